This is an optimization exercise on Yosys and OpenROAD, whose aim is small area, a short achievable clock period and few clock cycles per item, not a production implementation.
In this exercise RTL edits were held to simulation tests only and were not proved equivalent to the original.
Runs are listed by start time; runs that overlapped did not see each other's results, and the first one shown may already differ from the original design.
Not every run is shown, and edits may drop behaviour that the tests do not exercise.

<file path="flow/config.mk">
export PLATFORM = sky130hd
export DESIGN_NAME = fft1024
export DESIGN_NICKNAME = fft1024
export VERILOG_FILES = /design/flow/design.v
export SDC_FILE = /design/flow/constraint.sdc
export NUM_CORES = 4
export LEC_CHECK = 0
export CAP_MARGIN = 20
export CORE_MARGIN = 2
export CORE_UTILIZATION = 40
export SLEW_MARGIN = 20
</file>
<file path="flow/constraint.sdc">
create_clock -name core_clock -period 16.0 [get_ports {clk}]
set_input_delay 3.2000 -clock core_clock [delete_from_list [all_inputs] [get_ports {clk}]]
set_output_delay 3.2000 -clock core_clock [all_outputs]
set_load 0.01 [all_outputs]
</file>
<file path="flow/design.v">
module butterfly
(
    input [15:0] x0_re,
    input [15:0] x0_im,
    input [15:0] _x1_re,
    input [15:0] _x1_im,
    input [15:0] w_re,
    input w_re_sign,
    input [15:0] w_im,
    input w_im_sign,
    output [15:0] res_x0_re,
    output [15:0] res_x0_im,
    output [15:0] res_x1_re,
    output [15:0] res_x1_im
);
wire A, A0, A1, B, B0, B1, C, C0, C1, D, D0, D1;
wire [15:0] x1_re;
wire [15:0] x1_im;
wire [15:0] x1re_wre;
wire [15:0] x1im_wim;
wire [15:0] x1im_wre;
wire [15:0] x1re_wim;
wire [31:0] _x1re_wre;
wire [31:0] _x1im_wim;
wire [31:0] _x1im_wre;
wire [31:0] _x1re_wim;
assign A = _x1_re[15] ^ w_re_sign;
assign B = _x1_im[15] ^ w_im_sign;
assign C = _x1_im[15] ^ w_re_sign;
assign D = _x1_re[15] ^ w_im_sign;
assign A0 = A;
assign B0 = ~B;
assign C0 = C;
assign D0 = D;
assign A1 = ~A0;
assign B1 = ~B0;
assign C1 = ~C0;
assign D1 = ~D0;
assign x1_re = _x1_re[15] ? ~_x1_re + 16'd1 : _x1_re;
assign x1_im = _x1_im[15] ? ~_x1_im + 16'd1 : _x1_im;
assign _x1re_wre = x1_re * w_re;
assign _x1im_wim = x1_im * w_im;
assign _x1im_wre = x1_im * w_re;
assign _x1re_wim = x1_re * w_im;
assign x1re_wre = _x1re_wre[14] ? _x1re_wre[30:15] + 16'd1 : _x1re_wre[30:15];
assign x1im_wim = _x1im_wim[14] ? _x1im_wim[30:15] + 16'd1 : _x1im_wim[30:15];
assign x1im_wre = _x1im_wre[14] ? _x1im_wre[30:15] + 16'd1 : _x1im_wre[30:15];
assign x1re_wim = _x1re_wim[14] ? _x1re_wim[30:15] + 16'd1 : _x1re_wim[30:15];
function [15:0] calc;
input [15:0] x0;
input [15:0] x1w_0;
input [15:0] x1w_1;
input s0;
input s1;
case ({s0, s1})
    2'd0: calc = x0 + x1w_0 + x1w_1;
    2'd1: calc = x0 + x1w_0 + ~x1w_1 + 16'd1;
    2'd2: calc = x0 + ~x1w_0 + 16'd1 + x1w_1;
    2'd3: calc = x0 + ~x1w_0 + ~x1w_1 + 16'd2;
endcase
endfunction
assign res_x0_re = calc(x0_re, x1re_wre, x1im_wim, A0, B0);
assign res_x0_im = calc(x0_im, x1im_wre, x1re_wim, C0, D0);
assign res_x1_re = calc(x0_re, x1re_wre, x1im_wim, A1, B1);
assign res_x1_im = calc(x0_im, x1im_wre, x1re_wim, C1, D1);
endmodule
module fft1024_twindle_factor_index
(
    input [9:0] i,
    output [23:0] res
);
localparam N = 11'd1024;
localparam N4 = 11'd256;
localparam N4_2 = 11'd512;
localparam N4_3 = 11'd768;
function [23:0] calc;
    input [9:0] i;
    reg [10:0] _ad_re;
    reg [10:0] _ad_im;
    reg [10:0] ad_re;
    reg [10:0] ad_im;
    reg sign_re;
    reg sign_im;
    if (0 <= i && i <= N4) begin
        _ad_re = N4 - i;
        _ad_im = i;
        ad_re = _ad_re << 2;
        ad_im = _ad_im << 2;
        sign_re = 1'd0;
        sign_im = 1'd1;
        calc = {sign_re, ad_re, sign_im, ad_im};
    end
    else if(N4 < i && i <= N4_2) begin
        _ad_re = i - N4;
        _ad_im = N4_2 - i;
        ad_re = _ad_re << 2;
        ad_im = _ad_im << 2;
        sign_re = 1'd1;
        sign_im = 1'd1;
        calc = {sign_re, ad_re, sign_im, ad_im};
    end
    else if(N4_2 < i && i <= N4_3) begin
        _ad_re = N4_3 - i;
        _ad_im = i - N4_2;
        ad_re = _ad_re << 2;
        ad_im = _ad_im << 2;
        sign_re = 1'd1;
        sign_im = 1'd0;
        calc = {sign_re, ad_re, sign_im, ad_im};
    end
    else begin
        _ad_re = i - N4_3;
        _ad_im = i & (N4 - i);
        ad_re = _ad_re << 2;
        ad_im = _ad_im << 2;
        sign_re = 1'd0;
        sign_im = 1'd0;
        calc = {sign_re, ad_re, sign_im, ad_im};
    end
endfunction
assign res = calc(i);
endmodule
module fft1024
(
    input clk,
    input rst_n,
    input start,
    output reg finish,
    input clear,
    input [31:0] dout0,
    output reg oce0,
    output reg ce0,
    output reg wre0,
    output reg [10:0] ad0,
    output reg [31:0] din0,
    input [31:0] dout1,
    output reg oce1,
    output reg ce1,
    output reg wre1,
    output reg [10:0] ad1,
    output reg [31:0] din1,
    input [15:0] dout_w,
    output reg oce_w,
    output reg ce_w,
    output reg [10:0] ad_w
);
localparam N = 1024;
localparam N2 = N / 2;
localparam N4 = N / 4;
localparam N4_2 = N4 * 2;
localparam N4_3 = N4 * 3;
reg [15:0] w_re;
reg [15:0] x0_re;
reg [15:0] x0_im;
reg [15:0] x1_re;
reg [15:0] x1_im;
reg [9:0] step;
reg [9:0] half_step;
reg [9:0] index;
reg [9:0] i;
reg [9:0] j;
reg [9:0] k;
reg [10:0] prom_i_im;
reg w_re_sign;
reg w_im_sign;
reg [9:0] x_index;
reg [9:0] x_half_step_index;
localparam S_IDLE = 2'd0;
localparam S_BUTTERFLY2 = 2'd1;
localparam S_BUTTERFLY1 = 2'd2;
localparam S_FINISH = 2'd3;
reg [1:0] state;
reg [1:0] next_state;
reg [2:0] clk_cnt;
wire [63:0] butterfly0_res;
wire [63:0] butterfly1_res;
wire [31:0] butterfly_dout0;
wire [23:0] fft_twindle_factor_index_res;
assign butterfly_dout0 = (state == S_BUTTERFLY1) ? dout1 : dout0;
fft1024_twindle_factor_index fft_twindle_factor_index_instance
(
    i,
    fft_twindle_factor_index_res
);
butterfly butterfly0
(
    x0_re,
    x0_im,
    butterfly_dout0[31:16],
    butterfly_dout0[15:0],
    w_re,
    w_re_sign,
    dout_w,
    w_im_sign,
    butterfly0_res[63:48],
    butterfly0_res[47:32],
    butterfly0_res[31:16],
    butterfly0_res[15:0]
);
butterfly butterfly1
(
    x1_re,
    x1_im,
    dout1[31:16],
    dout1[15:0],
    w_re,
    w_re_sign,
    dout_w,
    w_im_sign,
    butterfly1_res[63:48],
    butterfly1_res[47:32],
    butterfly1_res[31:16],
    butterfly1_res[15:0]
);
always @(posedge clk or negedge rst_n) begin
    if (!rst_n) begin
        finish <= 1'd0;
        oce0 <= 1'd0;
        ce0 <= 1'd0;
        wre0 <= 1'd0;
        ad0 <= 11'd0;
        din0 <= 32'd0;
        oce1 <= 1'd0;
        ce1 <= 1'd0;
        wre1 <= 1'd0;
        ad1 <= 11'd0;
        din1 <= 32'd0;
        oce_w <= 1'd0;
        ce_w <= 1'd0;
        ad_w <= 11'd0;
        w_re <= 16'd0;
        x0_re <= 16'd0;
        x0_im <= 16'd0;
        x1_re <= 16'd0;
        x1_im <= 16'd0;
        step <= 10'd0;
        half_step <= 10'd0;
        index <= 10'd0;
        i <= 10'd0;
        j <= 10'd0;
        k <= 10'd0;
        prom_i_im <= 11'd0;
        w_re_sign <= 1'd0;
        w_im_sign <= 1'd0;
        x_index <= 10'd0;
        x_half_step_index <= 10'd0;
        state <= S_IDLE;
        next_state <= S_IDLE;
        clk_cnt <= 3'd0;
    end
    else begin
        if (clear == 1'd1 && state != S_FINISH) begin
            finish <= 1'd0;
        end
        case (state)
            S_IDLE: begin
                if (start == 1'd1) begin
                    ce_w <= 1'd1;
                    oce_w <= 1'd1;
                    ce0 <= 1'd1;
                    oce0 <= 1'd1;
                    wre0 <= 1'd0;
                    ad0 <= 11'd0;
                    ce1 <= 1'd1;
                    oce1 <= 1'd1;
                    wre1 <= 1'd0;
                    ad1 <= 11'd0;
                    half_step <= 10'd1;
                    step <= 10'd2;
                    index <= N2;
                    i <= 10'd0;
                    j <= 10'd0;
                    k <= 10'd0;
                    state <= S_BUTTERFLY2;
                    next_state <= S_BUTTERFLY2;
                    clk_cnt <= 3'd0;
                    w_re_sign <= fft_twindle_factor_index_res[23];
                    ad_w <= fft_twindle_factor_index_res[22:12];
                    w_im_sign <= fft_twindle_factor_index_res[11];
                    prom_i_im <= fft_twindle_factor_index_res[10:0];
                end
            end
            S_BUTTERFLY2: begin
                case (clk_cnt)
                    3'd0: begin
                        x_index <= k + j;
                        x_half_step_index <= k + j + half_step;
                        if (j == half_step - 1'd1) begin
                            j <= 10'd0;
                            i <= 10'd0;
                            if (k == N2 - step) begin
                                k <= 10'd0;
                                half_step <= step;
                                step <= step << 1;
                                index <= index >> 1;
                                next_state <= (step == N2) ? S_BUTTERFLY1 : S_BUTTERFLY2;
                            end
                            else begin
                                k <= k + step;
                            end
                        end
                        else begin
                            j <= j + 1'd1;
                            i <= i + index;
                        end
                        wre0 <= 1'd0;
                        wre1 <= 1'd0;
                        ad0 <= {1'd0, k + j};
                        ad1 <= {1'd0, k + j};
                        w_re_sign <= fft_twindle_factor_index_res[23];
                        ad_w <= fft_twindle_factor_index_res[22:12];
                        w_im_sign <= fft_twindle_factor_index_res[11];
                        prom_i_im <= fft_twindle_factor_index_res[10:0];
                        clk_cnt <= 3'd1;
                    end
                    3'd1: begin
                        ad0 <= {1'd0, x_half_step_index};
                        ad1 <= {1'd0, x_half_step_index};
                        ad_w <= prom_i_im;
                        clk_cnt <= 3'd2;
                    end
                    3'd2: begin
                        x0_re <= dout0[31:16];
                        x0_im <= dout0[15:0];
                        x1_re <= dout1[31:16];
                        x1_im <= dout1[15:0];
                        w_re <= dout_w;
                        clk_cnt <= 3'd3;
                    end
                    3'd3: begin
                        din0 <= butterfly0_res[63:32];
                        x0_re <= butterfly0_res[31:16];
                        x0_im <= butterfly0_res[15:0];
                        din1 <= butterfly1_res[63:32];
                        x1_re <= butterfly1_res[31:16];
                        x1_im <= butterfly1_res[15:0];
                        wre0 <= 1'd1;
                        wre1 <= 1'd1;
                        ad0 <= {1'd0, x_index};
                        ad1 <= {1'd0, x_index};
                        clk_cnt <= 3'd4;
                    end
                    3'd4: begin
                        ad0 <= {1'd0, x_half_step_index};
                        din0 <= {x0_re, x0_im};
                        ad1 <= {1'd0, x_half_step_index};
                        din1 <= {x1_re, x1_im};
                        state <= next_state;
                        if (next_state == S_BUTTERFLY1) begin
                            half_step <= N2;
                        end
                        clk_cnt <= 3'd0;
                    end
                endcase
            end
            S_BUTTERFLY1: begin
                case (clk_cnt)
                    3'd0: begin
                        x_index <= j;
                        x_half_step_index <= j + half_step;
                        if (j == half_step - 1'd1) begin
                            next_state <= S_FINISH;
                        end
                        else begin
                            j <= j + 1'd1;
                            i <= i + 1'd1;
                        end
                        wre0 <= 1'd0;
                        wre1 <= 1'd0;
                        ad0 <= {1'd0, j};
                        w_re_sign <= fft_twindle_factor_index_res[23];
                        ad_w <= fft_twindle_factor_index_res[22:12];
                        w_im_sign <= fft_twindle_factor_index_res[11];
                        prom_i_im <= fft_twindle_factor_index_res[10:0];
                        clk_cnt <= 3'd1;
                    end
                    3'd1: begin
                        ad1 <= {1'd0, x_index};
                        ad_w <= prom_i_im;
                        clk_cnt <= 3'd2;
                    end
                    3'd2: begin
                        x0_re <= dout0[31:16];
                        x0_im <= dout0[15:0];
                        w_re <= dout_w;
                        clk_cnt <= 3'd3;
                    end
                    3'd3: begin
                        din0 <= butterfly0_res[63:32];
                        x0_re <= butterfly0_res[31:16];
                        x0_im <= butterfly0_res[15:0];
                        wre0 <= 1'd1;
                        wre1 <= 1'd0;
                        ad0 <= {1'd0, x_index};
                        clk_cnt <= 3'd4;
                    end
                    3'd4: begin
                        wre0 <= 1'd0;
                        wre1 <= 1'd1;
                        ad1 <= {1'd0, x_index};
                        din1 <= {x0_re, x0_im};
                        state <= next_state;
                        clk_cnt <= 3'd0;
                    end
                endcase
            end
            S_FINISH: begin
                case (clk_cnt)
                    3'd0: begin
                        ce_w <= 1'd0;
                        oce_w <= 1'd0;
                        ad_w <= 11'd0;
                        ce0 <= 1'd0;
                        oce0 <= 1'd0;
                        wre0 <= 1'd0;
                        ad0 <= 11'd0;
                        ce1 <= 1'd0;
                        oce1 <= 1'd0;
                        wre1 <= 1'd0;
                        ad1 <= 11'd0;
                        clk_cnt <= 3'd1;
                        i <= 10'd0;
                    end
                    3'd1: begin
                        finish <= 1'd1;
                        state <= S_IDLE;
                        next_state <= S_IDLE;
                    end
                endcase
            end
        endcase
    end
end
endmodule
</file>
<file path="flow/run.sh">
#!/bin/bash
# synth_recipe.tcl (not shown) runs the flow's synth.tcl, then flattens the netlist and writes it again
# the make line also repeats each setting of config.mk as NAME=value (left out here)
make -C /OpenROAD-flow-scripts/flow DESIGN_CONFIG=/design/flow/config.mk WORK_HOME=/design/flow/orfs CLKGATE_MAP_FILE= SYNTH_SCRIPT=/design/flow/synth_recipe.tcl finish
</file>
==> results_dict.tcl, run 1 <==
set metrics [dict create \
    worstPathRequired_ns 16.48 \
    final_common_cell "inv_1" \
    tns_ns 0 \
    fillers 25617 \
    startpoint_type "input pin" \
    io_pins 190 \
    post_cts_buffers 0 \
    grt_util_all_layers 0.2568 \
    dr.pass1.iters 6 \
    synth_top_area_frac 0.3031 \
    avgSynthCellArea_um2 8.269 \
    post_drt_wl_per_cell_um 20.70 \
    grt_pass1_wl_um 523600 \
    clk_latency_ns 0.63 \
    fmax_mhz 65.28 \
    min_period_over_period 0.9575 \
    core_area_um2 256700 \
    drv_slew 0 \
    skew_ns 0.03631 \
    htree_levels 2 \
    die_w_um 512.0 \
    cts.sinks 264 \
    async_flop_share 1.000 \
    cp.arrival_ns 15.80 \
    synth-edff-count 0 \
    die-area_um2 262100 \
    utilization 0.4465 \
    slowest_delay_ns 0.63 \
    setup.worst_path.end_class "flip-flop" \
    layout_common_cells "inv_1 (2206), nand2_1 (1815), fa_1 (1563)" \
    port-buffer-count 185 \
    grt_overflow 0 \
    antenna_found_initial 22 \
    hp-class "flip-flop to flip-flop" \
    avgViaCountPerCell 5.316 \
    drt_iter0_markers 6235 \
    cts_tree "yes" \
    vias 86051 \
    gp_congestion 0.9496 \
    cp_top_family "adder cells" \
    rows 186 \
    yosys-top-cells-area "fa_1 (30%), ha_1 (15%), inv_1 (8.0%)" \
    dieHeight_um 512.0 \
    min_period_ns 15.32 \
    start_util 0.4021 \
    run_status "finished clean" \
    drive_above_1_share 0.08817 \
    relSlewSlack 0.2518 \
    rsz0062_at_grt "false" \
    drcViolationCount 0 \
    wirelength_um 335000 \
    cts-root-buf "clkbuf_16" \
    yosysTopAreaCell "fa_1" \
    finalHoldViolations 0 \
    path_buf_inv 7 \
    yosys_register_bits 264 \
    synth_warnings 3 \
    setup_violations 0 \
    syn_inst 12483 \
    critical_path_class "input pin to flip-flop" \
    clkTransAtPathRegs_ns 0.06 \
    netlist_area_um2 103200 \
    critPathSlowestCell "clkdlybuf4s50_1" \
    clk_path_buf_depth 3 \
    grt_pass1_vias 86580 \
    ys_seq_area_frac 0.06400 \
    synthDistinctLibCells 112 \
    drv_cap 0 \
    area_growth_syn_to_layout_pct 11.05 \
    path_max_fanout 5 \
    drtAntennaViolNets 0 \
    dp_hpwl_um 273600 \
    synth_ff_type "dfrtp_1" \
    tightest_slew_ns 1.115 \
    nets 15674 \
    cts_buffers 37 \
    cpMostUsedCell "fa_1" \
    grt_max_degree 91 \
]
==> state kept, by name (all words and copies together), names as in the netlist, 16 cells and up <==
name   flops
din0      32
w_re      16
x1_im     16
x0_im     16
x1_re     16
din1      32
x0_re     16
==> stage by stage <==
stage                     setup WS [ns]  hold slack (ns)  cells  instance area [um^2]
after floorplan                  0.9992           0.4386  12486                103200
after global placement          0.03098           0.4492  16112                113200
after detailed placement        0.05467           0.4572  16113                113200
after CTS                        0.6597           0.4690  16178                114600
after global routing            0.01142           0.4967  16181                114600
final                            0.6806           0.4655  16187                114600
==> cell type report <==
class                           count  area, um^2  share of cell area
Antenna cell                        9       22.52           0.0001965
Tap cell                         3384        4234             0.03694
Timing Repair Buffer              913        7427             0.06479
Inverter                         2207        8284             0.07227
Multi-Input combinational cell   9345       86650              0.7559
Clock inverter                     17       337.8            0.002947
Sequential cell                   264        6626             0.05781
Clock buffer                       48        1047            0.009136
==> repair_timing <==
| action | 4_1_cts | 5_1_grt |
|---|---|---|
| resized for setup | 0 | 6 |
| hold buffers | 0 | 0 |
| endpoints found under the setup margin | 0 | 6 |
==> routing by layer <==
layer | GRT usage | vias up | share of wire
met4 | 0.07118 | 8 | 0.032
li1 | - | 39895 | -
met5 | 0 | - | 0.00017
met3 | 0.04319 | 335 | 0.079
met2 | 0.4081 | 2658 | 0.45
met1 | 0.3589 | 43155 | 0.44
==> cells in the mapped netlist, types with 17 or more instances <==
library cell	n
o21a_1	50
a21o_1	174
a22oi_1	37
nand4_1	36
a311oi_1	19
and2_1	740
nand3_1	107
o41ai_1	21
o211ai_1	45
dfrtp_1	264
xnor2_1	494
nand2_1	1819
a211oi_1	71
o22ai_1	20
nor3b_1	32
fa_1	1563
nor2b_1	128
a21oi_1	535
nor2_1	451
o31ai_1	47
xor2_1	222
ha_1	1259
and3_1	54
nor4_1	17
clkbuf_1	624
or3_1	44
mux2_2	59
inv_1	2206
nand2b_1	70
or2_2	28
buf_1	24
mux4_2	63
nor3_1	145
mux2i_1	64
o21bai_1	92
o21ai_0	498
a22o_1	25
a31oi_1	36
==> worst register-to-register path: cells and delay by family, from the launching register on <==
kind | cells | cell delay [ns]
AOI/OAI and AO/OA | 19 | 3.62
xor gates and xnor gates | 5 | 0.86
adders and majority gates | 11 | 4.50
buffers and inverters | 10 | 1.44
DFF | 1 | 0.46
and+or+nand+nor | 11 | 2.49
==> kinds of logic after synthesis <==
group | synth area share
mux | 0.02639
other cells | 0.00003633
simple gates | 0.1712
flops | 0.06400
xor+xnor | 0.06287
buf+inv | 0.1051
compound gates | 0.1146
fa+ha+maj | 0.4559
==> final timing paths <==
kind | from | to | slack, ns | cells after the start
setup / recovery | dout1[6] | din1[15] | 0.68 | 51
min in group asynchronous | rst_n | x_index[6] | 2.58 | 1
hold / removal | prom_i_im[7] | prom_i_im[7] | 0.47 | 2
hold reg to reg | prom_i_im[7] | prom_i_im[7] | 0.47 | 2
max in group asynchronous | rst_n | x0_im[0] | 11.24 | 3
setup reg to reg | state[0] | x0_re[15] | 2.51 | 56
Testbench counts, summed over its fixed seeds: cycles 168,996, ffts 12.
Power of run 1 is left out: the tool's default activity adds up to more than one toggle a clock period on the data nets, which glitch-free logic cannot reach.
==> inputs of run 2 (changes only) <==
==> flow/design.v (replaced) <==
module bfly_mul
(
    input clk,
    input [15:0] x,
    input [14:0] t,
    output reg [15:0] s,
    output reg [15:0] c,
    output reg ci
);
wire signed [15:0] xs = x;
wire signed [16:0] ts = {2'b00, t};
wire signed [31:0] rc = 32'd16383 + {31'd0, ~x[15]};
wire signed [31:0] p = xs * ts + rc;
always @(posedge clk) begin
    s <= p[30:15];
    c <= 16'd0;
    ci <= 1'b0;
end
endmodule
module fft1024
(
    input clk,
    input rst_n,
    input start,
    output reg finish,
    input clear,
    input [31:0] dout0,
    output reg oce0,
    output reg ce0,
    output reg wre0,
    output reg [10:0] ad0,
    output reg [31:0] din0,
    input [31:0] dout1,
    output reg oce1,
    output reg ce1,
    output reg wre1,
    output reg [10:0] ad1,
    output reg [31:0] din1,
    input [15:0] dout_w,
    output reg oce_w,
    output reg ce_w,
    output reg [10:0] ad_w
);
reg run;             
reg ph;              
reg [3:0] s;         
reg [8:0] u;         
reg gap;             
wire        n_valid = (s <= 4'd9) && !gap;
wire        n_cross = (s == 4'd9) && !gap;
wire        n_bank  = u[0];
wire [7:0]  n_b     = u[8:1];
reg  [8:0]  n_mask;    
always @(*) begin
    case (s)
        4'd0: n_mask = 9'h000;
        4'd1: n_mask = 9'h001;
        4'd2: n_mask = 9'h003;
        4'd3: n_mask = 9'h007;
        4'd4: n_mask = 9'h00f;
        4'd5: n_mask = 9'h01f;
        4'd6: n_mask = 9'h03f;
        4'd7: n_mask = 9'h07f;
        default: n_mask = 9'h0ff;
    endcase
end
wire [8:0] n_bw  = {1'b0, n_b};
wire [8:0] n_ins = ((n_bw << 1) & ~{n_mask[7:0], 1'b1}) | (n_bw & n_mask);
wire [8:0] n_a0  = n_cross ? u : n_ins;
wire [8:0] n_a1  = n_cross ? u : (n_ins | (n_mask + 9'd1));
reg  [8:0] n_i;
always @(*) begin
    case (s)
        4'd0: n_i = 9'd0;
        4'd1: n_i = {n_b[0], 8'd0};
        4'd2: n_i = {n_b[1:0], 7'd0};
        4'd3: n_i = {n_b[2:0], 6'd0};
        4'd4: n_i = {n_b[3:0], 5'd0};
        4'd5: n_i = {n_b[4:0], 4'd0};
        4'd6: n_i = {n_b[5:0], 3'd0};
        4'd7: n_i = {n_b[6:0], 2'd0};
        4'd8: n_i = {n_b[7:0], 1'd0};
        default: n_i = u;
    endcase
end
reg       e0_v, e1_v, e2_v, e3_v;
reg       e0_x, e1_x, e2_x, e3_x;      
reg       e0_b, e1_b, e2_b, e3_b;      
reg [8:0] e0_a0, e1_a0, e2_a0;
reg [8:0] e0_a1, e1_a1, e2_a1, e3_a1;
reg [8:0] e0_i;
reg       e1_sr, e2_sr;
wire e0_sr = e0_i > 9'd256;
wire [10:0] e0_adre = e0_sr ? {e0_i - 9'd256, 2'b00} : {9'd256 - e0_i, 2'b00};
wire [10:0] e0_adim = e0_sr ? {9'd0 - e0_i, 2'b00} : {e0_i, 2'b00};
wire advance = run ? ph : start;
wire done = run && !ph && (s == 4'd10) && !e0_v && !e1_v && !e2_v && !(e3_v && !e3_x);
always @(posedge clk or negedge rst_n) begin
    if (!rst_n) begin
        run <= 1'b0;
        ph <= 1'b0;
        s <= 4'd0;
        u <= 9'd0;
        gap <= 1'b0;
        e0_v <= 1'b0;
        e1_v <= 1'b0;
        e2_v <= 1'b0;
        e3_v <= 1'b0;
        finish <= 1'b0;
    end
    else begin
        if (clear)
            finish <= 1'b0;
        if (!run) begin
            ph <= 1'b0;
            if (start)
                run <= 1'b1;
        end
        else begin
            ph <= ~ph;
            if (done) begin
                run <= 1'b0;
                finish <= 1'b1;
                s <= 4'd0;
                u <= 9'd0;
            end
        end
        if (advance) begin
            e0_v <= n_valid;
            e1_v <= e0_v;
            e2_v <= e1_v;
            e3_v <= e2_v;
            if (gap) begin
                gap <= 1'b0;
            end
            else if (s <= 4'd9) begin
                u <= u + 9'd1;
                if (u == 9'd511) begin
                    s <= s + 4'd1;
                    if (s == 4'd8)
                        gap <= 1'b1;
                end
            end
        end
    end
end
always @(posedge clk) begin
    if (advance) begin
        e0_x <= n_cross;  e1_x <= e0_x;  e2_x <= e1_x;  e3_x <= e2_x;
        e0_b <= n_bank;   e1_b <= e0_b;  e2_b <= e1_b;  e3_b <= e2_b;
        e0_a0 <= n_a0;    e1_a0 <= e0_a0; e2_a0 <= e1_a0;
        e0_a1 <= n_a1;    e1_a1 <= e0_a1; e2_a1 <= e1_a1; e3_a1 <= e2_a1;
        e0_i <= n_i;
        e1_sr <= e0_sr;   e2_sr <= e1_sr;
    end
end
wire r1_0 = e0_v && !e0_x && !e0_b;             
wire r1_1 = e0_v && (e0_x || e0_b);             
wire r0_0 = e1_v && (e1_x || !e1_b);            
wire r0_1 = e1_v && !e1_x && e1_b;              
wire w0_0 = e2_v && (e2_x || !e2_b);            
wire w0_1 = e2_v && !e2_x && e2_b;              
wire w1_0 = e3_v && !e3_x && !e3_b;             
wire w1_1 = (e3_v && !e3_x && e3_b) || (e2_v && e2_x);   
always @(posedge clk or negedge rst_n) begin
    if (!rst_n) begin
        ce0 <= 1'b0; oce0 <= 1'b0; wre0 <= 1'b0;
        ce1 <= 1'b0; oce1 <= 1'b0; wre1 <= 1'b0;
        ce_w <= 1'b0; oce_w <= 1'b0;
    end
    else if (run && !done) begin
        if (!ph) begin
            ce0 <= r1_0 || r0_0;  oce0 <= r1_0 || r0_0;  wre0 <= 1'b0;
            ce1 <= r1_1 || r0_1;  oce1 <= r1_1 || r0_1;  wre1 <= 1'b0;
        end
        else begin
            ce0 <= w0_0 || w1_0;  oce0 <= w0_0 || w1_0;  wre0 <= 1'b1;
            ce1 <= w0_1 || w1_1;  oce1 <= w0_1 || w1_1;  wre1 <= 1'b1;
        end
        ce_w <= 1'b1; oce_w <= 1'b1;
    end
    else begin
        ce0 <= 1'b0; oce0 <= 1'b0; wre0 <= 1'b0;
        ce1 <= 1'b0; oce1 <= 1'b0; wre1 <= 1'b0;
        ce_w <= 1'b0; oce_w <= 1'b0;
    end
end
always @(posedge clk) begin
    if (!ph) begin
        ad0 <= {2'b00, r1_0 ? e0_a1 : e1_a0};
        ad1 <= {2'b00, r1_1 ? e0_a1 : e1_a0};
        ad_w <= e0_adre;
    end
    else begin
        ad0 <= {2'b00, w0_0 ? e2_a0 : e3_a1};
        ad1 <= {2'b00, w0_1 ? e2_a0 : (e2_x ? e2_a1 : e3_a1)};
        ad_w <= e0_adim;
    end
end
reg [14:0] tw;                  
reg [31:0] x1;                  
reg [31:0] x0;                  
reg [15:0] rrr, rir;            
reg [31:0] hold;                
wire [15:0] ma_s, ma_c, mb_s, mb_c;
wire ma_ci, mb_ci;
bfly_mul mul_a (.clk(clk), .x(x1[31:16]), .t(tw), .s(ma_s), .c(ma_c), .ci(ma_ci));
bfly_mul mul_b (.clk(clk), .x(x1[15:0]),  .t(tw), .s(mb_s), .c(mb_c), .ci(mb_ci));
wire [15:0] ra = ma_s + ma_c + {15'd0, ma_ci};
wire [15:0] rb = mb_s + mb_c + {15'd0, mb_ci};
wire [15:0] pre = rrr + rb;     
wire [15:0] pim = rir - ra;     
wire [31:0] y0 = {x0[31:16] + pre, x0[15:0] + pim};
wire [31:0] y1 = {x0[31:16] - pre, x0[15:0] - pim};
always @(posedge clk) begin
    tw <= dout_w[14:0];
    x0 <= (e2_x || !e2_b) ? dout0 : dout1;           
    rrr <= e2_sr ? 16'd0 - ra : ra;                   
    rir <= e2_sr ? 16'd0 - rb : rb;                   
    din0 <= (e2_x || !e2_b) ? y0 : hold;              
    din1 <= e2_x ? y1 : (e2_b ? y0 : hold);           
    if (!ph)
        x1 <= (e1_x || e1_b) ? dout1 : dout0;
    else
        hold <= y1;
end
endmodule
==> run 2 against run 1 <==
Compared with the run above:
- clock-buffer cell count rose by 21
- die area fell by 64%
- design area fell by 64%
- critical endpoint is now mul_a.s[15]
==> results_dict.tcl, run 2 <==
set metrics [dict create \
    run_status "finished clean" \
    nets 4756 \
    startpoint_type "flip-flop" \
    drv_cap 0 \
    post_cts_buffers 0 \
    min_period_ns 6.839 \
    grt_max_degree 78 \
    htree_levels 2 \
    setup_slack_ns 9.161 \
    grt_pass1_wl_um 144300 \
    finalInstanceArea_um2 40810 \
    post_drt_wl_per_cell_um 17.73 \
    dp_hpwl_um 68650 \
    area_growth_syn_to_layout_pct 12.47 \
    tightest_slew_ns 1.019 \
    yosys-top-cells-area "fa_1 (28%), edfxtp_1 (12%), dfxtp_1 (11%)" \
    drt_iter0_markers 1663 \
    cts-root-buf "clkbuf_16" \
    rows 110 \
    cts_tree "yes" \
    synthDistinctLibCells 80 \
    drv_slew 0 \
    skew_ns 0.03023 \
    async_flop_share 0.06702 \
    hp-class "flip-flop to flip-flop" \
    yosysMostFrequentCell "inv_1" \
    postCtsHoldBufs 0 \
    clk_latency_ns 0.64 \
    post-place-ws_ns 9.117 \
    wirelength_um 90490 \
    final_common_cell "inv_1" \
    start_util 0.4032 \
    cts.sinks 373 \
    yosysTopAreaCell "fa_1" \
    cts_resized 0 \
    synth_ff_type "dfxtp_1" \
    port-buffer-count 182 \
    synth-edff-count 146 \
    clkTransAtPathRegs_ns 0.07 \
    relSlewSlack 0.3206 \
    worstPathRequired_ns 16.49 \
    synth_common_cells "inv_1 (733), fa_1 (512), nand2_1 (500)" \
    synth_warnings 2 \
    drive_above_1_share 0.04180 \
    antenna_found_initial 3 \
    drcViolationCount 0 \
    grt_util_all_layers 0.1974 \
    core_area_um2 90010 \
    gp_congestion 0.8761 \
    avgViaCountPerCell 4.949 \
    grt_overflow 0 \
    path_max_fanout 19 \
    die_w_um 305.2 \
    rsz0062_at_grt "false" \
    dr.pass1.iters 5 \
    yosys_register_bits 373 \
    ys_seq_area_frac 0.2495 \
    grt_pass1_vias 25998 \
    vias 25253 \
    tns_ns 0 \
    layout_common_cells "inv_1 (732), fa_1 (512), nand2_1 (499)" \
    netlist_area_um2 36290 \
    die-area_um2 93150 \
    synth_top_area_frac 0.2825 \
    worst_hold_slack_ns 0.3977 \
    min_period_over_period 0.4274 \
    cp.arrival_ns 7.33 \
    cts_buffers 45 \
    finalHoldViolations 0 \
    critical_path_class "flip-flop to flip-flop" \
    io_pins 190 \
    fmax_mhz 146.2 \
    setup_violations 0 \
    drtAntennaViolNets 0 \
    dieHeight_um 305.2 \
    avgSynthCellArea_um2 9.595 \
    syn_inst 3782 \
    placed_area_um2 39220 \
    setup.worst_path.end_class "flip-flop" \
    clk_path_buf_depth 3 \
]
[run 2: cell count changes after synthesis, moves of 486 or more]
cell,delta
inv_1,-1473
fa_1,-1051
and2_1,-501
ha_1,-985
nand2_1,-1319
clkbuf_1,-486
[run 2: cell families (layout without fill, tap and decap cells)]
| group | count (synthesis) | in the layout | synth area share |
|---|---|---|---|
| AOI/OAI and AO/OA | 455 | 455 | 0.08279 |
| xor gates and xnor gates | 175 | 175 | 0.04224 |
| buffers and inverters | 899 | 1035 | 0.09416 |
| adders and majority gates | 786 | 786 | 0.3769 |
| and+or+nand+nor | 1016 | 1016 | 0.1318 |
| other | 1 | 10 | 0.0001033 |
| DFF | 373 | 373 | 0.2495 |
| muxes | 77 | 77 | 0.02248 |
[run 2: final cells by class]
type                       instances  area [um^2]
antenna                            4        10.01
clock buffer                      69         1421
clock inverter                    15        167.7
fill                            8673        49200
inverter                         738         2770
multi-input combinational       2515        23860
sequential                       373         9055
tap                             1176         1471
timing repair buffer             213         2054
[run 2: per-stage QoR]
stage | util | std cells
detailed placement | 0.4357 | 5015
global route | 0.4533 | 5099
CTS | 0.4533 | 5099
finish | 0.4534 | 5103
global placement | 0.4357 | 5015
floorplan | - | 3787
[run 2: per-layer routing]
layer	wire (um)	GRT usage	vias to the layer above
met5	0	0	-
met4	1990	0.04789	0
met3	5001	0.02940	120
met2	41830	0.3263	556
met1	41660	0.2728	12585
li1	-	-	11992
[run 2: path summary, 6_finish.rpt]
| check | slack (ns) | start | endpoint | depth (start not counted) |
|---|---|---|---|---|
| hold reg to reg | 0.40 | e0_i[0] | ad_w[2] | 0 |
| min in group asynchronous | 2.98 | rst_n | e0_v | 2 |
| max in group asynchronous | 12.72 | rst_n | ph | 2 |
| setup / recovery | 9.16 | x1[31] | mul_a.s[15] | 18 |
| hold / removal | 0.40 | e0_i[0] | ad_w[2] | 0 |
| setup reg to reg | 9.16 | x1[31] | mul_a.s[15] | 18 |
[run 2: worst max-delay path, cell delays in order, from the launching register on]
cell and delay (ns):
edfxtp_1 0.85, nand2_1 0.28, fa_1 0.56, fa_1 0.53, fa_1 0.52, inv_1 0.07, fa_1 0.50, fa_1 0.49
inv_1 0.05, fa_1 0.47, inv_1 0.04, ha_1 0.41, nand4_1 0.12, o32ai_1 0.72, o211a_1 0.33, a31oi_1 0.18
o2111ai_1 0.30, a21oi_1 0.12, xnor2_1 0.14
Testbench counts for the RTL of run 2, summed over its fixed seeds: cycles 122,976, ffts 12.
Power of run 2 is left out for the same reason.
==> inputs of run 3 (changes only) <==
--- a/flow/design.v
+++ b/flow/design.v
@@ -5,14 +5,1333 @@
     input [14:0] t,
-    output reg [15:0] s,
-    output reg [15:0] c,
+    output reg [22:0] s,
+    output reg [22:0] c,
     output reg ci
 );
-wire signed [15:0] xs = x;
-wire signed [16:0] ts = {2'b00, t};
-wire signed [31:0] rc = 32'd16383 + {31'd0, ~x[15]};
-wire signed [31:0] p = xs * ts + rc;
+wire pp1;
+wire pp2;
+wire pp3;
+wire pp4;
+wire pp5;
+wire pp6;
+wire pp7;
+wire pp8;
+wire pp9;
+wire pp10;
+wire pp11;
+wire pp12;
+wire pp13;
+wire pp14;
+wire pp15;
+wire pp16;
+wire pp17;
+wire pp18;
+wire pp19;
+wire pp20;
+wire pp21;
+wire pp22;
+wire pp23;
+wire pp24;
+wire pp25;
+wire pp26;
+wire pp27;
+wire pp28;
+wire pp29;
+wire pp30;
+wire pp31;
+wire pp32;
+wire pp33;
+wire pp34;
+wire pp35;
+wire pp36;
+wire pp37;
+wire pp38;
+wire pp39;
+wire pp40;
+wire pp41;
+wire pp42;
+wire pp43;
+wire pp44;
+wire pp45;
+wire pp46;
+wire pp47;
+wire pp48;
+wire pp49;
+wire pp50;
+wire pp51;
+wire pp52;
+wire pp53;
+wire pp54;
+wire pp55;
+wire pp56;
+wire pp57;
+wire pp58;
+wire pp59;
+wire pp60;
+wire pp61;
+wire pp62;
+wire pp63;
+wire pp64;
+wire pp65;
+wire pp66;
+wire pp67;
+wire pp68;
+wire pp69;
+wire pp70;
+wire pp71;
+wire pp72;
+wire pp73;
+wire pp74;
+wire pp75;
+wire pp76;
+wire pp77;
+wire pp78;
+wire pp79;
+wire pp80;
+wire pp81;
+wire pp82;
+wire pp83;
+wire pp84;
+wire pp85;
+wire pp86;
+wire pp87;
+wire pp88;
+wire pp89;
+wire pp90;
+wire pp91;
+wire pp92;
+wire pp93;
+wire pp94;
+wire pp95;
+wire pp96;
+wire pp97;
+wire pp98;
+wire pp99;
+wire pp100;
+wire pp101;
+wire pp102;
+wire pp103;
+wire pp104;
+wire pp105;
+wire pp106;
+wire pp107;
+wire pp108;
+wire pp109;
+wire pp110;
+wire pp111;
+wire pp112;
+wire pp113;
+wire pp114;
+wire pp115;
+wire pp116;
+wire pp117;
+wire pp118;
+wire pp119;
+wire pp120;
+wire pp121;
+wire pp122;
+wire pp123;
+wire pp124;
+wire pp125;
+wire pp126;
+wire pp127;
+wire pp128;
+wire pp129;
+wire pp130;
+wire pp131;
+wire pp132;
+wire pp133;
+wire pp134;
+wire pp135;
+wire pp136;
+wire pp137;
+wire pp138;
+wire pp139;
+wire pp140;
+wire pp141;
+wire pp142;
+wire pp143;
+wire pp144;
+wire pp145;
+wire pp146;
+wire pp147;
+wire pp148;
+wire pp149;
+wire pp150;
+wire pp151;
+wire pp152;
+wire pp153;
+wire pp154;
+wire pp155;
+wire pp156;
+wire pp157;
+wire pp158;
+wire pp159;
+wire pp160;
+wire pp161;
+wire pp162;
+wire pp163;
+wire pp164;
+wire pp165;
+wire pp166;
+wire pp167;
+wire pp168;
+wire pp169;
+wire pp170;
+wire pp171;
+wire pp172;
+wire pp173;
+wire pp174;
+wire pp175;
+wire pp176;
+wire pp177;
+wire pp178;
+wire pp179;
+wire pp180;
+wire pp181;
+wire pp182;
+wire pp183;
+wire pp184;
+wire pp185;
+wire pp186;
+wire pp187;
+wire pp188;
+wire pp189;
+wire pp190;
+wire pp191;
+wire pp192;
+wire pp193;
+wire pp194;
+wire pp195;
+wire pp196;
+wire pp197;
+wire pp198;
+wire pp199;
+wire pp200;
+wire pp201;
+wire pp202;
+wire pp203;
+wire pp204;
+wire pp205;
+wire pp206;
+wire pp207;
+wire pp208;
+wire pp209;
+wire pp210;
+wire pp211;
+wire pp212;
+wire pp213;
+wire pp214;
+wire pp215;
+wire pp216;
+wire pp217;
+wire pp218;
+wire pp219;
+wire pp220;
+wire pp221;
+wire pp222;
+wire pp223;
+wire pp224;
+wire pp225;
+wire pp226;
+wire pp227;
+wire pp228;
+wire pp229;
+wire pp230;
+wire pp231;
+wire pp232;
+wire pp233;
+wire pp234;
+wire pp235;
+wire pp236;
+wire pp237;
+wire pp238;
+wire pp239;
+wire pp240;
+wire pp241;
+wire s242;
+wire c243;
+wire s244;
+wire c245;
+wire s246;
+wire c247;
+wire s248;
+wire c249;
+wire s250;
+wire c251;
+wire s252;
+wire c253;
+wire s254;
+wire c255;
+wire s256;
+wire c257;
+wire s258;
+wire c259;
+wire s260;
+wire c261;
+wire s262;
+wire c263;
+wire s264;
+wire c265;
+wire s266;
+wire c267;
+wire s268;
+wire c269;
+wire s270;
+wire c271;
+wire s272;
+wire c273;
+wire s274;
+wire c275;
+wire s276;
+wire c277;
+wire s278;
+wire c279;
+wire s280;
+wire c281;
+wire s282;
+wire c283;
+wire s284;
+wire c285;
+wire s286;
+wire c287;
+wire s288;
+wire c289;
+wire s290;
+wire c291;
+wire s292;
+wire c293;
+wire s294;
+wire c295;
+wire s296;
+wire c297;
+wire s298;
+wire c299;
+wire s300;
+wire c301;
+wire s302;
+wire c303;
+wire s304;
+wire c305;
+wire s306;
+wire c307;
+wire s308;
+wire c309;
+wire s310;
+wire c311;
+wire s312;
+wire c313;
+wire s314;
+wire c315;
+wire s316;
+wire c317;
+wire s318;
+wire c319;
+wire s320;
+wire c321;
+wire s322;
+wire c323;
+wire s324;
+wire c325;
+wire s326;
+wire c327;
+wire s328;
+wire c329;
+wire s330;
+wire c331;
+wire s332;
+wire c333;
+wire s334;
+wire c335;
+wire s336;
+wire c337;
+wire s338;
+wire c339;
+wire s340;
+wire c341;
+wire s342;
+wire c343;
+wire s344;
+wire c345;
+wire s346;
+wire c347;
+wire s348;
+wire c349;
+wire s350;
+wire c351;
+wire s352;
+wire c353;
+wire s354;
+wire c355;
+wire s356;
+wire c357;
+wire s358;
+wire c359;
+wire s360;
+wire c361;
+wire s362;
+wire c363;
+wire s364;
+wire c365;
+wire s366;
+wire c367;
+wire s368;
+wire c369;
+wire s370;
+wire c371;
+wire s372;
+wire c373;
+wire s374;
+wire c375;
+wire s376;
+wire c377;
+wire s378;
+wire c379;
+wire s380;
+wire c381;
+wire s382;
+wire c383;
+wire s384;
+wire c385;
+wire s386;
+wire c387;
+wire s388;
+wire c389;
+wire s390;
+wire c391;
+wire s392;
+wire c393;
+wire s394;
+wire c395;
+wire s396;
+wire c397;
+wire s398;
+wire c399;
+wire s400;
+wire c401;
+wire s402;
+wire c403;
+wire s404;
+wire c405;
+wire s406;
+wire c407;
+wire s408;
+wire c409;
+wire s410;
+wire c411;
+wire s412;
+wire c413;
+wire s414;
+wire c415;
+wire s416;
+wire c417;
+wire s418;
+wire c419;
+wire s420;
+wire c421;
+wire s422;
+wire c423;
+wire s424;
+wire c425;
+wire s426;
+wire c427;
+wire s428;
+wire c429;
+wire s430;
+wire c431;
+wire s432;
+wire c433;
+wire s434;
+wire c435;
+wire s436;
+wire c437;
+wire s438;
+wire c439;
+wire s440;
+wire c441;
+wire s442;
+wire c443;
+wire s444;
+wire c445;
+wire s446;
+wire c447;
+wire s448;
+wire c449;
+wire s450;
+wire c451;
+wire s452;
+wire c453;
+wire s454;
+wire c455;
+wire s456;
+wire c457;
+wire s458;
+wire c459;
+wire s460;
+wire c461;
+wire s462;
+wire c463;
+wire s464;
+wire c465;
+wire s466;
+wire c467;
+wire s468;
+wire c469;
+wire s470;
+wire c471;
+wire s472;
+wire c473;
+wire s474;
+wire c475;
+wire s476;
+wire c477;
+wire s478;
+wire c479;
+wire s480;
+wire c481;
+wire s482;
+wire c483;
+wire s484;
+wire c485;
+wire s486;
+wire c487;
+wire s488;
+wire c489;
+wire s490;
+wire c491;
+wire s492;
+wire c493;
+wire s494;
+wire c495;
+wire s496;
+wire c497;
+wire s498;
+wire c499;
+wire s500;
+wire c501;
+wire s502;
+wire c503;
+wire s504;
+wire c505;
+wire s506;
+wire c507;
+wire s508;
+wire c509;
+wire s510;
+wire c511;
+wire s512;
+wire c513;
+wire s514;
+wire c515;
+wire s516;
+wire c517;
+wire s518;
+wire c519;
+wire s520;
+wire c521;
+wire s522;
+wire c523;
+wire s524;
+wire c525;
+wire s526;
+wire c527;
+wire s528;
+wire c529;
+wire s530;
+wire c531;
+wire s532;
+wire c533;
+wire s534;
+wire c535;
+wire s536;
+wire c537;
+wire s538;
+wire c539;
+wire s540;
+wire c541;
+wire s542;
+wire c543;
+wire s544;
+wire c545;
+wire s546;
+wire c547;
+wire s548;
+wire c549;
+wire s550;
+wire c551;
+wire s552;
+wire c553;
+wire s554;
+wire c555;
+wire s556;
+wire c557;
+wire s558;
+wire c559;
+wire s560;
+wire c561;
+wire s562;
+wire c563;
+wire s564;
+wire c565;
+wire s566;
+wire c567;
+wire s568;
+wire c569;
+wire s570;
+wire c571;
+wire s572;
+wire c573;
+wire s574;
+wire c575;
+wire s576;
+wire c577;
+wire s578;
+wire c579;
+wire s580;
+wire c581;
+wire s582;
+wire c583;
+wire s584;
+wire c585;
+wire s586;
+wire c587;
+wire s588;
+wire c589;
+wire s590;
+wire c591;
+wire s592;
+wire c593;
+wire s594;
+wire c595;
+wire s596;
+wire c597;
+wire s598;
+wire c599;
+wire s600;
+wire c601;
+wire s602;
+wire c603;
+wire s604;
+wire c605;
+wire s606;
+wire c607;
+wire s608;
+wire c609;
+wire s610;
+wire c611;
+wire s612;
+wire c613;
+wire s614;
+wire c615;
+wire s616;
+wire c617;
+wire s618;
+wire c619;
+wire s620;
+wire c621;
+wire s622;
+wire c623;
+wire s624;
+wire c625;
+wire s626;
+wire c627;
+wire s628;
+wire c629;
+wire s630;
+wire c631;
+wire s632;
+wire c633;
+wire s634;
+wire c635;
+wire s636;
+wire c637;
+wire s638;
+wire c639;
+wire s640;
+wire c641;
+wire s642;
+wire c643;
+wire s644;
+wire c645;
+wire s646;
+wire c647;
+wire s648;
+wire c649;
+wire s650;
+wire c651;
+wire s652;
+wire c653;
+wire s654;
+wire c655;
+wire s656;
+wire c657;
+wire s658;
+wire c659;
+wire s660;
+wire c661;
+assign pp1 = x[0] & t[0];
+assign pp2 = x[0] & t[1];
+assign pp3 = x[0] & t[2];
+assign pp4 = x[0] & t[3];
+assign pp5 = x[0] & t[4];
+assign pp6 = x[0] & t[5];
+assign pp7 = x[0] & t[6];
+assign pp8 = x[0] & t[7];
+assign pp9 = x[0] & t[8];
+assign pp10 = x[0] & t[9];
+assign pp11 = x[0] & t[10];
+assign pp12 = x[0] & t[11];
+assign pp13 = x[0] & t[12];
+assign pp14 = x[0] & t[13];
+assign pp15 = x[0] & t[14];
+assign pp16 = x[1] & t[0];
+assign pp17 = x[1] & t[1];
+assign pp18 = x[1] & t[2];
+assign pp19 = x[1] & t[3];
+assign pp20 = x[1] & t[4];
+assign pp21 = x[1] & t[5];
+assign pp22 = x[1] & t[6];
+assign pp23 = x[1] & t[7];
+assign pp24 = x[1] & t[8];
+assign pp25 = x[1] & t[9];
+assign pp26 = x[1] & t[10];
+assign pp27 = x[1] & t[11];
+assign pp28 = x[1] & t[12];
+assign pp29 = x[1] & t[13];
+assign pp30 = x[1] & t[14];
+assign pp31 = x[2] & t[0];
+assign pp32 = x[2] & t[1];
+assign pp33 = x[2] & t[2];
+assign pp34 = x[2] & t[3];
+assign pp35 = x[2] & t[4];
+assign pp36 = x[2] & t[5];
+assign pp37 = x[2] & t[6];
+assign pp38 = x[2] & t[7];
+assign pp39 = x[2] & t[8];
+assign pp40 = x[2] & t[9];
+assign pp41 = x[2] & t[10];
+assign pp42 = x[2] & t[11];
+assign pp43 = x[2] & t[12];
+assign pp44 = x[2] & t[13];
+assign pp45 = x[2] & t[14];
+assign pp46 = x[3] & t[0];
+assign pp47 = x[3] & t[1];
+assign pp48 = x[3] & t[2];
+assign pp49 = x[3] & t[3];
+assign pp50 = x[3] & t[4];
+assign pp51 = x[3] & t[5];
+assign pp52 = x[3] & t[6];
+assign pp53 = x[3] & t[7];
+assign pp54 = x[3] & t[8];
+assign pp55 = x[3] & t[9];
+assign pp56 = x[3] & t[10];
+assign pp57 = x[3] & t[11];
+assign pp58 = x[3] & t[12];
+assign pp59 = x[3] & t[13];
+assign pp60 = x[3] & t[14];
+assign pp61 = x[4] & t[0];
+assign pp62 = x[4] & t[1];
+assign pp63 = x[4] & t[2];
+assign pp64 = x[4] & t[3];
+assign pp65 = x[4] & t[4];
+assign pp66 = x[4] & t[5];
+assign pp67 = x[4] & t[6];
+assign pp68 = x[4] & t[7];
+assign pp69 = x[4] & t[8];
+assign pp70 = x[4] & t[9];
+assign pp71 = x[4] & t[10];
+assign pp72 = x[4] & t[11];
+assign pp73 = x[4] & t[12];
+assign pp74 = x[4] & t[13];
+assign pp75 = x[4] & t[14];
+assign pp76 = x[5] & t[0];
+assign pp77 = x[5] & t[1];
+assign pp78 = x[5] & t[2];
+assign pp79 = x[5] & t[3];
+assign pp80 = x[5] & t[4];
+assign pp81 = x[5] & t[5];
+assign pp82 = x[5] & t[6];
+assign pp83 = x[5] & t[7];
+assign pp84 = x[5] & t[8];
+assign pp85 = x[5] & t[9];
+assign pp86 = x[5] & t[10];
+assign pp87 = x[5] & t[11];
+assign pp88 = x[5] & t[12];
+assign pp89 = x[5] & t[13];
+assign pp90 = x[5] & t[14];
+assign pp91 = x[6] & t[0];
+assign pp92 = x[6] & t[1];
+assign pp93 = x[6] & t[2];
+assign pp94 = x[6] & t[3];
+assign pp95 = x[6] & t[4];
+assign pp96 = x[6] & t[5];
+assign pp97 = x[6] & t[6];
+assign pp98 = x[6] & t[7];
+assign pp99 = x[6] & t[8];
+assign pp100 = x[6] & t[9];
+assign pp101 = x[6] & t[10];
+assign pp102 = x[6] & t[11];
+assign pp103 = x[6] & t[12];
+assign pp104 = x[6] & t[13];
+assign pp105 = x[6] & t[14];
+assign pp106 = x[7] & t[0];
+assign pp107 = x[7] & t[1];
+assign pp108 = x[7] & t[2];
+assign pp109 = x[7] & t[3];
+assign pp110 = x[7] & t[4];
+assign pp111 = x[7] & t[5];
+assign pp112 = x[7] & t[6];
+assign pp113 = x[7] & t[7];
+assign pp114 = x[7] & t[8];
+assign pp115 = x[7] & t[9];
+assign pp116 = x[7] & t[10];
+assign pp117 = x[7] & t[11];
+assign pp118 = x[7] & t[12];
+assign pp119 = x[7] & t[13];
+assign pp120 = x[7] & t[14];
+assign pp121 = x[8] & t[0];
+assign pp122 = x[8] & t[1];
+assign pp123 = x[8] & t[2];
+assign pp124 = x[8] & t[3];
+assign pp125 = x[8] & t[4];
+assign pp126 = x[8] & t[5];
+assign pp127 = x[8] & t[6];
+assign pp128 = x[8] & t[7];
+assign pp129 = x[8] & t[8];
+assign pp130 = x[8] & t[9];
+assign pp131 = x[8] & t[10];
+assign pp132 = x[8] & t[11];
+assign pp133 = x[8] & t[12];
+assign pp134 = x[8] & t[13];
+assign pp135 = x[8] & t[14];
+assign pp136 = x[9] & t[0];
+assign pp137 = x[9] & t[1];
+assign pp138 = x[9] & t[2];
+assign pp139 = x[9] & t[3];
+assign pp140 = x[9] & t[4];
+assign pp141 = x[9] & t[5];
+assign pp142 = x[9] & t[6];
+assign pp143 = x[9] & t[7];
+assign pp144 = x[9] & t[8];
+assign pp145 = x[9] & t[9];
+assign pp146 = x[9] & t[10];
+assign pp147 = x[9] & t[11];
+assign pp148 = x[9] & t[12];
+assign pp149 = x[9] & t[13];
+assign pp150 = x[9] & t[14];
+assign pp151 = x[10] & t[0];
+assign pp152 = x[10] & t[1];
+assign pp153 = x[10] & t[2];
+assign pp154 = x[10] & t[3];
+assign pp155 = x[10] & t[4];
+assign pp156 = x[10] & t[5];
+assign pp157 = x[10] & t[6];
+assign pp158 = x[10] & t[7];
+assign pp159 = x[10] & t[8];
+assign pp160 = x[10] & t[9];
+assign pp161 = x[10] & t[10];
+assign pp162 = x[10] & t[11];
+assign pp163 = x[10] & t[12];
+assign pp164 = x[10] & t[13];
+assign pp165 = x[10] & t[14];
+assign pp166 = x[11] & t[0];
+assign pp167 = x[11] & t[1];
+assign pp168 = x[11] & t[2];
+assign pp169 = x[11] & t[3];
+assign pp170 = x[11] & t[4];
+assign pp171 = x[11] & t[5];
+assign pp172 = x[11] & t[6];
+assign pp173 = x[11] & t[7];
+assign pp174 = x[11] & t[8];
+assign pp175 = x[11] & t[9];
+assign pp176 = x[11] & t[10];
+assign pp177 = x[11] & t[11];
+assign pp178 = x[11] & t[12];
+assign pp179 = x[11] & t[13];
+assign pp180 = x[11] & t[14];
+assign pp181 = x[12] & t[0];
+assign pp182 = x[12] & t[1];
+assign pp183 = x[12] & t[2];
+assign pp184 = x[12] & t[3];
+assign pp185 = x[12] & t[4];
+assign pp186 = x[12] & t[5];
+assign pp187 = x[12] & t[6];
+assign pp188 = x[12] & t[7];
+assign pp189 = x[12] & t[8];
+assign pp190 = x[12] & t[9];
+assign pp191 = x[12] & t[10];
+assign pp192 = x[12] & t[11];
+assign pp193 = x[12] & t[12];
+assign pp194 = x[12] & t[13];
+assign pp195 = x[12] & t[14];
+assign pp196 = x[13] & t[0];
+assign pp197 = x[13] & t[1];
+assign pp198 = x[13] & t[2];
+assign pp199 = x[13] & t[3];
+assign pp200 = x[13] & t[4];
+assign pp201 = x[13] & t[5];
+assign pp202 = x[13] & t[6];
+assign pp203 = x[13] & t[7];
+assign pp204 = x[13] & t[8];
+assign pp205 = x[13] & t[9];
+assign pp206 = x[13] & t[10];
+assign pp207 = x[13] & t[11];
+assign pp208 = x[13] & t[12];
+assign pp209 = x[13] & t[13];
+assign pp210 = x[13] & t[14];
+assign pp211 = x[14] & t[0];
+assign pp212 = x[14] & t[1];
+assign pp213 = x[14] & t[2];
+assign pp214 = x[14] & t[3];
+assign pp215 = x[14] & t[4];
+assign pp216 = x[14] & t[5];
+assign pp217 = x[14] & t[6];
+assign pp218 = x[14] & t[7];
+assign pp219 = x[14] & t[8];
+assign pp220 = x[14] & t[9];
+assign pp221 = x[14] & t[10];
+assign pp222 = x[14] & t[11];
+assign pp223 = x[14] & t[12];
+assign pp224 = x[14] & t[13];
+assign pp225 = x[14] & t[14];
+assign pp226 = ~(x[15] & t[0]);
+assign pp227 = ~(x[15] & t[1]);
+assign pp228 = ~(x[15] & t[2]);
+assign pp229 = ~(x[15] & t[3]);
+assign pp230 = ~(x[15] & t[4]);
+assign pp231 = ~(x[15] & t[5]);
+assign pp232 = ~(x[15] & t[6]);
+assign pp233 = ~(x[15] & t[7]);
+assign pp234 = ~(x[15] & t[8]);
+assign pp235 = ~(x[15] & t[9]);
+assign pp236 = ~(x[15] & t[10]);
+assign pp237 = ~(x[15] & t[11]);
+assign pp238 = ~(x[15] & t[12]);
+assign pp239 = ~(x[15] & t[13]);
+assign pp240 = ~(x[15] & t[14]);
+assign pp241 = ~x[15];
+assign s242 = 1'b1 ^ pp13;
+assign c243 = 1'b1 & pp13;
+assign s244 = 1'b1 ^ pp14 ^ pp28;
+assign c245 = (1'b1 & pp14) | (pp28 & (1'b1 ^ pp14));
+assign s246 = pp42 ^ pp56;
+assign c247 = pp42 & pp56;
+assign s248 = pp15 ^ pp29 ^ pp43;
+assign c249 = (pp15 & pp29) | (pp43 & (pp15 ^ pp29));
+assign s250 = pp57 ^ pp71 ^ pp85;
+assign c251 = (pp57 & pp71) | (pp85 & (pp57 ^ pp71));
+assign s252 = 1'b1 ^ pp30 ^ pp44;
+assign c253 = (1'b1 & pp30) | (pp44 & (1'b1 ^ pp30));
+assign s254 = pp58 ^ pp72 ^ pp86;
+assign c255 = (pp58 & pp72) | (pp86 & (pp58 ^ pp72));
+assign s256 = pp100 ^ pp114;
+assign c257 = pp100 & pp114;
+assign s258 = pp45 ^ pp59 ^ pp73;
+assign c259 = (pp45 & pp59) | (pp73 & (pp45 ^ pp59));
+assign s260 = pp87 ^ pp101 ^ pp115;
+assign c261 = (pp87 & pp101) | (pp115 & (pp87 ^ pp101));
+assign s262 = pp60 ^ pp74 ^ pp88;
+assign c263 = (pp60 & pp74) | (pp88 & (pp60 ^ pp74));
+assign s264 = 1'b1 ^ pp9;
+assign c265 = 1'b1 & pp9;
+assign s266 = 1'b1 ^ pp10 ^ pp24;
+assign c267 = (1'b1 & pp10) | (pp24 & (1'b1 ^ pp10));
+assign s268 = pp38 ^ pp52;
+assign c269 = pp38 & pp52;
+assign s270 = 1'b1 ^ pp11 ^ pp25;
+assign c271 = (1'b1 & pp11) | (pp25 & (1'b1 ^ pp11));
+assign s272 = pp39 ^ pp53 ^ pp67;
+assign c273 = (pp39 & pp53) | (pp67 & (pp39 ^ pp53));
+assign s274 = pp81 ^ pp95;
+assign c275 = pp81 & pp95;
+assign s276 = 1'b1 ^ pp12 ^ pp26;
+assign c277 = (1'b1 & pp12) | (pp26 & (1'b1 ^ pp12));
+assign s278 = pp40 ^ pp54 ^ pp68;
+assign c279 = (pp40 & pp54) | (pp68 & (pp40 ^ pp54));
+assign s280 = pp82 ^ pp96 ^ pp110;
+assign c281 = (pp82 & pp96) | (pp110 & (pp82 ^ pp96));
+assign s282 = pp124 ^ pp138;
+assign c283 = pp124 & pp138;
+assign s284 = pp27 ^ pp41 ^ pp55;
+assign c285 = (pp27 & pp41) | (pp55 & (pp27 ^ pp41));
+assign s286 = pp69 ^ pp83 ^ pp97;
+assign c287 = (pp69 & pp83) | (pp97 & (pp69 ^ pp83));
+assign s288 = pp111 ^ pp125 ^ pp139;
+assign c289 = (pp111 & pp125) | (pp139 & (pp111 ^ pp125));
+assign s290 = pp153 ^ pp167 ^ pp181;
+assign c291 = (pp153 & pp167) | (pp181 & (pp153 ^ pp167));
+assign s292 = pp70 ^ pp84 ^ pp98;
+assign c293 = (pp70 & pp84) | (pp98 & (pp70 ^ pp84));
+assign s294 = pp112 ^ pp126 ^ pp140;
+assign c295 = (pp112 & pp126) | (pp140 & (pp112 ^ pp126));
+assign s296 = pp154 ^ pp168 ^ pp182;
+assign c297 = (pp154 & pp168) | (pp182 & (pp154 ^ pp168));
+assign s298 = pp196 ^ c243 ^ s246;
+assign c299 = (pp196 & c243) | (s246 & (pp196 ^ c243));
+assign s300 = pp99 ^ pp113 ^ pp127;
+assign c301 = (pp99 & pp113) | (pp127 & (pp99 ^ pp113));
+assign s302 = pp141 ^ pp155 ^ pp169;
+assign c303 = (pp141 & pp155) | (pp169 & (pp141 ^ pp155));
+assign s304 = pp183 ^ pp197 ^ pp211;
+assign c305 = (pp183 & pp197) | (pp211 & (pp183 ^ pp197));
+assign s306 = c247 ^ c245 ^ s248;
+assign c307 = (c247 & c245) | (s248 & (c247 ^ c245));
+assign s308 = pp128 ^ pp142 ^ pp156;
+assign c309 = (pp128 & pp142) | (pp156 & (pp128 ^ pp142));
+assign s310 = pp170 ^ pp184 ^ pp198;
+assign c311 = (pp170 & pp184) | (pp198 & (pp170 ^ pp184));
+assign s312 = pp212 ^ pp226 ^ s256;
+assign c313 = (pp212 & pp226) | (s256 & (pp212 ^ pp226));
+assign s314 = c249 ^ c251 ^ s252;
+assign c315 = (c249 & c251) | (s252 & (c249 ^ c251));
+assign s316 = pp129 ^ pp143 ^ pp157;
+assign c317 = (pp129 & pp143) | (pp157 & (pp129 ^ pp143));
+assign s318 = pp171 ^ pp185 ^ pp199;
+assign c319 = (pp171 & pp185) | (pp199 & (pp171 ^ pp185));
+assign s320 = pp213 ^ pp227 ^ c257;
+assign c321 = (pp213 & pp227) | (c257 & (pp213 ^ pp227));
+assign s322 = c253 ^ c255 ^ s258;
+assign c323 = (c253 & c255) | (s258 & (c253 ^ c255));
+assign s324 = pp102 ^ pp116 ^ pp130;
+assign c325 = (pp102 & pp116) | (pp130 & (pp102 ^ pp116));
+assign s326 = pp144 ^ pp158 ^ pp172;
+assign c327 = (pp144 & pp158) | (pp172 & (pp144 ^ pp158));
+assign s328 = pp186 ^ pp200 ^ pp214;
+assign c329 = (pp186 & pp200) | (pp214 & (pp186 ^ pp200));
+assign s330 = pp228 ^ c259 ^ c261;
+assign c331 = (pp228 & c259) | (c261 & (pp228 ^ c259));
+assign s332 = pp75 ^ pp89 ^ pp103;
+assign c333 = (pp75 & pp89) | (pp103 & (pp75 ^ pp89));
+assign s334 = pp117 ^ pp131 ^ pp145;
+assign c335 = (pp117 & pp131) | (pp145 & (pp117 ^ pp131));
+assign s336 = pp159 ^ pp173 ^ pp187;
+assign c337 = (pp159 & pp173) | (pp187 & (pp159 ^ pp173));
+assign s338 = pp201 ^ pp215 ^ pp229;
+assign c339 = (pp201 & pp215) | (pp229 & (pp201 ^ pp215));
+assign s340 = pp90 ^ pp104 ^ pp118;
+assign c341 = (pp90 & pp104) | (pp118 & (pp90 ^ pp104));
+assign s342 = pp132 ^ pp146 ^ pp160;
+assign c343 = (pp132 & pp146) | (pp160 & (pp132 ^ pp146));
+assign s344 = pp174 ^ pp188 ^ pp202;
+assign c345 = (pp174 & pp188) | (pp202 & (pp174 ^ pp188));
+assign s346 = pp105 ^ pp119 ^ pp133;
+assign c347 = (pp105 & pp119) | (pp133 & (pp105 ^ pp119));
+assign s348 = pp147 ^ pp161 ^ pp175;
+assign c349 = (pp147 & pp161) | (pp175 & (pp147 ^ pp161));
+assign s350 = pp120 ^ pp134 ^ pp148;
+assign c351 = (pp120 & pp134) | (pp148 & (pp120 ^ pp134));
+assign s352 = 1'b1 ^ pp6;
+assign c353 = 1'b1 & pp6;
+assign s354 = 1'b1 ^ pp7 ^ pp21;
+assign c355 = (1'b1 & pp7) | (pp21 & (1'b1 ^ pp7));
+assign s356 = pp35 ^ pp49;
+assign c357 = pp35 & pp49;
+assign s358 = 1'b1 ^ pp8 ^ pp22;
+assign c359 = (1'b1 & pp8) | (pp22 & (1'b1 ^ pp8));
+assign s360 = pp36 ^ pp50 ^ pp64;
+assign c361 = (pp36 & pp50) | (pp64 & (pp36 ^ pp50));
+assign s362 = pp78 ^ pp92;
+assign c363 = pp78 & pp92;
+assign s364 = pp23 ^ pp37 ^ pp51;
+assign c365 = (pp23 & pp37) | (pp51 & (pp23 ^ pp37));
+assign s366 = pp65 ^ pp79 ^ pp93;
+assign c367 = (pp65 & pp79) | (pp93 & (pp65 ^ pp79));
+assign s368 = pp107 ^ pp121 ^ s264;
+assign c369 = (pp107 & pp121) | (s264 & (pp107 ^ pp121));
+assign s370 = pp66 ^ pp80 ^ pp94;
+assign c371 = (pp66 & pp80) | (pp94 & (pp66 ^ pp80));
+assign s372 = pp108 ^ pp122 ^ pp136;
+assign c373 = (pp108 & pp122) | (pp136 & (pp108 ^ pp122));
+assign s374 = c265 ^ s268 ^ s266;
+assign c375 = (c265 & s268) | (s266 & (c265 ^ s268));
+assign s376 = pp109 ^ pp123 ^ pp137;
+assign c377 = (pp109 & pp123) | (pp137 & (pp109 ^ pp123));
+assign s378 = pp151 ^ c269 ^ s274;
+assign c379 = (pp151 & c269) | (s274 & (pp151 ^ c269));
+assign s380 = c267 ^ s270 ^ s272;
+assign c381 = (c267 & s270) | (s272 & (c267 ^ s270));
+assign s382 = pp152 ^ pp166 ^ c275;
+assign c383 = (pp152 & pp166) | (c275 & (pp152 ^ pp166));
+assign s384 = s282 ^ c271 ^ c273;
+assign c385 = (s282 & c271) | (c273 & (s282 ^ c271));
+assign s386 = s276 ^ s278 ^ s280;
+assign c387 = (s276 & s278) | (s280 & (s276 ^ s278));
+assign s388 = c283 ^ s242 ^ c277;
+assign c389 = (c283 & s242) | (c277 & (c283 ^ s242));
+assign s390 = c279 ^ c281 ^ s284;
+assign c391 = (c279 & c281) | (s284 & (c279 ^ c281));
+assign s392 = s286 ^ s288 ^ s290;
+assign c393 = (s286 & s288) | (s290 & (s286 ^ s288));
+assign s394 = c285 ^ c287 ^ c289;
+assign c395 = (c285 & c287) | (c289 & (c285 ^ c287));
+assign s396 = c291 ^ s244 ^ s292;
+assign c397 = (c291 & s244) | (s292 & (c291 ^ s244));
+assign s398 = s294 ^ s296 ^ s298;
+assign c399 = (s294 & s296) | (s298 & (s294 ^ s296));
+assign s400 = c293 ^ c295 ^ c297;
+assign c401 = (c293 & c295) | (c297 & (c293 ^ c295));
+assign s402 = s250 ^ s300 ^ s302;
+assign c403 = (s250 & s300) | (s302 & (s250 ^ s300));
+assign s404 = s304 ^ c299 ^ s306;
+assign c405 = (s304 & c299) | (s306 & (s304 ^ c299));
+assign s406 = c301 ^ c303 ^ c305;
+assign c407 = (c301 & c303) | (c305 & (c301 ^ c303));
+assign s408 = s254 ^ s308 ^ s310;
+assign c409 = (s254 & s308) | (s310 & (s254 ^ s308));
+assign s410 = s312 ^ c307 ^ s314;
+assign c411 = (s312 & c307) | (s314 & (s312 ^ c307));
+assign s412 = c309 ^ c311 ^ s260;
+assign c413 = (c309 & c311) | (s260 & (c309 ^ c311));
+assign s414 = s316 ^ s318 ^ s320;
+assign c415 = (s316 & s318) | (s320 & (s316 ^ s318));
+assign s416 = c313 ^ c315 ^ s322;
+assign c417 = (c313 & c315) | (s322 & (c313 ^ c315));
+assign s418 = c317 ^ c319 ^ s262;
+assign c419 = (c317 & c319) | (s262 & (c317 ^ c319));
+assign s420 = s324 ^ s326 ^ s328;
+assign c421 = (s324 & s326) | (s328 & (s324 ^ s326));
+assign s422 = c321 ^ s330 ^ c323;
+assign c423 = (c321 & s330) | (c323 & (c321 ^ s330));
+assign s424 = c263 ^ c325 ^ c327;
+assign c425 = (c263 & c325) | (c327 & (c263 ^ c325));
+assign s426 = c329 ^ s332 ^ s334;
+assign c427 = (c329 & s332) | (s334 & (c329 ^ s332));
+assign s428 = s336 ^ s338 ^ c331;
+assign c429 = (s336 & s338) | (c331 & (s336 ^ s338));
+assign s430 = pp216 ^ pp230 ^ c333;
+assign c431 = (pp216 & pp230) | (c333 & (pp216 ^ pp230));
+assign s432 = c335 ^ c337 ^ c339;
+assign c433 = (c335 & c337) | (c339 & (c335 ^ c337));
+assign s434 = s340 ^ s342 ^ s344;
+assign c435 = (s340 & s342) | (s344 & (s340 ^ s342));
+assign s436 = pp189 ^ pp203 ^ pp217;
+assign c437 = (pp189 & pp203) | (pp217 & (pp189 ^ pp203));
+assign s438 = pp231 ^ c341 ^ c343;
+assign c439 = (pp231 & c341) | (c343 & (pp231 ^ c341));
+assign s440 = c345 ^ s346 ^ s348;
+assign c441 = (c345 & s346) | (s348 & (c345 ^ s346));
+assign s442 = pp162 ^ pp176 ^ pp190;
+assign c443 = (pp162 & pp176) | (pp190 & (pp162 ^ pp176));
+assign s444 = pp204 ^ pp218 ^ pp232;
+assign c445 = (pp204 & pp218) | (pp232 & (pp204 ^ pp218));
+assign s446 = c347 ^ c349 ^ s350;
+assign c447 = (c347 & c349) | (s350 & (c347 ^ c349));
+assign s448 = pp135 ^ pp149 ^ pp163;
+assign c449 = (pp135 & pp149) | (pp163 & (pp135 ^ pp149));
+assign s450 = pp177 ^ pp191 ^ pp205;
+assign c451 = (pp177 & pp191) | (pp205 & (pp177 ^ pp191));
+assign s452 = pp219 ^ pp233 ^ c351;
+assign c453 = (pp219 & pp233) | (c351 & (pp219 ^ pp233));
+assign s454 = pp150 ^ pp164 ^ pp178;
+assign c455 = (pp150 & pp164) | (pp178 & (pp150 ^ pp164));
+assign s456 = pp192 ^ pp206 ^ pp220;
+assign c457 = (pp192 & pp206) | (pp220 & (pp192 ^ pp206));
+assign s458 = pp165 ^ pp179 ^ pp193;
+assign c459 = (pp165 & pp179) | (pp193 & (pp165 ^ pp179));
+assign s460 = 1'b1 ^ pp4;
+assign c461 = 1'b1 & pp4;
+assign s462 = 1'b1 ^ pp5 ^ pp19;
+assign c463 = (1'b1 & pp5) | (pp19 & (1'b1 ^ pp5));
+assign s464 = pp33 ^ pp47;
+assign c465 = pp33 & pp47;
+assign s466 = pp20 ^ pp34 ^ pp48;
+assign c467 = (pp20 & pp34) | (pp48 & (pp20 ^ pp34));
+assign s468 = pp62 ^ pp76 ^ s352;
+assign c469 = (pp62 & pp76) | (s352 & (pp62 ^ pp76));
+assign s470 = pp63 ^ pp77 ^ pp91;
+assign c471 = (pp63 & pp77) | (pp91 & (pp63 ^ pp77));
+assign s472 = c353 ^ s356 ^ s354;
+assign c473 = (c353 & s356) | (s354 & (c353 ^ s356));
+assign s474 = pp106 ^ c357 ^ s362;
+assign c475 = (pp106 & c357) | (s362 & (pp106 ^ c357));
+assign s476 = c355 ^ s358 ^ s360;
+assign c477 = (c355 & s358) | (s360 & (c355 ^ s358));
+assign s478 = c363 ^ c359 ^ c361;
+assign c479 = (c363 & c359) | (c361 & (c363 ^ c359));
+assign s480 = s364 ^ s366 ^ s368;
+assign c481 = (s364 & s366) | (s368 & (s364 ^ s366));
+assign s482 = c365 ^ c367 ^ s370;
+assign c483 = (c365 & c367) | (s370 & (c365 ^ c367));
+assign s484 = s372 ^ c369 ^ s374;
+assign c485 = (s372 & c369) | (s374 & (s372 ^ c369));
+assign s486 = c371 ^ c373 ^ s376;
+assign c487 = (c371 & c373) | (s376 & (c371 ^ c373));
+assign s488 = s378 ^ c375 ^ s380;
+assign c489 = (s378 & c375) | (s380 & (s378 ^ c375));
+assign s490 = c377 ^ s382 ^ c379;
+assign c491 = (c377 & s382) | (c379 & (c377 ^ s382));
+assign s492 = s384 ^ c381 ^ s386;
+assign c493 = (s384 & c381) | (s386 & (s384 ^ c381));
+assign s494 = c383 ^ c385 ^ s388;
+assign c495 = (c383 & c385) | (s388 & (c383 ^ c385));
+assign s496 = c387 ^ s390 ^ s392;
+assign c497 = (c387 & s390) | (s392 & (c387 ^ s390));
+assign s498 = c389 ^ s394 ^ c391;
+assign c499 = (c389 & s394) | (c391 & (c389 ^ s394));
+assign s500 = c393 ^ s396 ^ s398;
+assign c501 = (c393 & s396) | (s398 & (c393 ^ s396));
+assign s502 = c395 ^ s400 ^ c397;
+assign c503 = (c395 & s400) | (c397 & (c395 ^ s400));
+assign s504 = s402 ^ c399 ^ s404;
+assign c505 = (s402 & c399) | (s404 & (s402 ^ c399));
+assign s506 = c401 ^ s406 ^ c403;
+assign c507 = (c401 & s406) | (c403 & (c401 ^ s406));
+assign s508 = s408 ^ c405 ^ s410;
+assign c509 = (s408 & c405) | (s410 & (s408 ^ c405));
+assign s510 = c407 ^ c409 ^ s412;
+assign c511 = (c407 & c409) | (s412 & (c407 ^ c409));
+assign s512 = s414 ^ c411 ^ s416;
+assign c513 = (s414 & c411) | (s416 & (s414 ^ c411));
+assign s514 = c413 ^ s418 ^ s420;
+assign c515 = (c413 & s418) | (s420 & (c413 ^ s418));
+assign s516 = c415 ^ s422 ^ c417;
+assign c517 = (c415 & s422) | (c417 & (c415 ^ s422));
+assign s518 = s424 ^ c419 ^ c421;
+assign c519 = (s424 & c419) | (c421 & (s424 ^ c419));
+assign s520 = s426 ^ c423 ^ s428;
+assign c521 = (s426 & c423) | (s428 & (s426 ^ c423));
+assign s522 = c425 ^ s430 ^ s432;
+assign c523 = (c425 & s430) | (s432 & (c425 ^ s430));
+assign s524 = c427 ^ s434 ^ c429;
+assign c525 = (c427 & s434) | (c429 & (c427 ^ s434));
+assign s526 = s436 ^ c431 ^ c433;
+assign c527 = (s436 & c431) | (c433 & (s436 ^ c431));
+assign s528 = s438 ^ c435 ^ s440;
+assign c529 = (s438 & c435) | (s440 & (s438 ^ c435));
+assign s530 = c437 ^ s442 ^ s444;
+assign c531 = (c437 & s442) | (s444 & (c437 ^ s442));
+assign s532 = c439 ^ c441 ^ s446;
+assign c533 = (c439 & c441) | (s446 & (c439 ^ c441));
+assign s534 = c443 ^ c445 ^ s448;
+assign c535 = (c443 & c445) | (s448 & (c443 ^ c445));
+assign s536 = s450 ^ s452 ^ c447;
+assign c537 = (s450 & s452) | (c447 & (s450 ^ s452));
+assign s538 = pp234 ^ c449 ^ c451;
+assign c539 = (pp234 & c449) | (c451 & (pp234 ^ c449));
+assign s540 = s454 ^ s456 ^ c453;
+assign c541 = (s454 & s456) | (c453 & (s454 ^ s456));
+assign s542 = pp207 ^ pp221 ^ pp235;
+assign c543 = (pp207 & pp221) | (pp235 & (pp207 ^ pp221));
+assign s544 = c455 ^ c457 ^ s458;
+assign c545 = (c455 & c457) | (s458 & (c455 ^ c457));
+assign s546 = pp180 ^ pp194 ^ pp208;
+assign c547 = (pp180 & pp194) | (pp208 & (pp180 ^ pp194));
+assign s548 = pp222 ^ pp236 ^ c459;
+assign c549 = (pp222 & pp236) | (c459 & (pp222 ^ pp236));
+assign s550 = pp195 ^ pp209 ^ pp223;
+assign c551 = (pp195 & pp209) | (pp223 & (pp195 ^ pp209));
+assign s552 = 1'b1 ^ pp3;
+assign c553 = 1'b1 & pp3;
+assign s554 = pp18 ^ pp32 ^ pp46;
+assign c555 = (pp18 & pp32) | (pp46 & (pp18 ^ pp32));
+assign s556 = pp61 ^ c461 ^ s464;
+assign c557 = (pp61 & c461) | (s464 & (pp61 ^ c461));
+assign s558 = c465 ^ c463 ^ s466;
+assign c559 = (c465 & c463) | (s466 & (c465 ^ c463));
+assign s560 = c467 ^ s470 ^ c469;
+assign c561 = (c467 & s470) | (c469 & (c467 ^ s470));
+assign s562 = c471 ^ s474 ^ c473;
+assign c563 = (c471 & s474) | (c473 & (c471 ^ s474));
+assign s564 = c475 ^ s478 ^ c477;
+assign c565 = (c475 & s478) | (c477 & (c475 ^ s478));
+assign s566 = c479 ^ s482 ^ c481;
+assign c567 = (c479 & s482) | (c481 & (c479 ^ s482));
+assign s568 = c483 ^ s486 ^ c485;
+assign c569 = (c483 & s486) | (c485 & (c483 ^ s486));
+assign s570 = c487 ^ s490 ^ c489;
+assign c571 = (c487 & s490) | (c489 & (c487 ^ s490));
+assign s572 = c491 ^ s494 ^ c493;
+assign c573 = (c491 & s494) | (c493 & (c491 ^ s494));
+assign s574 = c495 ^ s498 ^ c497;
+assign c575 = (c495 & s498) | (c497 & (c495 ^ s498));
+assign s576 = c499 ^ s502 ^ c501;
+assign c577 = (c499 & s502) | (c501 & (c499 ^ s502));
+assign s578 = c503 ^ s506 ^ c505;
+assign c579 = (c503 & s506) | (c505 & (c503 ^ s506));
+assign s580 = c507 ^ s510 ^ c509;
+assign c581 = (c507 & s510) | (c509 & (c507 ^ s510));
+assign s582 = c511 ^ s514 ^ s516;
+assign c583 = (c511 & s514) | (s516 & (c511 ^ s514));
+assign s584 = s518 ^ c515 ^ s520;
+assign c585 = (s518 & c515) | (s520 & (s518 ^ c515));
+assign s586 = c519 ^ s522 ^ s524;
+assign c587 = (c519 & s522) | (s524 & (c519 ^ s522));
+assign s588 = c523 ^ s526 ^ s528;
+assign c589 = (c523 & s526) | (s528 & (c523 ^ s526));
+assign s590 = s530 ^ c527 ^ c529;
+assign c591 = (s530 & c527) | (c529 & (s530 ^ c527));
+assign s592 = c531 ^ s534 ^ s536;
+assign c593 = (c531 & s534) | (s536 & (c531 ^ s534));
+assign s594 = s538 ^ c535 ^ c537;
+assign c595 = (s538 & c535) | (c537 & (s538 ^ c535));
+assign s596 = s542 ^ c539 ^ s544;
+assign c597 = (s542 & c539) | (s544 & (s542 ^ c539));
+assign s598 = c543 ^ s546 ^ s548;
+assign c599 = (c543 & s546) | (s548 & (c543 ^ s546));
+assign s600 = pp237 ^ c547 ^ s550;
+assign c601 = (pp237 & c547) | (s550 & (pp237 ^ c547));
+assign s602 = pp210 ^ pp224 ^ pp238;
+assign c603 = (pp210 & pp224) | (pp238 & (pp210 ^ pp224));
+assign s604 = 1'b1 ^ pp241;
+assign c605 = 1'b1 & pp241;
+assign s606 = 1'b1 ^ pp2 ^ pp16;
+assign c607 = (1'b1 & pp2) | (pp16 & (1'b1 ^ pp2));
+assign s608 = pp17 ^ pp31 ^ s552;
+assign c609 = (pp17 & pp31) | (s552 & (pp17 ^ pp31));
+assign s610 = c553 ^ s460 ^ s554;
+assign c611 = (c553 & s460) | (s554 & (c553 ^ s460));
+assign s612 = c555 ^ s462 ^ s556;
+assign c613 = (c555 & s462) | (s556 & (c555 ^ s462));
+assign s614 = c557 ^ s468 ^ s558;
+assign c615 = (c557 & s468) | (s558 & (c557 ^ s468));
+assign s616 = c559 ^ s472 ^ s560;
+assign c617 = (c559 & s472) | (s560 & (c559 ^ s472));
+assign s618 = s476 ^ c561 ^ s562;
+assign c619 = (s476 & c561) | (s562 & (s476 ^ c561));
+assign s620 = c563 ^ s480 ^ s564;
+assign c621 = (c563 & s480) | (s564 & (c563 ^ s480));
+assign s622 = c565 ^ s484 ^ s566;
+assign c623 = (c565 & s484) | (s566 & (c565 ^ s484));
+assign s624 = s488 ^ c567 ^ s568;
+assign c625 = (s488 & c567) | (s568 & (s488 ^ c567));
+assign s626 = s492 ^ c569 ^ s570;
+assign c627 = (s492 & c569) | (s570 & (s492 ^ c569));
+assign s628 = s496 ^ c571 ^ s572;
+assign c629 = (s496 & c571) | (s572 & (s496 ^ c571));
+assign s630 = s500 ^ c573 ^ s574;
+assign c631 = (s500 & c573) | (s574 & (s500 ^ c573));
+assign s632 = c575 ^ s504 ^ s576;
+assign c633 = (c575 & s504) | (s576 & (c575 ^ s504));
+assign s634 = s508 ^ c577 ^ s578;
+assign c635 = (s508 & c577) | (s578 & (s508 ^ c577));
+assign s636 = s512 ^ c579 ^ s580;
+assign c637 = (s512 & c579) | (s580 & (s512 ^ c579));
+assign s638 = c513 ^ c581 ^ s582;
+assign c639 = (c513 & c581) | (s582 & (c513 ^ c581));
+assign s640 = c517 ^ s584 ^ c583;
+assign c641 = (c517 & s584) | (c583 & (c517 ^ s584));
+assign s642 = c521 ^ c585 ^ s586;
+assign c643 = (c521 & c585) | (s586 & (c521 ^ c585));
+assign s644 = c525 ^ s588 ^ c587;
+assign c645 = (c525 & s588) | (c587 & (c525 ^ s588));
+assign s646 = s532 ^ s590 ^ c589;
+assign c647 = (s532 & s590) | (c589 & (s532 ^ s590));
+assign s648 = c533 ^ c591 ^ s592;
+assign c649 = (c533 & c591) | (s592 & (c533 ^ c591));
+assign s650 = s540 ^ s594 ^ c593;
+assign c651 = (s540 & s594) | (c593 & (s540 ^ s594));
+assign s652 = c541 ^ s596 ^ c595;
+assign c653 = (c541 & s596) | (c595 & (c541 ^ s596));
+assign s654 = c545 ^ s598 ^ c597;
+assign c655 = (c545 & s598) | (c597 & (c545 ^ s598));
+assign s656 = c549 ^ s600 ^ c599;
+assign c657 = (c549 & s600) | (c599 & (c549 ^ s600));
+assign s658 = c551 ^ s602 ^ c601;
+assign c659 = (c551 & s602) | (c601 & (c551 ^ s602));
+assign s660 = pp225 ^ pp239 ^ c603;
+assign c661 = (pp225 & pp239) | (c603 & (pp225 ^ pp239));
+wire [8:0] lo = {1'b0, {s618, s616, s614, s612, s610, s608, s606, pp1}} + {1'b0, {c617, c615, c613, c611, c609, c607, c605, s604}};
 always @(posedge clk) begin
-    s <= p[30:15];
-    c <= 16'd0;
-    ci <= 1'b0;
+    s <= {1'b1, pp240, s660, s658, s656, s654, s652, s650, s648, s646, s644, s642, s640, s638, s636, s634, s632, s630, s628, s626, s624, s622, s620};
+    c <= {1'b0, c661, c659, c657, c655, c653, c651, c649, c647, c645, c643, c641, c639, c637, c635, c633, c631, c629, c627, c625, c623, c621, c619};
+    ci <= lo[8];
 end
@@ -95,3 +1414,3 @@
 wire [10:0] e0_adim = e0_sr ? {9'd0 - e0_i, 2'b00} : {e0_i, 2'b00};
-wire advance = run ? ph : start;
+wire advance = !run || ph;
 wire done = run && !ph && (s == 4'd10) && !e0_v && !e1_v && !e2_v && !(e3_v && !e3_x);
@@ -127,3 +1446,11 @@
         end
-        if (advance) begin
+        if (!run) begin
+            e0_v <= start;
+            e1_v <= 1'b0;
+            e2_v <= 1'b0;
+            e3_v <= 1'b0;
+            if (start)
+                u <= 9'd1;
+        end
+        else if (advance) begin
             e0_v <= n_valid;
@@ -204,3 +1531,4 @@
 reg [31:0] hold;                
-wire [15:0] ma_s, ma_c, mb_s, mb_c;
+localparam MK = 8;                  
+wire [30-MK:0] ma_s, ma_c, mb_s, mb_c;
 wire ma_ci, mb_ci;
@@ -208,8 +1536,15 @@
 bfly_mul mul_b (.clk(clk), .x(x1[15:0]),  .t(tw), .s(mb_s), .c(mb_c), .ci(mb_ci));
-wire [15:0] ra = ma_s + ma_c + {15'd0, ma_ci};
-wire [15:0] rb = mb_s + mb_c + {15'd0, mb_ci};
-wire [15:0] pre = rrr + rb;     
-wire [15:0] pim = rir - ra;     
-wire [31:0] y0 = {x0[31:16] + pre, x0[15:0] + pim};
-wire [31:0] y1 = {x0[31:16] - pre, x0[15:0] - pim};
+wire [15-MK:0] la = {1'b0, ma_s[14-MK:0]} + {1'b0, ma_c[14-MK:0]} + {{(15-MK){1'b0}}, ma_ci};
+wire [15-MK:0] lb = {1'b0, mb_s[14-MK:0]} + {1'b0, mb_c[14-MK:0]} + {{(15-MK){1'b0}}, mb_ci};
+wire lca = la[15-MK];
+wire lcb = lb[15-MK];
+wire [15:0] sah = ma_s[30-MK:15-MK], cah = ma_c[30-MK:15-MK];
+wire [15:0] sbh = mb_s[30-MK:15-MK], cbh = mb_c[30-MK:15-MK];
+wire [15:0] e2_m = {16{e2_sr}};
+wire [15:0] rrr_n = (sah ^ e2_m) + (cah ^ e2_m) + {14'd0, e2_sr & ~lca, lca};
+wire [15:0] rir_n = (sbh ^ e2_m) + (cbh ^ e2_m) + {14'd0, e2_sr & ~lcb, lcb};
+wire [31:0] y0 = {x0[31:16] + rrr + sbh + cbh + {15'd0, lcb},
+                  x0[15:0] + rir - sah - cah - {15'd0, lca}};
+wire [31:0] y1 = {x0[31:16] - rrr - sbh - cbh - {15'd0, lcb},
+                  x0[15:0] - rir + sah + cah + {15'd0, lca}};
 always @(posedge clk) begin
@@ -217,4 +1552,4 @@
     x0 <= (e2_x || !e2_b) ? dout0 : dout1;           
-    rrr <= e2_sr ? 16'd0 - ra : ra;                   
-    rir <= e2_sr ? 16'd0 - rb : rb;                   
+    rrr <= rrr_n;                                     
+    rir <= rir_n;                                     
     din0 <= (e2_x || !e2_b) ? y0 : hold;              
==> run 3 against run 2 <==
Compared with the run above:
- register-to-register slack improved by 1.3 ns
- still clean
- flip-flop and latch count increased by 58
- wire length decreased by 0.62%
- design area decreased by 1.6%
- critical endpoint is now din1[14]
- sequential share of layout area increased by 3.3 points
- critical path depth increased by 2
- setup slack improved by 1.3 ns
- final cell count decreased by 4.8%
- utilization increased by 0.32 points
- clock skew increased by 0.00084 ns
- synthesized area decreased by 2.6%
==> results_dict.tcl, run 3 <==
set metrics [dict create \
    post-place-ws_ns 10.51 \
    finalHoldViolations 0 \
    setup.worst_path.end_class "flip-flop" \
    avgViaCountPerCell 4.971 \
    drv_slew 0 \
    io_pins 190 \
    nets 4428 \
    postCtsHoldBufs 0 \
    path_buf_inv 2 \
    path_cells "ha_1 > a21o_1 > a21o_1 > a21o_1 > a21o_1 > a21oi_1 > o21ai_0 > fa_1 > fa_1 > inv_1 > ha_1 > inv_1 > fa_1 > nor2b_1 > o31a_1 > a41oi_1 > a21oi_1 > a31oi_1 > and3_1 > o32a_1" \
    synth-edff-count 146 \
    drtAntennaViolNets 0 \
    min_period_ns 5.536 \
    grt_pass1_wl_um 143100 \
    grt_overflow 0 \
    yosysMostFrequentCell "inv_1" \
    port-buffer-count 182 \
    met3_length_um 5358 \
    start_util 0.4018 \
    synthDistinctLibCells 83 \
    post_cts_buffers 0 \
    synth_ff_type "dfxtp_1" \
    synth_warnings 2 \
    cp.arrival_ns 6.05 \
    cts_resized 0 \
    core_area_um2 87970 \
    relSlewSlack 0.3265 \
    cpMostUsedCell "a21o_1" \
    fillers 8339 \
    drt_iter0_markers 1182 \
    die_w_um 301.3 \
    num_antenna_cells 0 \
    vias 24146 \
    netlist_area_um2 35340 \
    dieHeight_um 301.3 \
    yosys-top-cells-area "fa_1 (28%), dfxtp_1 (15%), edfxtp_1 (12%)" \
    fmax_mhz 180.6 \
    drive_above_1_share 0.04848 \
    route.met2.wl_um 43570 \
    die-area_um2 90750 \
    startpoint_type "flip-flop" \
    drt-met1-wl_um 38330 \
    drv_cap 0 \
    area_growth_syn_to_layout_pct 13.64 \
    clk_latency_ns 0.63 \
    cts.sinks 431 \
    post_drt_wl_per_cell_um 18.51 \
    wirelength_um 89930 \
    path_max_fanout 4 \
    clk_path_buf_depth 3 \
    critPathSlowestCell "fa_1" \
    antenna_found_initial 15 \
    clkTransAtPathRegs_ns 0.06 \
    grt_util_all_layers 0.2046 \
    layout_common_cells "inv_1 (621), fa_1 (498), and2_1 (392)" \
    critical_path_class "flip-flop to flip-flop" \
    tns_ns 0 \
    drcViolationCount 0 \
    synth_top_area_frac 0.2821 \
    rows 109 \
    htree_levels 2 \
    rsz0062_at_grt "false" \
    dr.pass1.iters 7 \
    skew_ns 0.03106 \
    yosysTopAreaCell "fa_1" \
    yosys_register_bits 431 \
    cts_buffers 50 \
    run_status "finished clean" \
    cts-root-buf "clkbuf_16" \
    async_flop_share 0.05800 \
    cts_tree "yes" \
    slowest_delay_ns 0.63 \
    synth_common_cells "inv_1 (622), fa_1 (498), and2_1 (392)" \
    worstPathRequired_ns 16.51 \
    grt_pass1_vias 25646 \
    avgSynthCellArea_um2 10.01 \
    final_common_cell "inv_1" \
    dp_hpwl_um 66570 \
    setup_violations 0 \
    hp-class "flip-flop to flip-flop" \
    highest_layer "met5" \
    setup_slack_ns 10.46 \
    min_period_over_period 0.3460 \
    syn_inst 3530 \
    grt_max_degree 84 \
    gp_congestion 0.8665 \
    cp_top_family "compound AO/OA/AOI/OAI gates" \
    tightest_slew_ns 1.010 \
    ys_seq_area_frac 0.2890 \
    reg2reg_slack_ns 10.46 \
]
run 3: changes by cell type in the layout (fill, tap and decap cells not counted), moves of 30 or more:
cell	before	now
o21ai_0	74	114
xnor2_1	134	64
inv_1	732	621
and2_1	239	392
ha_1	274	196
nand2_1	499	387
nor2_1	109	79
dfxtp_1	202	253
run 3: layout make-up:
class                      count  area, um^2  area share
clock buffer                  73        1545     0.03847
clock inverter                21       294.0    0.007321
inverter                     625        2346     0.05841
multi-input combinational   2333       22250      0.5540
sequential                   431       10220      0.2546
tap                         1165        1458     0.03629
timing repair buffer         209        2044     0.05090
run 3: final timing paths:
| check | to | cells after the start | from |
|---|---|---|---|
| max | din1[14] | 20 | mul_a.s[0] |
| max reg2reg | din1[14] | 20 | mul_a.s[0] |
| min | e2_a1[5] | 0 | e1_a1[5] |
| max in group asynchronous | ph | 2 | rst_n |
| min in group asynchronous | ce1 | 2 | rst_n |
| min reg2reg | e2_a1[5] | 0 | e1_a1[5] |
run 3: cell families after synthesis:
group	share of synthesized area
AOI/OAI and AO/OA	0.07640
adders and majority gates	0.3515
xor gates and xnor gates	0.02676
DFF	0.2890
and+or+nand+nor	0.1477
muxes	0.02556
buffers and inverters	0.08301
other	0.0001061
run 3: worst register-to-register path, cell delays in order, from the launching register on:
cell	delay (ns)
dfxtp_1	0.30
ha_1	0.27
a21o_1	0.19
a21o_1	0.18
a21o_1	0.17
a21o_1	0.17
a21oi_1	0.18
o21ai_0	0.35
fa_1	0.63
fa_1	0.41
inv_1	0.07
ha_1	0.17
inv_1	0.06
fa_1	0.40
nor2b_1	0.20
o31a_1	0.25
a41oi_1	0.24
a21oi_1	0.39
a31oi_1	0.25
and3_1	0.25
o32a_1	0.33
run 3: layer usage:
metal  track usage  vias to the layer above
met2        0.3547                      532
met3       0.04070                      146
met1        0.2583                    12128
met4       0.05828                       26
li1              -                    11314
met5             0                        -
run 3: through the flow:
stage	hold slack [ns]	instances	utilization	cell area, um^2
after global routing	0.4246	4857	0.4566	40160
after global placement	0.4005	4762	0.4353	38290
after CTS	0.4193	4856	0.4562	40130
after detailed placement	0.4045	4762	0.4353	38290
after floorplan	0.3724	3535	-	35360
final	0.4183	4857	0.4566	40160
Testbench counts for the RTL of run 3, summed over its fixed seeds: cycles 122,976, ffts 12.
Power of run 3 is left out for the same reason.
==> inputs of run 4 (changes only) <==
--- a/flow/design.v
+++ b/flow/design.v
@@ -5,4 +5,4 @@
     input [14:0] t,
-    output reg [22:0] s,
-    output reg [22:0] c,
+    output reg [18:0] s,
+    output reg [18:0] c,
     output reg ci
@@ -1331,7 +1331,7 @@
 assign c661 = (pp225 & pp239) | (c603 & (pp225 ^ pp239));
-wire [8:0] lo = {1'b0, {s618, s616, s614, s612, s610, s608, s606, pp1}} + {1'b0, {c617, c615, c613, c611, c609, c607, c605, s604}};
+wire [12:0] lo = {1'b0, {s626, s624, s622, s620, s618, s616, s614, s612, s610, s608, s606, pp1}} + {1'b0, {c625, c623, c621, c619, c617, c615, c613, c611, c609, c607, c605, s604}};
 always @(posedge clk) begin
-    s <= {1'b1, pp240, s660, s658, s656, s654, s652, s650, s648, s646, s644, s642, s640, s638, s636, s634, s632, s630, s628, s626, s624, s622, s620};
-    c <= {1'b0, c661, c659, c657, c655, c653, c651, c649, c647, c645, c643, c641, c639, c637, c635, c633, c631, c629, c627, c625, c623, c621, c619};
-    ci <= lo[8];
+    s <= {1'b1, pp240, s660, s658, s656, s654, s652, s650, s648, s646, s644, s642, s640, s638, s636, s634, s632, s630, s628};
+    c <= {1'b0, c661, c659, c657, c655, c653, c651, c649, c647, c645, c643, c641, c639, c637, c635, c633, c631, c629, c627};
+    ci <= lo[12];
 end
@@ -1531,3 +1531,3 @@
 reg [31:0] hold;                
-localparam MK = 8;                  
+localparam MK = 12;                  
 wire [30-MK:0] ma_s, ma_c, mb_s, mb_c;
@@ -1536,15 +1536,20 @@
 bfly_mul mul_b (.clk(clk), .x(x1[15:0]),  .t(tw), .s(mb_s), .c(mb_c), .ci(mb_ci));
-wire [15-MK:0] la = {1'b0, ma_s[14-MK:0]} + {1'b0, ma_c[14-MK:0]} + {{(15-MK){1'b0}}, ma_ci};
-wire [15-MK:0] lb = {1'b0, mb_s[14-MK:0]} + {1'b0, mb_c[14-MK:0]} + {{(15-MK){1'b0}}, mb_ci};
-wire lca = la[15-MK];
-wire lcb = lb[15-MK];
-wire [15:0] sah = ma_s[30-MK:15-MK], cah = ma_c[30-MK:15-MK];
-wire [15:0] sbh = mb_s[30-MK:15-MK], cbh = mb_c[30-MK:15-MK];
-wire [15:0] e2_m = {16{e2_sr}};
-wire [15:0] rrr_n = (sah ^ e2_m) + (cah ^ e2_m) + {14'd0, e2_sr & ~lca, lca};
-wire [15:0] rir_n = (sbh ^ e2_m) + (cbh ^ e2_m) + {14'd0, e2_sr & ~lcb, lcb};
-wire [31:0] y0 = {x0[31:16] + rrr + sbh + cbh + {15'd0, lcb},
-                  x0[15:0] + rir - sah - cah - {15'd0, lca}};
-wire [31:0] y1 = {x0[31:16] - rrr - sbh - cbh - {15'd0, lcb},
-                  x0[15:0] - rir + sah + cah + {15'd0, lca}};
+localparam SH = 15 - MK;
+localparam WW = 31 - MK;
+wire [WW-1:0] ci_a = {{(WW-1){1'b0}}, ma_ci};
+wire [WW-1:0] ci_b = {{(WW-1){1'b0}}, mb_ci};
+wire [WW-1:0] e2_m = {WW{e2_sr}};
+wire [WW-1:0] e2_ka = {{(WW-SH-1){1'b0}}, e2_sr, {(SH-1){1'b0}}, e2_sr ^ ma_ci};
+wire [WW-1:0] e2_kb = {{(WW-SH-1){1'b0}}, e2_sr, {(SH-1){1'b0}}, e2_sr ^ mb_ci};
+wire [WW-1:0] rrr_w = (ma_s ^ e2_m) + (ma_c ^ e2_m) + e2_ka;
+wire [WW-1:0] rir_w = (mb_s ^ e2_m) + (mb_c ^ e2_m) + e2_kb;
+wire [15:0] rrr_n = rrr_w[WW-1:SH];
+wire [15:0] rir_n = rir_w[WW-1:SH];
+wire [WW-1:0] rnd = {{(WW-SH){1'b0}}, {SH{1'b1}}};
+wire [WW-1:0] t0re = {x0[31:16], {SH{1'b0}}} + {rrr, {SH{1'b0}}} + mb_s + mb_c + ci_b;
+wire [WW-1:0] t1re = {x0[31:16], {SH{1'b0}}} - {rrr, {SH{1'b0}}} - mb_s - mb_c - ci_b + rnd;
+wire [WW-1:0] t0im = {x0[15:0], {SH{1'b0}}} + {rir, {SH{1'b0}}} - ma_s - ma_c - ci_a + rnd;
+wire [WW-1:0] t1im = {x0[15:0], {SH{1'b0}}} - {rir, {SH{1'b0}}} + ma_s + ma_c + ci_a;
+wire [31:0] y0 = {t0re[WW-1:SH], t0im[WW-1:SH]};
+wire [31:0] y1 = {t1re[WW-1:SH], t1im[WW-1:SH]};
 always @(posedge clk) begin
==> run 4 against run 3 <==
Compared with the run above:
- flip-flop and latch count fell by 16
- wire length grew 5.0%
- worst hold slack lost 0.0048 ns
- die area rose by 2.2%
==> results_dict.tcl, run 4 <==
set metrics [dict create \
    path_max_fanout 2 \
    cp.arrival_ns 1.61 \
    tns_ns 0 \
    synth-edff-count 146 \
    cts_resized 0 \
    met3_length_um 7706 \
    antenna_found_initial 5 \
    min_period_over_period 0.3005 \
    drv_cap 0 \
    hp-class "flip-flop to flip-flop" \
    drtAntennaViolNets 0 \
    die_w_um 304.5 \
    dieHeight_um 304.5 \
    reg2reg_slack_ns 11.53 \
    crit_cells 1 \
    drive_above_1_share 0.04840 \
    run_status "finished clean" \
    postCtsHoldBufs 0 \
    gp_congestion 0.8815 \
    dr.pass1.iters 5 \
    htree_levels 2 \
    ys_seq_area_frac 0.2739 \
    core_area_um2 89740 \
    critPathSlowestCell "clkdlybuf4s50_1" \
    start_util 0.4025 \
    drcViolationCount 0 \
    yosys_register_bits 415 \
    nets 4672 \
    cts.sinks 415 \
    path_buf_inv 1 \
    die-area_um2 92720 \
    grt_util_all_layers 0.2079 \
    path_cells "clkdlybuf4s50_1" \
    drv_slew 0 \
    fmax_mhz 208.0 \
    startpoint_type "flip-flop" \
    clkTransAtPathRegs_ns 0.06 \
    area_growth_syn_to_layout_pct 13.09 \
    wirelength_um 94450 \
    vias 24681 \
    synth_warnings 2 \
    port-buffer-count 182 \
    clk_path_buf_depth 3 \
    rows 110 \
    drt_iter0_markers 1320 \
    avgSynthCellArea_um2 9.715 \
    clk_latency_ns 0.65 \
    avgViaCountPerCell 4.877 \
    tightest_slew_ns 0.9862 \
    reg2reg_depth 15 \
    synth_ff_type "dfxtp_1" \
    cts_tree "yes" \
    dp_hpwl_um 71350 \
    cts_buffers 50 \
    cp_top_family "buffers and inverters" \
    skew_ns 0.04576 \
    grt_max_degree 84 \
    netlist_area_um2 36120 \
    io_pins 190 \
    yosysMostFrequentCell "inv_1" \
    synth_common_cells "inv_1 (780), fa_1 (510), nand2_1 (506)" \
    yosysTopAreaCell "fa_1" \
    slowest_delay_ns 0.56 \
    grt_pass1_wl_um 148300 \
    setup_violations 0 \
    finalHoldViolations 0 \
    synthDistinctLibCells 85 \
    route.met2.wl_um 43680 \
    worstPathRequired_ns 12.80 \
    async_flop_share 0.06024 \
    post_cts_buffers 0 \
    cts-root-buf "clkbuf_16" \
    min_period_ns 4.808 \
    hold_depth 0 \
    drt-met1-wl_um 40530 \
    highest_layer "met5" \
    yosys-top-cells-area "fa_1 (28%), dfxtp_1 (14%), edfxtp_1 (12%)" \
    syn_inst 3718 \
    rsz0062_at_grt "false" \
    layout_common_cells "inv_1 (779), fa_1 (510), nand2_1 (504)" \
    relSlewSlack 0.3425 \
    post_drt_wl_per_cell_um 18.66 \
    fillers 8540 \
    final_common_cell "inv_1" \
    grt_overflow 0 \
    grt_pass1_vias 26060 \
    synth_top_area_frac 0.2827 \
    setup.worst_path.end_class "output pin" \
    critical_path_class "flip-flop to output pin" \
]
-- run 4: path summary, 6_finish.rpt --
path	from	to
worst max-delay path	wre1	wre0
worst min-delay path	e0_a0[2]	e1_a0[2]
max in group asynchronous	rst_n	ph
min in group asynchronous	rst_n	ce0
worst max register to register	mul_b.c[4]	din1[27]
worst min register to register	e0_a0[2]	e1_a0[2]
-- run 4: layout make-up --
type / instances / area (um^2) / area share
Multi-Input combinational cell: 2379 / 22750 / 0.5571
Timing Repair Buffer: 213 / 2054 / 0.05030
Tap cell: 1176 / 1471 / 0.03602
Clock inverter: 25 / 265.3 / 0.006494
Antenna cell: 1 / 2.502 / 0.00006126
Inverter: 783 / 2939 / 0.07195
Clock buffer: 69 / 1454 / 0.03559
Sequential cell: 415 / 9906 / 0.2425
-- run 4: per-layer routing --
layer  global-route usage  vias up
li1                     -    11646
met1               0.2670    12185
met2               0.3444      704
met3              0.05577      140
met4              0.05918        6
met5                    0        -
-- run 4: through the flow --
stage | setup slack [ns] | utilization | instances | hold slack, ns | cell area, um^2
detailed placement | 11.48 | 0.4359 | 4966 | 0.4045 | 39120
global placement | 11.47 | 0.4359 | 4966 | 0.4011 | 39120
CTS | 11.13 | 0.4551 | 5060 | 0.4169 | 40840
global route | 11.14 | 0.4552 | 5060 | 0.4221 | 40840
floorplan | 11.11 | - | 3723 | 0.3724 | 36140
finish | 11.19 | 0.4552 | 5061 | 0.4134 | 40850
-- run 4: kinds of logic (layout without fill, tap and decap cells) --
logic type                 after synthesis  count (layout)  share of synthesized area
DFF                                    415             415                     0.2739
buffers and inverters                  929            1090                    0.09769
AOI/OAI and AO/OA                      372             372                    0.06849
muxes                                   83              83                    0.02411
other                                    1               7                  0.0001038
xor gates and xnor gates               144             144                    0.03492
and+or+nand+nor                       1028            1028                     0.1363
adders and majority gates              746             746                     0.3644
Testbench counts for the RTL of run 4, summed over its fixed seeds: cycles 122,976, ffts 12.
Power of run 4 is left out for the same reason.
==> inputs of run 5 (changes only) <==
--- a/flow/design.v
+++ b/flow/design.v
@@ -1367,46 +1367,39 @@
 reg gap;             
-wire        n_valid = (s <= 4'd9) && !gap;
-wire        n_cross = (s == 4'd9) && !gap;
-wire        n_bank  = u[0];
-wire [7:0]  n_b     = u[8:1];
-reg  [8:0]  n_mask;    
+wire        e0_v = run && (s <= 4'd9) && !gap;
+wire        e0_x = (s == 4'd9) && !gap;
+wire        e0_b = u[0];
+wire [7:0]  e0_bi = u[8:1];
+reg  [8:0]  e0_mask;    
 always @(*) begin
     case (s)
-        4'd0: n_mask = 9'h000;
-        4'd1: n_mask = 9'h001;
-        4'd2: n_mask = 9'h003;
-        4'd3: n_mask = 9'h007;
-        4'd4: n_mask = 9'h00f;
-        4'd5: n_mask = 9'h01f;
-        4'd6: n_mask = 9'h03f;
-        4'd7: n_mask = 9'h07f;
-        default: n_mask = 9'h0ff;
+        4'd0: e0_mask = 9'h000;
+        4'd1: e0_mask = 9'h001;
+        4'd2: e0_mask = 9'h003;
+        4'd3: e0_mask = 9'h007;
+        4'd4: e0_mask = 9'h00f;
+        4'd5: e0_mask = 9'h01f;
+        4'd6: e0_mask = 9'h03f;
+        4'd7: e0_mask = 9'h07f;
+        default: e0_mask = 9'h0ff;
     endcase
 end
-wire [8:0] n_bw  = {1'b0, n_b};
-wire [8:0] n_ins = ((n_bw << 1) & ~{n_mask[7:0], 1'b1}) | (n_bw & n_mask);
-wire [8:0] n_a0  = n_cross ? u : n_ins;
-wire [8:0] n_a1  = n_cross ? u : (n_ins | (n_mask + 9'd1));
-reg  [8:0] n_i;
+wire [8:0] e0_bw  = {1'b0, e0_bi};
+wire [8:0] e0_ins = ((e0_bw << 1) & ~{e0_mask[7:0], 1'b1}) | (e0_bw & e0_mask);
+wire [8:0] e0_a0  = e0_x ? u : e0_ins;
+wire [8:0] e0_a1  = e0_x ? u : (e0_ins | (e0_mask + 9'd1));
+reg  [8:0] e0_i;
 always @(*) begin
     case (s)
-        4'd0: n_i = 9'd0;
-        4'd1: n_i = {n_b[0], 8'd0};
-        4'd2: n_i = {n_b[1:0], 7'd0};
-        4'd3: n_i = {n_b[2:0], 6'd0};
-        4'd4: n_i = {n_b[3:0], 5'd0};
-        4'd5: n_i = {n_b[4:0], 4'd0};
-        4'd6: n_i = {n_b[5:0], 3'd0};
-        4'd7: n_i = {n_b[6:0], 2'd0};
-        4'd8: n_i = {n_b[7:0], 1'd0};
-        default: n_i = u;
+        4'd0: e0_i = 9'd0;
+        4'd1: e0_i = {e0_bi[0], 8'd0};
+        4'd2: e0_i = {e0_bi[1:0], 7'd0};
+        4'd3: e0_i = {e0_bi[2:0], 6'd0};
+        4'd4: e0_i = {e0_bi[3:0], 5'd0};
+        4'd5: e0_i = {e0_bi[4:0], 4'd0};
+        4'd6: e0_i = {e0_bi[5:0], 3'd0};
+        4'd7: e0_i = {e0_bi[6:0], 2'd0};
+        4'd8: e0_i = {e0_bi[7:0], 1'd0};
+        default: e0_i = u;
     endcase
 end
-reg       e0_v, e1_v, e2_v, e3_v;
-reg       e0_x, e1_x, e2_x, e3_x;      
-reg       e0_b, e1_b, e2_b, e3_b;      
-reg [8:0] e0_a0, e1_a0, e2_a0;
-reg [8:0] e0_a1, e1_a1, e2_a1, e3_a1;
-reg [8:0] e0_i;
-reg       e1_sr, e2_sr;
 wire e0_sr = e0_i > 9'd256;
@@ -1414,4 +1407,9 @@
 wire [10:0] e0_adim = e0_sr ? {9'd0 - e0_i, 2'b00} : {e0_i, 2'b00};
-wire advance = !run || ph;
-wire done = run && !ph && (s == 4'd10) && !e0_v && !e1_v && !e2_v && !(e3_v && !e3_x);
+reg       e1_v, e2_v, e3_v;
+reg       e1_x, e2_x, e3_x;      
+reg       e1_b, e2_b, e3_b;      
+reg [8:0] e1_a0, e2_a0;
+reg [8:0] e1_a1, e2_a1, e3_a1;
+reg       e1_sr, e2_sr;
+wire done = run && !ph && (s == 4'd10) && !e1_v && !e2_v && !(e3_v && !e3_x);
 always @(posedge clk or negedge rst_n) begin
@@ -1423,3 +1421,2 @@
         gap <= 1'b0;
-        e0_v <= 1'b0;
         e1_v <= 1'b0;
@@ -1434,2 +1431,5 @@
             ph <= 1'b0;
+            e1_v <= 1'b0;
+            e2_v <= 1'b0;
+            e3_v <= 1'b0;
             if (start)
@@ -1445,25 +1445,16 @@
             end
-        end
-        if (!run) begin
-            e0_v <= start;
-            e1_v <= 1'b0;
-            e2_v <= 1'b0;
-            e3_v <= 1'b0;
-            if (start)
-                u <= 9'd1;
-        end
-        else if (advance) begin
-            e0_v <= n_valid;
-            e1_v <= e0_v;
-            e2_v <= e1_v;
-            e3_v <= e2_v;
-            if (gap) begin
-                gap <= 1'b0;
-            end
-            else if (s <= 4'd9) begin
-                u <= u + 9'd1;
-                if (u == 9'd511) begin
-                    s <= s + 4'd1;
-                    if (s == 4'd8)
-                        gap <= 1'b1;
+            else if (ph) begin
+                e1_v <= e0_v;
+                e2_v <= e1_v;
+                e3_v <= e2_v;
+                if (gap) begin
+                    gap <= 1'b0;
+                end
+                else if (s <= 4'd9) begin
+                    u <= u + 9'd1;
+                    if (u == 9'd511) begin
+                        s <= s + 4'd1;
+                        if (s == 4'd8)
+                            gap <= 1'b1;
+                    end
                 end
@@ -1474,9 +1465,8 @@
 always @(posedge clk) begin
-    if (advance) begin
-        e0_x <= n_cross;  e1_x <= e0_x;  e2_x <= e1_x;  e3_x <= e2_x;
-        e0_b <= n_bank;   e1_b <= e0_b;  e2_b <= e1_b;  e3_b <= e2_b;
-        e0_a0 <= n_a0;    e1_a0 <= e0_a0; e2_a0 <= e1_a0;
-        e0_a1 <= n_a1;    e1_a1 <= e0_a1; e2_a1 <= e1_a1; e3_a1 <= e2_a1;
-        e0_i <= n_i;
-        e1_sr <= e0_sr;   e2_sr <= e1_sr;
+    if (ph) begin
+        e1_x <= e0_x;   e2_x <= e1_x;   e3_x <= e2_x;
+        e1_b <= e0_b;   e2_b <= e1_b;   e3_b <= e2_b;
+        e1_a0 <= e0_a0; e2_a0 <= e1_a0;
+        e1_a1 <= e0_a1; e2_a1 <= e1_a1; e3_a1 <= e2_a1;
+        e1_sr <= e0_sr; e2_sr <= e1_sr;
     end
==> run 5 against run 4 <==
Compared with the run above:
- non-clock buffer count is 9 lower
- worst hold slack better by 0.0067 ns
- synthesized area is 3.0% lower
- clock-buffer cell count is 13 lower
- sequential share of layout area is 1.5 points lower
- clock skew is 0.015 ns lower
- synthesized cell count is 1.2% lower
- register-to-register slack worse by 0.28 ns
- critical path type unchanged
==> results_dict.tcl, run 5 <==
set metrics [dict create \
    min_period_ns 4.758 \
    gp_congestion 0.8591 \
    path_max_fanout 2 \
    postCtsHoldBufs 0 \
    avgSynthCellArea_um2 9.537 \
    post_cts_buffers 0 \
    hold_end "e2_a1[3]" \
    finalHoldViolations 0 \
    run_status "finished clean" \
    vias 24105 \
    slowest_delay_ns 0.55 \
    dp_hpwl_um 69140 \
    reg2reg_depth 16 \
    io_pins 190 \
    grtUsageMet3 0.04538 \
    grt_max_degree 77 \
    netlist_area_um2 35020 \
    port-buffer-count 182 \
    nets 4611 \
    htree_levels 2 \
    setup.worst_path.end_class "output pin" \
    cts.sinks 385 \
    drive_above_1_share 0.04294 \
    synth-edff-count 117 \
    worstPathRequired_ns 12.80 \
    tns_ns 0 \
    fmax_mhz 210.2 \
    reg2reg_to "din1[30]" \
    path_cells "clkdlybuf4s50_1" \
    core_area_um2 86750 \
    drtAntennaViolNets 0 \
    busiest_layer "met2" \
    start_util 0.4037 \
    die_w_um 299.9 \
    final_common_cell "inv_1" \
    startpoint_type "flip-flop" \
    tightest_slew_ns 1.003 \
    synthDistinctLibCells 68 \
    drv_cap 0 \
    avgViaCountPerCell 4.846 \
    met2_usage 0.3279 \
    drcViolationCount 0 \
    synth_common_cells "inv_1 (775), nand2_1 (512), fa_1 (510)" \
    setup_violations 0 \
    fillers 8407 \
    yosys_register_bits 385 \
    syn_inst 3672 \
    hold_depth 0 \
    path_buf_inv 1 \
    clk_latency_ns 0.62 \
    yosysMostFrequentCell "inv_1" \
    area_growth_syn_to_layout_pct 13.15 \
    clk_path_buf_depth 3 \
    reg2reg_slack_ns 11.25 \
    rsz0062_at_grt "false" \
    hp-class "flip-flop to flip-flop" \
    cts_resized 0 \
    critical_path_class "flip-flop to output pin" \
    skew_ns 0.03044 \
    relSlewSlack 0.3303 \
    grt_util_all_layers 0.2078 \
    yosys-top-cells-area "fa_1 (29%), dfxtp_1 (14%), edfxtp_1 (10%)" \
    synth_top_area_frac 0.2915 \
    drv_slew 0 \
    synth_warnings 2 \
    use_met1 0.2952 \
    cts_buffers 46 \
    cts_tree "yes" \
    rows 108 \
    cp_top_family "buffers and inverters" \
    layout_common_cells "inv_1 (774), nand2_1 (511), fa_1 (510)" \
    cts-root-buf "clkbuf_16" \
    synth_ff_type "dfxtp_1" \
    cp.arrival_ns 1.56 \
    ys_seq_area_frac 0.2570 \
    dr.pass1.iters 6 \
    drt_iter0_markers 1328 \
    num_antenna_cells 0 \
    grt_pass1_vias 25330 \
    clkTransAtPathRegs_ns 0.06 \
    async_flop_share 0.06234 \
    yosysTopAreaCell "fa_1" \
    antenna_found_initial 4 \
    die-area_um2 89930 \
    post_drt_wl_per_cell_um 18.31 \
    worstReg2RegStart "mul_b.s[4]" \
    critPathSlowestCell "clkdlybuf4s50_1" \
    min_period_over_period 0.2974 \
    dieHeight_um 299.9 \
    hold_path.startpoint "e1_a1[3]" \
    wirelength_um 91080 \
    grt_pass1_wl_um 144700 \
    grt_overflow 0 \
]
run 5: cell count changes after synthesis, sizes merged, moves of 8 or more:
cell / delta
o21ai: +23
a211oi: -8
edfxtp: -29
mux2: +8
nor2: +8
run 5: worst max path at each step:
stage,slack (ns),end,cells after the start,from
after global placement,11.29,din1[30],16,mul_b.s[4]
after CTS,11.19,ce_w,1,ce_w
after floorplan,11.97,din0[15],16,mul_a.c[4]
final,11.24,ce_w,1,ce_w
after global routing,10.98,din1[30],16,mul_b.s[4]
after detailed placement,11.30,din1[30],16,mul_b.s[4]
run 5: per-stage QoR:
stage | hold slack (ns) | worst slack (ns) | utilization | cells | instance area [um^2]
floorplan | 0.4003 | 11.97 | - | 3677 | 35040
global placement | 0.4009 | 11.29 | 0.4370 | 4889 | 37920
detailed placement | 0.4045 | 11.30 | 0.4370 | 4889 | 37920
CTS | 0.4185 | 11.19 | 0.4568 | 4974 | 39630
global route | 0.4240 | 10.98 | 0.4568 | 4974 | 39630
finish | 0.4201 | 11.24 | 0.4568 | 4974 | 39630
run 5: final cells by class:
cell class / count / area, um^2 / share of cell area
inverter: 776 / 2913 / 0.07351
clock inverter: 29 / 439.2 / 0.01108
multi-input combinational: 2369 / 22560 / 0.5693
tap: 1155 / 1445 / 0.03647
clock buffer: 56 / 1271 / 0.03208
sequential: 385 / 9011 / 0.2274
timing repair buffer: 204 / 1987 / 0.05014
run 5: per-layer routing:
metal	wire length, um	up-vias
li1	-	11392
met1	42910	12042
met2	40460	581
met4	1569	2
met5	12	-
met3	6125	88
run 5: cells by family (layout without fill, tap and decap cells):
family,after synthesis,after routing,share of synthesized area
AND/OR/NAND/NOR,1032,1032,0.1396
buffers and inverters,923,1065,0.1002
adder cells (fa/ha/maj),745,745,0.3755
flip-flops,385,385,0.2570
AO/OA/AOI/OAI,357,357,0.06581
XOR/XNOR,141,141,0.03526
multiplexers,88,88,0.02658
other,1,6,0.0001071
Testbench counts for the RTL of run 5, summed over its fixed seeds: cycles 122,976, ffts 12.
Power of run 5 is left out for the same reason.
==> inputs of run 6 (changes only) <==
==> flow/flow/run.sh (new file) <==
#!/bin/bash
set -o pipefail
export BUFFER_PORTS_ARGS="-buffer_cell sky130_fd_sc_hd__buf_2"
cp standard.sh standard_copy.txt 2>/dev/null
bash standard.sh > standard.log 2>&1
==> flow/standard.sh (new file) <==
#!/bin/bash
# synth_recipe.tcl (not shown) runs the flow's synth.tcl, then flattens the netlist and writes it again
# the make line also repeats each setting of config.mk as NAME=value (left out here)
make -C /OpenROAD-flow-scripts/flow DESIGN_CONFIG=/design/flow/config.mk WORK_HOME=/design/flow/orfs CLKGATE_MAP_FILE= SYNTH_SCRIPT=/design/flow/synth_recipe.tcl "${@:-finish}"
removed: flow/run.sh
==> run 6 against run 5 <==
Compared with the run above:
- highest routed layer unchanged
- sequential share of layout area increased by 0.56 points
- first-iteration DRC count decreased by 2.6%
- flip-flop and latch count unchanged
- worst hold slack got worse by 0.0064 ns
- via count about the same
- setup slack improved by 0.062 ns
- largest cell class unchanged
- register-to-register slack improved by 0.05 ns
- clock-buffer cell count decreased by 1
- critical path depth increased by 14
- non-clock buffer count decreased by 3
- clock skew increased by 0.015 ns
==> results_dict.tcl, run 6 <==
set metrics [dict create \
    run_status "finished clean" \
    reg2reg_to "din1[31]" \
    setup.worst_path.end_class "flip-flop" \
    postCtsHoldBufs 0 \
    drt_iter0_markers 1294 \
    hold_end "e2_a1[0]" \
    wirelength_um 90180 \
    finalHoldViolations 0 \
    post_drt_wl_per_cell_um 18.13 \
    setup_violations 0 \
    antenna_found_initial 9 \
    dp_hpwl_um 68380 \
    final_common_cell "inv_1" \
    worstPathRequired_ns 16.50 \
    htree_levels 2 \
    synth_common_cells "inv_1 (775), nand2_1 (512), fa_1 (510)" \
    yosys_register_bits 385 \
    hold_path.startpoint "e1_a1[0]" \
    cts_tree "yes" \
    clkTransAtPathRegs_ns 0.06 \
    avgSynthCellArea_um2 9.537 \
    reg2reg_depth 15 \
    drive_above_1_share 0.09112 \
    vias 24098 \
    layout_common_cells "inv_1 (774), nand2_1 (511), fa_1 (510)" \
    syn_inst 3672 \
    synth_ff_type "dfxtp_1" \
    drcViolationCount 0 \
    ys_seq_area_frac 0.2570 \
    yosysMostFrequentCell "inv_1" \
    cts_resized 0 \
    rows 108 \
    die_w_um 299.9 \
    gp_congestion 0.8572 \
    yosys-top-cells-area "fa_1 (29%), dfxtp_1 (14%), edfxtp_1 (10%)" \
    grt_overflow 0 \
    dieHeight_um 299.9 \
    rsz0062_at_grt "false" \
    synth-edff-count 117 \
    yosysTopAreaCell "fa_1" \
    start_util 0.4037 \
    nets 4609 \
    regArea_um2 9012 \
    async_flop_share 0.06234 \
    relSlewSlack 0.3138 \
    fmax_mhz 213.0 \
    grt_util_all_layers 0.2058 \
    worstReg2RegStart "mul_b.s[4]" \
    synth_top_area_frac 0.2915 \
    grt_max_degree 74 \
    grt_pass1_vias 24977 \
    drv_cap 0 \
    drv_slew 0 \
    post_cts_buffers 0 \
    grt_pass1_wl_um 142600 \
    area_growth_syn_to_layout_pct 10.43 \
    io_pins 190 \
    cts.sinks 385 \
    tightest_slew_ns 1.028 \
    reg2reg_slack_ns 11.30 \
    synth_warnings 2 \
    netlist_area_um2 35020 \
    path_max_fanout 4 \
    drtAntennaViolNets 0 \
    dr.pass1.iters 5 \
    hold_depth 0 \
    critical_path_class "flip-flop to flip-flop" \
    avgViaCountPerCell 4.844 \
    hp-class "flip-flop to flip-flop" \
    fillers 8451 \
    min_period_ns 4.695 \
    port-buffer-count 182 \
    cts-root-buf "clkbuf_16" \
    cp.arrival_ns 5.19 \
    clk_latency_ns 0.63 \
    multi_input_area_um2 22560 \
    tns_ns 0 \
    synthDistinctLibCells 68 \
    skew_ns 0.04579 \
    cts_buffers 47 \
    core_area_um2 86750 \
    utilization 0.4458 \
    die-area_um2 89930 \
    min_period_over_period 0.2935 \
    clk_path_buf_depth 3 \
    startpoint_type "flip-flop" \
]
-- run 6: metrics by stage --
stage | hold slack, ns | std cells | worst slack, ns | area, um^2
finish | 0.4137 | 4975 | 11.30 | 38670
global route | 0.4184 | 4974 | 11.03 | 38670
CTS | 0.4125 | 4974 | 11.26 | 38670
detailed placement | 0.4045 | 4886 | 11.29 | 36980
global placement | 0.4008 | 4886 | 11.27 | 36980
floorplan | 0.4003 | 3677 | 11.97 | 35040
-- run 6: logic make-up (layout without fill, tap and decap cells) --
| kind of cell | Yosys count | in the layout | synth area share |
|---|---|---|---|
| other | 1 | 7 | 0.0001071 |
| XOR/XNOR | 141 | 141 | 0.03526 |
| AND/OR/NAND/NOR | 1032 | 1032 | 0.1396 |
| AO/OA/AOI/OAI | 357 | 357 | 0.06581 |
| multiplexers | 88 | 88 | 0.02658 |
| buffers and inverters | 923 | 1065 | 0.1002 |
| flip-flops | 385 | 385 | 0.2570 |
| adder cells (fa/ha/maj) | 745 | 745 | 0.3755 |
-- run 6: area by class of cell --
cell class | instances | share of cell area
repair buffers | 201 | 0.02724
clock inverters | 33 | 0.01084
inverters | 776 | 0.07532
clock buffers | 55 | 0.03277
multi-input cells | 2369 | 0.5833
flip-flops and latches | 385 | 0.2330
diodes | 1 | 0.00006471
well taps | 1155 | 0.03737
-- run 6: how the worst max path moves through the flow --
stage | startpoint | depth (start not counted) | to
floorplan | mul_a.c[4] | 16 | din0[15]
global route | mul_b.s[4] | 16 | din1[30]
detailed placement | mul_b.s[4] | 16 | din1[30]
global placement | mul_a.s[5] | 16 | din1[14]
CTS | mul_b.s[4] | 16 | din1[30]
finish | mul_b.s[4] | 15 | din1[31]
-- run 6: worst max-delay path, cell delays in order (launching register included) --
cell	delay, ns
dfxtp_1	0.42
inv_1	0.13
fa_1	0.51
inv_1	0.05
fa_1	0.44
fa_1	0.49
inv_1	0.05
ha_1	0.32
a21o_1	0.23
a31oi_1	0.24
a21oi_1	0.18
a221oi_1	0.50
a21oi_1	0.13
o21ai_0	0.34
a31oi_1	0.19
a221o_1	0.38
-- run 6: metal layers --
| metal | vias up | wire [um] | track usage |
|---|---|---|---|
| li1 | 11388 | - | - |
| met1 | 11952 | 42030 | 0.2943 |
| met2 | 644 | 39880 | 0.3239 |
| met3 | 108 | 6536 | 0.04083 |
| met4 | 6 | 1705 | 0.04381 |
| met5 | - | 25 | 0 |
Power of run 6 is left out for the same reason.
==> inputs of run 7 (changes only) <==
==> flow/run.sh (new file) <==
#!/bin/bash
# synth_recipe.tcl (not shown) runs the flow's synth.tcl, then flattens the netlist and writes it again
# the make line also repeats each setting of config.mk as NAME=value (left out here)
make -C /OpenROAD-flow-scripts/flow DESIGN_CONFIG=/design/flow/config.mk WORK_HOME=/design/flow/orfs CLKGATE_MAP_FILE= SYNTH_SCRIPT=/design/flow/synth_recipe.tcl finish
--- a/flow/config.mk
+++ b/flow/config.mk
@@ -9,3 +9,4 @@
 export CORE_MARGIN = 2
-export CORE_UTILIZATION = 40
+export CORE_UTILIZATION = 70
+export PLACE_DENSITY = 0.75
 export SLEW_MARGIN = 20
removed: flow/flow/run.sh
removed: flow/standard.sh
==> run 7 against run 6 <==
Compared with the run above:
- still clean on timing, DRC and antenna
- via count increased by 5.7%
- setup slack got worse by 0.097 ns
- utilization increased by 35 points
- flip-flop and latch count unchanged
- design area increased by 0.64%
- clock-buffer cell count increased by 1
- first-iteration DRC count increased by 44%
- clock skew decreased by 0.011 ns
- register-to-register slack got worse by 0.097 ns
- non-clock buffer count increased by 10
- largest cell class unchanged
==> results_dict.tcl, run 7 <==
set metrics [dict create \
    yosys-top-cells-area "fa_1 (29%), dfxtp_1 (14%), edfxtp_1 (10%)" \
    grt_pass1_wl_um 141100 \
    yosysMostFrequentCell "inv_1" \
    worst_hold_slack_ns 0.4221 \
    worstSetupStartpoint "mul_b.s[4]" \
    cp.arrival_ns 5.28 \
    path_max_fanout 4 \
    layout_common_cells "inv_1 (775), nand2_1 (511), fa_1 (510)" \
    setup_violations 0 \
    final_common_cell "inv_1" \
    yosysTopAreaCell "fa_1" \
    grt_util_all_layers 0.3546 \
    gp_congestion 0.9064 \
    min_period_ns 4.792 \
    vias 25483 \
    drv_slew 0 \
    reg2reg_to "din1[30]" \
    worstReg2RegStart "mul_b.s[4]" \
    drt_iter0_markers 1863 \
    cp-endpoint "din1[30]" \
    cts_resized 0 \
    die-area_um2 51830 \
    reg2reg_depth 16 \
    post_cts_buffers 0 \
    clkTransAtPathRegs_ns 0.06 \
    rsz0062_at_grt "false" \
    rows 81 \
    synth_ff_type "dfxtp_1" \
    syn_inst 3672 \
    drive_above_1_share 0.04081 \
    finalHoldViolations 0 \
    nets 4616 \
    drtAntennaViolNets 0 \
    grt_pass1_vias 27337 \
    synth-edff-count 117 \
    clk_latency_ns 0.60 \
    setup.worst_path.end_class "flip-flop" \
    cts.sinks 385 \
    drv_cap 0 \
    synth_top_area_frac 0.2915 \
    run_status "finished clean" \
    cts_buffers 44 \
    synth_common_cells "inv_1 (775), nand2_1 (512), fa_1 (510)" \
    dr.pass1.iters 6 \
    htree_levels 2 \
    antenna_found_initial 2 \
    synthDistinctLibCells 68 \
    port-buffer-count 182 \
    start_util 0.7125 \
    avgViaCountPerCell 5.679 \
    io_pins 190 \
    tightest_slew_ns 0.9590 \
    grt_max_degree 84 \
    wirelength_um 87830 \
    area_growth_syn_to_layout_pct 11.14 \
    num_antenna_cells 0 \
    avgSynthCellArea_um2 9.537 \
    tns_ns 0 \
    startpoint_type "flip-flop" \
    netlist_area_um2 35020 \
    skew_ns 0.03505 \
    dp_hpwl_um 66080 \
    hp-class "flip-flop to flip-flop" \
    postCtsHoldBufs 0 \
    synth_warnings 2 \
    core_area_um2 49150 \
    worstPathRequired_ns 16.48 \
    yosys_register_bits 385 \
    die_w_um 227.7 \
    reg2reg_slack_ns 11.21 \
    min_period_over_period 0.2995 \
    grt_overflow 0 \
    cts-root-buf "clkbuf_16" \
    fmax_mhz 208.7 \
    post_drt_wl_per_cell_um 19.57 \
    drcViolationCount 0 \
    relSlewSlack 0.3607 \
    clk_path_buf_depth 3 \
    fillers 3207 \
    cts_tree "yes" \
    ys_seq_area_frac 0.2570 \
    critical_path_class "flip-flop to flip-flop" \
    dieHeight_um 227.7 \
    async_flop_share 0.06234 \
]
==> run 7: metrics by stage <==
stage,instance area [um^2],setup WS [ns],util,cells
final,38920,11.21,0.7918,4487
after global placement,37330,11.42,0.7594,4404
after detailed placement,37330,11.36,0.7594,4404
after global routing,38920,11.00,0.7918,4487
after CTS,38890,11.22,0.7913,4486
after floorplan,35040,11.97,-,3677
==> run 7: area by class of cell <==
cell class / instances / area [um^2] / share of cell area
Tap cell: 664 / 830.8 / 0.02135
Clock buffer: 56 / 1176 / 0.03022
Sequential cell: 385 / 9002 / 0.2313
Timing Repair Buffer: 211 / 2059 / 0.05291
Clock inverter: 26 / 390.4 / 0.01003
Inverter: 776 / 2913 / 0.07484
Multi-Input combinational cell: 2369 / 22550 / 0.5794
==> run 7: kinds of logic after synthesis <==
logic type,share of synthesized area
AOI/OAI and AO/OA,0.06581
xor gates and xnor gates,0.03526
adders and majority gates,0.3755
buffers and inverters,0.1002
DFF,0.2570
muxes,0.02658
other,0.0001071
and+or+nand+nor,0.1396
==> run 7: critical path, cell delays in order (launching register included) <==
cell      delay [ns]
dfxtp_1         0.41
inv_1           0.12
fa_1            0.51
inv_1           0.05
fa_1            0.44
fa_1            0.48
inv_1           0.04
ha_1            0.34
nand2_1         0.07
o31ai_1         0.58
a41o_1          0.33
o21ai_1         0.21
o21ai_0         0.32
and2_1          0.19
mux2i_1         0.21
nand2_1         0.10
a221oi_1        0.28
==> run 7: worst min path at each step <==
stage | slack (ns) | from | depth (start not counted) | endpoint
2_1_floorplan | 0.40 | e1_a1[0] | 0 | e2_a1[0]
3_3_place_gp | 0.40 | e1_a1[5] | 0 | e2_a1[5]
3_5_place_dp | 0.41 | e1_a1[4] | 0 | e2_a1[4]
4_1_cts | 0.42 | e1_a1[7] | 0 | e2_a1[7]
5_1_grt | 0.44 | e1_a1[5] | 0 | e2_a1[5]
6_report | 0.42 | e1_a1[7] | 0 | e2_a1[7]
==> run 7: layer usage <==
metal / global-route usage / vias up / share of wire
li1: - / 11393 / -
met1: 0.4458 / 12685 / 0.38
met2: 0.6055 / 1127 / 0.49
met3: 0.07327 / 274 / 0.090
met4: 0.1387 / 4 / 0.040
met5: 0 / - / 0.00026
Power of run 7 is left out for the same reason.
==> inputs of run 8 (changes only) <==
--- a/flow/design.v
+++ b/flow/design.v
@@ -1537,7 +1537,13 @@
 wire [15:0] rir_n = rir_w[WW-1:SH];
+wire [WW-1:0] ua = {rrr, {(SH-1){1'b0}}, mb_ci};
+wire [WW-1:0] us = ua ^ mb_s ^ mb_c;
+wire [WW-1:0] uc = {(ua & mb_s) | (ua & mb_c) | (mb_s & mb_c), 1'b0};
+wire [WW-1:0] wa = {rir, {(SH-2){1'b0}}, ~ma_ci, ma_ci};
+wire [WW-1:0] ws = wa ^ ~ma_s ^ ~ma_c;
+wire [WW-1:0] wc = {(wa & ~ma_s) | (wa & ~ma_c) | (~ma_s & ~ma_c), 1'b0};
 wire [WW-1:0] rnd = {{(WW-SH){1'b0}}, {SH{1'b1}}};
-wire [WW-1:0] t0re = {x0[31:16], {SH{1'b0}}} + {rrr, {SH{1'b0}}} + mb_s + mb_c + ci_b;
-wire [WW-1:0] t1re = {x0[31:16], {SH{1'b0}}} - {rrr, {SH{1'b0}}} - mb_s - mb_c - ci_b + rnd;
-wire [WW-1:0] t0im = {x0[15:0], {SH{1'b0}}} + {rir, {SH{1'b0}}} - ma_s - ma_c - ci_a + rnd;
-wire [WW-1:0] t1im = {x0[15:0], {SH{1'b0}}} - {rir, {SH{1'b0}}} + ma_s + ma_c + ci_a;
+wire [WW-1:0] t0re = {x0[31:16], {SH{1'b0}}} + us + uc;
+wire [WW-1:0] t1re = {x0[31:16], {SH{1'b0}}} + ~us + ~uc + rnd + 2;
+wire [WW-1:0] t0im = {x0[15:0], {SH{1'b0}}} + ws + wc + rnd;
+wire [WW-1:0] t1im = {x0[15:0], {SH{1'b0}}} + ~ws + ~wc + 2;
 wire [31:0] y0 = {t0re[WW-1:SH], t0im[WW-1:SH]};
==> flow/flow/run.sh (new file) <==
#!/bin/bash
set -o pipefail
export BUFFER_PORTS_ARGS="-buffer_cell sky130_fd_sc_hd__buf_2"
cp standard.sh standard_copy.txt 2>/dev/null
bash standard.sh > standard.log 2>&1
==> flow/standard.sh (new file) <==
#!/bin/bash
# synth_recipe.tcl (not shown) runs the flow's synth.tcl, then flattens the netlist and writes it again
# the make line also repeats each setting of config.mk as NAME=value (left out here)
make -C /OpenROAD-flow-scripts/flow DESIGN_CONFIG=/design/flow/config.mk WORK_HOME=/design/flow/orfs CLKGATE_MAP_FILE= SYNTH_SCRIPT=/design/flow/synth_recipe.tcl "${@:-finish}"
--- a/flow/config.mk
+++ b/flow/config.mk
@@ -9,4 +9,3 @@
 export CORE_MARGIN = 2
-export CORE_UTILIZATION = 70
-export PLACE_DENSITY = 0.75
+export CORE_UTILIZATION = 40
 export SLEW_MARGIN = 20
removed: flow/run.sh
==> run 8 against run 7 <==
Compared with the run above:
- design area shrank 5.6%
- setup slack improved by 0.23 ns
- worst hold slack got worse by 0.0060 ns
- die area is 64% higher
- fmax grew 5.1%
- critical path type unchanged
==> results_dict.tcl, run 8 <==
set metrics [dict create \
    run_status "finished clean" \
    die_w_um 291.8 \
    rsz0062_at_grt "false" \
    crit_cells 12 \
    area_growth_syn_to_layout_pct 10.86 \
    layout_common_cells "inv_1 (591), nand2_1 (590), fa_1 (468)" \
    tightest_slew_ns 1.043 \
    drive_above_1_share 0.1009 \
    start_util 0.4041 \
    worstReg2RegStart "x1[4]" \
    grt_max_degree 93 \
    ys_seq_area_frac 0.2717 \
    worstPathRequired_ns 16.43 \
    yosys_register_bits 385 \
    worstSetupStartpoint "x1[4]" \
    hp-class "flip-flop to flip-flop" \
    tns_ns 0 \
    htree_levels 2 \
    cp.arrival_ns 4.99 \
    drv_slew 0 \
    antenna_found_initial 11 \
    synth-edff-count 117 \
    drt_iter0_markers 1303 \
    cts_resized 0 \
    post_cts_buffers 0 \
    synth_warnings 2 \
    setup_violations 0 \
    wirelength_um 85490 \
    path_cells "nand2_1 > fa_1 > inv_1 > fa_1 > fa_1 > inv_1 > fa_1 > inv_1 > ha_1 > o211a_1 > a2111oi_0 > o21ai_1" \
    critPathSlowestCell "edfxtp_1" \
    min_period_over_period 0.2850 \
    reg2reg_depth 12 \
    grt_pass1_vias 24523 \
    io_pins 190 \
    relSlewSlack 0.3032 \
    drtAntennaViolNets 0 \
    cpMostUsedCell "fa_1" \
    nets 4276 \
    dr.pass1.iters 7 \
    synthDistinctLibCells 83 \
    dieHeight_um 291.8 \
    gp_congestion 0.8557 \
    critical_path_class "flip-flop to flip-flop" \
    clk_latency_ns 0.61 \
    synth_top_area_frac 0.2828 \
    startpoint_type "flip-flop" \
    clkTransAtPathRegs_ns 0.06 \
    fillers 7954 \
    use_met1 0.2615 \
    cts_tree "yes" \
    busiest_layer "met2" \
    async_flop_share 0.06234 \
    die-area_um2 85130 \
    dp_hpwl_um 64090 \
    drv_cap 0 \
    netlist_area_um2 33130 \
    path_max_fanout 15 \
    grt_pass1_wl_um 136600 \
    met2_usage 0.3568 \
    reg2reg_slack_ns 11.44 \
    yosysTopAreaCell "fa_1" \
    syn_inst 3394 \
    grtUsageMet3 0.03844 \
    finalHoldViolations 0 \
    final_common_cell "inv_1" \
    rows 105 \
    reg2reg_to "mul_b.ci" \
    vias 22964 \
    cts-root-buf "clkbuf_16" \
    grt_util_all_layers 0.2062 \
    core_area_um2 81980 \
    avgSynthCellArea_um2 9.760 \
    avgViaCountPerCell 4.968 \
    synth_ff_type "dfxtp_1" \
    cp_top_family "adder cells" \
    grt_overflow 0 \
    path_buf_inv 3 \
    cts.sinks 385 \
    clk_path_buf_depth 3 \
    cts_buffers 48 \
    drcViolationCount 0 \
    postCtsHoldBufs 0 \
    cp-endpoint "mul_b.ci" \
    yosys-top-cells-area "fa_1 (28%), dfxtp_1 (15%), edfxtp_1 (11%)" \
    post_drt_wl_per_cell_um 18.50 \
    slowest_delay_ns 0.89 \
    fmax_mhz 219.3 \
    skew_ns 0.04836 \
    port-buffer-count 182 \
    setup.worst_path.end_class "flip-flop" \
    min_period_ns 4.559 \
    synth_common_cells "inv_1 (591), nand2_1 (591), fa_1 (468)" \
]
## run 8: final cells by class
class                      count  area [um^2]  share of cell area
tap                         1070         1339             0.03646
inverter                     594         2230             0.06071
antenna                        5        12.51           0.0003407
clock buffer                  66         1361             0.03707
sequential                   385         9011              0.2454
clock inverter                24        339.1            0.009233
timing repair buffer         211         1132             0.03083
multi-input combinational   2267        21300              0.5800
## run 8: cells by family (layout without fill, tap and decap cells)
kind of cell | count (synthesis) | after routing | synth area share
simple gates | 971 | 971 | 0.1324
buf+inv | 747 | 895 | 0.08661
fa+ha+maj | 686 | 686 | 0.3651
flops | 385 | 385 | 0.2717
compound gates | 330 | 330 | 0.06580
xor+xnor | 179 | 179 | 0.04789
mux | 95 | 95 | 0.03048
other cells | 1 | 11 | 0.0001132
## run 8: worst reg2reg max path, cell delays in order (launching register included)
cell and delay [ns]:
edfxtp_1 0.89, nand2_1 0.20, fa_1 0.57, inv_1 0.06, fa_1 0.45, fa_1 0.55, inv_1 0.06, fa_1 0.53
inv_1 0.04, ha_1 0.30, o211a_1 0.12, a2111oi_0 0.41, o21ai_1 0.22
## run 8: layer usage
layer,wire length [um],vias up
met4,2608,16
met1,36570,11519
li1,-,10753
met5,96,-
met3,4859,127
met2,41360,549
## run 8: worst min path at each step
| stage | cells after the start | startpoint | endpoint | slack, ns |
|---|---|---|---|---|
| 6_report | 0 | e1_a1[4] | e2_a1[4] | 0.42 |
| 5_1_grt | 0 | e1_a1[4] | e2_a1[4] | 0.42 |
| 4_1_cts | 0 | e1_a1[4] | e2_a1[4] | 0.42 |
| 3_5_place_dp | 0 | e1_a1[0] | e2_a1[0] | 0.41 |
| 3_3_place_gp | 0 | e1_a1[6] | e2_a1[6] | 0.40 |
| 2_1_floorplan | 0 | e1_a1[0] | e2_a1[0] | 0.40 |
## run 8: stage by stage
stage	utilization	worst slack, ns	cells	hold WS, ns	cell area [um^2]
after floorplan	-	11.50	3399	0.4003	33140
after global placement	0.4270	11.50	4527	0.4005	35010
after detailed placement	0.4270	11.50	4527	0.4070	35010
after CTS	0.4478	11.45	4617	0.4160	36710
after global routing	0.4479	11.21	4620	0.4222	36720
final	0.4480	11.44	4622	0.4161	36720
Testbench counts for the RTL of run 8, summed over its fixed seeds: cycles 122,976, ffts 12.
Power of run 8 is left out for the same reason.
==> inputs of run 9 (changes only) <==
--- a/flow/config.mk
+++ b/flow/config.mk
@@ -7,5 +7,5 @@
 export LEC_CHECK = 0
-export CAP_MARGIN = 20
+export CAP_MARGIN = 50
 export CORE_MARGIN = 2
 export CORE_UTILIZATION = 40
-export SLEW_MARGIN = 20
+export SLEW_MARGIN = 75
==> run 9 against run 8 <==
Compared with the run above:
- largest cell class unchanged
- non-clock buffer count is 106 higher
- critical path type unchanged
- first-iteration DRC count is 3.2% lower
- utilization is 1.5 points higher
==> results_dict.tcl, run 9 <==
set metrics [dict create \
    run_status "finished clean" \
    reg2reg_depth 18 \
    rsz0062_at_grt "false" \
    gp_congestion 0.8557 \
    synth_top_area_frac 0.2828 \
    critical_path_class "flip-flop to flip-flop" \
    dp_hpwl_um 68600 \
    hold_end "e2_a1[0]" \
    antenna_found_initial 11 \
    fmax_mhz 225.4 \
    placedCellCount 4629 \
    worstSetupStartpoint "mul_b.s[3]" \
    synth_ff_type "dfxtp_1" \
    hold_depth 0 \
    finalHoldViolations 0 \
    dieHeight_um 291.8 \
    synthDistinctLibCells 83 \
    drt_iter0_markers 1261 \
    tns_ns 0 \
    cp.arrival_ns 4.97 \
    setup.worst_path.end_class "flip-flop" \
    start_util 0.4041 \
    cts_buffers 47 \
    clkTransAtPathRegs_ns 0.06 \
    die-area_um2 85130 \
    avgViaCountPerCell 4.978 \
    reg2reg_slack_ns 11.56 \
    yosys-top-cells-area "fa_1 (28%), dfxtp_1 (15%), edfxtp_1 (11%)" \
    layout_common_cells "inv_1 (591), nand2_1 (587), fa_1 (468)" \
    area_growth_syn_to_layout_pct 14.55 \
    htree_levels 2 \
    synth_warnings 2 \
    grt_overflow 0 \
    skew_ns 0.03621 \
    worstReg2RegStart "mul_b.s[3]" \
    ys_seq_area_frac 0.2717 \
    min_period_over_period 0.2773 \
    clk_path_buf_depth 3 \
    regArea_um2 9046 \
    hp-class "flip-flop to flip-flop" \
    drcViolationCount 0 \
    post_cts_buffers 0 \
    stdcell_count 4723 \
    rows 105 \
    grt_pass1_vias 25011 \
    die_w_um 291.8 \
    cts_resized 0 \
    nets 4381 \
    startpoint_type "flip-flop" \
    fillers 7881 \
    dr.pass1.iters 6 \
    grt_util_all_layers 0.2082 \
    reg2reg_to "din1[30]" \
    drv_slew 0 \
    yosysTopAreaCell "fa_1" \
    setup_violations 0 \
    multi_input_area_um2 21620 \
    cts_tree "yes" \
    grt_pass1_wl_um 137800 \
    min_period_ns 4.437 \
    synth_common_cells "inv_1 (591), nand2_1 (591), fa_1 (468)" \
    core_area_um2 81980 \
    clk_latency_ns 0.62 \
    port-buffer-count 182 \
    worstPathRequired_ns 16.54 \
    drive_above_1_share 0.1444 \
    yosys_register_bits 385 \
    postCtsHoldBufs 0 \
    io_pins 190 \
    grt_max_degree 39 \
    final_common_cell "inv_1" \
    async_flop_share 0.06234 \
    cts.sinks 385 \
    syn_inst 3394 \
    avgSynthCellArea_um2 9.760 \
    synth-edff-count 117 \
    hold_path.startpoint "e1_a1[0]" \
    worst_hold_slack_ns 0.4209 \
    drv_cap 0 \
    post_drt_wl_per_cell_um 18.48 \
    cts-root-buf "clkbuf_16" \
    netlist_area_um2 33130 \
    vias 23513 \
    drtAntennaViolNets 0 \
    path_max_fanout 3 \
    wirelength_um 87300 \
]
run 9: cell counts after synthesis:
No cell type changed its count.
run 9: how the worst max path moves through the flow:
stage | end | slack [ns]
floorplan | s[2] | 11.50
global placement | mul_b.ci | 11.50
detailed placement | din1[30] | 11.55
CTS | din1[30] | 11.56
global route | din1[30] | 11.33
finish | din1[30] | 11.56
run 9: cell type report:
| type | instances | share of cell area |
|---|---|---|
| repair buffers | 317 | 0.05477 |
| well taps | 1070 | 0.03528 |
| diodes | 3 | 0.0001978 |
| clock buffers | 61 | 0.03647 |
| inverters | 594 | 0.05876 |
| multi-input cells | 2267 | 0.5698 |
| clock inverters | 26 | 0.006298 |
| flip-flops and latches | 385 | 0.2384 |
run 9: logic make-up after synthesis:
kind of cell               after synthesis  synth area share
AOI/OAI and AO/OA                      330           0.06580
DFF                                    385            0.2717
buffers and inverters                  747           0.08661
muxes                                   95           0.03048
xor gates and xnor gates               179           0.04789
and+or+nand+nor                        971            0.1324
adders and majority gates              686            0.3651
other                                    1         0.0001132
run 9: metrics by stage:
step / utilization / instance area [um^2] / setup slack, ns
after global routing: 0.4629 / 37950 / 11.33
after global placement: 0.4270 / 35010 / 11.50
after detailed placement: 0.4404 / 36110 / 11.55
after CTS: 0.4602 / 37730 / 11.56
final: 0.4629 / 37950 / 11.56
after floorplan: - / 33140 / 11.50
run 9: worst max-delay path, cell delays in order, from the launching register on:
cell	delay (ns)
dfxtp_1	0.41
inv_1	0.09
fa_1	0.61
inv_1	0.10
ha_1	0.29
inv_1	0.04
fa_1	0.47
ha_1	0.17
inv_1	0.07
fa_1	0.47
nor2b_1	0.18
o31a_1	0.16
o21ai_1	0.11
a21oi_1	0.30
o41ai_2	0.10
buf_1	0.12
o21ai_1	0.25
mux2_1	0.35
o211ai_1	0.08
run 9: routing by layer:
| layer | routed length [um] | part of all wire | up-vias | track usage |
|---|---|---|---|---|
| li1 | - | - | 10968 | - |
| met1 | 36560 | 0.42 | 11737 | 0.2638 |
| met2 | 41780 | 0.48 | 636 | 0.3533 |
| met3 | 5637 | 0.065 | 156 | 0.04095 |
| met4 | 3234 | 0.037 | 16 | 0.07556 |
| met5 | 87 | 0.0010 | - | 0 |
Power of run 9 is left out for the same reason.
==> inputs of run 10 (changes only) <==
--- a/flow/config.mk
+++ b/flow/config.mk
@@ -7,5 +7,5 @@
 export LEC_CHECK = 0
-export CAP_MARGIN = 50
+export CAP_MARGIN = 20
 export CORE_MARGIN = 2
 export CORE_UTILIZATION = 40
-export SLEW_MARGIN = 75
+export SLEW_MARGIN = 60
==> run 10 against run 9 <==
Compared with the run above:
- wire length down 1.7%
- register-to-register slack worse by 0.09 ns
- via count down 1.5%
==> results_dict.tcl, run 10 <==
set metrics [dict create \
    drv_cap 0 \
    cp.arrival_ns 5.05 \
    worstReg2RegStart "mul_b.s[3]" \
    path_cells "inv_1 > fa_1 > inv_1 > ha_1 > inv_1 > fa_1 > ha_1 > inv_1 > fa_1 > nor2b_1 > o31a_1 > o21ai_1 > a21oi_1 > o41ai_1 > o21ai_1 > mux2_1 > o211ai_1" \
    port-buffer-count 182 \
    drcViolationCount 0 \
    reg2reg_to "din1[30]" \
    io_pins 190 \
    finalInstanceArea_um2 37020 \
    fmax_mhz 221.0 \
    rows 105 \
    cpMostUsedCell "inv_1" \
    critical_path_class "flip-flop to flip-flop" \
    die_w_um 291.8 \
    placedCellCount 4567 \
    area_growth_syn_to_layout_pct 11.77 \
    drtAntennaViolNets 0 \
    avgViaCountPerCell 4.970 \
    yosys-top-cells-area "fa_1 (28%), dfxtp_1 (15%), edfxtp_1 (11%)" \
    postCtsHoldBufs 0 \
    critPathSlowestCell "fa_1" \
    min_period_over_period 0.2828 \
    setup_violations 0 \
    layout_common_cells "inv_1 (591), nand2_1 (588), fa_1 (468)" \
    nets 4317 \
    min_period_ns 4.525 \
    cp-endpoint "din1[30]" \
    avgSynthCellArea_um2 9.760 \
    drt_iter0_markers 1296 \
    dp_hpwl_um 65860 \
    drv_slew 0 \
    cts_buffers 48 \
    post_drt_wl_per_cell_um 18.41 \
    relSlewSlack 0.5938 \
    reg2reg_depth 17 \
    htree_levels 2 \
    ys_seq_area_frac 0.2717 \
    grt_pass1_vias 24827 \
    stdcell_count 4660 \
    vias 23159 \
    clkTransAtPathRegs_ns 0.06 \
    synth_warnings 2 \
    wirelength_um 85810 \
    reg2reg_slack_ns 11.48 \
    run_status "finished clean" \
    antenna_found_initial 10 \
    drive_above_1_share 0.1135 \
    hold_path.startpoint "e1_a1[0]" \
    setup.worst_path.end_class "flip-flop" \
    synth-edff-count 117 \
    gp_congestion 0.8557 \
    clk_path_buf_depth 3 \
    cts-root-buf "clkbuf_16" \
    hp-class "flip-flop to flip-flop" \
    dieHeight_um 291.8 \
    grt_util_all_layers 0.2072 \
    grt_max_degree 66 \
    clk_latency_ns 0.60 \
    worstSetupStartpoint "mul_b.s[3]" \
    grt_pass1_wl_um 137100 \
    slowest_delay_ns 0.62 \
    fillers 7933 \
    cts.sinks 385 \
    utilization 0.4516 \
    worstPathRequired_ns 16.52 \
    cts_resized 0 \
    skew_ns 0.03092 \
    start_util 0.4041 \
    rsz0062_at_grt "false" \
    finalHoldViolations 0 \
    netlist_area_um2 33130 \
    tns_ns 0 \
    synth_common_cells "inv_1 (591), nand2_1 (591), fa_1 (468)" \
    core_area_um2 81980 \
    final_common_cell "inv_1" \
    synth_top_area_frac 0.2828 \
    placed_area_um2 35410 \
    post_cts_buffers 0 \
    yosysTopAreaCell "fa_1" \
    tightest_slew_ns 0.6015 \
    startpoint_type "flip-flop" \
    syn_inst 3394 \
    grt_overflow 0 \
    die-area_um2 85130 \
    dr.pass1.iters 7 \
    yosys_register_bits 385 \
    async_flop_share 0.06234 \
    cts_tree "yes" \
    synth_ff_type "dfxtp_1" \
    synthDistinctLibCells 83 \
    path_max_fanout 3 \
]
-- run 10: cell counts after synthesis --
Identical to the previous run, type by type.
-- run 10: worst min path at each step --
stage          cells past startpoint  endpoint  slack, ns
6_report                           0  e2_a1[0]       0.42
5_1_grt                            0  e2_a1[5]       0.43
2_1_floorplan                      0  e2_a1[0]       0.40
3_3_place_gp                       0  e2_a1[6]       0.40
3_5_place_dp                       0  e2_a1[0]       0.41
4_1_cts                            0  e2_a1[0]       0.41
-- run 10: cell type report --
type | instances | area (um^2) | area share
antenna | 3 | 7.507 | 0.0002028
clock buffer | 70 | 1408 | 0.03802
clock inverter | 19 | 165.2 | 0.004461
inverter | 594 | 2230 | 0.06022
multi-input combinational | 2267 | 21320 | 0.5759
sequential | 385 | 9029 | 0.2439
tap | 1070 | 1339 | 0.03616
timing repair buffer | 252 | 1523 | 0.04113
-- run 10: kinds of logic (layout without fill, tap and decap cells) --
kind of cell | count (synthesis) | count (layout) | share of synthesized area
other | 1 | 9 | 0.0001132
xor gates and xnor gates | 179 | 179 | 0.04789
and+or+nand+nor | 971 | 971 | 0.1324
buffers and inverters | 747 | 935 | 0.08661
muxes | 95 | 95 | 0.03048
DFF | 385 | 385 | 0.2717
AOI/OAI and AO/OA | 330 | 330 | 0.06580
adders and majority gates | 686 | 686 | 0.3651
-- run 10: worst max-delay path, delay by kind of cell, from the launching register on --
| family | cells | cell delay (ns) |
|---|---|---|
| flip-flops | 1 | 0.42 |
| adder cells (fa/ha/maj) | 5 | 1.76 |
| buffers and inverters | 4 | 0.36 |
| AO/OA/AOI/OAI | 6 | 1.52 |
| multiplexers | 1 | 0.35 |
| AND/OR/NAND/NOR | 1 | 0.07 |
-- run 10: routing by layer --
metal / up-vias / share of wire / GRT usage
li1: 10823 / - / -
met1: 11524 / 0.42 / 0.2596
met2: 644 / 0.48 / 0.3519
met3: 154 / 0.067 / 0.04392
met4: 14 / 0.037 / 0.07631
met5: - / 0.00090 / 0
-- run 10: per-stage QoR --
step	hold slack, ns	worst slack, ns
final	0.4173	11.48
after detailed placement	0.4070	11.51
after global placement	0.4005	11.50
after floorplan	0.4003	11.50
after global routing	0.4251	11.30
after CTS	0.4129	11.54
Power of run 10 is left out for the same reason.
==> inputs of run 11 (changes only) <==
--- a/flow/config.mk
+++ b/flow/config.mk
@@ -7,2 +7,3 @@
 export LEC_CHECK = 0
+export ABC_AREA = 1
 export CAP_MARGIN = 20
@@ -10,2 +11,4 @@
 export CORE_UTILIZATION = 40
-export SLEW_MARGIN = 60
+export CTS_CLUSTER_DIAMETER = 60
+export CTS_CLUSTER_SIZE = 30
+export SLEW_MARGIN = 20
==> run 11 against run 10 <==
Compared with the run above:
- clock skew is 0.021 ns higher
- largest cell class unchanged
- utilization fell by 0.55 points
- die area increased by 4.4%
- flip-flop and latch count stayed put
- design area increased by 2.9%
- first-iteration DRC count is 32% higher
- global-route usage grew 1.4 points
==> results_dict.tcl, run 11 <==
set metrics [dict create \
    synth_ff_type "dfxtp_1" \
    postCtsHoldBufs 0 \
    grt_util_all_layers 0.2209 \
    fillers 8539 \
    num_antenna_cells 0 \
    cts_resized 0 \
    worstPathRequired_ns 12.80 \
    yosysTopAreaCell "fa_1" \
    cp.arrival_ns 1.17 \
    antenna_found_initial 3 \
    rsz0062_at_grt "false" \
    run_status "finished clean" \
    synth_top_family_by_area "adder cells" \
    rows 107 \
    relSlewSlack 0.3097 \
    dieHeight_um 298.2 \
    synth_warnings 2 \
    htree_levels 2 \
    synth-adder-area-share 0.3491 \
    clk_latency_ns 0.63 \
    reg2reg_depth 10 \
    synth-edff-count 117 \
    drt_iter0_markers 1710 \
    cts.sinks 385 \
    avgSynthCellArea_um2 8.359 \
    synth_common_cells "nand2_1 (985), inv_1 (939), fa_1 (468)" \
    drive_above_1_share 0.07771 \
    io_pins 190 \
    cts_buffers 43 \
    grt_pass1_vias 27727 \
    hold_depth 0 \
    cts_tree "yes" \
    min_period_ns 4.366 \
    netlist_area_um2 34610 \
    synth_top_area_frac 0.2707 \
    synth_compound_area_frac 0.06865 \
    tns_ns 0 \
    port-buffer-count 182 \
    tightest_slew_ns 1.032 \
    grt_max_degree 78 \
    vias 26563 \
    area_growth_syn_to_layout_pct 10.10 \
    worstReg2RegStart "tw[11]" \
    slowest_delay_ns 0.39 \
    final_common_cell "nand2_1" \
    grt_pass1_wl_um 152100 \
    critPathSlowestCell "dfrtp_1" \
    syn_inst 4141 \
    die_w_um 298.2 \
    cp_top_family "flip-flops" \
    clk_path_buf_depth 3 \
    core_area_um2 85410 \
    critical_path_class "flip-flop to output pin" \
    die-area_um2 88900 \
    dp_hpwl_um 73100 \
    start_util 0.4052 \
    synth-simple-area-share 0.1629 \
    hp-class "flip-flop to flip-flop" \
    yosysMostFrequentCell "nand2_1" \
    drv_cap 0 \
    setup_violations 0 \
    setup.worst_path.end_class "output pin" \
    fmax_mhz 229.0 \
    grt_overflow 0 \
    async_flop_share 0.06234 \
    post_cts_buffers 0 \
    multi_input_area_um2 21470 \
    drcViolationCount 0 \
    synthDistinctLibCells 54 \
    layout_common_cells "nand2_1 (985), inv_1 (938), fa_1 (468)" \
    reg2reg_to "mul_a.s[5]" \
    reg2reg_slack_ns 11.70 \
    min_period_over_period 0.2729 \
    post_drt_wl_per_cell_um 17.68 \
    nets 5019 \
    gp_congestion 0.9373 \
    path_buf_inv 1 \
    regArea_um2 9015 \
    startpoint_type "flip-flop" \
    path_cells "buf_2" \
    finalHoldViolations 0 \
    wirelength_um 95960 \
    hold_end "e2_sr" \
    synthMuxAreaShare 0 \
    avgViaCountPerCell 4.893 \
    cts-root-buf "clkbuf_16" \
    yosys_register_bits 385 \
    dr.pass1.iters 5 \
    hold_path.startpoint "e1_sr" \
    skew_ns 0.05222 \
    yosys-top-cells-area "fa_1 (27%), dfxtp_1 (14%), nand2_1 (11%)" \
    synth_xor_area_frac 0.03846 \
    ys_seq_area_frac 0.2600 \
    clkTransAtPathRegs_ns 0.08 \
    drv_slew 0 \
    path_max_fanout 2 \
    drtAntennaViolNets 0 \
]
==> run 11: stage by stage <==
step                worst slack (ns)  hold WS, ns    util  cells  area [um^2]
floorplan                      12.14       0.4003       -   4146        34630
global placement               11.73       0.4006  0.4280   5349        36560
detailed placement             11.69       0.4045  0.4280   5349        36560
CTS                            11.58       0.4180  0.4462   5429        38110
global route                   11.54       0.4257  0.4462   5429        38110
finish                         11.63       0.4168  0.4462   5429        38110
==> run 11: how the worst max path moves through the flow <==
stage	startpoint	to	slack (ns)	cells after the start
floorplan	x1[18]	mul_a.s[5]	12.14	11
global placement	tw[11]	mul_a.s[5]	11.73	10
detailed placement	tw[11]	mul_a.s[5]	11.69	10
CTS	finish	finish	11.58	1
global route	tw[3]	mul_a.ci	11.54	13
finish	finish	finish	11.63	1
==> run 11: layout make-up <==
class                   count  area share
multi-input cells        2667      0.5633
inverters                 950     0.09377
clock inverters            31     0.01060
clock buffers              49     0.03017
well taps                1144     0.03756
repair buffers            203     0.02804
flip-flops and latches    385      0.2366
==> run 11: kinds of logic (layout without fill, tap and decap cells) <==
logic type	after synthesis	after routing
AO/OA/AOI/OAI	430	430
XOR/XNOR	152	152
adder cells (fa/ha/maj)	685	685
buffers and inverters	1094	1233
flip-flops	385	385
other	1	6
AND/OR/NAND/NOR	1394	1394
==> run 11: per-layer routing <==
| layer | share of wire | global-route usage | up-vias |
|---|---|---|---|
| li1 | - | - | 12681 |
| met1 | 0.42 | 0.2764 | 12862 |
| met2 | 0.48 | 0.3775 | 828 |
| met3 | 0.061 | 0.03442 | 192 |
| met4 | 0.047 | 0.09608 | 0 |
| met5 | 0 | 0 | - |
==> run 11: worst reg2reg max path, delay by kind of cell, from the launching register on <==
kind	cells	cell delay, ns
adders and majority gates	6	2.93
buffers and inverters	3	0.14
DFF	1	0.93
and+or+nand+nor	1	0.20
Power of run 11 is left out for the same reason.
==> inputs of run 12 (changes only) <==
--- a/flow/config.mk
+++ b/flow/config.mk
@@ -11,4 +11,3 @@
 export CORE_UTILIZATION = 40
-export CTS_CLUSTER_DIAMETER = 60
-export CTS_CLUSTER_SIZE = 30
+export CTS_CLUSTER_SIZE = 25
 export SLEW_MARGIN = 20
==> run 12 against run 11 <==
Compared with the run above:
- synthesized area unchanged
- via count about the same
- wire length increased by 0.39%
- clock-buffer cell count increased by 19
- critical path depth unchanged
- still clean on timing, DRC and antenna
- non-clock buffer count unchanged
- sequential share of layout area about the same
- utilization about the same
- worst hold slack got worse by 0.0011 ns
==> results_dict.tcl, run 12 <==
set metrics [dict create \
    run_status "finished clean" \
    min_period_ns 4.353 \
    yosys_register_bits 385 \
    placed_area_um2 36560 \
    post_cts_buffers 0 \
    synthDistinctLibCells 54 \
    cts.sinks 385 \
    cp.arrival_ns 1.15 \
    setup_violations 0 \
    netlist_area_um2 34610 \
    finalHoldViolations 0 \
    start_util 0.4052 \
    drive_above_1_share 0.07572 \
    rsz0062_at_grt "false" \
    post_drt_wl_per_cell_um 17.72 \
    drtAntennaViolNets 0 \
    min_period_over_period 0.2721 \
    grt_pass1_wl_um 152600 \
    wirelength_um 96340 \
    tightest_slew_ns 1.054 \
    critical_path_class "flip-flop to output pin" \
    cts_resized 0 \
    htree_levels 2 \
    cts-root-buf "clkbuf_16" \
    synth_warnings 2 \
    synth_common_cells "nand2_1 (985), inv_1 (939), fa_1 (468)" \
    post-place-ws_ns 11.69 \
    rows 107 \
    die-area_um2 88900 \
    critPathSlowestCell "dfrtp_1" \
    avgViaCountPerCell 4.887 \
    grt_overflow 0 \
    avgSynthCellArea_um2 8.359 \
    ys_seq_area_frac 0.2600 \
    cts_buffers 47 \
    async_flop_share 0.06234 \
    yosysMostFrequentCell "nand2_1" \
    clk_path_buf_depth 3 \
    num_antenna_cells 0 \
    port-buffer-count 182 \
    drv_cap 0 \
    vias 26565 \
    syn_inst 4141 \
    startpoint_type "flip-flop" \
    core_area_um2 85410 \
    hp-class "flip-flop to flip-flop" \
    tns_ns 0 \
    setup_slack_ns 11.65 \
    die_w_um 298.2 \
    area_growth_syn_to_layout_pct 10.21 \
    cts_tree "yes" \
    slowest_delay_ns 0.38 \
    clkTransAtPathRegs_ns 0.06 \
    fillers 8523 \
    layout_common_cells "nand2_1 (985), inv_1 (938), fa_1 (468)" \
    cp_top_family "flip-flops" \
    path_cells "buf_2" \
    drt_iter0_markers 1815 \
    reg2reg_depth 10 \
    postCtsHoldBufs 0 \
    reg2reg_slack_ns 11.72 \
    utilization 0.4466 \
    dr.pass1.iters 6 \
    final_common_cell "nand2_1" \
    crit_cells 1 \
    setup.worst_path.end_class "output pin" \
    drcViolationCount 0 \
    yosys-top-cells-area "fa_1 (27%), dfxtp_1 (14%), nand2_1 (11%)" \
    dp_hpwl_um 73100 \
    relSlewSlack 0.2947 \
    synth_top_area_frac 0.2707 \
    grt_max_degree 78 \
    hold_depth 0 \
    synth-edff-count 117 \
    yosysTopAreaCell "fa_1" \
    dieHeight_um 298.2 \
    gp_congestion 0.9373 \
    grt_util_all_layers 0.2214 \
    worstSetupStartpoint "finish" \
    synth_ff_type "dfxtp_1" \
    antenna_found_initial 3 \
    drv_slew 0 \
    path_max_fanout 2 \
    worstReg2RegStart "tw[11]" \
    finalInstanceArea_um2 38150 \
    grt_pass1_vias 27735 \
    path_buf_inv 1 \
    worstPathRequired_ns 12.80 \
    nets 5023 \
    skew_ns 0.03624 \
    fmax_mhz 229.7 \
    io_pins 190 \
    hold_path.startpoint "e1_sr" \
    clk_latency_ns 0.64 \
]
-- run 12: routing by layer --
metal,vias to the layer above,wire (um),GRT usage
met1,12814,39310,0.2762
met4,0,4469,0.09596
met5,-,0,0
met3,181,6560,0.03427
li1,12683,-,-
met2,887,46000,0.3798
-- run 12: area by class of cell --
class / instances / area, um^2 / share of cell area
clock buffers: 68 / 1349 / 0.03536
clock inverters: 19 / 244.0 / 0.006396
inverters: 950 / 3573 / 0.09367
multi-input cells: 2667 / 21470 / 0.5627
flip-flops and latches: 385 / 9015 / 0.2363
well taps: 1144 / 1431 / 0.03752
repair buffers: 203 / 1069 / 0.02801
-- run 12: kinds of logic after synthesis --
kind of cell | count (synthesis) | synth area share
buffers and inverters | 1094 | 0.1208
AND/OR/NAND/NOR | 1394 | 0.1629
adder cells (fa/ha/maj) | 685 | 0.3491
other | 1 | 0.0001083
flip-flops | 385 | 0.2600
XOR/XNOR | 152 | 0.03846
AO/OA/AOI/OAI | 430 | 0.06865
-- run 12: worst paths after layout --
check                                   to
min in group asynchronous           finish
max in group asynchronous               ph
worst max-delay path                finish
worst min register to register       e2_sr
worst max register to register  mul_a.s[5]
worst min-delay path                 e2_sr
-- run 12: through the flow --
stage	hold slack, ns	std cells
2_1_floorplan	0.4003	4146
3_3_place_gp	0.4006	5349
3_5_place_dp	0.4045	5349
4_1_cts	0.4170	5436
5_1_grt	0.4247	5436
6_report	0.4157	5436
Power of run 12 is left out for the same reason.
==> inputs of run 13 (changes only) <==
--- a/flow/config.mk
+++ b/flow/config.mk
@@ -11,3 +11,2 @@
 export CORE_UTILIZATION = 40
-export CTS_CLUSTER_SIZE = 25
 export SLEW_MARGIN = 20
==> run 13 against run 12 <==
Compared with the run above:
- via count unchanged
- synthesized cell count unchanged
- setup slack unchanged
- critical path type unchanged
- critical endpoint unchanged
- largest cell class unchanged
==> results_dict.tcl, run 13 <==
set metrics [dict create \
    run_status "finished clean" \
    hp-class "flip-flop to flip-flop" \
    tightest_slew_ns 1.054 \
    avgSynthCellArea_um2 8.359 \
    area_growth_syn_to_layout_pct 10.21 \
    synth_top_area_frac 0.2707 \
    setup_slack_ns 11.65 \
    tns_ns 0 \
    yosysTopAreaCell "fa_1" \
    cts.sinks 385 \
    critical_path_class "flip-flop to output pin" \
    avgViaCountPerCell 4.887 \
    post_cts_buffers 0 \
    synth-edff-count 117 \
    antenna_found_initial 3 \
    use_met1 0.2762 \
    cts_resized 0 \
    path_max_fanout 2 \
    core_area_um2 85410 \
    drv_slew 0 \
    drcViolationCount 0 \
    wirelength_um 96340 \
    synth_common_cells "nand2_1 (985), inv_1 (939), fa_1 (468)" \
    grt_pass1_wl_um 152600 \
    gp_congestion 0.9373 \
    nets 5023 \
    yosys_register_bits 385 \
    synth_warnings 2 \
    path_buf_inv 1 \
    final_common_cell "nand2_1" \
    async_flop_share 0.06234 \
    syn_inst 4141 \
    netlist_area_um2 34610 \
    drv_cap 0 \
    met2_usage 0.3798 \
    setup.worst_path.end_class "output pin" \
    die-area_um2 88900 \
    worst_hold_slack_ns 0.4157 \
    dieHeight_um 298.2 \
    clk_latency_ns 0.64 \
    post-place-ws_ns 11.69 \
    grtUsageMet3 0.03427 \
    min_period_ns 4.353 \
    skew_ns 0.03624 \
    worstPathRequired_ns 12.80 \
    stdcell_count 5436 \
    die_w_um 298.2 \
    ys_seq_area_frac 0.2600 \
    postCtsHoldBufs 0 \
    port-buffer-count 182 \
    cts_tree "yes" \
    grt_pass1_vias 27735 \
    synthDistinctLibCells 54 \
    num_antenna_cells 0 \
    cp_top_family "flip-flops" \
    drtAntennaViolNets 0 \
    io_pins 190 \
    dr.pass1.iters 6 \
    cts-root-buf "clkbuf_16" \
    start_util 0.4052 \
    clkTransAtPathRegs_ns 0.06 \
    yosys-top-cells-area "fa_1 (27%), dfxtp_1 (14%), nand2_1 (11%)" \
    finalHoldViolations 0 \
    clk_path_buf_depth 3 \
    drive_above_1_share 0.07572 \
    placedCellCount 5349 \
    fmax_mhz 229.7 \
    critPathSlowestCell "dfrtp_1" \
    startpoint_type "flip-flop" \
    min_period_over_period 0.2721 \
    rsz0062_at_grt "false" \
    drt_iter0_markers 1815 \
    synth_ff_type "dfxtp_1" \
    htree_levels 2 \
    grt_overflow 0 \
    setup_violations 0 \
    grt_util_all_layers 0.2214 \
    layout_common_cells "nand2_1 (985), inv_1 (938), fa_1 (468)" \
    post_drt_wl_per_cell_um 17.72 \
    fillers 8523 \
    grt_max_degree 78 \
    path_cells "buf_2" \
    rows 107 \
    slowest_delay_ns 0.38 \
    vias 26565 \
    relSlewSlack 0.2947 \
    dp_hpwl_um 73100 \
    cp.arrival_ns 1.15 \
    busiest_layer "met2" \
    yosysMostFrequentCell "nand2_1" \
    cts_buffers 47 \
]
## run 13: cell counts in the layout (fill, tap and decap cells not counted)
No cell type changed its count.
## run 13: through the flow
stage | util | cell area [um^2]
6_report | 0.4466 | 38150
5_1_grt | 0.4466 | 38150
4_1_cts | 0.4466 | 38150
3_5_place_dp | 0.4280 | 36560
3_3_place_gp | 0.4280 | 36560
2_1_floorplan | - | 34630
## run 13: cells by family (layout without fill, tap and decap cells)
group	count (synthesis)	in the layout	share of synthesized area
compound gates	430	430	0.06865
other cells	1	6	0.0001083
simple gates	1394	1394	0.1629
buf+inv	1094	1240	0.1208
fa+ha+maj	685	685	0.3491
flops	385	385	0.2600
xor+xnor	152	152	0.03846
## run 13: final cells by class
type                            count  area [um^2]  share of cell area
Inverter                          950         3573             0.09367
Clock buffer                       68         1349             0.03536
Timing Repair Buffer              203         1069             0.02801
Sequential cell                   385         9015              0.2363
Tap cell                         1144         1431             0.03752
Multi-Input combinational cell   2667        21470              0.5627
Clock inverter                     19        244.0            0.006396
## run 13: metal layers
| layer | share of wire | vias up |
|---|---|---|
| met4 | 0.046 | 0 |
| li1 | - | 12683 |
| met1 | 0.41 | 12814 |
| met5 | 0 | - |
| met3 | 0.068 | 181 |
| met2 | 0.48 | 887 |
## run 13: worst paths after layout
| path | start | to | slack (ns) | cells after the start |
|---|---|---|---|---|
| setup reg to reg | tw[11] | mul_a.s[5] | 11.72 | 10 |
| hold reg to reg | e1_sr | e2_sr | 0.42 | 0 |
| hold / removal | e1_sr | e2_sr | 0.42 | 0 |
| max in group asynchronous | rst_n | ph | 13.04 | 1 |
| min in group asynchronous | rst_n | finish | 2.54 | 1 |
| setup / recovery | finish | finish | 11.65 | 1 |
Power of run 13 is left out for the same reason.
==> inputs of run 14 (changes only) <==
--- a/flow/config.mk
+++ b/flow/config.mk
@@ -11,2 +11,4 @@
 export CORE_UTILIZATION = 40
+export CTS_CLUSTER_DIAMETER = 40
+export CTS_CLUSTER_SIZE = 50
 export SLEW_MARGIN = 20
==> run 14 against run 13 <==
Compared with the run above:
- fmax is 0.49% higher
- design area rose by 2.3%
- first-iteration DRC count fell by 5.2%
- clock skew shrank 0.014 ns
- synthesized cell count unchanged
- global-route usage increased by 0.21 points
- die area is the same
- critical path type unchanged
- flip-flop and latch count did not move
- synthesized area unchanged
- clock-buffer cell count is 14 higher
- critical path depth did not move
- via count grew 0.87%
- critical endpoint unchanged
==> results_dict.tcl, run 14 <==
set metrics [dict create \
    run_status "finished clean" \
    dr.pass1.iters 7 \
    clk_latency_ns 0.63 \
    yosysTopAreaCell "fa_1" \
    hp-class "flip-flop to flip-flop" \
    synth-edff-count 117 \
    path_buf_inv 1 \
    worstPathRequired_ns 12.80 \
    cts-root-buf "clkbuf_16" \
    drv_cap 0 \
    clkTransAtPathRegs_ns 0.04 \
    finalHoldViolations 0 \
    slowest_delay_ns 0.38 \
    grt_util_all_layers 0.2235 \
    io_pins 190 \
    cts.sinks 385 \
    ys_seq_area_frac 0.2600 \
    grt_pass1_vias 28007 \
    start_util 0.4052 \
    reg2reg_to "mul_a.ci" \
    drv_slew 0 \
    post_cts_buffers 0 \
    core_area_um2 85410 \
    drive_above_1_share 0.08785 \
    hold_depth 0 \
    postCtsHoldBufs 0 \
    min_period_ns 4.332 \
    cp.arrival_ns 1.13 \
    syn_inst 4141 \
    path_max_fanout 2 \
    crit_cells 1 \
    dieHeight_um 298.2 \
    cp_top_family "flip-flops" \
    min_period_over_period 0.2708 \
    fmax_mhz 230.8 \
    nets 5048 \
    reg2reg_slack_ns 11.69 \
    drcViolationCount 0 \
    layout_common_cells "nand2_1 (985), inv_1 (938), fa_1 (468)" \
    multi_input_area_um2 21470 \
    yosysMostFrequentCell "nand2_1" \
    tightest_slew_ns 1.011 \
    gp_congestion 0.9373 \
    synthDistinctLibCells 54 \
    avgSynthCellArea_um2 8.359 \
    path_cells "buf_2" \
    cts_tree "yes" \
    startpoint_type "flip-flop" \
    regArea_um2 9015 \
    die_w_um 298.2 \
    fillers 8452 \
    setup.worst_path.end_class "output pin" \
    synth_top_area_frac 0.2707 \
    critical_path_class "flip-flop to output pin" \
    final_common_cell "nand2_1" \
    vias 26797 \
    drtAntennaViolNets 0 \
    setup_violations 0 \
    yosys_register_bits 385 \
    cts_resized 0 \
    area_growth_syn_to_layout_pct 12.70 \
    grt_pass1_wl_um 153500 \
    cp-endpoint "finish" \
    port-buffer-count 182 \
    avgViaCountPerCell 4.889 \
    synth_common_cells "nand2_1 (985), inv_1 (939), fa_1 (468)" \
    grt_max_degree 78 \
    synth_warnings 2 \
    grt_overflow 0 \
    post_drt_wl_per_cell_um 17.65 \
    cts_buffers 72 \
    htree_levels 3 \
    worstReg2RegStart "x1[20]" \
    rows 107 \
    rsz0062_at_grt "false" \
    synth_ff_type "dfxtp_1" \
    tns_ns 0 \
    antenna_found_initial 5 \
    worstSetupStartpoint "finish" \
    netlist_area_um2 34610 \
    reg2reg_depth 12 \
    skew_ns 0.02180 \
    relSlewSlack 0.3236 \
    die-area_um2 88900 \
    clk_path_buf_depth 3 \
    critPathSlowestCell "dfrtp_1" \
    num_antenna_cells 0 \
    async_flop_share 0.06234 \
    wirelength_um 96740 \
    drt_iter0_markers 1721 \
    dp_hpwl_um 73100 \
    yosys-top-cells-area "fa_1 (27%), dfxtp_1 (14%), nand2_1 (11%)" \
]
## run 14: final cells by class
| type | count | share of cell area |
|---|---|---|
| well taps | 1144 | 0.03669 |
| multi-input cells | 2667 | 0.5503 |
| inverters | 950 | 0.09161 |
| flip-flops and latches | 385 | 0.2311 |
| clock buffers | 82 | 0.04927 |
| clock inverters | 50 | 0.01363 |
| repair buffers | 203 | 0.02739 |
## run 14: cell families after synthesis
kind of cell	count (synthesis)	synth area share
AO/OA/AOI/OAI	430	0.06865
XOR/XNOR	152	0.03846
adder cells (fa/ha/maj)	685	0.3491
buffers and inverters	1094	0.1208
flip-flops	385	0.2600
other	1	0.0001083
AND/OR/NAND/NOR	1394	0.1629
## run 14: worst min path at each step
stage	slack, ns	to	start
5_1_grt	0.42	e2_sr	e1_sr
4_1_cts	0.42	e2_sr	e1_sr
3_3_place_gp	0.40	e2_a1[1]	e1_a1[1]
2_1_floorplan	0.40	e2_a1[0]	e1_a1[0]
6_report	0.41	e2_sr	e1_sr
3_5_place_dp	0.40	e2_sr	e1_sr
## run 14: through the flow
step             util  area, um^2  hold slack, ns  setup slack [ns]  std cells
2_1_floorplan       -       34630          0.4003             12.14       4146
3_3_place_gp   0.4280       36560          0.4006             11.73       5349
3_5_place_dp   0.4280       36560          0.4045             11.69       5349
4_1_cts        0.4567       39010          0.4152             11.62       5481
5_1_grt        0.4567       39010          0.4228             11.54       5481
6_report       0.4567       39010          0.4146             11.67       5481
## run 14: per-layer routing
metal | vias to the layer above | share of wire | global-route usage | wire length [um]
met5 | - | 0 | 0 | 0
li1 | 12767 | - | - | -
met4 | 0 | 0.045 | 0.09631 | 4341
met2 | 875 | 0.48 | 0.3815 | 46080
met3 | 182 | 0.067 | 0.03945 | 6480
met1 | 12973 | 0.41 | 0.2775 | 39840
Power of run 14 is left out for the same reason.
==> inputs of run 15 (changes only) <==
--- a/flow/config.mk
+++ b/flow/config.mk
@@ -11,4 +11,4 @@
 export CORE_UTILIZATION = 40
-export CTS_CLUSTER_DIAMETER = 40
-export CTS_CLUSTER_SIZE = 50
+export CTS_CLUSTER_DIAMETER = 60
+export CTS_CLUSTER_SIZE = 80
 export SLEW_MARGIN = 20
==> run 15 against run 14 <==
Compared with the run above:
- still clean on timing, DRC and antenna
- setup slack worse by 0.034 ns
- clock-buffer cell count is 33 lower
- sequential share of layout area is 0.55 points higher
- non-clock buffer count stayed put
- synthesized cell count stayed put
- die area stayed put
- utilization is 1.1 points lower
- flip-flop and latch count stayed put
- critical path depth stayed put
- critical endpoint unchanged
- largest cell class unchanged
==> results_dict.tcl, run 15 <==
set metrics [dict create \
    grtUsageMet3 0.03442 \
    tns_ns 0 \
    post_cts_buffers 0 \
    min_period_over_period 0.2729 \
    path_cells "buf_2" \
    stdcell_count 5429 \
    path_max_fanout 2 \
    critPathSlowestCell "dfrtp_1" \
    rows 107 \
    postCtsHoldBufs 0 \
    fmax_mhz 229.0 \
    drv_slew 0 \
    cts.sinks 385 \
    busiest_layer "met2" \
    grt_max_degree 78 \
    worstPathRequired_ns 12.80 \
    clk_latency_ns 0.63 \
    rsz0062_at_grt "false" \
    synth_common_cells "nand2_1 (985), inv_1 (939), fa_1 (468)" \
    placedCellCount 5349 \
    dp_hpwl_um 73100 \
    die-area_um2 88900 \
    gp_congestion 0.9373 \
    synth-edff-count 117 \
    clkTransAtPathRegs_ns 0.08 \
    dr.pass1.iters 5 \
    antenna_found_initial 3 \
    skew_ns 0.05222 \
    ys_seq_area_frac 0.2600 \
    run_status "finished clean" \
    setup_slack_ns 11.63 \
    core_area_um2 85410 \
    syn_inst 4141 \
    netlist_area_um2 34610 \
    num_antenna_cells 0 \
    post-place-ws_ns 11.69 \
    synth_top_area_frac 0.2707 \
    wirelength_um 95960 \
    drv_cap 0 \
    grt_overflow 0 \
    yosys-top-cells-area "fa_1 (27%), dfxtp_1 (14%), nand2_1 (11%)" \
    cts_resized 0 \
    use_met1 0.2764 \
    avgSynthCellArea_um2 8.359 \
    cp.arrival_ns 1.17 \
    worstSetupStartpoint "finish" \
    yosys_register_bits 385 \
    dieHeight_um 298.2 \
    final_common_cell "nand2_1" \
    grt_pass1_wl_um 152100 \
    synth_warnings 2 \
    path_buf_inv 1 \
    met2_usage 0.3775 \
    port-buffer-count 182 \
    synthDistinctLibCells 54 \
    start_util 0.4052 \
    cts-root-buf "clkbuf_16" \
    drive_above_1_share 0.07771 \
    hold_path.startpoint "e1_sr" \
    layout_common_cells "nand2_1 (985), inv_1 (938), fa_1 (468)" \
    setup_violations 0 \
    critical_path_class "flip-flop to output pin" \
    cts_buffers 43 \
    drtAntennaViolNets 0 \
    drt_iter0_markers 1710 \
    finalHoldViolations 0 \
    nets 5019 \
    synth_ff_type "dfxtp_1" \
    area_growth_syn_to_layout_pct 10.10 \
    io_pins 190 \
    startpoint_type "flip-flop" \
    grt_pass1_vias 27727 \
    grt_util_all_layers 0.2209 \
    setup.worst_path.end_class "output pin" \
    clk_path_buf_depth 3 \
    cp_top_family "flip-flops" \
    avgViaCountPerCell 4.893 \
    worstReg2RegStart "tw[11]" \
    drcViolationCount 0 \
    hp-class "flip-flop to flip-flop" \
    htree_levels 2 \
    yosysTopAreaCell "fa_1" \
    post_drt_wl_per_cell_um 17.68 \
    tightest_slew_ns 1.032 \
    slowest_delay_ns 0.39 \
    vias 26563 \
    relSlewSlack 0.3097 \
    die_w_um 298.2 \
    cts_tree "yes" \
    min_period_ns 4.366 \
    async_flop_share 0.06234 \
    yosysMostFrequentCell "nand2_1" \
]
==> run 15: cell count changes in the layout (fill, tap and decap cells not counted) <==
cell        change
clkbuf_1        -2
clkinv_8        +8
clkinv_1        -2
inv_12          +3
inv_4           -1
clkinv_2        -2
clkbuf_8        -1
inv_6          -15
inv_8           +1
clkinvlp_4      -5
clkbuf_16      -30
clkinv_4        -4
bufinv_16       -5
inv_16          +3
==> run 15: worst reg2reg max path: cells and delay by family (launching register included) <==
kind / cells / cell delay, ns
fa+ha+maj: 6 / 2.93
buf+inv: 3 / 0.14
flops: 1 / 0.93
simple gates: 1 / 0.20
==> run 15: path summary, 6_finish.rpt <==
check | cells after the start | slack, ns | endpoint
min in group asynchronous | 1 | 2.53 | finish
worst min register to register | 0 | 0.42 | e2_sr
max in group asynchronous | 1 | 13.05 | ph
worst max-delay path | 1 | 11.63 | finish
worst max register to register | 10 | 11.70 | mul_a.s[5]
worst min-delay path | 0 | 0.42 | e2_sr
==> run 15: kinds of logic after synthesis <==
logic type	count (synthesis)	share of synthesized area
AO/OA/AOI/OAI	430	0.06865
XOR/XNOR	152	0.03846
adder cells (fa/ha/maj)	685	0.3491
buffers and inverters	1094	0.1208
flip-flops	385	0.2600
other	1	0.0001083
AND/OR/NAND/NOR	1394	0.1629
==> run 15: area by class of cell <==
cell class              instances  area, um^2
clock buffers                  49        1150
clock inverters                31       404.1
fillers                      8539       47310
inverters                     950        3573
multi-input cells            2667       21470
flip-flops and latches        385        9015
well taps                    1144        1431
repair buffers                203        1069
==> run 15: per-stage QoR <==
step / utilization / instance area (um^2) / hold WS, ns
final: 0.4462 / 38110 / 0.4168
after CTS: 0.4462 / 38110 / 0.4180
after floorplan: - / 34630 / 0.4003
after global routing: 0.4462 / 38110 / 0.4257
after global placement: 0.4280 / 36560 / 0.4006
after detailed placement: 0.4280 / 36560 / 0.4045
==> run 15: routing by layer <==
layer	vias to the layer above	part of all wire
met2	828	0.48
met5	-	0
met1	12862	0.42
li1	12681	-
met3	192	0.061
met4	0	0.047
Power of run 15 is left out for the same reason.
==> inputs of run 16 (changes only) <==
--- a/flow/design.v
+++ b/flow/design.v
@@ -1413,3 +1413,3 @@
 reg       e1_sr, e2_sr;
-wire done = run && !ph && (s == 4'd10) && !e1_v && !e2_v && !(e3_v && !e3_x);
+wire done = run && !ph && (s == 4'd10) && !e1_v && !e2_v && !e3_v;
 always @(posedge clk or negedge rst_n) begin
@@ -1480,3 +1480,3 @@
 wire w1_0 = e3_v && !e3_x && !e3_b;             
-wire w1_1 = (e3_v && !e3_x && e3_b) || (e2_v && e2_x);   
+wire w1_1 = e3_v && (e3_x || e3_b);               
 always @(posedge clk or negedge rst_n) begin
@@ -1512,3 +1512,3 @@
         ad0 <= {2'b00, w0_0 ? e2_a0 : e3_a1};
-        ad1 <= {2'b00, w0_1 ? e2_a0 : (e2_x ? e2_a1 : e3_a1)};
+        ad1 <= {2'b00, w0_1 ? e2_a0 : e3_a1};
         ad_w <= e0_adim;
@@ -1556,3 +1556,3 @@
     din0 <= (e2_x || !e2_b) ? y0 : hold;              
-    din1 <= e2_x ? y1 : (e2_b ? y0 : hold);           
+    din1 <= (e2_b && !e2_x) ? y0 : hold;              
     if (!ph)
--- a/flow/config.mk
+++ b/flow/config.mk
@@ -11,4 +11,2 @@
 export CORE_UTILIZATION = 40
-export CTS_CLUSTER_DIAMETER = 60
-export CTS_CLUSTER_SIZE = 80
 export SLEW_MARGIN = 20
==> run 16 against run 15 <==
Compared with the run above:
- still clean
- sequential share of layout area rose by 0.45 points
- clock skew fell by 0.018 ns
- setup slack got worse by 0.039 ns
- via count fell by 4.5%
- critical path depth did not move
- synthesized cell count fell by 4.5%
- design area fell by 1.8%
- flip-flop and latch count did not move
- first-iteration DRC count fell by 7.0%
- utilization barely moved
- synthesized area fell by 2.0%
- clock-buffer cell count rose by 13
- critical path type unchanged
==> results_dict.tcl, run 16 <==
set metrics [dict create \
    run_status "finished clean" \
    cp_top_family "flip-flops" \
    yosys_register_bits 385 \
    async_flop_share 0.06234 \
    drive_above_1_share 0.07873 \
    use_met1 0.2725 \
    nets 4821 \
    cp.arrival_ns 1.21 \
    cts-root-buf "clkbuf_16" \
    worstPathRequired_ns 12.80 \
    reg2reg_depth 10 \
    skew_ns 0.03393 \
    port-buffer-count 182 \
    tns_ns 0 \
    io_pins 190 \
    htree_levels 2 \
    path_max_fanout 2 \
    fmax_mhz 227.0 \
    hp-class "flip-flop to flip-flop" \
    crit_cells 1 \
    syn_inst 3955 \
    netlist_area_um2 33930 \
    wirelength_um 92990 \
    grt_pass1_wl_um 148800 \
    synthDistinctLibCells 50 \
    post_cts_buffers 0 \
    grtUsageMet3 0.02842 \
    drv_cap 0 \
    yosys-top-cells-area "fa_1 (28%), dfxtp_1 (14%), edfxtp_1 (10%)" \
    avgViaCountPerCell 4.854 \
    cts_resized 0 \
    dp_hpwl_um 70450 \
    path_cells "buf_2" \
    synth_ff_type "dfxtp_1" \
    drv_slew 0 \
    relSlewSlack 0.3289 \
    drt_iter0_markers 1591 \
    min_period_over_period 0.2753 \
    clk_path_buf_depth 3 \
    final_common_cell "nand2_1" \
    hold_depth 0 \
    drtAntennaViolNets 0 \
    slowest_delay_ns 0.43 \
    critPathSlowestCell "dfrtp_1" \
    met2_usage 0.3941 \
    dr.pass1.iters 6 \
    path_buf_inv 1 \
    grt_util_all_layers 0.2219 \
    synth_warnings 2 \
    antenna_found_initial 4 \
    vias 25363 \
    die_w_um 295.2 \
    grt_overflow 0 \
    layout_common_cells "nand2_1 (900), inv_1 (899), fa_1 (468)" \
    start_util 0.4048 \
    ys_seq_area_frac 0.2652 \
    min_period_ns 4.405 \
    cts.sinks 385 \
    synth_top_area_frac 0.2761 \
    critical_path_class "flip-flop to output pin" \
    core_area_um2 83820 \
    yosysTopAreaCell "fa_1" \
    clk_latency_ns 0.61 \
    grt_pass1_vias 26859 \
    cts_tree "yes" \
    yosysMostFrequentCell "inv_1" \
    die-area_um2 87170 \
    gp_congestion 0.9284 \
    finalHoldViolations 0 \
    post_drt_wl_per_cell_um 17.80 \
    synth-edff-count 117 \
    reg2reg_slack_ns 11.65 \
    avgSynthCellArea_um2 8.579 \
    postCtsHoldBufs 0 \
    area_growth_syn_to_layout_pct 10.27 \
    busiest_layer "met2" \
    clkTransAtPathRegs_ns 0.06 \
    grt_max_degree 79 \
    cts_buffers 46 \
    synth_common_cells "inv_1 (901), nand2_1 (900), fa_1 (468)" \
    tightest_slew_ns 0.9961 \
    rows 106 \
    startpoint_type "flip-flop" \
    dieHeight_um 295.2 \
    rsz0062_at_grt "false" \
    drcViolationCount 0 \
    setup.worst_path.end_class "output pin" \
    setup_violations 0 \
]
run 16: changes by cell type after synthesis, moves of 6 or more:
cell	change
a21oi_1	+18
nand2_1	-85
nor2_1	-72
nand2_2	-6
inv_1	-38
o21ai_0	+27
o22ai_1	-15
xnor2_1	+9
a31oi_1	-8
run 16: layer usage:
| layer | share of wire | up-vias |
|---|---|---|
| met5 | 0.00026 | - |
| met4 | 0.042 | 4 |
| met3 | 0.051 | 147 |
| met2 | 0.50 | 652 |
| met1 | 0.41 | 12451 |
| li1 | - | 12109 |
run 16: kinds of logic after synthesis:
group                    count (synthesis)  share of synthesized area
AND/OR/NAND/NOR                       1225                     0.1479
buffers and inverters                 1055                     0.1192
adder cells (fa/ha/maj)                685                     0.3562
AO/OA/AOI/OAI                          443                    0.06992
flip-flops                             385                     0.2652
XOR/XNOR                               161                    0.04156
other                                    1                  0.0001105
run 16: through the flow:
| step | setup WS, ns | std cells | cell area (um^2) | hold slack (ns) | utilization |
|---|---|---|---|---|---|
| 3_5_place_dp | 11.66 | 5137 | 35760 | 0.4052 | 0.4266 |
| 2_1_floorplan | 12.14 | 3960 | 33950 | 0.4003 | - |
| 6_report | 11.59 | 5225 | 37410 | 0.4126 | 0.4464 |
| 4_1_cts | 11.56 | 5223 | 37400 | 0.4107 | 0.4462 |
| 5_1_grt | 11.51 | 5224 | 37410 | 0.4234 | 0.4463 |
| 3_3_place_gp | 11.68 | 5137 | 35760 | 0.4007 | 0.4266 |
run 16: path summary, 6_finish.rpt:
kind                       startpoint    endpoint
min                          e1_a1[3]    e2_a1[3]
max                               ce1        oce1
max reg2reg                    tw[11]  mul_a.s[5]
min reg2reg                  e1_a1[3]    e2_a1[3]
min in group asynchronous       rst_n        s[1]
max in group asynchronous       rst_n          ph
run 16: layout make-up:
| type | instances | area (um^2) |
|---|---|---|
| fillers | 8381 | 46410 |
| diodes | 1 | 2.502 |
| inverters | 905 | 3402 |
| clock inverters | 24 | 275.3 |
| clock buffers | 62 | 1366 |
| well taps | 1134 | 1419 |
| repair buffers | 194 | 1008 |
| multi-input cells | 2520 | 20920 |
| flip-flops and latches | 385 | 9020 |
Testbench counts for the RTL of run 16, summed over its fixed seeds: cycles 123,000, ffts 12.
Power of run 16 is left out for the same reason.
==> inputs of run 17 (changes only) <==
--- a/flow/config.mk
+++ b/flow/config.mk
@@ -10,3 +10,4 @@
 export CORE_MARGIN = 2
-export CORE_UTILIZATION = 40
+export CORE_UTILIZATION = 60
+export PLACE_DENSITY = 0.7
 export SLEW_MARGIN = 20
==> run 17 against run 16 <==
Compared with the run above:
- still clean on timing, DRC and antenna
- critical path depth unchanged
- non-clock buffer count increased by 3
- synthesized area unchanged
- first-iteration DRC count increased by 6.6%
- clock skew decreased by 0.014 ns
- worst hold slack improved by 0.0028 ns
- design area decreased by 1.8%
- critical path type unchanged
- highest routed layer unchanged
==> results_dict.tcl, run 17 <==
set metrics [dict create \
    run_status "finished clean" \
    cts_tree "yes" \
    layout_common_cells "nand2_1 (900), inv_1 (899), fa_1 (468)" \
    path_max_fanout 2 \
    fmax_mhz 231.5 \
    skew_ns 0.01961 \
    clkTransAtPathRegs_ns 0.06 \
    synth_top_area_frac 0.2761 \
    port-buffer-count 182 \
    dr.pass1.iters 6 \
    rsz0062_at_grt "false" \
    tightest_slew_ns 0.9760 \
    htree_levels 2 \
    setup_violations 0 \
    drcViolationCount 0 \
    cts_resized 0 \
    die-area_um2 58470 \
    grt_overflow 0 \
    vias 25624 \
    post-place-ws_ns 11.63 \
    synth_warnings 2 \
    start_util 0.6040 \
    drtAntennaViolNets 0 \
    cp_top_family "flip-flops" \
    die_w_um 241.8 \
    setup_slack_ns 11.68 \
    min_period_ns 4.320 \
    synthDistinctLibCells 50 \
    critical_path_class "flip-flop to output pin" \
    path_cells "buf_2" \
    grt_pass1_wl_um 140800 \
    critPathSlowestCell "dfrtp_1" \
    avgViaCountPerCell 5.289 \
    setup.worst_path.end_class "output pin" \
    yosys_register_bits 385 \
    cts.sinks 385 \
    async_flop_share 0.06234 \
    core_area_um2 56170 \
    worstPathRequired_ns 12.80 \
    dieHeight_um 241.8 \
    placedCellCount 4763 \
    cts-root-buf "clkbuf_16" \
    clk_latency_ns 0.60 \
    postCtsHoldBufs 0 \
    post_drt_wl_per_cell_um 17.88 \
    syn_inst 3955 \
    drv_cap 0 \
    drt_iter0_markers 1696 \
    nets 4821 \
    antenna_found_initial 5 \
    startpoint_type "flip-flop" \
    grt_pass1_vias 26709 \
    yosys-top-cells-area "fa_1 (28%), dfxtp_1 (14%), edfxtp_1 (10%)" \
    yosysMostFrequentCell "inv_1" \
    avgSynthCellArea_um2 8.579 \
    finalInstanceArea_um2 36740 \
    grt_max_degree 77 \
    stdcell_count 4845 \
    io_pins 190 \
    cp.arrival_ns 1.12 \
    drive_above_1_share 0.07585 \
    wirelength_um 86620 \
    yosysTopAreaCell "fa_1" \
    slowest_delay_ns 0.38 \
    path_buf_inv 1 \
    grt_util_all_layers 0.3098 \
    post_cts_buffers 0 \
    tns_ns 0 \
    netlist_area_um2 33930 \
    area_growth_syn_to_layout_pct 8.271 \
    finalHoldViolations 0 \
    synth_common_cells "inv_1 (901), nand2_1 (900), fa_1 (468)" \
    drv_slew 0 \
    ys_seq_area_frac 0.2652 \
    placed_area_um2 35310 \
    hp-class "flip-flop to flip-flop" \
    rows 87 \
    final_common_cell "nand2_1" \
    synth-edff-count 117 \
    clk_path_buf_depth 3 \
    cts_buffers 43 \
    synth_ff_type "dfxtp_1" \
    dp_hpwl_um 66370 \
    gp_congestion 0.9574 \
    fillers 4808 \
    min_period_over_period 0.2700 \
    relSlewSlack 0.3425 \
]
## run 17: kinds of logic after synthesis
family	synth area share
and+or+nand+nor	0.1479
buffers and inverters	0.1192
adders and majority gates	0.3562
AOI/OAI and AO/OA	0.06992
DFF	0.2652
xor gates and xnor gates	0.04156
other	0.0001105
## run 17: metal layers
layer | share of wire | vias to the layer above | global-route usage | wire [um]
met1 | 0.39 | 12423 | 0.3807 | 33730
li1 | - | 12102 | - | -
met4 | 0.045 | 2 | 0.1322 | 3865
met5 | 0.00013 | - | 0 | 11
met2 | 0.48 | 903 | 0.5243 | 41710
met3 | 0.084 | 194 | 0.07336 | 7298
## run 17: worst reg2reg max path: cells and delay by family, from the launching register on
kind,cells,cell delay (ns)
buf+inv,3,0.26
compound gates,1,0.13
simple gates,2,0.29
fa+ha+maj,6,2.60
flops,1,0.87
## run 17: layout make-up
class,instances,area (um^2),area share
timing repair buffer,197,1023,0.02786
multi-input combinational,2520,20920,0.5695
tap,756,945.9,0.02575
clock buffer,59,1197,0.03260
antenna,2,5.005,0.0001362
inverter,905,3402,0.09261
sequential,385,9015,0.2454
clock inverter,21,225.2,0.006131
## run 17: through the flow
step	hold WS [ns]	util
after floorplan	0.4003	-
after global routing	0.4269	0.6540
after detailed placement	0.4045	0.6286
after global placement	0.4012	0.6285
after CTS	0.4181	0.6539
final	0.4154	0.6540
## run 17: worst paths after layout
path / slack (ns) / endpoint / cells past startpoint / from
min: 0.42 / e2_a1[5] / 0 / e1_a1[5]
max in group asynchronous: 12.99 / ph / 1 / rst_n
max reg2reg: 11.72 / mul_a.ci / 12 / x1[20]
min reg2reg: 0.42 / e2_a1[5] / 0 / e1_a1[5]
min in group asynchronous: 2.59 / u[7] / 1 / rst_n
max: 11.68 / ce0 / 1 / ce0
Power of run 17 is left out for the same reason.
==> inputs of run 18 (changes only) <==
--- a/flow/design.v
+++ b/flow/design.v
@@ -1533,4 +1533,11 @@
 wire [WW-1:0] e2_kb = {{(WW-SH-1){1'b0}}, e2_sr, {(SH-1){1'b0}}, e2_sr ^ mb_ci};
-wire [WW-1:0] rrr_w = (ma_s ^ e2_m) + (ma_c ^ e2_m) + e2_ka;
-wire [WW-1:0] rir_w = (mb_s ^ e2_m) + (mb_c ^ e2_m) + e2_kb;
+wire [WW-1:0] ra_x = ma_s ^ e2_m, ra_y = ma_c ^ e2_m, ra_z = {e2_ka[WW-1:1], 1'b0};
+wire [WW-1:0] rb_x = mb_s ^ e2_m, rb_y = mb_c ^ e2_m, rb_z = {e2_kb[WW-1:1], 1'b0};
+wire [WW-1:0] rrr_w, rir_w;
+pfx_bk19 add_rrr (.a(ra_x ^ ra_y ^ ra_z),
+    .b({(ra_x[WW-2:0] & ra_y[WW-2:0]) | (ra_z[WW-2:0] & (ra_x[WW-2:0] ^ ra_y[WW-2:0])), 1'b0}),
+    .ci(e2_ka[0]), .y(rrr_w));
+pfx_bk19 add_rir (.a(rb_x ^ rb_y ^ rb_z),
+    .b({(rb_x[WW-2:0] & rb_y[WW-2:0]) | (rb_z[WW-2:0] & (rb_x[WW-2:0] ^ rb_y[WW-2:0])), 1'b0}),
+    .ci(e2_kb[0]), .y(rir_w));
 wire [15:0] rrr_n = rrr_w[WW-1:SH];
@@ -1539,11 +1546,22 @@
 wire [WW-1:0] us = ua ^ mb_s ^ mb_c;
-wire [WW-1:0] uc = {(ua & mb_s) | (ua & mb_c) | (mb_s & mb_c), 1'b0};
+wire [WW-1:0] uc = {(ua[WW-2:0] & mb_s[WW-2:0]) | (ua[WW-2:0] & mb_c[WW-2:0]) | (mb_s[WW-2:0] & mb_c[WW-2:0]), 1'b0};
 wire [WW-1:0] wa = {rir, {(SH-2){1'b0}}, ~ma_ci, ma_ci};
 wire [WW-1:0] ws = wa ^ ~ma_s ^ ~ma_c;
-wire [WW-1:0] wc = {(wa & ~ma_s) | (wa & ~ma_c) | (~ma_s & ~ma_c), 1'b0};
-wire [WW-1:0] rnd = {{(WW-SH){1'b0}}, {SH{1'b1}}};
-wire [WW-1:0] t0re = {x0[31:16], {SH{1'b0}}} + us + uc;
-wire [WW-1:0] t1re = {x0[31:16], {SH{1'b0}}} + ~us + ~uc + rnd + 2;
-wire [WW-1:0] t0im = {x0[15:0], {SH{1'b0}}} + ws + wc + rnd;
-wire [WW-1:0] t1im = {x0[15:0], {SH{1'b0}}} + ~ws + ~wc + 2;
+wire [WW-1:0] wc = {(wa[WW-2:0] & ~ma_s[WW-2:0]) | (wa[WW-2:0] & ~ma_c[WW-2:0]) | (~ma_s[WW-2:0] & ~ma_c[WW-2:0]), 1'b0};
+wire [WW-1:0] xre0 = {x0[31:16], {SH{1'b0}}}, xre1 = {x0[31:16], {SH{1'b1}}};
+wire [WW-1:0] xim0 = {x0[15:0], {SH{1'b0}}},  xim1 = {x0[15:0], {SH{1'b1}}};
+wire [WW-1:0] nus = ~us, nuc = ~uc, nws = ~ws, nwc = ~wc;
+wire [WW-1:0] t0re, t1re, t0im, t1im;
+pfx_sk19 add_t0re (.a(xre0 ^ us ^ uc),
+    .b({(xre0[WW-2:0] & us[WW-2:0]) | (uc[WW-2:0] & (xre0[WW-2:0] ^ us[WW-2:0])), 1'b0}),
+    .ci(1'b0), .y(t0re));
+pfx_sk19 add_t1re (.a(xre1 ^ nus ^ nuc),
+    .b({(xre1[WW-2:0] & nus[WW-2:0]) | (nuc[WW-2:0] & (xre1[WW-2:0] ^ nus[WW-2:0])), 1'b1}),
+    .ci(1'b1), .y(t1re));
+pfx_sk19 add_t0im (.a(xim1 ^ ws ^ wc),
+    .b({(xim1[WW-2:0] & ws[WW-2:0]) | (wc[WW-2:0] & (xim1[WW-2:0] ^ ws[WW-2:0])), 1'b0}),
+    .ci(1'b0), .y(t0im));
+pfx_sk19 add_t1im (.a(xim0 ^ nws ^ nwc),
+    .b({(xim0[WW-2:0] & nws[WW-2:0]) | (nwc[WW-2:0] & (xim0[WW-2:0] ^ nws[WW-2:0])), 1'b1}),
+    .ci(1'b1), .y(t1im));
 wire [31:0] y0 = {t0re[WW-1:SH], t0im[WW-1:SH]};
@@ -1563 +1581,370 @@
 endmodule
+module pfx_bk19
+(
+    input [18:0] a,
+    input [18:0] b,
+    input ci,
+    output [18:0] y
+);
+wire g0_0, p0_0;
+wire g1_0, p1_0;
+wire g2_0, p2_0;
+wire g3_0, p3_0;
+wire g4_0, p4_0;
+wire g5_0, p5_0;
+wire g6_0, p6_0;
+wire g7_0, p7_0;
+wire g8_0, p8_0;
+wire g9_0, p9_0;
+wire g10_0, p10_0;
+wire g11_0, p11_0;
+wire g12_0, p12_0;
+wire g13_0, p13_0;
+wire g14_0, p14_0;
+wire g15_0, p15_0;
+wire g16_0, p16_0;
+wire g17_0, p17_0;
+wire g18_0, p18_0;
+wire g1_1, p1_1;
+wire g3_1, p3_1;
+wire g5_1, p5_1;
+wire g7_1, p7_1;
+wire g9_1, p9_1;
+wire g11_1, p11_1;
+wire g13_1, p13_1;
+wire g15_1, p15_1;
+wire g17_1, p17_1;
+wire g3_2, p3_2;
+wire g7_2, p7_2;
+wire g11_2, p11_2;
+wire g15_2, p15_2;
+wire g7_3, p7_3;
+wire g15_3, p15_3;
+wire g15_4, p15_4;
+wire g11_5, p11_5;
+wire g5_6, p5_6;
+wire g9_6, p9_6;
+wire g13_6, p13_6;
+wire g17_6, p17_6;
+wire g2_7, p2_7;
+wire g4_7, p4_7;
+wire g6_7, p6_7;
+wire g8_7, p8_7;
+wire g10_7, p10_7;
+wire g12_7, p12_7;
+wire g14_7, p14_7;
+wire g16_7, p16_7;
+wire g18_7, p18_7;
+assign g0_0 = (a[0] & b[0]) | ((a[0] ^ b[0]) & ci);
+assign p0_0 = a[0] ^ b[0];
+assign g1_0 = a[1] & b[1];
+assign p1_0 = a[1] ^ b[1];
+assign g2_0 = a[2] & b[2];
+assign p2_0 = a[2] ^ b[2];
+assign g3_0 = a[3] & b[3];
+assign p3_0 = a[3] ^ b[3];
+assign g4_0 = a[4] & b[4];
+assign p4_0 = a[4] ^ b[4];
+assign g5_0 = a[5] & b[5];
+assign p5_0 = a[5] ^ b[5];
+assign g6_0 = a[6] & b[6];
+assign p6_0 = a[6] ^ b[6];
+assign g7_0 = a[7] & b[7];
+assign p7_0 = a[7] ^ b[7];
+assign g8_0 = a[8] & b[8];
+assign p8_0 = a[8] ^ b[8];
+assign g9_0 = a[9] & b[9];
+assign p9_0 = a[9] ^ b[9];
+assign g10_0 = a[10] & b[10];
+assign p10_0 = a[10] ^ b[10];
+assign g11_0 = a[11] & b[11];
+assign p11_0 = a[11] ^ b[11];
+assign g12_0 = a[12] & b[12];
+assign p12_0 = a[12] ^ b[12];
+assign g13_0 = a[13] & b[13];
+assign p13_0 = a[13] ^ b[13];
+assign g14_0 = a[14] & b[14];
+assign p14_0 = a[14] ^ b[14];
+assign g15_0 = a[15] & b[15];
+assign p15_0 = a[15] ^ b[15];
+assign g16_0 = a[16] & b[16];
+assign p16_0 = a[16] ^ b[16];
+assign g17_0 = a[17] & b[17];
+assign p17_0 = a[17] ^ b[17];
+assign g18_0 = a[18] & b[18];
+assign p18_0 = a[18] ^ b[18];
+assign g1_1 = g1_0 | (p1_0 & g0_0);
+assign p1_1 = p1_0 & p0_0;
+assign g3_1 = g3_0 | (p3_0 & g2_0);
+assign p3_1 = p3_0 & p2_0;
+assign g5_1 = g5_0 | (p5_0 & g4_0);
+assign p5_1 = p5_0 & p4_0;
+assign g7_1 = g7_0 | (p7_0 & g6_0);
+assign p7_1 = p7_0 & p6_0;
+assign g9_1 = g9_0 | (p9_0 & g8_0);
+assign p9_1 = p9_0 & p8_0;
+assign g11_1 = g11_0 | (p11_0 & g10_0);
+assign p11_1 = p11_0 & p10_0;
+assign g13_1 = g13_0 | (p13_0 & g12_0);
+assign p13_1 = p13_0 & p12_0;
+assign g15_1 = g15_0 | (p15_0 & g14_0);
+assign p15_1 = p15_0 & p14_0;
+assign g17_1 = g17_0 | (p17_0 & g16_0);
+assign p17_1 = p17_0 & p16_0;
+assign g3_2 = g3_1 | (p3_1 & g1_1);
+assign p3_2 = p3_1 & p1_1;
+assign g7_2 = g7_1 | (p7_1 & g5_1);
+assign p7_2 = p7_1 & p5_1;
+assign g11_2 = g11_1 | (p11_1 & g9_1);
+assign p11_2 = p11_1 & p9_1;
+assign g15_2 = g15_1 | (p15_1 & g13_1);
+assign p15_2 = p15_1 & p13_1;
+assign g7_3 = g7_2 | (p7_2 & g3_2);
+assign p7_3 = p7_2 & p3_2;
+assign g15_3 = g15_2 | (p15_2 & g11_2);
+assign p15_3 = p15_2 & p11_2;
+assign g15_4 = g15_3 | (p15_3 & g7_3);
+assign p15_4 = p15_3 & p7_3;
+assign g11_5 = g11_2 | (p11_2 & g7_3);
+assign p11_5 = p11_2 & p7_3;
+assign g5_6 = g5_1 | (p5_1 & g3_2);
+assign p5_6 = p5_1 & p3_2;
+assign g9_6 = g9_1 | (p9_1 & g7_3);
+assign p9_6 = p9_1 & p7_3;
+assign g13_6 = g13_1 | (p13_1 & g11_5);
+assign p13_6 = p13_1 & p11_5;
+assign g17_6 = g17_1 | (p17_1 & g15_4);
+assign p17_6 = p17_1 & p15_4;
+assign g2_7 = g2_0 | (p2_0 & g1_1);
+assign p2_7 = p2_0 & p1_1;
+assign g4_7 = g4_0 | (p4_0 & g3_2);
+assign p4_7 = p4_0 & p3_2;
+assign g6_7 = g6_0 | (p6_0 & g5_6);
+assign p6_7 = p6_0 & p5_6;
+assign g8_7 = g8_0 | (p8_0 & g7_3);
+assign p8_7 = p8_0 & p7_3;
+assign g10_7 = g10_0 | (p10_0 & g9_6);
+assign p10_7 = p10_0 & p9_6;
+assign g12_7 = g12_0 | (p12_0 & g11_5);
+assign p12_7 = p12_0 & p11_5;
+assign g14_7 = g14_0 | (p14_0 & g13_6);
+assign p14_7 = p14_0 & p13_6;
+assign g16_7 = g16_0 | (p16_0 & g15_4);
+assign p16_7 = p16_0 & p15_4;
+assign g18_7 = g18_0 | (p18_0 & g17_6);
+assign p18_7 = p18_0 & p17_6;
+assign y[0] = a[0] ^ b[0] ^ ci;
+assign y[1] = a[1] ^ b[1] ^ g0_0;
+assign y[2] = a[2] ^ b[2] ^ g1_1;
+assign y[3] = a[3] ^ b[3] ^ g2_7;
+assign y[4] = a[4] ^ b[4] ^ g3_2;
+assign y[5] = a[5] ^ b[5] ^ g4_7;
+assign y[6] = a[6] ^ b[6] ^ g5_6;
+assign y[7] = a[7] ^ b[7] ^ g6_7;
+assign y[8] = a[8] ^ b[8] ^ g7_3;
+assign y[9] = a[9] ^ b[9] ^ g8_7;
+assign y[10] = a[10] ^ b[10] ^ g9_6;
+assign y[11] = a[11] ^ b[11] ^ g10_7;
+assign y[12] = a[12] ^ b[12] ^ g11_5;
+assign y[13] = a[13] ^ b[13] ^ g12_7;
+assign y[14] = a[14] ^ b[14] ^ g13_6;
+assign y[15] = a[15] ^ b[15] ^ g14_7;
+assign y[16] = a[16] ^ b[16] ^ g15_4;
+assign y[17] = a[17] ^ b[17] ^ g16_7;
+assign y[18] = a[18] ^ b[18] ^ g17_6;
+endmodule
+module pfx_sk19
+(
+    input [18:0] a,
+    input [18:0] b,
+    input ci,
+    output [18:0] y
+);
+wire g0_0, p0_0;
+wire g1_0, p1_0;
+wire g2_0, p2_0;
+wire g3_0, p3_0;
+wire g4_0, p4_0;
+wire g5_0, p5_0;
+wire g6_0, p6_0;
+wire g7_0, p7_0;
+wire g8_0, p8_0;
+wire g9_0, p9_0;
+wire g10_0, p10_0;
+wire g11_0, p11_0;
+wire g12_0, p12_0;
+wire g13_0, p13_0;
+wire g14_0, p14_0;
+wire g15_0, p15_0;
+wire g16_0, p16_0;
+wire g17_0, p17_0;
+wire g18_0, p18_0;
+wire g1_1, p1_1;
+wire g3_1, p3_1;
+wire g5_1, p5_1;
+wire g7_1, p7_1;
+wire g9_1, p9_1;
+wire g11_1, p11_1;
+wire g13_1, p13_1;
+wire g15_1, p15_1;
+wire g17_1, p17_1;
+wire g2_2, p2_2;
+wire g3_2, p3_2;
+wire g6_2, p6_2;
+wire g7_2, p7_2;
+wire g10_2, p10_2;
+wire g11_2, p11_2;
+wire g14_2, p14_2;
+wire g15_2, p15_2;
+wire g18_2, p18_2;
+wire g4_3, p4_3;
+wire g5_3, p5_3;
+wire g6_3, p6_3;
+wire g7_3, p7_3;
+wire g12_3, p12_3;
+wire g13_3, p13_3;
+wire g14_3, p14_3;
+wire g15_3, p15_3;
+wire g8_4, p8_4;
+wire g9_4, p9_4;
+wire g10_4, p10_4;
+wire g11_4, p11_4;
+wire g12_4, p12_4;
+wire g13_4, p13_4;
+wire g14_4, p14_4;
+wire g15_4, p15_4;
+wire g16_5, p16_5;
+wire g17_5, p17_5;
+wire g18_5, p18_5;
+assign g0_0 = (a[0] & b[0]) | ((a[0] ^ b[0]) & ci);
+assign p0_0 = a[0] ^ b[0];
+assign g1_0 = a[1] & b[1];
+assign p1_0 = a[1] ^ b[1];
+assign g2_0 = a[2] & b[2];
+assign p2_0 = a[2] ^ b[2];
+assign g3_0 = a[3] & b[3];
+assign p3_0 = a[3] ^ b[3];
+assign g4_0 = a[4] & b[4];
+assign p4_0 = a[4] ^ b[4];
+assign g5_0 = a[5] & b[5];
+assign p5_0 = a[5] ^ b[5];
+assign g6_0 = a[6] & b[6];
+assign p6_0 = a[6] ^ b[6];
+assign g7_0 = a[7] & b[7];
+assign p7_0 = a[7] ^ b[7];
+assign g8_0 = a[8] & b[8];
+assign p8_0 = a[8] ^ b[8];
+assign g9_0 = a[9] & b[9];
+assign p9_0 = a[9] ^ b[9];
+assign g10_0 = a[10] & b[10];
+assign p10_0 = a[10] ^ b[10];
+assign g11_0 = a[11] & b[11];
+assign p11_0 = a[11] ^ b[11];
+assign g12_0 = a[12] & b[12];
+assign p12_0 = a[12] ^ b[12];
+assign g13_0 = a[13] & b[13];
+assign p13_0 = a[13] ^ b[13];
+assign g14_0 = a[14] & b[14];
+assign p14_0 = a[14] ^ b[14];
+assign g15_0 = a[15] & b[15];
+assign p15_0 = a[15] ^ b[15];
+assign g16_0 = a[16] & b[16];
+assign p16_0 = a[16] ^ b[16];
+assign g17_0 = a[17] & b[17];
+assign p17_0 = a[17] ^ b[17];
+assign g18_0 = a[18] & b[18];
+assign p18_0 = a[18] ^ b[18];
+assign g1_1 = g1_0 | (p1_0 & g0_0);
+assign p1_1 = p1_0 & p0_0;
+assign g3_1 = g3_0 | (p3_0 & g2_0);
+assign p3_1 = p3_0 & p2_0;
+assign g5_1 = g5_0 | (p5_0 & g4_0);
+assign p5_1 = p5_0 & p4_0;
+assign g7_1 = g7_0 | (p7_0 & g6_0);
+assign p7_1 = p7_0 & p6_0;
+assign g9_1 = g9_0 | (p9_0 & g8_0);
+assign p9_1 = p9_0 & p8_0;
+assign g11_1 = g11_0 | (p11_0 & g10_0);
+assign p11_1 = p11_0 & p10_0;
+assign g13_1 = g13_0 | (p13_0 & g12_0);
+assign p13_1 = p13_0 & p12_0;
+assign g15_1 = g15_0 | (p15_0 & g14_0);
+assign p15_1 = p15_0 & p14_0;
+assign g17_1 = g17_0 | (p17_0 & g16_0);
+assign p17_1 = p17_0 & p16_0;
+assign g2_2 = g2_0 | (p2_0 & g1_1);
+assign p2_2 = p2_0 & p1_1;
+assign g3_2 = g3_1 | (p3_1 & g1_1);
+assign p3_2 = p3_1 & p1_1;
+assign g6_2 = g6_0 | (p6_0 & g5_1);
+assign p6_2 = p6_0 & p5_1;
+assign g7_2 = g7_1 | (p7_1 & g5_1);
+assign p7_2 = p7_1 & p5_1;
+assign g10_2 = g10_0 | (p10_0 & g9_1);
+assign p10_2 = p10_0 & p9_1;
+assign g11_2 = g11_1 | (p11_1 & g9_1);
+assign p11_2 = p11_1 & p9_1;
+assign g14_2 = g14_0 | (p14_0 & g13_1);
+assign p14_2 = p14_0 & p13_1;
+assign g15_2 = g15_1 | (p15_1 & g13_1);
+assign p15_2 = p15_1 & p13_1;
+assign g18_2 = g18_0 | (p18_0 & g17_1);
+assign p18_2 = p18_0 & p17_1;
+assign g4_3 = g4_0 | (p4_0 & g3_2);
+assign p4_3 = p4_0 & p3_2;
+assign g5_3 = g5_1 | (p5_1 & g3_2);
+assign p5_3 = p5_1 & p3_2;
+assign g6_3 = g6_2 | (p6_2 & g3_2);
+assign p6_3 = p6_2 & p3_2;
+assign g7_3 = g7_2 | (p7_2 & g3_2);
+assign p7_3 = p7_2 & p3_2;
+assign g12_3 = g12_0 | (p12_0 & g11_2);
+assign p12_3 = p12_0 & p11_2;
+assign g13_3 = g13_1 | (p13_1 & g11_2);
+assign p13_3 = p13_1 & p11_2;
+assign g14_3 = g14_2 | (p14_2 & g11_2);
+assign p14_3 = p14_2 & p11_2;
+assign g15_3 = g15_2 | (p15_2 & g11_2);
+assign p15_3 = p15_2 & p11_2;
+assign g8_4 = g8_0 | (p8_0 & g7_3);
+assign p8_4 = p8_0 & p7_3;
+assign g9_4 = g9_1 | (p9_1 & g7_3);
+assign p9_4 = p9_1 & p7_3;
+assign g10_4 = g10_2 | (p10_2 & g7_3);
+assign p10_4 = p10_2 & p7_3;
+assign g11_4 = g11_2 | (p11_2 & g7_3);
+assign p11_4 = p11_2 & p7_3;
+assign g12_4 = g12_3 | (p12_3 & g7_3);
+assign p12_4 = p12_3 & p7_3;
+assign g13_4 = g13_3 | (p13_3 & g7_3);
+assign p13_4 = p13_3 & p7_3;
+assign g14_4 = g14_3 | (p14_3 & g7_3);
+assign p14_4 = p14_3 & p7_3;
+assign g15_4 = g15_3 | (p15_3 & g7_3);
+assign p15_4 = p15_3 & p7_3;
+assign g16_5 = g16_0 | (p16_0 & g15_4);
+assign p16_5 = p16_0 & p15_4;
+assign g17_5 = g17_1 | (p17_1 & g15_4);
+assign p17_5 = p17_1 & p15_4;
+assign g18_5 = g18_2 | (p18_2 & g15_4);
+assign p18_5 = p18_2 & p15_4;
+assign y[0] = a[0] ^ b[0] ^ ci;
+assign y[1] = a[1] ^ b[1] ^ g0_0;
+assign y[2] = a[2] ^ b[2] ^ g1_1;
+assign y[3] = a[3] ^ b[3] ^ g2_2;
+assign y[4] = a[4] ^ b[4] ^ g3_2;
+assign y[5] = a[5] ^ b[5] ^ g4_3;
+assign y[6] = a[6] ^ b[6] ^ g5_3;
+assign y[7] = a[7] ^ b[7] ^ g6_3;
+assign y[8] = a[8] ^ b[8] ^ g7_3;
+assign y[9] = a[9] ^ b[9] ^ g8_4;
+assign y[10] = a[10] ^ b[10] ^ g9_4;
+assign y[11] = a[11] ^ b[11] ^ g10_4;
+assign y[12] = a[12] ^ b[12] ^ g11_4;
+assign y[13] = a[13] ^ b[13] ^ g12_4;
+assign y[14] = a[14] ^ b[14] ^ g13_4;
+assign y[15] = a[15] ^ b[15] ^ g14_4;
+assign y[16] = a[16] ^ b[16] ^ g15_4;
+assign y[17] = a[17] ^ b[17] ^ g16_5;
+assign y[18] = a[18] ^ b[18] ^ g17_5;
+endmodule
--- a/flow/config.mk
+++ b/flow/config.mk
@@ -10,4 +10,3 @@
 export CORE_MARGIN = 2
-export CORE_UTILIZATION = 60
-export PLACE_DENSITY = 0.7
+export CORE_UTILIZATION = 40
 export SLEW_MARGIN = 20
==> run 18 against run 17 <==
Compared with the run above:
- fmax fell by 3.4%
- worst hold slack improved by 0.0026 ns
- utilization decreased by 21 points
- flip-flop and latch count did not move
- die area is 45% higher
- final cell count grew 2.8%
- clock-buffer cell count grew 5
- wire length is 3.2% lower
- design area fell by 0.74%
- global-route usage fell by 11 points
- synthesized area shrank 2.9%
- highest routed layer unchanged
==> results_dict.tcl, run 18 <==
set metrics [dict create \
    synth_top_area_frac 0.3001 \
    run_status "finished clean" \
    cts_tree "yes" \
    cts.sinks 385 \
    synthDistinctLibCells 52 \
    relSlewSlack 0.3622 \
    synth_xor_area_frac 0.02737 \
    startpoint_type "flip-flop" \
    min_period_ns 4.473 \
    setup_slack_ns 11.53 \
    antenna_found_initial 6 \
    tns_ns 0 \
    drcViolationCount 0 \
    tightest_slew_ns 0.9567 \
    area_growth_syn_to_layout_pct 10.63 \
    min_period_over_period 0.2796 \
    grt_max_degree 74 \
    cpMostUsedCell "fa_1" \
    clk_latency_ns 0.63 \
    yosysMostFrequentCell "inv_1" \
    synth_compound_area_frac 0.05763 \
    critPathSlowestCell "dfxtp_2" \
    syn_inst 3749 \
    dr.pass1.iters 6 \
    avgViaCountPerCell 4.789 \
    dp_hpwl_um 61990 \
    rsz0062_at_grt "false" \
    cts_resized 0 \
    cts_buffers 46 \
    gp_congestion 0.8497 \
    critical_path_class "flip-flop to flip-flop" \
    drtAntennaViolNets 0 \
    path_max_fanout 32 \
    grt_pass1_vias 25161 \
    post-place-ws_ns 11.55 \
    clk_path_buf_depth 3 \
    die-area_um2 84710 \
    path_cells "nand2_1 > fa_1 > fa_1 > inv_1 > fa_1 > inv_1 > fa_1 > inv_1 > fa_1 > ha_1 > nand2_1 > inv_1 > nand3_1 > nor2_1 > a211o_1" \
    io_pins 190 \
    post_cts_buffers 0 \
    finalHoldViolations 0 \
    synth-simple-area-share 0.1413 \
    cp.arrival_ns 4.94 \
    worstPathRequired_ns 16.47 \
    synth_warnings 2 \
    core_area_um2 81850 \
    final_common_cell "inv_1" \
    skew_ns 0.05758 \
    clkTransAtPathRegs_ns 0.06 \
    synth-adder-area-share 0.3775 \
    port-buffer-count 182 \
    avgSynthCellArea_um2 8.791 \
    post_drt_wl_per_cell_um 16.83 \
    drv_slew 0 \
    start_util 0.4027 \
    vias 23855 \
    drt_iter0_markers 1304 \
    postCtsHoldBufs 0 \
    dieHeight_um 291.0 \
    fmax_mhz 223.6 \
    synth-edff-count 117 \
    ys_seq_area_frac 0.2730 \
    async_flop_share 0.06234 \
    yosys-top-cells-area "fa_1 (30%), dfxtp_1 (15%), edfxtp_1 (11%)" \
    htree_levels 2 \
    rows 105 \
    yosysTopAreaCell "fa_1" \
    netlist_area_um2 32960 \
    drive_above_1_share 0.08596 \
    synth_common_cells "inv_1 (905), nand2_1 (893), fa_1 (494)" \
    drv_cap 0 \
    grt_pass1_wl_um 135000 \
    yosys_register_bits 385 \
    wirelength_um 83810 \
    synth_ff_type "dfxtp_1" \
    slowest_delay_ns 0.96 \
    die_w_um 291.0 \
    layout_common_cells "inv_1 (903), nand2_1 (893), fa_1 (494)" \
    grt_util_all_layers 0.2044 \
    setup_violations 0 \
    setup.worst_path.end_class "flip-flop" \
    hp-class "flip-flop to flip-flop" \
    synthMuxAreaShare 0 \
    cts-root-buf "clkbuf_16" \
    grt_overflow 0 \
    nets 4654 \
    synth_top_family_by_area "adder cells" \
]
-- run 18: changes by cell type in the layout (fill, tap and decap cells not counted), sizes merged, moves of 13 or more --
cell	before	now
o21ai	230	189
ha	217	204
fa	468	494
a21oi	141	97
buf	197	214
nand3	120	87
xor2	126	71
-- run 18: final timing paths --
check / cells after the start / slack, ns / from / end
max: 15 / 11.53 / tw[7] / mul_a.ci
min: 0 / 0.42 / e1_a1[0] / e2_a1[0]
max reg2reg: 15 / 11.53 / tw[7] / mul_a.ci
min reg2reg: 0 / 0.42 / e1_a1[0] / e2_a1[0]
max in group asynchronous: 1 / 13.02 / rst_n / ph
min in group asynchronous: 1 / 2.56 / rst_n / ce_w
-- run 18: area by class of cell --
| class | instances | area [um^2] |
|---|---|---|
| Inverter | 911 | 3425 |
| Tap cell | 1070 | 1339 |
| Clock buffer | 64 | 1340 |
| Sequential cell | 385 | 9011 |
| Fill cell | 8004 | 45380 |
| Clock inverter | 21 | 252.7 |
| Antenna cell | 2 | 5.005 |
| Timing Repair Buffer | 214 | 1151 |
| Multi-Input combinational cell | 2314 | 19940 |
-- run 18: cell families (layout without fill, tap and decap cells) --
family,Yosys count,count (layout)
AO/OA/AOI/OAI,349,349
adder cells (fa/ha/maj),698,698
buffers and inverters,1055,1210
flip-flops,385,385
other,1,8
AND/OR/NAND/NOR,1158,1158
XOR/XNOR,103,103
-- run 18: through the flow --
| step | instances | instance area, um^2 | utilization | hold slack (ns) |
|---|---|---|---|---|
| 4_1_cts | 4979 | 36460 | 0.4454 | 0.4188 |
| 6_report | 4981 | 36460 | 0.4455 | 0.4179 |
| 5_1_grt | 4980 | 36460 | 0.4455 | 0.4219 |
| 3_3_place_gp | 4894 | 34860 | 0.4260 | 0.4011 |
| 3_5_place_dp | 4894 | 34860 | 0.4260 | 0.4045 |
| 2_1_floorplan | 3754 | 32980 | - | 0.4003 |
-- run 18: worst max-delay path, delay by kind of cell (launching register included) --
family,cells,cell delay (ns)
AOI/OAI and AO/OA,1,0.27
adders and majority gates,6,2.48
DFF,1,0.96
and+or+nand+nor,4,0.39
buffers and inverters,4,0.24
-- run 18: layer usage --
metal | vias up | global-route usage | wire (um)
li1 | 11329 | - | -
met1 | 11698 | 0.2496 | 33940
met2 | 641 | 0.3603 | 41610
met3 | 179 | 0.03146 | 4745
met4 | 8 | 0.08278 | 3466
met5 | - | 0 | 47
Testbench counts for the RTL of run 18, summed over its fixed seeds: cycles 123,000, ffts 12.
Power of run 18 is left out for the same reason.
==> inputs of run 19 (changes only) <==
--- a/flow/config.mk
+++ b/flow/config.mk
@@ -10,3 +10,4 @@
 export CORE_MARGIN = 2
-export CORE_UTILIZATION = 40
+export CORE_UTILIZATION = 60
+export PLACE_DENSITY = 0.7
 export SLEW_MARGIN = 20
==> run 19 against run 18 <==
Compared with the run above:
- setup slack better by 0.061 ns
- first-iteration DRC count up 15%
- critical path depth decreased by 5
- largest cell class unchanged
==> results_dict.tcl, run 19 <==
set metrics [dict create \
    grt_pass1_wl_um 129100 \
    dr.pass1.iters 5 \
    drive_above_1_share 0.08293 \
    antenna_found_initial 0 \
    port-buffer-count 182 \
    hold_depth 0 \
    tns_ns 0 \
    avgSynthCellArea_um2 8.791 \
    grtUsageMet3 0.04003 \
    layout_common_cells "inv_1 (903), nand2_1 (893), fa_1 (494)" \
    area_growth_syn_to_layout_pct 8.732 \
    gp_congestion 0.9282 \
    final_common_cell "inv_1" \
    path_max_fanout 15 \
    vias 23923 \
    use_met1 0.3841 \
    reg2reg_depth 10 \
    rsz0062_at_grt "false" \
    fillers 4499 \
    clkTransAtPathRegs_ns 0.06 \
    cp_top_family "adder cells" \
    core_area_um2 54030 \
    avgViaCountPerCell 5.211 \
    wirelength_um 79360 \
    min_period_over_period 0.2757 \
    setup.worst_path.end_class "flip-flop" \
    min_period_ns 4.412 \
    synth_warnings 2 \
    drtAntennaViolNets 0 \
    grt_max_degree 80 \
    postCtsHoldBufs 0 \
    drv_slew 0 \
    crit_cells 10 \
    startpoint_type "flip-flop" \
    run_status "finished clean" \
    rows 85 \
    post_cts_buffers 0 \
    synth_ff_type "dfxtp_1" \
    dieHeight_um 238.4 \
    drv_cap 0 \
    syn_inst 3749 \
    skew_ns 0.02706 \
    hp-class "flip-flop to flip-flop" \
    dp_hpwl_um 59410 \
    grt_util_all_layers 0.2939 \
    yosys_register_bits 385 \
    ys_seq_area_frac 0.2730 \
    clk_latency_ns 0.59 \
    setup_violations 0 \
    relSlewSlack 0.3665 \
    utilization 0.6633 \
    grt_overflow 0 \
    cts_buffers 44 \
    start_util 0.6100 \
    busiest_layer "met2" \
    clk_path_buf_depth 3 \
    htree_levels 2 \
    drt_iter0_markers 1499 \
    finalHoldViolations 0 \
    num_antenna_cells 0 \
    cp.arrival_ns 4.87 \
    critPathSlowestCell "edfxtp_1" \
    synth_common_cells "inv_1 (905), nand2_1 (893), fa_1 (494)" \
    io_pins 190 \
    cpMostUsedCell "fa_1" \
    path_cells "nand2_1 > fa_1 > fa_1 > fa_1 > inv_1 > fa_1 > fa_1 > inv_1 > fa_1 > inv_1" \
    slowest_delay_ns 0.95 \
    grt_pass1_vias 24814 \
    cts-root-buf "clkbuf_16" \
    post_drt_wl_per_cell_um 17.29 \
    nets 4641 \
    worstPathRequired_ns 16.46 \
    async_flop_share 0.06234 \
    cts_tree "yes" \
    yosysMostFrequentCell "inv_1" \
    cts.sinks 385 \
    cts_resized 0 \
    synth-edff-count 117 \
    yosys-top-cells-area "fa_1 (30%), dfxtp_1 (15%), edfxtp_1 (11%)" \
    critical_path_class "flip-flop to flip-flop" \
    drcViolationCount 0 \
    yosysTopAreaCell "fa_1" \
    path_buf_inv 3 \
    die_w_um 238.4 \
    worst_hold_slack_ns 0.4162 \
    die-area_um2 56820 \
    synth_top_area_frac 0.3001 \
    met2_usage 0.5093 \
    fmax_mhz 226.7 \
    tightest_slew_ns 0.9503 \
    synthDistinctLibCells 52 \
    netlist_area_um2 32960 \
]
==> run 19: path summary, 6_finish.rpt <==
kind,start,end,slack [ns]
setup / recovery,x1[3],mul_b.s[5],11.59
hold / removal,e1_a1[2],e2_a1[2],0.42
setup reg to reg,x1[3],mul_b.s[5],11.59
hold reg to reg,e1_a1[2],e2_a1[2],0.42
max in group asynchronous,rst_n,ph,13.01
min in group asynchronous,rst_n,s[3],2.58
==> run 19: area by class of cell <==
cell class	instances	area [um^2]	area share
tap	696	870.8	0.02430
sequential	385	9012	0.2515
clock buffer	53	1217	0.03397
timing repair buffer	203	1069	0.02982
multi-input combinational	2314	19940	0.5564
clock inverter	29	304.0	0.008484
inverter	911	3423	0.09553
==> run 19: cell families after synthesis <==
logic type               count (synthesis)  share of synthesized area
AND/OR/NAND/NOR                       1158                     0.1413
buffers and inverters                 1055                     0.1230
adder cells (fa/ha/maj)                698                     0.3775
flip-flops                             385                     0.2730
AO/OA/AOI/OAI                          349                    0.05763
XOR/XNOR                               103                    0.02737
other                                    1                  0.0001138
==> run 19: per-layer routing <==
layer,wire length [um],part of all wire,vias up
met5,0,0,-
met4,2210,0.028,0
met3,5541,0.070,161
met2,39360,0.50,829
met1,32250,0.41,11640
li1,-,-,11293
==> run 19: through the flow <==
| step | setup slack [ns] | std cells | instance area [um^2] |
|---|---|---|---|
| global route | 11.41 | 4591 | 35840 |
| detailed placement | 11.62 | 4509 | 34310 |
| CTS | 11.58 | 4591 | 35840 |
| global placement | 11.64 | 4509 | 34310 |
| finish | 11.59 | 4591 | 35840 |
| floorplan | 12.04 | 3754 | 32980 |
Power of run 19 is left out for the same reason.
==> inputs of run 20 (changes only) <==
--- a/flow/design.v
+++ b/flow/design.v
@@ -1411,4 +1411,21 @@
 reg [8:0] e1_a0, e2_a0;
-reg [8:0] e1_a1, e2_a1, e3_a1;
+reg [8:0] e3_a1;
+reg       e1_f, e2_f;    
 reg       e1_sr, e2_sr;
+wire s_inc = !gap && (s <= 4'd9) && (u == 9'd511);
+wire [3:0] e2_s = s - {3'd0, e2_f};
+reg  [8:0] e2_h;
+always @(*) begin
+    case (e2_s)
+        4'd0: e2_h = 9'h001;
+        4'd1: e2_h = 9'h002;
+        4'd2: e2_h = 9'h004;
+        4'd3: e2_h = 9'h008;
+        4'd4: e2_h = 9'h010;
+        4'd5: e2_h = 9'h020;
+        4'd6: e2_h = 9'h040;
+        4'd7: e2_h = 9'h080;
+        default: e2_h = 9'h100;
+    endcase
+end
 wire done = run && !ph && (s == 4'd10) && !e1_v && !e2_v && !e3_v;
@@ -1469,3 +1486,4 @@
         e1_a0 <= e0_a0; e2_a0 <= e1_a0;
-        e1_a1 <= e0_a1; e2_a1 <= e1_a1; e3_a1 <= e2_a1;
+        e3_a1 <= e2_x ? e2_a0 : (e2_a0 | e2_h);
+        e1_f <= s_inc;  e2_f <= e1_f || s_inc;
         e1_sr <= e0_sr; e2_sr <= e1_sr;
==> run 20 against run 19 <==
Compared with the run above:
- final cell count is the same
- highest routed layer unchanged
- wire length shrank 0.62%
- register-to-register slack lost 0.05 ns
- worst hold slack gained 0.0072 ns
- global-route usage is essentially flat
- critical endpoint is now mul_a.ci
- fmax shrank 1.1%
- clock skew shrank 0.012 ns
- critical path depth grew 5
==> results_dict.tcl, run 20 <==
set metrics [dict create \
    cts_tree "yes" \
    synthDistinctLibCells 55 \
    cts-root-buf "clkbuf_16" \
    tns_ns 0 \
    run_status "finished clean" \
    yosysMostFrequentCell "inv_1" \
    cts_buffers 41 \
    drv_slew 0 \
    clk_path_buf_depth 3 \
    area_growth_syn_to_layout_pct 7.967 \
    synth_compound_area_frac 0.06166 \
    cp.arrival_ns 4.91 \
    synth-edff-count 101 \
    setup.worst_path.end_class "flip-flop" \
    htree_levels 2 \
    synthMuxAreaShare 0 \
    dieHeight_um 237.5 \
    avgViaCountPerCell 5.232 \
    rsz0062_at_grt "false" \
    syn_inst 3762 \
    finalHoldViolations 0 \
    gp_congestion 0.9071 \
    synth_xor_area_frac 0.02731 \
    yosys-top-cells-area "fa_1 (30%), dfxtp_1 (15%), inv_1 (10%)" \
    core_area_um2 53810 \
    grt_pass1_vias 24444 \
    drtAntennaViolNets 0 \
    clkTransAtPathRegs_ns 0.06 \
    cts_resized 0 \
    die-area_um2 56400 \
    grt_util_all_layers 0.2935 \
    synth_top_area_frac 0.3023 \
    die_w_um 237.5 \
    drt_iter0_markers 1709 \
    start_util 0.6079 \
    setup_slack_ns 11.54 \
    tightest_slew_ns 0.9292 \
    path_max_fanout 32 \
    grt_max_degree 100 \
    worstPathRequired_ns 16.45 \
    grt_overflow 0 \
    hp-class "flip-flop to flip-flop" \
    synth_top_family_by_area "adder cells" \
    utilization 0.6563 \
    cts.sinks 369 \
    synth-adder-area-share 0.3811 \
    num_antenna_cells 0 \
    synth_warnings 2 \
    skew_ns 0.01481 \
    rows 85 \
    synth-simple-area-share 0.1444 \
    post_cts_buffers 0 \
    async_flop_share 0.06504 \
    layout_common_cells "inv_1 (904), nand2_1 (895), fa_1 (494)" \
    yosys_register_bits 369 \
    yosysTopAreaCell "fa_1" \
    synth_ff_type "dfxtp_1" \
    drive_above_1_share 0.08216 \
    final_common_cell "inv_1" \
    min_period_over_period 0.2787 \
    startpoint_type "flip-flop" \
    relSlewSlack 0.3805 \
    postCtsHoldBufs 0 \
    wirelength_um 78860 \
    drv_cap 0 \
    grt_pass1_wl_um 128500 \
    fillers 4552 \
    port-buffer-count 182 \
    fmax_mhz 224.3 \
    drcViolationCount 0 \
    post_drt_wl_per_cell_um 17.18 \
    io_pins 190 \
    avgSynthCellArea_um2 8.695 \
    dr.pass1.iters 6 \
    synth_common_cells "inv_1 (906), nand2_1 (896), fa_1 (494)" \
    clk_latency_ns 0.57 \
    vias 24018 \
    min_period_ns 4.459 \
    antenna_found_initial 2 \
    ys_seq_area_frac 0.2604 \
    post-place-ws_ns 11.51 \
    setup_violations 0 \
    netlist_area_um2 32710 \
    nets 4647 \
    dp_hpwl_um 59420 \
    critical_path_class "flip-flop to flip-flop" \
]
-- run 20: cell count changes after synthesis, sizes merged, moves of 3 or more --
| cell | before | now |
|---|---|---|
| o211ai | 0 | 5 |
| nor2 | 130 | 120 |
| a21oi | 97 | 106 |
| nand3 | 87 | 99 |
| buf | 32 | 35 |
| edfxtp | 117 | 101 |
| inv | 909 | 914 |
| o22ai | 23 | 14 |
| o21ai | 189 | 194 |
| nand2 | 901 | 905 |
| o21bai | 12 | 16 |
-- run 20: through the flow --
stage	hold slack [ns]	instance area, um^2	instances
detailed placement	0.4081	34010	4516
CTS	0.4223	35320	4591
floorplan	0.4003	32730	3767
global route	0.4545	35320	4591
global placement	0.4014	34010	4516
finish	0.4234	35320	4591
-- run 20: area by class of cell --
class | count | area [um^2] | area share
multi-input combinational | 2338 | 20140 | 0.5702
timing repair buffer | 198 | 1031 | 0.02919
sequential | 369 | 8532 | 0.2416
tap | 696 | 870.8 | 0.02466
clock buffer | 54 | 1136 | 0.03217
clock inverter | 21 | 171.4 | 0.004854
inverter | 915 | 3440 | 0.09739
-- run 20: worst max-delay path, cell delays in order (launching register included) --
cell and delay (ns):
dfxtp_2 0.92, nand2_1 0.18, fa_1 0.52, fa_1 0.49, inv_1 0.05, fa_1 0.35
inv_1 0.07, fa_1 0.40, inv_1 0.09, fa_1 0.42, ha_1 0.30, nand2_1 0.08
inv_1 0.04, nand3_1 0.08, nor2_1 0.05, a211o_1 0.30
-- run 20: cell families (layout without fill, tap and decap cells) --
| group | after synthesis | in the layout |
|---|---|---|
| AND/OR/NAND/NOR | 1163 | 1163 |
| buffers and inverters | 1060 | 1188 |
| adder cells (fa/ha/maj) | 700 | 700 |
| flip-flops | 369 | 369 |
| AO/OA/AOI/OAI | 367 | 367 |
| XOR/XNOR | 102 | 102 |
| other | 1 | 6 |
-- run 20: final timing paths --
check,startpoint,end,slack (ns),cells after the start
min in group asynchronous,rst_n,u[3],2.62,1
hold reg to reg,e1_sr,e2_sr,0.42,0
max in group asynchronous,rst_n,ph,12.97,1
setup / recovery,tw[8],mul_a.ci,11.54,15
setup reg to reg,tw[8],mul_a.ci,11.54,15
hold / removal,e1_sr,e2_sr,0.42,0
-- run 20: metal layers --
layer / vias up / track usage / part of all wire
met1: 11652 / 0.3852 / 0.41
met3: 149 / 0.05400 / 0.080
met2: 886 / 0.4955 / 0.48
li1: 11331 / - / -
met5: - / 0 / 0
met4: 0 / 0.09529 / 0.032
Testbench counts for the RTL of run 20, summed over its fixed seeds: cycles 123,000, ffts 12.
Power of run 20 is left out for the same reason.
==> inputs of run 21 (changes only) <==
--- a/flow/config.mk
+++ b/flow/config.mk
@@ -11,2 +11,3 @@
 export CORE_UTILIZATION = 60
+export GPL_TIMING_DRIVEN = 1
 export PLACE_DENSITY = 0.7
==> run 21 against run 20 <==
Compared with the run above:
- wire length unchanged
- utilization stayed put
- global-route usage is the same
- critical path depth is the same
- non-clock buffer count unchanged
- clock-buffer cell count unchanged
- design area did not move
- first-iteration DRC count unchanged
- synthesized area unchanged
- fmax unchanged
- clock skew unchanged
- critical path type unchanged
==> results_dict.tcl, run 21 <==
set metrics [dict create \
    grt_pass1_wl_um 128500 \
    path_cells "nand2_1 > fa_1 > fa_1 > inv_1 > fa_1 > inv_1 > fa_1 > inv_1 > fa_1 > ha_1 > nand2_1 > inv_1 > nand3_1 > nor2_1 > a211o_1" \
    avgSynthCellArea_um2 8.695 \
    drv_cap 0 \
    grt_overflow 0 \
    min_period_over_period 0.2787 \
    cts-root-buf "clkbuf_16" \
    post_drt_wl_per_cell_um 17.18 \
    avgViaCountPerCell 5.232 \
    critical_path_class "flip-flop to flip-flop" \
    cts.sinks 369 \
    setup.worst_path.end_class "flip-flop" \
    async_flop_share 0.06504 \
    final_common_cell "inv_1" \
    synth_common_cells "inv_1 (906), nand2_1 (896), fa_1 (494)" \
    num_antenna_cells 0 \
    wirelength_um 78860 \
    dieHeight_um 237.5 \
    run_status "finished clean" \
    clkTransAtPathRegs_ns 0.06 \
    relSlewSlack 0.3805 \
    hp-class "flip-flop to flip-flop" \
    dp_hpwl_um 59420 \
    die_w_um 237.5 \
    slowest_delay_ns 0.92 \
    skew_ns 0.01481 \
    critPathSlowestCell "dfxtp_2" \
    reg2reg_slack_ns 11.54 \
    synthDistinctLibCells 55 \
    port-buffer-count 182 \
    htree_levels 2 \
    startpoint_type "flip-flop" \
    drtAntennaViolNets 0 \
    yosys_register_bits 369 \
    reg2reg_depth 15 \
    cts_resized 0 \
    area_growth_syn_to_layout_pct 7.967 \
    post-place-ws_ns 11.51 \
    utilization 0.6563 \
    vias 24018 \
    path_max_fanout 32 \
    cp_top_family "adder cells" \
    path_buf_inv 4 \
    reg2reg_to "mul_a.ci" \
    cts_buffers 41 \
    drcViolationCount 0 \
    fmax_mhz 224.3 \
    rsz0062_at_grt "false" \
    cts_tree "yes" \
    hold_end "e2_sr" \
    yosysMostFrequentCell "inv_1" \
    tns_ns 0 \
    drv_slew 0 \
    rows 85 \
    hold_path.startpoint "e1_sr" \
    start_util 0.6079 \
    synth_top_area_frac 0.3023 \
    io_pins 190 \
    antenna_found_initial 2 \
    postCtsHoldBufs 0 \
    cp.arrival_ns 4.91 \
    cpMostUsedCell "fa_1" \
    tightest_slew_ns 0.9292 \
    gp_congestion 0.9071 \
    grt_util_all_layers 0.2935 \
    placedCellCount 4516 \
    clk_path_buf_depth 3 \
    core_area_um2 53810 \
    min_period_ns 4.459 \
    worstPathRequired_ns 16.45 \
    ys_seq_area_frac 0.2604 \
    grt_max_degree 100 \
    stdcell_count 4591 \
    synth-edff-count 101 \
    worstReg2RegStart "tw[8]" \
    drive_above_1_share 0.08216 \
    setup_slack_ns 11.54 \
    netlist_area_um2 32710 \
    nets 4647 \
    syn_inst 3762 \
    yosys-top-cells-area "fa_1 (30%), dfxtp_1 (15%), inv_1 (10%)" \
    synth_warnings 2 \
    yosysTopAreaCell "fa_1" \
    die-area_um2 56400 \
    layout_common_cells "inv_1 (904), nand2_1 (895), fa_1 (494)" \
    finalHoldViolations 0 \
    synth_ff_type "dfxtp_1" \
    hold_depth 0 \
    clk_latency_ns 0.57 \
    drt_iter0_markers 1709 \
    dr.pass1.iters 6 \
    post_cts_buffers 0 \
    worstSetupStartpoint "tw[8]" \
    setup_violations 0 \
    grt_pass1_vias 24444 \
]
run 21: worst max path at each step:
stage | end | depth (start not counted)
global route | mul_a.ci | 15
finish | mul_a.ci | 15
floorplan | mul_a.ci | 16
global placement | mul_a.ci | 15
CTS | mul_a.ci | 15
detailed placement | mul_a.ci | 15
run 21: per-stage QoR:
stage                     cell area [um^2]  hold WS, ns
final                                35320       0.4234
after global routing                 35320       0.4545
after CTS                            35320       0.4223
after detailed placement             34010       0.4081
after global placement               34010       0.4014
after floorplan                      32730       0.4003
run 21: area by class of cell:
type,instances,area [um^2]
Sequential cell,369,8532
Inverter,915,3440
Tap cell,696,870.8
Fill cell,4552,18500
Clock buffer,54,1136
Clock inverter,21,171.4
Multi-Input combinational cell,2338,20140
Timing Repair Buffer,198,1031
run 21: per-layer routing:
| layer | part of all wire | global-route usage | up-vias |
|---|---|---|---|
| met1 | 0.41 | 0.3852 | 11652 |
| met4 | 0.032 | 0.09529 | 0 |
| li1 | - | - | 11331 |
| met5 | 0 | 0 | - |
| met2 | 0.48 | 0.4955 | 886 |
| met3 | 0.080 | 0.05400 | 149 |
run 21: cells by family after synthesis:
logic type	after synthesis	synth area share
AND/OR/NAND/NOR	1163	0.1444
buffers and inverters	1060	0.1250
adder cells (fa/ha/maj)	700	0.3811
flip-flops	369	0.2604
AO/OA/AOI/OAI	367	0.06166
XOR/XNOR	102	0.02731
other	1	0.0001146
Power of run 21 is left out for the same reason.
==> inputs of run 22 (changes only) <==
--- a/flow/config.mk
+++ b/flow/config.mk
@@ -11,4 +11,3 @@
 export CORE_UTILIZATION = 60
-export GPL_TIMING_DRIVEN = 1
 export PLACE_DENSITY = 0.7
-export SLEW_MARGIN = 20
+export SLEW_MARGIN = 70
==> run 22 against run 21 <==
Compared with the run above:
- global-route usage up 0.58 points
- still clean on timing, DRC and antenna
- critical endpoint unchanged
- first-iteration DRC count up 2.8%
- register-to-register slack improved by 0.10 ns
- synthesized cell count stayed put
- clock-buffer cell count unchanged
- wire length increased by 1.6%
==> results_dict.tcl, run 22 <==
set metrics [dict create \
    worst_hold_slack_ns 0.4386 \
    grt_pass1_wl_um 131300 \
    finalHoldViolations 0 \
    cp.arrival_ns 4.81 \
    synth_common_cells "inv_1 (906), nand2_1 (896), fa_1 (494)" \
    netlist_area_um2 32710 \
    io_pins 190 \
    drv_slew 0 \
    worstSetupStartpoint "x1[19]" \
    post_drt_wl_per_cell_um 17.10 \
    worstPathRequired_ns 16.45 \
    synth_warnings 2 \
    synth_top_area_frac 0.3023 \
    vias 24252 \
    setup_violations 0 \
    layout_common_cells "inv_1 (902), nand2_1 (895), fa_1 (494)" \
    synth-edff-count 101 \
    dr.pass1.iters 5 \
    cts_buffers 43 \
    drive_above_1_share 0.1073 \
    dieHeight_um 237.5 \
    critPathSlowestCell "fa_1" \
    avgViaCountPerCell 5.178 \
    grt_pass1_vias 25165 \
    cts_tree "yes" \
    regArea_um2 8551 \
    path_max_fanout 7 \
    critical_path_class "flip-flop to flip-flop" \
    min_period_ns 4.358 \
    hold_path.startpoint "e1_sr" \
    tns_ns 0 \
    worstReg2RegStart "x1[19]" \
    syn_inst 3762 \
    antenna_found_initial 0 \
    drt_iter0_markers 1757 \
    yosysMostFrequentCell "inv_1" \
    clk_path_buf_depth 3 \
    drv_cap 0 \
    grt_util_all_layers 0.2993 \
    drtAntennaViolNets 0 \
    gp_congestion 0.9071 \
    min_period_over_period 0.2724 \
    multi_input_area_um2 20180 \
    grt_overflow 0 \
    slowest_delay_ns 0.50 \
    port-buffer-count 182 \
    wirelength_um 80100 \
    async_flop_share 0.06504 \
    fmax_mhz 229.5 \
    run_status "finished clean" \
    area_growth_syn_to_layout_pct 11.20 \
    cts-root-buf "clkbuf_16" \
    cpMostUsedCell "fa_1" \
    hp-class "flip-flop to flip-flop" \
    cts_resized 0 \
    ys_seq_area_frac 0.2604 \
    final_common_cell "inv_1" \
    fillers 4265 \
    yosys_register_bits 369 \
    avgSynthCellArea_um2 8.695 \
    post_cts_buffers 0 \
    cts.sinks 369 \
    setup.worst_path.end_class "flip-flop" \
    start_util 0.6079 \
    yosys-top-cells-area "fa_1 (30%), dfxtp_1 (15%), inv_1 (10%)" \
    skew_ns 0.02316 \
    drcViolationCount 0 \
    startpoint_type "flip-flop" \
    postCtsHoldBufs 0 \
    rows 85 \
    path_cells "buf_2 > buf_4 > nand2_1 > fa_1 > fa_1 > inv_1 > fa_1 > inv_1 > fa_1 > inv_1 > fa_1 > ha_1 > nand2_1 > inv_1 > nand3_1 > nor2_1 > a211o_1" \
    clkTransAtPathRegs_ns 0.06 \
    die-area_um2 56400 \
    yosysTopAreaCell "fa_1" \
    clk_latency_ns 0.59 \
    synth_ff_type "dfxtp_1" \
    num_antenna_cells 0 \
    nets 4737 \
    htree_levels 2 \
    grt_max_degree 65 \
    core_area_um2 53810 \
    rsz0062_at_grt "false" \
    synthDistinctLibCells 55 \
    dp_hpwl_um 63480 \
    die_w_um 237.5 \
]
## run 22: cell type report
type	instances	share of cell area
Clock buffer	54	0.03388
Sequential cell	369	0.2351
Timing Repair Buffer	286	0.05174
Tap cell	696	0.02394
Clock inverter	26	0.005985
Multi-Input combinational cell	2338	0.5547
Inverter	915	0.09466
## run 22: routing by layer
metal  track usage  up-vias  wire length (um)
met5             0        -                 0
met4       0.09796        0              2522
met3       0.05040      167              6307
met2        0.5064      862             38490
met1        0.3946    11693             32790
li1              -    11530                 -
## run 22: path summary, 6_finish.rpt
check / endpoint / slack, ns / cells after the start
worst max register to register: mul_a.ci / 11.64 / 17
worst min register to register: e2_sr / 0.44 / 0
worst max-delay path: mul_a.ci / 11.64 / 17
worst min-delay path: e2_sr / 0.44 / 0
min in group asynchronous: u[2] / 2.51 / 1
max in group asynchronous: ph / 13.22 / 1
## run 22: logic make-up (layout without fill, tap and decap cells)
| group | count (synthesis) | after routing | share of synthesized area |
|---|---|---|---|
| other | 1 | 6 | 0.0001146 |
| and+or+nand+nor | 1163 | 1163 | 0.1444 |
| buffers and inverters | 1060 | 1281 | 0.1250 |
| AOI/OAI and AO/OA | 367 | 367 | 0.06166 |
| xor gates and xnor gates | 102 | 102 | 0.02731 |
| adders and majority gates | 700 | 700 | 0.3811 |
| DFF | 369 | 369 | 0.2604 |
## run 22: through the flow
stage / worst slack (ns) / utilization / instances / instance area [um^2]
floorplan: 12.04 / - / 3767 / 32730
global placement: 11.56 / 0.6320 / 4516 / 34010
detailed placement: 11.67 / 0.6473 / 4601 / 34840
CTS: 11.64 / 0.6743 / 4681 / 36290
global route: 11.44 / 0.6759 / 4684 / 36370
finish: 11.64 / 0.6759 / 4684 / 36370
## run 22: critical path, delay by kind of cell, from the launching register on
kind            cells  cell delay (ns)
flops               1             0.49
fa+ha+maj           6             2.44
buf+inv             6             0.72
compound gates      1             0.31
simple gates        4             0.29
Power of run 22 is left out for the same reason.
==> inputs of run 23 (changes only) <==
--- a/flow/config.mk
+++ b/flow/config.mk
@@ -8,3 +8,3 @@
 export ABC_AREA = 1
-export CAP_MARGIN = 20
+export CAP_MARGIN = 40
 export CORE_MARGIN = 2
@@ -12,2 +12,2 @@
 export PLACE_DENSITY = 0.7
-export SLEW_MARGIN = 70
+export SLEW_MARGIN = 60
==> run 23 against run 22 <==
Compared with the run above:
- still clean
- utilization fell by 0.89 points
- synthesized cell count did not move
- design area fell by 1.3%
- critical path depth did not move
- worst hold slack got worse by 0.015 ns
- sequential share of layout area rose by 0.31 points
- clock-buffer cell count rose by 7
- fmax rose by 1.4%
- final cell count fell by 0.79%
- via count fell by 0.56%
- wire length fell by 0.61%
- critical path type unchanged
- critical endpoint unchanged
- highest routed layer unchanged
==> results_dict.tcl, run 23 <==
set metrics [dict create \
    ys_seq_area_frac 0.2604 \
    rsz0062_at_grt "false" \
    avgSynthCellArea_um2 8.695 \
    grt_pass1_wl_um 129700 \
    die-area_um2 56400 \
    synth_common_cells "inv_1 (906), nand2_1 (896), fa_1 (494)" \
    antenna_found_initial 0 \
    postCtsHoldBufs 0 \
    async_flop_share 0.06504 \
    cts_resized 0 \
    synth_top_area_frac 0.3023 \
    cp_top_family "adder cells" \
    gp_congestion 0.9071 \
    utilization 0.6670 \
    reg2reg_depth 17 \
    reg2reg_to "mul_a.ci" \
    finalHoldViolations 0 \
    critical_path_class "flip-flop to flip-flop" \
    yosysTopAreaCell "fa_1" \
    setup_violations 0 \
    wirelength_um 79620 \
    cpMostUsedCell "fa_1" \
    final_common_cell "inv_1" \
    yosys-top-cells-area "fa_1 (30%), dfxtp_1 (15%), inv_1 (10%)" \
    layout_common_cells "inv_1 (904), nand2_1 (895), fa_1 (494)" \
    crit_cells 17 \
    drt_iter0_markers 1649 \
    io_pins 190 \
    worstPathRequired_ns 16.47 \
    core_area_um2 53810 \
    cp-endpoint "mul_a.ci" \
    skew_ns 0.02050 \
    run_status "finished clean" \
    area_growth_syn_to_layout_pct 9.727 \
    synth_warnings 2 \
    drive_above_1_share 0.09593 \
    drcViolationCount 0 \
    relSlewSlack 0.6146 \
    synthDistinctLibCells 55 \
    num_antenna_cells 0 \
    path_buf_inv 6 \
    clk_path_buf_depth 3 \
    rows 85 \
    tightest_slew_ns 0.5721 \
    min_period_ns 4.300 \
    vias 24117 \
    yosys_register_bits 369 \
    min_period_over_period 0.2687 \
    netlist_area_um2 32710 \
    cts-root-buf "clkbuf_16" \
    slowest_delay_ns 0.50 \
    cts.sinks 369 \
    path_cells "buf_4 > buf_4 > nand2_1 > fa_1 > fa_1 > inv_1 > fa_1 > inv_1 > fa_1 > inv_1 > fa_1 > ha_1 > nand2_1 > inv_1 > nand3_1 > nor2_1 > a211o_1" \
    dp_hpwl_um 61880 \
    post_cts_buffers 0 \
    dr.pass1.iters 7 \
    grt_pass1_vias 24733 \
    drv_slew 0 \
    grt_util_all_layers 0.2957 \
    worstSetupStartpoint "x1[19]" \
    cts_tree "yes" \
    post_drt_wl_per_cell_um 17.13 \
    grt_overflow 0 \
    worstReg2RegStart "x1[19]" \
    cts_buffers 43 \
    yosysMostFrequentCell "inv_1" \
    grt_max_degree 100 \
    cp.arrival_ns 4.77 \
    clk_latency_ns 0.59 \
    critPathSlowestCell "fa_1" \
    htree_levels 2 \
    setup.worst_path.end_class "flip-flop" \
    avgViaCountPerCell 5.190 \
    port-buffer-count 182 \
    tns_ns 0 \
    nets 4700 \
    fmax_mhz 232.6 \
    reg2reg_slack_ns 11.70 \
    synth_ff_type "dfxtp_1" \
    synth-edff-count 101 \
    die_w_um 237.5 \
    drv_cap 0 \
    startpoint_type "flip-flop" \
    clkTransAtPathRegs_ns 0.06 \
    hp-class "flip-flop to flip-flop" \
    drtAntennaViolNets 0 \
    dieHeight_um 237.5 \
    syn_inst 3762 \
    start_util 0.6079 \
    path_max_fanout 8 \
]
## run 23: worst min path at each step
stage	start	endpoint	slack (ns)	cells after the start
floorplan	e1_sr	e2_sr	0.40	0
global placement	e1_sr	e2_sr	0.40	0
detailed placement	e1_sr	e2_sr	0.41	0
CTS	e1_sr	e2_sr	0.42	0
global route	e1_sr	e2_sr	0.45	0
finish	e1_sr	e2_sr	0.42	0
## run 23: final cells by class
class / count / area (um^2)
flip-flops and latches: 369 / 8549
inverters: 915 / 3441
well taps: 696 / 870.8
repair buffers: 249 / 1469
multi-input cells: 2338 / 20150
fillers: 4478 / 17920
clock buffers: 61 / 1235
clock inverters: 19 / 181.4
## run 23: through the flow
stage | instance area (um^2) | worst slack, ns | hold WS (ns) | instances
floorplan | 32730 | 12.04 | 0.4003 | 3767
global placement | 34010 | 11.56 | 0.4014 | 4516
detailed placement | 34460 | 11.74 | 0.4081 | 4566
CTS | 35870 | 11.68 | 0.4228 | 4646
global route | 35890 | 11.51 | 0.4545 | 4647
finish | 35890 | 11.70 | 0.4237 | 4647
## run 23: cells by family (layout without fill, tap and decap cells)
group / Yosys count / count (layout) / synth area share
AOI/OAI and AO/OA: 367 / 367 / 0.06166
xor gates and xnor gates: 102 / 102 / 0.02731
adders and majority gates: 700 / 700 / 0.3811
buffers and inverters: 1060 / 1244 / 0.1250
DFF: 369 / 369 / 0.2604
other: 1 / 6 / 0.0001146
and+or+nand+nor: 1163 / 1163 / 0.1444
## run 23: metal layers
layer  share of wire  vias up  routed length [um]  track usage
li1                -    11440                   -            -
met1            0.41    11712               32910       0.3860
met2            0.48      812               38120       0.5019
met3           0.076      153                6035      0.05447
met4           0.032        0                2548      0.09529
met5               0        -                   0            0
## run 23: worst register-to-register path: stages, from the launching register on
cell and delay (ns):
edfxtp_1 0.49, buf_4 0.24, buf_4 0.17, nand2_1 0.07, fa_1 0.49, fa_1 0.50, inv_1 0.05, fa_1 0.35
inv_1 0.07, fa_1 0.40, inv_1 0.09, fa_1 0.41, ha_1 0.29, nand2_1 0.08, inv_1 0.04, nand3_1 0.09
nor2_1 0.05, a211o_1 0.31
Power of run 23 is left out for the same reason.
==> inputs of run 24 (changes only) <==
--- a/flow/config.mk
+++ b/flow/config.mk
@@ -8,3 +8,3 @@
 export ABC_AREA = 1
-export CAP_MARGIN = 40
+export CAP_MARGIN = 20
 export CORE_MARGIN = 2
==> run 24 against run 23 <==
Compared with the run above:
- worst hold slack unchanged
- final cell count unchanged
- fmax unchanged
- synthesized cell count unchanged
- synthesized area unchanged
- largest cell class unchanged
- highest routed layer unchanged
==> results_dict.tcl, run 24 <==
set metrics [dict create \
    run_status "finished clean" \
    tns_ns 0 \
    drv_slew 0 \
    fmax_mhz 232.6 \
    multi_input_area_um2 20150 \
    yosys-top-cells-area "fa_1 (30%), dfxtp_1 (15%), inv_1 (10%)" \
    layout_common_cells "inv_1 (904), nand2_1 (895), fa_1 (494)" \
    synthDistinctLibCells 55 \
    synth_warnings 2 \
    skew_ns 0.02050 \
    drive_above_1_share 0.09593 \
    min_period_over_period 0.2687 \
    cts_resized 0 \
    path_cells "buf_4 > buf_4 > nand2_1 > fa_1 > fa_1 > inv_1 > fa_1 > inv_1 > fa_1 > inv_1 > fa_1 > ha_1 > nand2_1 > inv_1 > nand3_1 > nor2_1 > a211o_1" \
    synth_ff_type "dfxtp_1" \
    post-place-ws_ns 11.74 \
    tightest_slew_ns 0.5721 \
    placedCellCount 4566 \
    drtAntennaViolNets 0 \
    hold_depth 0 \
    relSlewSlack 0.6146 \
    hp-class "flip-flop to flip-flop" \
    start_util 0.6079 \
    critPathSlowestCell "fa_1" \
    core_area_um2 53810 \
    final_common_cell "inv_1" \
    wirelength_um 79620 \
    drt_iter0_markers 1649 \
    synth_common_cells "inv_1 (906), nand2_1 (896), fa_1 (494)" \
    yosysMostFrequentCell "inv_1" \
    clk_path_buf_depth 3 \
    rsz0062_at_grt "false" \
    vias 24117 \
    avgSynthCellArea_um2 8.695 \
    post_cts_buffers 0 \
    finalHoldViolations 0 \
    hold_end "e2_sr" \
    regArea_um2 8549 \
    netlist_area_um2 32710 \
    reg2reg_depth 17 \
    ys_seq_area_frac 0.2604 \
    min_period_ns 4.300 \
    nets 4700 \
    async_flop_share 0.06504 \
    clkTransAtPathRegs_ns 0.06 \
    crit_cells 17 \
    avgViaCountPerCell 5.190 \
    fillers 4478 \
    cp.arrival_ns 4.77 \
    cp_top_family "adder cells" \
    cts_tree "yes" \
    synth-edff-count 101 \
    dieHeight_um 237.5 \
    clk_latency_ns 0.59 \
    cts-root-buf "clkbuf_16" \
    cts_buffers 43 \
    grt_pass1_vias 24733 \
    grt_max_degree 100 \
    worstReg2RegStart "x1[19]" \
    setup.worst_path.end_class "flip-flop" \
    htree_levels 2 \
    reg2reg_to "mul_a.ci" \
    setup_slack_ns 11.70 \
    drcViolationCount 0 \
    synth_top_area_frac 0.3023 \
    cts.sinks 369 \
    setup_violations 0 \
    antenna_found_initial 0 \
    startpoint_type "flip-flop" \
    die-area_um2 56400 \
    grt_overflow 0 \
    dr.pass1.iters 7 \
    postCtsHoldBufs 0 \
    syn_inst 3762 \
    die_w_um 237.5 \
    path_max_fanout 8 \
    gp_congestion 0.9071 \
    cpMostUsedCell "fa_1" \
    grt_pass1_wl_um 129700 \
    post_drt_wl_per_cell_um 17.13 \
    grt_util_all_layers 0.2957 \
    io_pins 190 \
    path_buf_inv 6 \
    rows 85 \
    critical_path_class "flip-flop to flip-flop" \
    worstPathRequired_ns 16.47 \
    yosysTopAreaCell "fa_1" \
    reg2reg_slack_ns 11.70 \
    num_antenna_cells 0 \
    hold_path.startpoint "e1_sr" \
    yosys_register_bits 369 \
    slowest_delay_ns 0.50 \
    dp_hpwl_um 61880 \
    area_growth_syn_to_layout_pct 9.727 \
    drv_cap 0 \
    stdcell_count 4647 \
    utilization 0.6670 \
    port-buffer-count 182 \
]
-- run 24: stage by stage --
step | area (um^2) | hold WS, ns
2_1_floorplan | 32730 | 0.4003
3_3_place_gp | 34010 | 0.4014
3_5_place_dp | 34460 | 0.4081
4_1_cts | 35870 | 0.4228
5_1_grt | 35890 | 0.4545
6_report | 35890 | 0.4237
-- run 24: area by class of cell --
type / count / area share
tap: 696 / 0.02426
sequential: 369 / 0.2382
inverter: 915 / 0.09586
clock buffer: 61 / 0.03441
timing repair buffer: 249 / 0.04092
multi-input combinational: 2338 / 0.5613
clock inverter: 19 / 0.005055
-- run 24: routing by layer --
metal / track usage / up-vias / wire (um)
li1: - / 11440 / -
met1: 0.3860 / 11712 / 32910
met2: 0.5019 / 812 / 38120
met3: 0.05447 / 153 / 6035
met4: 0.09529 / 0 / 2548
met5: 0 / - / 0
-- run 24: kinds of logic after synthesis --
logic type / Yosys count / synth area share
compound gates: 367 / 0.06166
xor+xnor: 102 / 0.02731
fa+ha+maj: 700 / 0.3811
buf+inv: 1060 / 0.1250
flops: 369 / 0.2604
other cells: 1 / 0.0001146
simple gates: 1163 / 0.1444
-- run 24: worst max path at each step --
stage,start,to,slack [ns]
finish,x1[19],mul_a.ci,11.70
global route,x1[19],mul_a.ci,11.51
CTS,ce0,oce0,11.68
detailed placement,x1[19],mul_a.ci,11.74
global placement,tw[8],mul_a.ci,11.56
floorplan,x1[18],mul_a.ci,12.04
Power of run 24 is left out for the same reason.
==> inputs of run 25 (changes only) <==
--- a/flow/config.mk
+++ b/flow/config.mk
@@ -10,4 +10,4 @@
 export CORE_MARGIN = 2
-export CORE_UTILIZATION = 60
-export PLACE_DENSITY = 0.7
+export CORE_UTILIZATION = 70
+export PLACE_DENSITY = 0.8
 export SLEW_MARGIN = 60
==> run 25 against run 24 <==
Compared with the run above:
- design area down 0.27%
- global-route usage rose by 5.7 points
- setup slack worse by 0.0022 ns
- sequential share of layout area barely moved
- fmax barely moved
- flip-flop and latch count stayed put
- worst hold slack better by 0.018 ns
- via count rose by 3.0%
- largest cell class unchanged
- highest routed layer unchanged
==> results_dict.tcl, run 25 <==
set metrics [dict create \
    gp_congestion 0.9246 \
    dieHeight_um 220.2 \
    rsz0062_at_grt "false" \
    cts_buffers 42 \
    setup_violations 0 \
    cpMostUsedCell "fa_1" \
    synth-adder-area-share 0.3811 \
    area_growth_syn_to_layout_pct 9.432 \
    met2_usage 0.6001 \
    tightest_slew_ns 0.6170 \
    reg2reg_depth 16 \
    grt_pass1_wl_um 131400 \
    run_status "finished clean" \
    cp_top_family "adder cells" \
    startpoint_type "flip-flop" \
    yosys_register_bits 369 \
    use_met1 0.4314 \
    die-area_um2 48470 \
    clkTransAtPathRegs_ns 0.06 \
    grt_max_degree 109 \
    clk_latency_ns 0.58 \
    core_area_um2 46360 \
    dr.pass1.iters 6 \
    grt_util_all_layers 0.3530 \
    synth_common_cells "inv_1 (906), nand2_1 (896), fa_1 (494)" \
    yosys-top-cells-area "fa_1 (30%), dfxtp_1 (15%), inv_1 (10%)" \
    cts_resized 0 \
    postCtsHoldBufs 0 \
    rows 79 \
    cp.arrival_ns 4.76 \
    slowest_delay_ns 0.60 \
    syn_inst 3762 \
    drcViolationCount 0 \
    layout_common_cells "inv_1 (904), nand2_1 (895), fa_1 (494)" \
    critical_path_class "flip-flop to flip-flop" \
    synth_warnings 2 \
    drv_cap 0 \
    hold_end "e2_sr" \
    min_period_over_period 0.2689 \
    antenna_found_initial 1 \
    grt_overflow 0 \
    worstPathRequired_ns 16.45 \
    synthDistinctLibCells 55 \
    dp_hpwl_um 61310 \
    worstReg2RegStart "x1[20]" \
    synth-edff-count 101 \
    synth_top_area_frac 0.3023 \
    busiest_layer "met2" \
    yosysTopAreaCell "fa_1" \
    synthMuxAreaShare 0 \
    skew_ns 0.02402 \
    port-buffer-count 182 \
    avgViaCountPerCell 5.451 \
    fmax_mhz 232.5 \
    path_cells "buf_4 > nand2_1 > fa_1 > fa_1 > inv_1 > fa_1 > inv_1 > fa_1 > inv_1 > fa_1 > ha_1 > nand2_1 > inv_1 > nand3_1 > nor2_1 > a211o_1" \
    synth_compound_area_frac 0.06166 \
    finalHoldViolations 0 \
    path_buf_inv 5 \
    relSlewSlack 0.5843 \
    synth_ff_type "dfxtp_1" \
    drt_iter0_markers 1904 \
    hold_path.startpoint "e1_sr" \
    netlist_area_um2 32710 \
    drive_above_1_share 0.09595 \
    drtAntennaViolNets 0 \
    setup.worst_path.end_class "flip-flop" \
    yosysMostFrequentCell "inv_1" \
    drv_slew 0 \
    wirelength_um 81470 \
    tns_ns 0 \
    final_common_cell "inv_1" \
    post_drt_wl_per_cell_um 17.87 \
    synth_xor_area_frac 0.02731 \
    die_w_um 220.2 \
    grt_pass1_vias 26031 \
    cts_tree "yes" \
    path_max_fanout 8 \
    clk_path_buf_depth 3 \
    io_pins 190 \
    reg2reg_slack_ns 11.70 \
    async_flop_share 0.06504 \
    start_util 0.7056 \
    min_period_ns 4.302 \
    hp-class "flip-flop to flip-flop" \
    hold_depth 0 \
    synth-simple-area-share 0.1444 \
    critPathSlowestCell "edfxtp_1" \
    post_cts_buffers 0 \
    cts-root-buf "clkbuf_16" \
    avgSynthCellArea_um2 8.695 \
    vias 24846 \
    grtUsageMet3 0.07216 \
    nets 4702 \
    synth_top_family_by_area "adder cells" \
    htree_levels 2 \
    ys_seq_area_frac 0.2604 \
    reg2reg_to "mul_a.ci" \
    cts.sinks 369 \
]
run 25: how the worst max path moves through the flow:
stage          depth (start not counted)    from  slack (ns)       end
6_report                              16  x1[20]       11.70  mul_a.ci
5_1_grt                               16  x1[20]       11.54  mul_a.ci
4_1_cts                                1    wre1       11.70      wre0
3_5_place_dp                          16  x1[20]       11.77  mul_a.ci
3_3_place_gp                          15   tw[8]       11.63  mul_a.ci
2_1_floorplan                         16  x1[18]       12.04  mul_a.ci
run 25: cell type report:
class,count,area [um^2]
inverters,915,3446
well taps,607,759.5
clock inverters,25,217.7
fillers,3130,10560
multi-input cells,2338,20140
diodes,1,2.502
clock buffers,51,1157
flip-flops and latches,369,8537
repair buffers,252,1533
run 25: worst register-to-register path, delay by kind of cell, from the launching register on:
kind,cells,cell delay (ns)
compound gates,1,0.29
fa+ha+maj,6,2.47
buf+inv,5,0.53
flops,1,0.60
simple gates,4,0.33
run 25: cell families after synthesis:
group | Yosys count
DFF | 369
and+or+nand+nor | 1163
AOI/OAI and AO/OA | 367
other | 1
adders and majority gates | 700
xor gates and xnor gates | 102
buffers and inverters | 1060
run 25: per-stage QoR:
step / util / instances / setup slack, ns / area [um^2] / hold WS [ns]
final: 0.7722 / 4558 / 11.70 / 35800 / 0.4416
after global routing: 0.7722 / 4558 / 11.54 / 35800 / 0.4428
after CTS: 0.7700 / 4551 / 11.70 / 35700 / 0.4368
after detailed placement: 0.7404 / 4475 / 11.77 / 34320 / 0.4234
after global placement: 0.7322 / 4433 / 11.63 / 33940 / 0.4016
after floorplan: - / 3767 / 12.04 / 32730 / 0.4003
run 25: layer usage:
layer	part of all wire	wire (um)
met1	0.37	29930
met2	0.48	39420
met3	0.095	7733
met4	0.054	4389
met5	0	0
Power of run 25 is left out for the same reason.
==> inputs of run 26 (changes only) <==
--- a/flow/config.mk
+++ b/flow/config.mk
@@ -10,4 +10,4 @@
 export CORE_MARGIN = 2
-export CORE_UTILIZATION = 70
-export PLACE_DENSITY = 0.8
-export SLEW_MARGIN = 60
+export CORE_UTILIZATION = 60
+export PLACE_DENSITY = 0.7
+export SLEW_MARGIN = 50
==> run 26 against run 25 <==
Compared with the run above:
- clock-buffer cell count increased by 5
- worst hold slack got worse by 0.0087 ns
- utilization decreased by 11 points
- sequential share of layout area increased by 0.067 points
- global-route usage decreased by 5.8 points
- register-to-register slack about the same
- design area decreased by 0.16%
- clock skew decreased by 0.0050 ns
- synthesized cell count unchanged
- die area increased by 16%
- first-iteration DRC count decreased by 14%
==> results_dict.tcl, run 26 <==
set metrics [dict create \
    run_status "finished clean" \
    postCtsHoldBufs 0 \
    fmax_mhz 232.7 \
    path_buf_inv 1 \
    yosys_register_bits 369 \
    htree_levels 2 \
    slowest_delay_ns 0.38 \
    drive_above_1_share 0.08901 \
    grt_pass1_vias 24664 \
    clkTransAtPathRegs_ns 0.06 \
    synth-edff-count 101 \
    synth_warnings 2 \
    area_growth_syn_to_layout_pct 9.253 \
    tightest_slew_ns 0.7515 \
    path_cells "buf_2" \
    min_period_over_period 0.2685 \
    die-area_um2 56400 \
    setup.worst_path.end_class "output pin" \
    cts-root-buf "clkbuf_16" \
    cts_tree "yes" \
    post_cts_buffers 0 \
    wirelength_um 79440 \
    layout_common_cells "inv_1 (904), nand2_1 (895), fa_1 (494)" \
    drv_slew 0 \
    yosysTopAreaCell "fa_1" \
    placedCellCount 4532 \
    grt_overflow 0 \
    start_util 0.6079 \
    netlist_area_um2 32710 \
    antenna_found_initial 2 \
    synthDistinctLibCells 55 \
    highest_layer "met5" \
    regArea_um2 8547 \
    stdcell_count 4618 \
    io_pins 190 \
    drcViolationCount 0 \
    grt_util_all_layers 0.2947 \
    yosysMostFrequentCell "inv_1" \
    grt_pass1_wl_um 129000 \
    clk_latency_ns 0.58 \
    final_common_cell "inv_1" \
    min_period_ns 4.297 \
    die_w_um 237.5 \
    path_max_fanout 2 \
    yosys-top-cells-area "fa_1 (30%), dfxtp_1 (15%), inv_1 (10%)" \
    drv_cap 0 \
    cp_top_family "flip-flops" \
    avgSynthCellArea_um2 8.695 \
    setup_violations 0 \
    ys_seq_area_frac 0.2604 \
    dp_hpwl_um 60500 \
    synth_common_cells "inv_1 (906), nand2_1 (896), fa_1 (494)" \
    dr.pass1.iters 6 \
    core_area_um2 53810 \
    cts_buffers 43 \
    critPathSlowestCell "dfrtp_1" \
    route.met2.wl_um 37910 \
    critical_path_class "flip-flop to output pin" \
    clk_path_buf_depth 3 \
    relSlewSlack 0.4990 \
    synth_ff_type "dfxtp_1" \
    async_flop_share 0.06504 \
    syn_inst 3762 \
    port-buffer-count 182 \
    synth_top_area_frac 0.3023 \
    grt_max_degree 100 \
    startpoint_type "flip-flop" \
    cts.sinks 369 \
    drt_iter0_markers 1636 \
    met3_length_um 6758 \
    finalHoldViolations 0 \
    post_drt_wl_per_cell_um 17.20 \
    multi_input_area_um2 20140 \
    rsz0062_at_grt "false" \
    fillers 4405 \
    gp_congestion 0.9071 \
    rows 85 \
    drtAntennaViolNets 0 \
    worstPathRequired_ns 12.80 \
    nets 4671 \
    avgViaCountPerCell 5.184 \
    cts_resized 0 \
    dieHeight_um 237.5 \
    cp.arrival_ns 1.10 \
    skew_ns 0.01901 \
    vias 23938 \
    drt-met1-wl_um 32380 \
    tns_ns 0 \
    hp-class "flip-flop to flip-flop" \
]
-- run 26: changes by cell type in the layout (fill, tap and decap cells not counted), sizes merged --
cell      change
inv           +2
clkinv        -8
clkinvlp      +2
bufinv        +2
buf          -31
clkbuf        +4
-- run 26: layout make-up --
type,count,area share
Sequential cell,369,0.2392
Timing Repair Buffer,220,0.03515
Clock inverter,23,0.007282
Inverter,915,0.09624
Antenna cell,1,0.00007002
Clock buffer,56,0.03407
Tap cell,696,0.02437
Multi-Input combinational cell,2338,0.5637
-- run 26: layer usage --
metal  vias to the layer above  track usage
met5                         -            0
met4                         2      0.09491
met3                       152      0.06074
met2                       852       0.4978
met1                     11558       0.3825
li1                      11374            -
-- run 26: worst register-to-register path, stage by stage (launching register included) --
cell	delay [ns]
edfxtp_1	0.61
buf_4	0.27
nand2_1	0.09
fa_1	0.51
fa_1	0.49
inv_1	0.05
fa_1	0.35
inv_1	0.07
fa_1	0.42
inv_1	0.08
fa_1	0.41
ha_1	0.29
nand2_1	0.08
inv_1	0.04
nand3_1	0.08
nor2_1	0.05
a211o_1	0.30
-- run 26: kinds of logic (layout without fill, tap and decap cells) --
family / count (synthesis) / count (layout) / synth area share
AND/OR/NAND/NOR: 1163 / 1163 / 0.1444
buffers and inverters: 1060 / 1214 / 0.1250
adder cells (fa/ha/maj): 700 / 700 / 0.3811
flip-flops: 369 / 369 / 0.2604
AO/OA/AOI/OAI: 367 / 367 / 0.06166
XOR/XNOR: 102 / 102 / 0.02731
other: 1 / 7 / 0.0001146
-- run 26: path summary, 6_finish.rpt --
check                       start  slack (ns)  cells after the start       end
setup / recovery              ce0       11.70                      1      oce0
hold / removal              e1_sr        0.43                      0     e2_sr
min in group asynchronous   rst_n        2.60                      1      u[2]
max in group asynchronous   rst_n       12.99                      1        ph
setup reg to reg           x1[18]       11.71                     16  mul_a.ci
hold reg to reg             e1_sr        0.43                      0     e2_sr
-- run 26: through the flow --
step	instance area, um^2	hold slack [ns]	util	setup WS (ns)
2_1_floorplan	32730	0.4003	-	12.04
3_3_place_gp	34010	0.4014	0.6320	11.56
3_5_place_dp	34190	0.4152	0.6353	11.65
4_1_cts	35670	0.4293	0.6628	11.65
5_1_grt	35740	0.4511	0.6641	11.53
6_report	35740	0.4329	0.6641	11.70
Power of run 26 is left out for the same reason.
==> inputs of run 27 (changes only) <==
--- a/flow/config.mk
+++ b/flow/config.mk
@@ -12,2 +12,2 @@
 export PLACE_DENSITY = 0.7
-export SLEW_MARGIN = 50
+export SLEW_MARGIN = 40
==> run 27 against run 26 <==
Compared with the run above:
- still clean
- first-iteration DRC count is 2.9% lower
- setup slack got worse by 0.094 ns
- flip-flop and latch count is the same
- synthesized area is the same
- final cell count is 0.48% lower
==> results_dict.tcl, run 27 <==
set metrics [dict create \
    synth_common_cells "inv_1 (906), nand2_1 (896), fa_1 (494)" \
    nets 4650 \
    clk_latency_ns 0.58 \
    critical_path_class "flip-flop to flip-flop" \
    placedCellCount 4517 \
    num_antenna_cells 0 \
    cpMostUsedCell "fa_1" \
    yosysMostFrequentCell "inv_1" \
    wirelength_um 79430 \
    regArea_um2 8534 \
    finalHoldViolations 0 \
    yosys_register_bits 369 \
    vias 23889 \
    postCtsHoldBufs 0 \
    drtAntennaViolNets 0 \
    synth_top_area_frac 0.3023 \
    ys_seq_area_frac 0.2604 \
    fillers 4435 \
    cts_resized 0 \
    die_w_um 237.5 \
    async_flop_share 0.06504 \
    die-area_um2 56400 \
    grt_overflow 0 \
    rows 85 \
    multi_input_area_um2 20140 \
    run_status "finished clean" \
    drv_slew 0 \
    startpoint_type "flip-flop" \
    grt_pass1_vias 24557 \
    avgSynthCellArea_um2 8.695 \
    critPathSlowestCell "edfxtp_1" \
    cp.arrival_ns 4.84 \
    cts.sinks 369 \
    clkTransAtPathRegs_ns 0.07 \
    min_period_over_period 0.2744 \
    grt_max_degree 100 \
    cts-root-buf "clkbuf_16" \
    setup_violations 0 \
    io_pins 190 \
    post_cts_buffers 0 \
    synth_ff_type "dfxtp_1" \
    area_growth_syn_to_layout_pct 8.644 \
    path_buf_inv 4 \
    layout_common_cells "inv_1 (904), nand2_1 (895), fa_1 (494)" \
    dr.pass1.iters 6 \
    htree_levels 2 \
    drt_iter0_markers 1589 \
    worstPathRequired_ns 16.45 \
    core_area_um2 53810 \
    yosysTopAreaCell "fa_1" \
    drv_cap 0 \
    syn_inst 3762 \
    hp-class "flip-flop to flip-flop" \
    avgViaCountPerCell 5.198 \
    tns_ns 0 \
    path_cells "nand2_1 > fa_1 > fa_1 > inv_1 > fa_1 > inv_1 > fa_1 > inv_1 > fa_1 > ha_1 > nand2_1 > inv_1 > nand3_1 > nor2_1 > a211o_1" \
    synth-edff-count 101 \
    dieHeight_um 237.5 \
    netlist_area_um2 32710 \
    antenna_found_initial 0 \
    drcViolationCount 0 \
    cts_buffers 42 \
    synth_warnings 2 \
    min_period_ns 4.390 \
    start_util 0.6079 \
    final_common_cell "inv_1" \
    path_max_fanout 15 \
    dp_hpwl_um 59510 \
    drive_above_1_share 0.08410 \
    yosys-top-cells-area "fa_1 (30%), dfxtp_1 (15%), inv_1 (10%)" \
    clk_path_buf_depth 3 \
    relSlewSlack 0.3990 \
    skew_ns 0.02254 \
    port-buffer-count 182 \
    grt_util_all_layers 0.2948 \
    synthDistinctLibCells 55 \
    fmax_mhz 227.8 \
    cts_tree "yes" \
    post_drt_wl_per_cell_um 17.28 \
    utilization 0.6604 \
    cp_top_family "adder cells" \
    rsz0062_at_grt "false" \
    gp_congestion 0.9071 \
    slowest_delay_ns 0.86 \
    setup.worst_path.end_class "flip-flop" \
    grt_pass1_wl_um 128500 \
    stdcell_count 4596 \
    tightest_slew_ns 0.8920 \
]
-- run 27: final timing paths --
| kind | from | endpoint | slack [ns] | depth (start not counted) |
|---|---|---|---|---|
| max in group asynchronous | rst_n | ph | 12.97 | 1 |
| worst min-delay path | e1_sr | e2_sr | 0.42 | 0 |
| worst max-delay path | x1[19] | mul_a.ci | 11.61 | 15 |
| worst min register to register | e1_sr | e2_sr | 0.42 | 0 |
| worst max register to register | x1[19] | mul_a.ci | 11.61 | 15 |
| min in group asynchronous | rst_n | u[4] | 2.62 | 1 |
-- run 27: layout make-up --
cell class / count / area share
Clock buffer: 53 / 0.03422
Multi-Input combinational cell: 2338 / 0.5666
Timing Repair Buffer: 200 / 0.03021
Clock inverter: 25 / 0.007534
Sequential cell: 369 / 0.2401
Inverter: 915 / 0.09678
Tap cell: 696 / 0.02450
-- run 27: kinds of logic (layout without fill, tap and decap cells) --
kind of cell    after synthesis  in the layout  share of synthesized area
simple gates               1163           1163                     0.1444
buf+inv                    1060           1193                     0.1250
fa+ha+maj                   700            700                     0.3811
flops                       369            369                     0.2604
compound gates              367            367                    0.06166
xor+xnor                    102            102                    0.02731
other cells                   1              6                  0.0001146
-- run 27: layer usage --
metal	global-route usage	vias to the layer above	wire (um)
li1	-	11351	-
met5	0	-	0
met2	0.4896	863	37450
met1	0.3763	11495	31640
met3	0.06910	180	7180
met4	0.1142	0	3162
-- run 27: stage by stage --
stage | hold slack [ns] | setup WS (ns) | instance area (um^2)
after global placement | 0.4014 | 11.56 | 34010
after detailed placement | 0.4081 | 11.60 | 34040
after floorplan | 0.4003 | 12.04 | 32730
after global routing | 0.4542 | 11.39 | 35540
final | 0.4228 | 11.61 | 35540
after CTS | 0.4223 | 11.60 | 35520
Power of run 27 is left out for the same reason.

==> port drivers added, routing unchanged <==
No port has a modelled driver above. Below, the same layouts with a new extraction and two added sets of constraints.
Step 1 assumes that a clkbuf_16 drives the clock port and a buf_2 every other input.
Step 2 moves the port delays by t, midway between the first and last clock arrival at a register: inputs arrive t later, outputs are due t later. That takes back most of the time a late clock gives input paths.
Three values: no drivers, after step 1, after step 2; two values: the first two.
run | t, ns | setup WS [ns] | worst setup path after step 2
run 1 | 0.673 | 0.681 / 0.690 / 0.017 | input to register
run 2 | 0.682 | 9.161 / 9.161 / 9.161 | register to register
run 3 | 0.679 | 10.464 / 10.464 / 10.464 | register to register
run 4 | 0.696 | 11.192 / 11.121 / 11.468 | input to register
run 5 | 0.674 | 11.242 / 11.172 / 11.245 | register to register
run 6 | 0.670 | 11.304 / 11.304 / 11.304 | register to register
run 7 | 0.646 | 11.208 / 11.178 / 11.208 | register to register
run 8 | 0.659 | 11.441 / 11.441 / 11.441 | register to register
run 9 | 0.665 | 11.563 / 11.562 / 11.563 | register to register
run 10 | 0.651 | 11.475 / 11.475 / 11.475 | register to register
run 11 | 0.674 | 11.634 / 11.567 / 11.703 | register to register
run 12 | 0.686 | 11.647 / 11.578 / 11.718 | register to register
run 13 | 0.686 | 11.647 / 11.578 / 11.718 | register to register
run 14 | 0.687 | 11.668 / 11.598 / 11.692 | register to register
run 15 | 0.674 | 11.634 / 11.567 / 11.703 | register to register
run 16 | 0.667 | 11.595 / 11.524 / 11.649 | register to register
run 17 | 0.655 | 11.680 / 11.615 / 11.555 | input to register
run 18 | 0.660 | 11.527 / 11.527 / 11.527 | register to register
run 19 | 0.644 | 11.588 / 11.561 / 11.588 | register to register
run 20 | 0.625 | 11.541 / 11.541 / 11.541 | register to register
run 21 | 0.625 | 11.541 / 11.541 / 11.541 | register to register
run 22 | 0.638 | 11.642 / 11.641 / 11.642 | register to register
run 23 | 0.641 | 11.700 / 11.646 / 11.700 | register to register
run 24 | 0.641 | 11.700 / 11.646 / 11.700 | register to register
run 25 | 0.621 | 11.698 / 11.650 / 11.698 | register to register
run 26 | 0.631 | 11.703 / 11.641 / 11.706 | register to register
run 27 | 0.627 | 11.610 / 11.610 / 11.606 | input to register
After both steps every run listed still meets setup and hold. The setup slack of run 1, which loses most, moves by +0.009 ns with the drivers and by -0.664 ns with both steps.
